Context: an optimization exercise on an open-source flow, tuned for small area, a short achievable clock period and few clock cycles. The choices shown serve that exercise and are no tape-out recipe.
The RTL was checked by simulation tests, not by an equivalence proof against the original design.
Order is by start time. A run may have started before the one above it ended, and the first run may already hold edits.
Not every run is shown, and edits may drop behaviour that the tests do not exercise.
Power and IR drop assume default switching activity.

<file path="config.mk">
export PLATFORM = sky130hd
export DESIGN_NAME = mycpu_top
export DESIGN_NICKNAME = mycpu_top
export VERILOG_FILES = /design/flow/design.v
export SDC_FILE = /design/flow/constraint.sdc
export NUM_CORES = 8
export LEC_CHECK = 0
export CAP_MARGIN = 20
export CORE_MARGIN = 2
export CORE_UTILIZATION = 35
export SLEW_MARGIN = 20
</file>
<file path="constraint.sdc">
create_clock -name core_clock -period 25.0 [get_ports {clk}]
set_input_delay 5.0000 -clock core_clock [delete_from_list [all_inputs] [get_ports {clk}]]
set_output_delay 5.0000 -clock core_clock [all_outputs]
set_load 0.01 [all_outputs]
</file>
<file path="design.v">
module npc(
    input  [31:0]            pc,
    input  [31:0]          dest,
    input                   jmp,  
    input             int_flush,
    input  [31:0]        int_pc,
    input  [2:0]             op,
    output [31:0]           npc      
);
assign npc = int_flush ? int_pc : (jmp ? dest : (pc + 16'd4)) ;
endmodule
module pc(
    input                                  clk,
    input                                rst_n,
    input                         hazard_stall,
    input                            exe_stall,
    input                 ie_mfc0_hazard_stall,
    input                 im_mfc0_hazard_stall,
    input                          cond_branch,
    input  [31:0]                     saved_pc,
    input  [31:0]                          din,
    output [31:0]                           pc,
    output reg                  cond_exe_stall,
    output reg                  cond_cp0_stall
);
reg [31:0] pc_addr;
always @(posedge clk) begin
    if(~rst_n) begin
        pc_addr <= 32'hBFC00000;
        cond_exe_stall <= 1'b0;
        cond_cp0_stall <= 1'b0;
    end 
    else if(cond_branch && exe_stall) begin
        pc_addr <= saved_pc;
        cond_exe_stall <= 1'b1;
    end
    else if(cond_branch && im_mfc0_hazard_stall) begin
        pc_addr <= saved_pc;
        cond_cp0_stall <= 1'b1;
    end
    else begin
        pc_addr <= din;
        cond_exe_stall <= 1'b0;
        cond_cp0_stall <= 1'b0;
    end
end
assign pc = (hazard_stall | exe_stall | im_mfc0_hazard_stall | ie_mfc0_hazard_stall) ? saved_pc : pc_addr;
endmodule
module ifetch(
    input                                  clk,
    input                                rst_n,
    input                         hazard_stall,
    input                            exe_stall,
    input                          cond_branch,
    input                 ie_mfc0_hazard_stall,
    input                 im_mfc0_hazard_stall,
    input                            int_flush,
    input                            ifetch_ex,
    input  [31:0]                       int_pc,
    input  [31:0]                         dest,
    input                                  jmp,
    input  [2:0]                            op,
    output [31:0]                           pc,
    output [31:0]                          npc,
    output [31:0]               inst_sram_addr,
    output                      cond_exe_stall,
    output                      cond_cp0_stall,
    output                              cp0_ex,
    output [4:0]                    cp0_excode,
    output [31:0]                 cp0_badvaddr
);
reg [31:0]   saved_pc;
npc u_npc(
    .pc(pc),
    .dest(dest),
    .jmp(jmp),
    .int_flush(int_flush),
    .int_pc(int_pc),
    .op(op),
    .npc(npc)
);
pc u_pc(
    .clk(clk),
    .ie_mfc0_hazard_stall(ie_mfc0_hazard_stall),
    .im_mfc0_hazard_stall(im_mfc0_hazard_stall),
    .hazard_stall(hazard_stall),
    .cond_branch(cond_branch),
    .exe_stall(exe_stall),
    .saved_pc(saved_pc),
    .rst_n(rst_n),
    .din(npc),
    .pc(pc),
    .cond_exe_stall(cond_exe_stall),
    .cond_cp0_stall(cond_cp0_stall)
);
always @(posedge clk) begin
    if (rst_n == 1'b0) begin
        saved_pc <= 32'hBFC00000;
    end else begin
        saved_pc <= pc;
    end
end
assign cp0_ex = pc[1:0] != 2'b00;
assign cp0_excode = 5'h04;
assign cp0_badvaddr = cp0_ex ? pc : 32'h0;
assign inst_sram_addr = ((npc[1:0] != 2'b00 | ifetch_ex) & ~int_flush) ? 32'h0 : npc;
endmodule
module if_id(
        input                 clk,
        input                 resetn,
        input                 jmp,
        input                 exe_stall,
        input                 hazard_stall,
        input                 cond_exe_stall,
        input                 cond_cp0_stall,
        input                 int_div_stall,
        input                 ie_mfc0_hazard_stall,
        input                 im_mfc0_hazard_stall,
        input                 int_flush,
        input                 cp0_ex,   
        input    [4:0]        cp0_excode,   
        input    [31:0]       cp0_badvaddr,   
        input    [31:0]       pc,
        input    [31:0]       inst,
        output   [31:0]       if_pc,
        output   [31:0]       if_inst,
        output   reg          if_cp0_ex,
        output   reg [4:0]    if_cp0_excode, 
        output   reg [31:0]   if_cp0_badvaddr 
    );
reg [31:0] reg_if_pc;
reg [31:0] reg_if_inst;
always @(posedge clk) begin
    if (resetn == 1'b0 | cond_exe_stall | cond_cp0_stall | int_flush) begin  
        reg_if_pc <= 32'h0;
        reg_if_inst <= 32'h0;
        if_cp0_ex <= 1'b0;
        if_cp0_excode <= 5'h0;
        if_cp0_badvaddr <= 32'h0;
    end
    else if (hazard_stall | exe_stall | ie_mfc0_hazard_stall | im_mfc0_hazard_stall | int_div_stall) begin
        reg_if_pc <= reg_if_pc;
        reg_if_inst <= reg_if_inst;
        if_cp0_ex <= if_cp0_ex;
        if_cp0_excode <= if_cp0_excode;
        if_cp0_badvaddr <= if_cp0_badvaddr;
    end else
    begin
        reg_if_pc <= pc;
        reg_if_inst <= inst;
        if_cp0_ex <= cp0_ex;
        if_cp0_excode <= cp0_excode;
        if_cp0_badvaddr <= cp0_badvaddr;
    end
end
assign if_pc = reg_if_pc;
assign if_inst = reg_if_inst;
endmodule
module controller(
    input                    clk,
    input                 resetn,
    input [5:0]           opcode,
    input [5:0]             func,
    input [4:0]               rs,
    input [4:0]               rt,
    input [4:0]               rd,
    input [2:0]         cp0_wsel,
    output [1:0]          rs_sel,
    output [1:0]          rt_sel,
    output [4:0]          alu_op,
    output [2:0]          npc_op,
    output [3:0]         ram_wen,   
    output [1:0]        ram_sign,
    output                 rf_we,
    output [2:0]         rf_wsel,
    output [1:0]         hilo_we,
    output [2:0]         sext_op,
    output                ram_we,
    output                is_ram,
    output                 of_op,
    output reg            cp0_bd,    
    output                cp0_we,
    output [4:0]        cp0_addr,
    output [4:0]      cp0_excode,
    output                cp0_ex
);
always @(posedge clk) begin
    if (~resetn) begin
        cp0_bd <= 1'b0;
    end else begin
        cp0_bd <= npc_op == 3'b011 || npc_op == 3'b100 || npc_op == 3'b010;
    end
end
wire valid_inst;
assign npc_op = ({3{opcode == 6'b000000 && (func != 5'b001000 || func != 5'b001001) }} & 3'b000) |     
                ({3{opcode == 6'b000100}} & 3'b010) |
                ({3{opcode == 6'b000101}} & 3'b010) |
                ({3{opcode == 6'b000001}} & 3'b010) |
                ({3{opcode == 6'b000111}} & 3'b010) |
                ({3{opcode == 6'b000110}} & 3'b010) |
                ({3{opcode == 6'b000000 && func == 6'b001000}} & 3'b100) |                               
                ({3{opcode == 6'b000000 && func == 6'b001001}} & 3'b100) |                               
                ({3{opcode == 6'b000010}} & 3'b011) |                                                    
                ({3{opcode == 6'b000011}} & 3'b011) |                                                    
                ({3{opcode[5:3] == 3'b001}} & 3'b000) |                                                
                ({3{opcode[5:3] == 3'b100}} & 3'b000) |                                                
                ({3{opcode[5:3] == 3'b101}} & 3'b000);                                                
assign rf_we = ({opcode == 6'b000000 && func != 6'b001000 } & 1'b1)   |    
               ({opcode == 6'b000001 && rt == 5'b10001} & 1'b1)   |        
               ({opcode == 6'b000001 && rt == 5'b10000} & 1'b1)   |        
               ({opcode == 6'b000011} & 1'b1) |                            
               ({opcode[5:3] == 3'b001} & 1'b1) |                          
               ({opcode[5:3] == 3'b100} & 1'b1) |                          
               ({opcode == 6'b010000 && rs == 5'b00000});                  
assign rf_wsel = ({3{opcode == 6'b000000 && (func[5:2] != 4'b0100 && func != 6'b001001)}} & 3'b001) |   
                 ({3{opcode == 6'b000000 && func == 6'b010000}}  & 3'b100) |    
                 ({3{opcode == 6'b000000 && func == 6'b010010}}  & 3'b101) |    
                 ({3{opcode == 6'b000000 && func == 6'b001001}} & 3'b110) |    
                 ({3{opcode == 6'b000000 && (func == 6'b010011 || func == 6'b010001)}}  & 3'b010) |    
                 ({3{opcode == 6'b010000 && rs == 5'b00100}}  & 3'b010) |       
                 ({3{opcode == 6'b000001}} & 3'b110) |                         
                 ({3{opcode == 6'b000011}} & 3'b110) |                         
                 ({3{opcode[5:3] == 6'b001}} & 3'b001) |                       
                 ({3{opcode[5:3] == 6'b100}} & 3'b011) |                       
                 ({3{opcode == 6'b010000 && rs == 5'b00000}} & 3'b111);                
assign hilo_we = ({2{opcode == 6'b000000 && func == 6'b010001}}  & 2'b10) |    
                 ({2{opcode == 6'b000000 && func == 6'b010011}}  & 2'b01) |
                 ({2{alu_op == 5'b10010 || alu_op == 5'b10011 || alu_op == 5'b10100 || alu_op == 5'b10101}} & 2'b11 );
assign rs_sel = ({2{opcode == 6'b000000 && func == 6'b000000}} & 2'b11) | 
                ({2{opcode == 6'b000000 && func == 6'b000010}} & 2'b11) | 
                ({2{opcode == 6'b000000 && func == 6'b000011}} & 2'b11) | 
                ({2{opcode == 6'b000000 && (func != 6'b000000 && func != 6'b000010 && func != 6'b000011)}} & 2'b10);       
assign rt_sel = ({2{opcode == 6'b000000}} & 2'b01) |       
                ({2{opcode[5:3] == 3'b001}} & 2'b11) |    
                ({2{opcode[5:3] == 3'b100}} & 2'b11) |    
                ({2{opcode[5:3] == 3'b101}} & 2'b11) |    
                ({2{opcode == 6'b000100}} & 2'b01) |       
                ({2{opcode == 6'b000101}} & 2'b01) ;       
assign sext_op = ({3{opcode == 6'b001111}} & 3'b101) |
                 ({3{opcode[5:2] == 4'b0011 && opcode != 6'b001111}} & 3'b001) |
                 ({3{opcode == 6'b000001 || opcode[5:2] == 4'b0001}} & 3'b011) |
                 ({3{opcode == 6'b000010 || opcode == 6'b000011}} & 3'b100) |
                 ({3{opcode[5:2] == 4'b0010 || opcode[5:3] == 3'b100 || opcode[5:3] == 3'b101}} & 3'b010) |
                 ({3{opcode == 6'b000000 && (func == 6'b000000 || func == 6'b000011 || func == 6'b000010)}} & 3'b110);
assign ram_we = opcode[5:3] == 3'b101 ? 1'b1 : 1'b0;
assign is_ram = opcode[5:3] == 3'b100 || opcode[5:3] == 3'b101;
assign ram_wen = ({4{opcode == 6'b100011 || opcode == 6'b101011}} & 4'b1111) |
                 ({4{opcode == 6'b100000 || opcode == 6'b100100 || opcode == 6'b101000}} & 4'b0001) |
                 ({4{opcode == 6'b100001 || opcode == 6'b100101 || opcode == 6'b101001}} & 4'b0011);
assign ram_sign = ({2{opcode == 6'b100000 || opcode == 6'b100001 || opcode == 6'b101000 || opcode == 6'b101001}} & 2'b01) |
                  ({2{opcode == 6'b100100 || opcode == 6'b100101 }} & 2'b10);
assign alu_op = ({5{ opcode == 6'b000000 && func == 6'b100000 }} & 5'b00001) |
                ({5{ opcode == 6'b000000 && func == 6'b100001 }} & 5'b00010) |
                ({5{ opcode == 6'b000000 && func == 6'b010001 }} & 5'b00001) |
                ({5{ opcode == 6'b000000 && func == 6'b010011 }} & 5'b00001) |
                ({5{ opcode == 6'b001000 }} & 5'b00001) |
                ({5{ opcode == 6'b001001 }} & 5'b00010) |
                ({5{ opcode == 6'b000000 && func == 6'b100010 }} & 5'b00011) |
                ({5{ opcode == 6'b000000 && func == 6'b100011 }} & 5'b00100) |
                ({5{ opcode == 6'b000000 && func == 6'b101010 }} & 5'b01110) |
                ({5{ opcode == 6'b001010 }} & 5'b01110) |
                ({5{ opcode == 6'b000000 && func == 6'b101011 }} & 5'b11100) |
                ({5{ opcode == 6'b001011 }} & 5'b11100) |
                ({5{ opcode == 6'b000000 && func == 6'b011010 }} & 5'b10100) |
                ({5{ opcode == 6'b000000 && func == 6'b011011 }} & 5'b10101) |
                ({5{ opcode == 6'b000000 && func == 6'b011000 }} & 5'b10010) |
                ({5{ opcode == 6'b000000 && func == 6'b011001 }} & 5'b10011) |
                ({5{ opcode == 6'b000000 && func == 6'b100100 }} & 5'b01001) |
                ({5{ opcode == 6'b001100 }} & 5'b01001) |
                ({5{ opcode == 6'b001111 }} & 5'b10001) |
                ({5{ opcode == 6'b000000 && func == 6'b100111 }} & 5'b10000 ) |
                ({5{ opcode == 6'b000000 && func == 6'b100101 }} & 5'b01000 ) |
                ({5{ opcode == 6'b001101 }} & 5'b01000 ) |
                ({5{ opcode == 6'b000000 && func == 6'b100110 }} & 5'b01011) |
                ({5{ opcode == 6'b001110 }} & 5'b01011) |
                ({5{ opcode == 6'b000000 && (func == 6'b000100 || func == 6'b000000) }} & 5'b01111) |
                ({5{ opcode == 6'b000000 && (func == 6'b000111 || func == 6'b000011) }} & 5'b00110) |
                ({5{ opcode == 6'b000000 && (func == 6'b000110 || func == 6'b000010) }} & 5'b00111) |
                ({5{ opcode == 6'b000100 }} & 5'b10110) |
                ({5{ opcode == 6'b000101 }} & 5'b10111) |
                ({5{ opcode == 6'b000001 && rt == 5'b00001 }} & 5'b11000) |
                ({5{ opcode == 6'b000111 }} & 5'b11001) |
                ({5{ opcode == 6'b000110 }} & 5'b11010) |
                ({5{ opcode == 6'b000001 && rt == 5'b10001 }} & 5'b11000) |
                ({5{ opcode == 6'b000001 && rt == 5'b00000 }} & 5'b11011) |
                ({5{ opcode == 6'b000001 && rt == 5'b10000 }} & 5'b11011) |
                ({5{ opcode[5:3] == 3'b100 }} & 5'b00001) |
                ({5{ opcode[5:3] == 3'b101 }} & 5'b00001);
assign of_op =  ( opcode == 6'b000000 && func == 6'b100000 ) |
                ( opcode == 6'b001000 ) |
                ( opcode == 6'b000000 && func == 6'b100010 );
assign cp0_ex = (opcode == 6'b000000 && (func == 6'b001101 || func == 6'b001100)) | (~valid_inst);
assign cp0_we = (opcode == 6'b010000 && rs == 5'b00100);    
assign cp0_excode = ({5{opcode == 6'b000000 && func == 6'b001101}} & 5'h09) |
                    ({5{opcode == 6'b000000 && func == 6'b001100}} & 5'h08) |
                    ({5{~valid_inst}} & 5'h0a);
assign cp0_addr = ({5{rd == 5'd0 && cp0_wsel == 3'h0}} & 5'h01) |
                  ({5{rd == 5'd2 && cp0_wsel == 3'h0}} & 5'h02) |
                  ({5{rd == 5'd3 && cp0_wsel == 3'h0}} & 5'h03) |
                  ({5{rd == 5'd8 && cp0_wsel == 3'h0}} & 5'h04) |
                  ({5{rd == 5'd9 && cp0_wsel == 3'h0}} & 5'h05) |
                  ({5{rd == 5'd10 && cp0_wsel == 3'h0}} & 5'h06) |
                  ({5{rd == 5'd11 && cp0_wsel == 3'h0}} & 5'h07) |
                  ({5{rd == 5'd12 && cp0_wsel == 3'h0}} & 5'h08) |
                  ({5{rd == 5'd13 && cp0_wsel == 3'h0}} & 5'h09) |
                  ({5{rd == 5'd14 && cp0_wsel == 3'h0}} & 5'h0a) |
                  ({5{rd == 5'd16 && cp0_wsel == 3'h0}} & 5'h0b) |
                  ({5{rd == 5'd16 && cp0_wsel == 3'h1}} & 5'h0c) ;
assign valid_inst = (opcode == 6'b000000 && (func == 6'b100000 || func == 6'b100001 || func == 6'b100010 || func == 6'b100011 || func == 6'b101010 ||
                                             func == 6'b101011 || func == 6'b011010 || func == 6'b011011 || func == 6'b011000 || func == 6'b011001 ||
                                             func == 6'b100100 || func == 6'b100111 || func == 6'b100101 || func == 6'b100110 || func == 6'b000000 ||       
                                             func == 6'b000100 || func == 6'b000010 || func == 6'b000111 || func == 6'b000011 || func == 6'b000010 ||
                                             func == 6'b000110 || func == 6'b001000 || func == 6'b001001 || func == 6'b010000 || func == 6'b010010 ||
                                             func == 6'b010001 || func == 6'b010011 || func == 6'b001101 || func == 6'b001100)) |
                    (opcode == 6'b010000 && (rs == 5'b00000 || rs == 5'b00100)) |
                    (opcode == 6'b010000 && func == 6'b011000) |
                    (opcode == 6'b001000) |
                    (opcode == 6'b001001) |
                    (opcode == 6'b001010) |
                    (opcode == 6'b001011) |
                    (opcode == 6'b001100) |
                    (opcode == 6'b001111 && rs == 5'b00000) |
                    (opcode == 6'b001101) |
                    (opcode == 6'b001110) |
                    (opcode == 6'b000100) |
                    (opcode == 6'b000101) |
                    (opcode == 6'b000001 && (rt == 5'b00001 || rt == 5'b00000 || rt == 5'b10001 || rt == 5'b10000)) |
                    (opcode == 6'b000111 && (rt == 5'b00000)) |
                    (opcode == 6'b000110 && (rt == 5'b00000)) |
                    (opcode == 6'b000010) |
                    (opcode == 6'b000011) |
                    (opcode == 6'b100000) |
                    (opcode == 6'b100100) |
                    (opcode == 6'b100001) |
                    (opcode == 6'b100101) |
                    (opcode == 6'b100011) |
                    (opcode == 6'b101000) |
                    (opcode == 6'b101001) |
                    (opcode == 6'b101011);
endmodule
module rf_mux(
    input  [2:0]         rf_wsel,
    input             mem_rf_nwe,
    input             mem_cp0_ex,
    input              int_flush,
    input  [31:0]             pc,
    input  [31:0]         alu_in,
    input  [31:0]          rs_in,
    input  [31:0]         ram_in,
    input  [63:0]        hilo_in,
    input  [31:0]         cp0_in,
    output [31:0]       rf_wdata,
    output                rf_nwe
);
assign rf_wdata = ({32{rf_wsel == 3'b001}} & alu_in) |
                ({32{rf_wsel == 3'b010}} & rs_in) |
                ({32{rf_wsel == 3'b011}} & ram_in) |
                ({32{rf_wsel == 3'b100}} & hilo_in[63:32]) |
                ({32{rf_wsel == 3'b101}} & hilo_in[31:0]) |
                ({32{rf_wsel == 3'b110}} & (pc + 32'h8)) |
                ({32{rf_wsel == 3'b111}} & cp0_in);
assign rf_nwe = (mem_cp0_ex | int_flush) ? 1'b0 : mem_rf_nwe;
endmodule
module sext(
    input  [2:0]        op,
    input  [25:0]      din,
    output [31:0]      ext
);
assign ext = ( {32{op == 3'b101}} & {din[15:0], {16{1'b0}}} )|
             ( {32{op == 3'b010}} & {{16{din[15]}}, din[15:0]} ) |
             ( {32{op == 3'b001}} & {{16{1'b0}}, din[15:0]} ) |
             ( {32{op == 3'b110}} & {{27{1'b0}}, din[10:6]} ) |
             ( {32{op == 3'b011}} & {{14{din[15]}}, din[15:0], {2{1'b0}}} ) |
             ( {32{op == 3'b100}} & {{4{1'b0}}, din[25:0], {2{1'b0}}} );
endmodule
module regfile(
    input            clk,
    input  [4:0]  raddr1,
    output [31:0] rdata1,
    input  [4:0]  raddr2,
    output [31:0] rdata2,
    input             we,
    input  [4:0]   waddr,
    input  [31:0]  wdata
);
reg [31:0] regfile[31:0];
always @(posedge clk) begin
    if(we && waddr != 5'b00000) begin
        regfile[waddr] <= wdata;
    end
end
assign rdata1 = (raddr1 == 5'b00000) ? 32'h0 : ((we && waddr == raddr1) ? wdata : regfile[raddr1]);
assign rdata2 = (raddr2 == 5'b00000) ? 32'h0 : ((we && waddr == raddr2) ? wdata : regfile[raddr2]);
endmodule
module hilo(
    input               clk,
    input             rst_n,
    input  [1:0]         we,
    input  [63:0]   hilo_in,
    output [63:0]  hilo_out
);
reg [31:0]   HI_reg;
reg [31:0]   LO_reg;
 always @(posedge clk) begin
     if(~rst_n) begin
         HI_reg <= 32'h0;
         LO_reg <= 32'h0;
     end else begin
         if(we[1] == 1'b1) begin
            HI_reg  <= hilo_in[63:32];
         end
         if(we[0] == 1'b1) begin
             LO_reg <= hilo_in[31:0];
         end
     end
 end
assign hilo_out = {(~rst_n) ? 32'h0 : (we[1] ? hilo_in[63:32] : HI_reg),
                   (~rst_n) ? 32'h0 : (we[0] ? hilo_in[31:0]  : LO_reg)};
endmodule
module forward(
    input                          clk,
    input                       resetn,
    input  [31:0]                   pc, 
    input  [31:0]                ex_pc,
    input  [31:0]                  imm, 
    input  [4:0]                alu_op,
    input  [2:0]                npc_op,
    input  [31:0]               rdata1,
    input  [31:0]               rdata2,
    input  [31:0]            id_rdata1,
    input  [31:0]              alu_out,
    input  [31:0]              ram_out,
    input  [63:0]             hilo_out,
    input  [31:0]            ex_rdata1,
    input  [31:0]           ex_alu_out,
    input  [63:0]          ex_hilo_out,
    input  [31:0]              cp0_out,
    input  [2:0]            ex_rf_wsel,
    input  [2:0]            id_rf_wsel,
    input         id_wb_rs_hazard_mfc0,
    input         id_wb_rt_hazard_mfc0,
    input             id_ex_hazard_mem,
    input          id_ex_rs_hazard_reg,
    input         id_mem_rs_hazard_mem,
    input         id_mem_rs_hazard_reg,
    input          id_ex_rt_hazard_reg,
    input         id_mem_rt_hazard_mem,
    input         id_mem_rt_hazard_reg,
    output reg [31:0]       out_rdata1,
    output reg [31:0]       out_rdata2,
    output [31:0]                 dest,
    output                 cond_branch,
    output                         jmp  
);
wire [31:0]       pc4;
always @(*) begin
    if (resetn == 1'b0 || id_ex_hazard_mem) begin  
        out_rdata1 = 32'h0;
    end
    else if(id_ex_rs_hazard_reg) begin    
        if(id_rf_wsel == 3'b100) begin
            out_rdata1 = hilo_out[63:32];   
        end
        else if(id_rf_wsel == 3'b101) begin
            out_rdata1 = hilo_out[31:0];    
        end
        else begin
            out_rdata1 = alu_out;        
        end
    end
    else if(id_mem_rs_hazard_mem) begin  
        out_rdata1 = ram_out;             
    end
    else if(id_mem_rs_hazard_reg) begin   
        if (ex_rf_wsel == 3'b110) begin                          
            out_rdata1 = ex_pc + 32'h8;           
        end else if (ex_rf_wsel == 3'b100) begin
            out_rdata1 = ex_hilo_out[63:32];
        end else if (ex_rf_wsel == 3'b101) begin
            out_rdata1 = ex_hilo_out[31:0];
        end else begin
            out_rdata1 = ex_alu_out;        
        end
    end
    else if(id_wb_rs_hazard_mfc0) begin
        out_rdata1 = cp0_out;
    end
    else begin
        out_rdata1 = rdata1;             
    end
end
always @(*) begin
    if (resetn == 1'b0 || id_ex_hazard_mem) begin
        out_rdata2 = 32'h0;
    end
    else if(id_ex_rt_hazard_reg) begin
        if(id_rf_wsel == 3'b100) begin
            out_rdata2 = hilo_out[63:32];
        end
        else if(id_rf_wsel == 3'b101) begin
            out_rdata2 = hilo_out[31:0];
        end
        else begin
            out_rdata2 = alu_out;
        end
    end
    else if(id_mem_rt_hazard_mem) begin
        out_rdata2 = ram_out;
    end
    else if(id_mem_rt_hazard_reg) begin
        if (ex_rf_wsel == 3'b110) begin
            out_rdata2 = ex_pc + 32'h8;
        end else if (ex_rf_wsel == 3'b100) begin
            out_rdata2 = ex_hilo_out[63:32];
        end else if (ex_rf_wsel == 3'b101) begin
            out_rdata2 = ex_hilo_out[31:0];
        end else begin
            out_rdata2 = ex_alu_out;
        end
    end else if(id_wb_rt_hazard_mfc0) begin
        out_rdata2 = cp0_out;
    end
    else begin
        out_rdata2 = rdata2;
    end
end
assign pc4 = pc + 32'h4;
assign dest = ({32{alu_op == 5'b10110}} & (pc4 + imm)) |
             ({32{alu_op == 5'b10111}} &  (pc4 + imm)) |
             ({32{alu_op == 5'b11000}} & (pc4 + imm)) |
             ({32{alu_op == 5'b11001}} & (pc4 + imm)) |
             ({32{alu_op == 5'b11010}} & (pc4 + imm)) |
             ({32{alu_op == 5'b11011}} & (pc4 + imm)) |
             ({32{npc_op == 3'b011}} & ({pc4[31:28], imm[27:0]})) |
             ({32{npc_op == 3'b100}} & out_rdata1) ;                      
assign cond_branch = (alu_op == 5'b10110) | (alu_op == 5'b10111) | (alu_op == 5'b11000) | 
                     (alu_op == 5'b11001) | (alu_op == 5'b11010) | (alu_op == 5'b11011) ;
assign jmp = ({alu_op == 5'b10110} & out_rdata1 == out_rdata2) |
             ({alu_op == 5'b10111} & out_rdata1 != out_rdata2) |
             ({alu_op == 5'b11000} & $signed(out_rdata1) >= $signed(32'b0)) |
             ({alu_op == 5'b11001} & $signed(out_rdata1) > $signed(32'b0)) |
             ({alu_op == 5'b11010} & $signed(out_rdata1) <= $signed(32'b0)) |
             ({alu_op == 5'b11011} & $signed(out_rdata1) < $signed(32'b0)) |
             ({npc_op == 3'b011}) |
             ({npc_op == 3'b100}) ;
endmodule
module idecode(
    input                          clk,  
    input                       resetn,
    input  [31:0]                 inst,  
    input  [4:0]                 rf_rd,  
    input  [31:0]             rf_wdata,  
    input                        rf_we,  
    input                    if_cp0_ex,
    input [4:0]          if_cp0_excode, 
    input                   idecode_ex,   
    output [31:0]               rdata1,   
    output [31:0]               rdata2,   
    output [1:0]                rs_sel,   
    output [1:0]                rt_sel,   
    output [31:0]                  imm,  
    output [4:0]                alu_op,   
    output [2:0]                npc_op,   
    output                      ram_we,  
    output [2:0]               rf_wsel,  
    output                      rf_nwe,  
    output [4:0]                    rd,  
    output [5:0]                  func,  
    output [5:0]                opcode,  
    output                      is_ram,  
    output                       of_op,   
    output [1:0]               hilo_we,    
    output [3:0]               ram_wen,
    output [1:0]              ram_sign,
    output                   id_cp0_ex,
    output [4:0]         id_cp0_excode,
    output                   id_cp0_bd,
    output                   id_cp0_we,
    output [4:0]           id_cp0_addr,
    output           id_cp0_eret_flush
);
wire [4:0]                 rs;   
wire [4:0]                 rt;   
wire [2:0]            sext_op;  
wire                   rf_twe;  
wire                   cp0_ex;
wire [4:0]             cp0_excode;
assign id_cp0_eret_flush = inst == 32'h42000018;
wire soft_interrupt;
assign soft_interrupt = inst == 32'h1000ffff;
assign id_cp0_ex = cp0_ex | if_cp0_ex | id_cp0_eret_flush | soft_interrupt;
assign id_cp0_excode = if_cp0_ex ? if_cp0_excode : (id_cp0_eret_flush ? 5'h0d : (soft_interrupt ? 5'h00 :cp0_excode ));   
assign opcode = inst[31:26];
assign func = inst[5:0];
assign rs = ({5{opcode != 6'b000010 && opcode != 6'b000011}} & inst[25:21]);  
assign rt = ( {5{opcode != 6'b000001 && opcode != 6'b000010 && opcode != 6'b000011 &&  opcode[5:3] != 3'b100}} & inst[20:16] ); 
assign rd = ({5{opcode == 6'b000000}} & inst[15:11]) |                           
            ({5{opcode[5:3] == 3'b001}} & inst[20:16]) |                         
            ({5{opcode[5:3] == 3'b100}} & inst[20:16]) |                         
            ({5{opcode == 6'b010000 && inst[25:21] == 5'b00000}} & inst[20:16]) |   
            ({5{opcode == 6'b000001}} & 5'd31) |                                 
            ({5{opcode == 6'b000011}} & 5'd31);                                  
controller u_controller(
    .clk(clk),
    .resetn(resetn),
    .opcode(opcode),
    .func(func),
    .rs(inst[25:21]),
    .rt(inst[20:16]),   
    .rd(inst[15:11]),
    .cp0_wsel(inst[2:0]),
    .rs_sel(rs_sel),
    .rt_sel(rt_sel),
    .alu_op(alu_op),
    .npc_op(npc_op),
    .rf_we(rf_twe),
    .ram_wen(ram_wen),
    .ram_sign(ram_sign),
    .rf_wsel(rf_wsel),
    .sext_op(sext_op),
    .ram_we(ram_we),
    .is_ram(is_ram),
    .hilo_we(hilo_we),
    .of_op(of_op),
    .cp0_ex(cp0_ex),
    .cp0_excode(cp0_excode),
    .cp0_bd(id_cp0_bd),
    .cp0_we(id_cp0_we),
    .cp0_addr(id_cp0_addr)
);
sext u_ext(
    .op(sext_op),
    .din(inst[25:0]),
    .ext(imm)
);
regfile u_regfile(
    .clk(clk),
    .raddr1(rs),
    .rdata1(rdata1),
    .raddr2(rt),
    .rdata2(rdata2),
    .we(rf_we),
    .waddr(rf_rd),
    .wdata(rf_wdata)
);
assign rf_nwe = inst[31:0] == 32'b0 ? 1'b0 : rf_twe;
endmodule
module id_ex(
    input                                 clk,    
    input                              resetn,    
    input       [31:0]                  if_pc,    
    input       [31:0]                  rdata1,   
    input       [31:0]                  rdata2,   
    input       [1:0]                   rs_sel,   
    input       [1:0]                   rt_sel,   
    input       [31:0]                     imm,   
    input       [4:0]                   alu_op,   
    input                               ram_we,    
    input       [3:0]                  ram_wen,    
    input       [1:0]                 ram_sign,    
    input       [2:0]                  rf_wsel,    
    input       [4:0]                       rd,    
    input       [5:0]                     func,    
    input       [5:0]                   opcode,    
    input                               rf_nwe,    
    input                               is_ram,    
    input                         hazard_stall,    
    input                            exe_stall,    
    input                                of_op,
    input       [1:0]                  hilo_we,    
    input                            int_flush,
    input                               cp0_ex,   
    input       [4:0]               cp0_excode,   
    input       [31:0]         if_cp0_badvaddr,   
    input                               cp0_we,   
    input                               cp0_bd,   
    input       [4:0]                 cp0_addr,   
    input                       cp0_eret_flush,
    input                 ie_mfc0_hazard_stall,
    input                 im_mfc0_hazard_stall,
    input                        int_div_stall,
    output reg                        id_of_op,
    output reg  [31:0]                   id_pc,    
    output reg  [31:0]               id_rdata1,    
    output reg  [31:0]               id_rdata2,    
    output reg  [1:0]                id_rs_sel,    
    output reg  [1:0]                id_rt_sel,    
    output reg  [31:0]                  id_imm,   
    output reg  [4:0]                id_alu_op,   
    output reg                       id_ram_we,   
    output reg  [2:0]               id_rf_wsel,   
    output reg  [4:0]                    id_rd,   
    output reg  [5:0]                  id_func,   
    output reg  [5:0]                id_opcode,   
    output reg                       id_rf_nwe,   
    output reg                       id_is_ram,   
    output reg  [3:0]               id_ram_wen,
    output reg  [1:0]              id_ram_sign,
    output reg  [1:0]               id_hilo_we,   
    output reg  [4:0]            id_cp0_excode,    
    output reg                       id_cp0_ex,        
    output reg  [31:0]         id_cp0_badvaddr,   
    output reg                       id_cp0_we,         
    output reg                       id_cp0_bd,         
    output reg  [4:0]              id_cp0_addr,       
    output reg                id_cp0_eret_flush
);
always @(posedge clk) begin
    if (resetn == 1'b0 | hazard_stall | int_flush | ie_mfc0_hazard_stall | im_mfc0_hazard_stall) begin
        id_pc <= 32'h0;
        id_rt_sel <= 2'h0;
        id_rs_sel <= 2'h0;  
        id_imm <= 32'h0;    
        id_alu_op <= 5'h0;  
        id_ram_we <= 1'b0;  
        id_rf_wsel <= 3'h0; 
        id_rd <= 5'h0;
        id_func <= 6'h0;   
        id_opcode <= 6'h0; 
        id_rf_nwe <= 1'b0; 
        id_is_ram <= 1'b0; 
        id_rdata1 <= 32'h0;
        id_rdata2 <= 32'h0;
        id_hilo_we <= 2'h0;
        id_ram_wen <= 4'h0;
        id_ram_sign <= 2'h0;
        id_cp0_ex <= 1'b0;
        id_cp0_excode <= 5'h0;
        id_cp0_badvaddr <= 32'h0;
        id_cp0_we <= 1'b0;
        id_cp0_bd <= 1'b0;
        id_cp0_addr <= 5'h0;
        id_cp0_eret_flush <= 1'b0;
        id_of_op <= 1'h0;
    end
    else if(!exe_stall & !int_div_stall) begin
        id_pc <= if_pc;
        id_rt_sel <= rt_sel;
        id_rs_sel <= rs_sel;
        id_imm <= imm;
        id_alu_op <= alu_op;
        id_ram_we <= ram_we;
        id_rf_wsel <= rf_wsel;
        id_rd <= rd;
        id_func <= func;
        id_opcode <= opcode;
        id_rf_nwe <= rf_nwe;
        id_is_ram <= is_ram;
        id_rdata1 <= rdata1;
        id_rdata2 <= rdata2;
        id_hilo_we <= hilo_we;
        id_ram_wen <= ram_wen;
        id_ram_sign <= ram_sign;
        id_cp0_ex <= cp0_ex;
        id_cp0_excode <= cp0_excode;
        id_cp0_badvaddr <= if_cp0_badvaddr;
        id_cp0_we <= cp0_we;
        id_cp0_bd <= cp0_bd;
        id_cp0_addr <= cp0_addr;
        id_cp0_eret_flush <= cp0_eret_flush;
        id_of_op <= of_op;
    end
end
endmodule
module alu (
    input  [31:0]   A   ,
    input  [31:0]   B   ,
    input  [4 :0]   Card,
    input           of_op,
    output [31:0]   F   ,
    output [31:0]   AddF,   
    output          Cout,
    output          OF,
    output          Zero
);
    wire [31:0] add_result;
    wire [31:0] addu_result;
    wire [31:0] sub_result;
    wire [31:0] subu_result;
    wire [31:0] eq_b_result;
    wire [31:0] sra_result;
    wire [31:0] srl_result;
    wire [31:0] or_result;
    wire [31:0] and_result;
    wire [31:0] xnor_result;
    wire [31:0] xor_result;
    wire [31:0] nor_result;
    wire [31:0] nand_result;
    wire [31:0] zero_result;
    wire [31:0] slt_result;
    wire [31:0] sltu_result;
    wire [31:0] sll_result;
    wire [31:0] lui_result;
    wire [63:0] mult_result;
    wire [63:0] multu_result;
    wire        add_cout;
    wire        addu_cout;
    wire        sub_cout;
    wire        subu_cout;
    assign {add_cout, add_result}  = {A[31], A} + {B[31], B};
    assign {addu_cout, addu_result}  = A + B ;
    assign {sub_cout, sub_result}  = {A[31], A} - {B[31], B};
    assign {subu_cout, subu_result}  = A - B;
    assign eq_b_result = B;
    assign sra_result = $signed(B) >>> A[4:0];   
    assign srl_result = (B >> A[4:0]);
    assign or_result = A | B;
    assign and_result = A & B;
    assign xnor_result = ~(A ^ B);
    assign xor_result = A ^ B;
    assign nor_result = ~(A | B);
    assign nand_result = ~(A & B);
    assign zero_result = 32'b0;
    assign slt_result = ($signed(A) < $signed(B)) ? 32'b1 : 32'b0;
    assign sltu_result = ({1'b0, A} < {1'b0, B}) ? 32'b1 : 32'b0;
    assign sll_result = (B << A[4:0]);
    assign lui_result = B;
    assign mult_result = $signed(A) * $signed(B);
    assign multu_result = A * B;
    assign  OF  =   ({Card == 5'b00001} & add_cout != add_result[31]) |
                    ({Card == 5'b00011} & sub_cout != sub_result[31]);
    assign  F   =   ({32{Card == 5'b00001}}  & add_result)  |
                    ({32{Card == 5'b00010}} & addu_result) |
                    ({32{Card == 5'b00011}} & sub_result) |
                    ({32{Card == 5'b00100}} & subu_result) |
                    ({32{Card == 5'b10000}} & nor_result) |
                    ({32{Card == 5'b00101}} & eq_b_result) |
                    ({32{Card == 5'b00110}} & sra_result) |
                    ({32{Card == 5'b00111}} & srl_result) |
                    ({32{Card == 5'b01000}} & or_result) |
                    ({32{Card == 5'b01001}} & and_result) |
                    ({32{Card == 5'b01010}} & xnor_result) |
                    ({32{Card == 5'b01011}} & xor_result) |
                    ({32{Card == 5'b01100}} & nand_result) |
                    ({32{Card == 5'b01101}} & zero_result) |
                    ({32{Card == 5'b01110}} & slt_result) |
                    ({32{Card == 5'b11100}} & sltu_result) |
                    ({32{Card == 5'b01111}} & sll_result) |
                    ({32{Card == 5'b10001}} & lui_result) |
                    ({32{Card == 5'b10010}} & mult_result[31:0]) |
                    ({32{Card == 5'b10011}} & multu_result[31:0]);
    assign AddF =   ({32{Card == 5'b10010}}  & mult_result[63:32])  |
                    ({32{Card == 5'b10011}} & multu_result[63:32])  |
                    ({32{Card == 5'b00001}} & add_result);
    assign  Cout =  ({Card == 5'b00001} & add_cout) |
                    ({Card == 5'b00010} & addu_cout) |
                    ({Card == 5'b00011} & sub_cout) |
                    ({Card == 5'b00100} & subu_cout);
    assign  Zero =  (F == 32'b0) & (Cout == 1'b0);
endmodule
module div(
    input                 clk,
    input              resetn,
    input                sign,    
    input           int_flush,
    input [31:0]            A,
    input [31:0]            B,
    input          sourceData,
    output [63:0]           F,
    output  reg       hasData,
    output  reg        dataOK
);
reg                 state;
reg  [5:0]            cnt;
reg  [31:0]             q;
reg  [31:0]             r;
reg  [31:0]             d;
reg                  qneg;
reg                  rneg;
wire [32:0]  trial = {r, q[31]};
wire         fits  = trial >= {1'b0, d};
wire [32:0]  diff  = trial - {1'b0, d};
wire [31:0]  absA = (sign & A[31]) ? (~A + 32'h1) : A;
wire [31:0]  absB = (sign & B[31]) ? (~B + 32'h1) : B;
assign F = {qneg ? (~q + 32'h1) : q, rneg ? (~r + 32'h1) : r};
always @(posedge clk) begin
    if(~resetn | int_flush) begin
        state <= 1'b0;
        cnt <= 6'h0;
        q <= 32'h0;
        r <= 32'h0;
        d <= 32'h0;
        qneg <= 1'b0;
        rneg <= 1'b0;
        hasData <= 1'b0;
        dataOK <= 1'b0;
    end
    else if (state == 1'b0) begin
        dataOK <= 1'b0;
        if (sourceData) begin
            state <= 1'b1;
            hasData <= 1'b1;
            cnt <= 6'd32;
            q <= absA;
            r <= 32'h0;
            d <= absB;
            qneg <= sign & (A[31] ^ B[31]);
            rneg <= sign & A[31];
        end
        else begin
            hasData <= 1'b0;
        end
    end
    else begin
        q <= {q[30:0], fits};
        r <= fits ? diff[31:0] : trial[31:0];
        cnt <= cnt - 6'h1;
        if (cnt == 6'h1) begin
            state <= 1'b0;
            hasData <= 1'b0;
            dataOK <= 1'b1;
        end
    end
end
endmodule
module execute(
    input                       clk,
    input                     rst_n,
    input                  id_of_op,
    input                 int_flush,
    input [4:0]       id_cp0_excode,     
    input                 id_cp0_ex,  
    input                     ex_ex,
    input [2:0]             rf_wsel,
    input [1:0]             hilo_we,
    input [4:0]              alu_op,
    input [1:0]              rs_sel,
    input [1:0]              rt_sel,
    input [31:0]             rdata1,
    input [31:0]             rdata2,
    input [31:0]                imm,
    output[31:0]            alu_out,
    output[63:0]           hilo_out,
    output                     zero,
    output                    stall,
    output [4:0]     exe_cp0_excode,    
    output               exe_cp0_ex,
    output                  cp0_tag,
    output               div_finish
);
reg                div_tag;
wire                  Cout;
wire [31:0]          data1;
wire [31:0]          data2;
wire [31:0]           AddF;   
wire [31:0]       quotient;
wire [31:0]      remainder;  
wire            sourceData;  
wire               hasData;
wire                dataOK;
wire [63:0]        hilo_in;
wire                    OF;
wire [1:0]        hilo_nwe;
always @(posedge clk) begin
    if (!rst_n | int_flush) begin
        div_tag <= 1'b0;
    end  else if(alu_op == 5'b10100 | alu_op == 5'b10101) begin
        div_tag <= 1'b1;
    end else if (div_finish) begin
        div_tag <= 1'b0;
    end else begin
        div_tag <= div_tag;
    end
end
assign exe_cp0_ex = id_cp0_ex | (id_of_op & OF);
assign exe_cp0_excode = id_cp0_ex ? id_cp0_excode : 5'h0c;
assign hilo_nwe = ({2{~ex_ex}}) & ({2{dataOK}} | hilo_we);
assign data1 = (rs_sel == 2'b11) ? imm : rdata1;
assign data2 = (rt_sel == 2'b11) ? imm : rdata2;
assign sourceData = alu_op == 5'b10100 | alu_op == 5'b10101;
assign stall = int_flush ? 1'b0 : ((rf_wsel == 3'b100 | rf_wsel == 3'b101 | hilo_we != 2'b0) & ~div_finish) ;   
assign cp0_tag = div_tag;
assign div_finish = ~hasData | dataOK;
assign hilo_in[63:32] = ({32{hilo_we[1]}} & AddF) |
                        ({32{!hilo_we[1] & dataOK}} & remainder);   
assign hilo_in[31:0] = ({32{hilo_we[0]}} & alu_out) |
                       ({32{!hilo_we[0] & dataOK}} & quotient);
alu u_alu(
    .A(data1),
    .B(data2),
    .of_op(id_of_op),
    .Card(alu_op),
    .F(alu_out),
    .OF(OF),
    .AddF(AddF),
    .Cout(Cout),
    .Zero(zero)   
);
div u_div(
    .clk(clk),
    .resetn(rst_n),
    .sign(alu_op == 5'b10100),
    .int_flush(int_flush),
    .A(data1),
    .B(data2),
    .sourceData(sourceData),
    .F({quotient, remainder}),   
    .hasData(hasData),
    .dataOK(dataOK)
);
hilo u_hilo(
    .clk(clk),
    .rst_n(rst_n),
    .we(hilo_nwe),
    .hilo_in(hilo_in),
    .hilo_out(hilo_out)
);
endmodule
module ex_mem(
    input                                clk,   
    input                             resetn,   
    input       [31:0]                 id_pc,   
    input       [31:0]               alu_out,   
    input       [63:0]              hilo_out,   
    input                         div_finish, 
    input                          int_flush,
    input                      int_div_stall,
    input                            cp0_tag,
    input       [4:0]         exe_cp0_excode,   
    input                         exe_cp0_ex,   
    input       [4:0]      memory_cp0_excode,   
    input                      memory_cp0_ex,   
    input       [31:0]   memory_cp0_badvaddr,   
    input       [31:0]       id_cp0_badvaddr,   
    input                          id_cp0_we,   
    input                          id_cp0_bd,   
    input       [4:0]            id_cp0_addr,   
    input                  id_cp0_eret_flush,
    input       [2:0]             id_rf_wsel,   
    input       [4:0]                  id_rd,   
    input       [31:0]             id_rdata1,   
    input       [31:0]             id_rdata2,   
    input                          id_ram_we,   
    input                          id_rf_nwe,   
    input                          id_is_ram,   
    input      [3:0]              id_ram_wen,
    input      [1:0]             id_ram_sign,
    input      [5:0]               id_opcode,
    input      [5:0]                 id_func,
    input                          exe_stall,
    output reg [31:0]                  ex_pc,    
    output reg [31:0]             ex_alu_out,    
    output reg  [2:0]             ex_rf_wsel,    
    output reg  [4:0]                  ex_rd,    
    output reg [31:0]              ex_rdata1,   
    output reg [31:0]              ex_rdata2,   
    output reg [63:0]            ex_hilo_out,   
    output reg [5:0]               ex_opcode,
    output reg [5:0]                 ex_func,
    output reg                     ex_ram_we,   
    output reg                     ex_rf_nwe,   
    output reg                     ex_is_ram,   
    output reg [3:0]              ex_ram_wen,
    output reg [1:0]             ex_ram_sign,
    output reg                     ex_cp0_ex,  
    output reg [4:0]           ex_cp0_excode,  
    output reg [31:0]        ex_cp0_badvaddr,
    output reg                     ex_cp0_we,
    output reg                     ex_cp0_bd,
    output reg [4:0]             ex_cp0_addr,
    output reg             ex_cp0_eret_flush,
    output reg                    ex_cp0_tag
);
always @(posedge clk) begin
    if (resetn == 1'b0 | exe_stall | int_flush) begin
        ex_pc <= 32'h0;
        ex_alu_out <= 32'h0;
        ex_rf_wsel <= 3'h0;
        ex_rd <= 5'h0;  
        ex_rdata1 <= 32'h0;
        ex_rdata2 <= 32'h0;
        ex_ram_we <= 1'b0;
        ex_rf_nwe <= 1'b0;
        ex_is_ram <= 1'b0;
        ex_hilo_out <= 64'h0;
        ex_ram_wen <= 4'h0;
        ex_ram_sign <= 2'h0;
        ex_opcode <= 6'h0;
        ex_func <= 6'h0;
        ex_cp0_ex <= 1'b0;
        ex_cp0_excode <= 5'h0;
        ex_cp0_badvaddr <= 32'h0;
        ex_cp0_we <= 1'b0;
        ex_cp0_bd <= 1'b0;
        ex_cp0_addr <= 5'h0;
        ex_cp0_eret_flush <= 1'b0;
        ex_cp0_tag <= 1'b0;
    end
    else if(~int_div_stall) begin
        ex_pc <= id_pc;
        ex_alu_out <= alu_out;  
        ex_rf_wsel <= id_rf_wsel;
        ex_rd <= id_rd;          
        ex_rdata1 <= id_rdata1;  
        ex_rdata2 <= id_rdata2;  
        ex_ram_we <= id_ram_we;  
        ex_rf_nwe <= id_rf_nwe;    
        ex_is_ram <= id_is_ram;  
        ex_hilo_out <= hilo_out;
        ex_opcode <= id_opcode;
        ex_func <= id_func;
        ex_ram_wen <= id_ram_wen;
        ex_ram_sign <= id_ram_sign;
        ex_cp0_ex <= exe_cp0_ex | memory_cp0_ex;
        ex_cp0_excode <= exe_cp0_ex ? exe_cp0_excode : memory_cp0_excode;
        ex_cp0_badvaddr <= exe_cp0_ex ? id_cp0_badvaddr : memory_cp0_badvaddr;
        ex_cp0_we <= id_cp0_we;
        ex_cp0_bd <= id_cp0_bd;
        ex_cp0_addr <= id_cp0_addr;
        ex_cp0_eret_flush <= id_cp0_eret_flush;
        ex_cp0_tag <= div_finish ? 1'b0 : cp0_tag;
    end
end
endmodule
module memory(
    input  [1:0]            ex_ram_addr,
    input  [3:0]             ex_ram_wen,
    input  [1:0]            ex_ram_sign,
    input  [31:0]           id_ram_addr,
    input  [3:0]             id_ram_wen,
    input                     id_ram_we,
    input                     memory_ex,
    input                     id_cp0_ex,
    output [3:0]          data_sram_wen,
    output [31:0]        data_sram_addr,
    input  [31:0]                ram_in,
    output [31:0]               ram_out,
    input  [31:0]              s_ram_in,
    output [31:0]             s_ram_out,
    output [4:0]      memory_cp0_excode,    
    output                memory_cp0_ex,        
    output [31:0]   memory_cp0_badvaddr  
);
wire [31:0]  format_ram_in;
wire [5:0] ex_ram_addr_bias = ex_ram_addr << 3;
assign format_ram_in = ram_in >> ex_ram_addr_bias ;
assign ram_out = ({32{ex_ram_wen == 4'b1111}} & format_ram_in) |
                 ({32{ex_ram_wen == 4'b0001 & ex_ram_sign == 2'b01}} & {{24{format_ram_in[7]}},format_ram_in[7:0]}) |
                 ({32{ex_ram_wen == 4'b0001 & ex_ram_sign == 2'b10}} & {{24{1'b0}}, format_ram_in[7:0]}) |
                 ({32{ex_ram_wen == 4'b0011 & ex_ram_sign == 2'b01}} & {{16{format_ram_in[15]}}, format_ram_in[15:0]}) |
                 ({32{ex_ram_wen == 4'b0011 & ex_ram_sign == 2'b10}} & {{16{1'b0}}, format_ram_in[15:0]}) ;
assign data_sram_wen = ({4{!(memory_cp0_ex | memory_ex) && id_ram_we}}) & (id_ram_wen << id_ram_addr[1:0]);   
assign data_sram_addr  = memory_cp0_ex ? 32'h0 : ((id_ram_addr[31:28] >= 4'h8 && id_ram_addr[31:28] < 4'hC) ? {3'b0, id_ram_addr[28:0]}: id_ram_addr);
assign s_ram_out = ({32{id_ram_wen == 4'b1111}} & s_ram_in) |
                   ({32{id_ram_wen == 4'b0001}} & {4{s_ram_in[7:0]}}) |
                   ({32{id_ram_wen == 4'b0011}} & {2{s_ram_in[15:0]}}) ;
assign memory_cp0_ex = (id_ram_wen == 4'b0011 && id_ram_addr[0] != 1'b0) |
                       (id_ram_wen == 4'b1111 && id_ram_addr[1:0] != 2'b00) |
                       id_cp0_ex;
assign memory_cp0_excode = id_ram_we ? 5'h05 : 5'h04;
assign memory_cp0_badvaddr = (memory_cp0_ex | memory_ex) ? id_ram_addr : 32'h0;
endmodule
module mem_wb(
    input                            clk,   
    input                         resetn,   
    input                     div_finish,
    input                  int_div_stall,
    input       [5:0]          ex_opcode,
    input       [5:0]            ex_func,
    input       [31:0]             ex_pc,   
    input       [31:0]        ex_alu_out,   
    input       [31:0]           ram_out,   
    input       [31:0]         ex_rdata1,   
    input       [31:0]         ex_rdata2,   
    input       [2:0]         ex_rf_wsel,   
    input                      ex_rf_nwe,   
    input       [63:0]       ex_hilo_out,   
    input       [4:0]              ex_rd,   
    input                     ex_cp0_tag,
    input                      int_flush,
    input                      ex_cp0_ex,  
    input      [4:0]       ex_cp0_excode,  
    input      [31:0]    ex_cp0_badvaddr,
    input                      ex_cp0_we,
    input                      ex_cp0_bd,
    input      [4:0]         ex_cp0_addr,
    input              ex_cp0_eret_flush,
    output reg  [31:0]            mem_pc,   
    output reg  [31:0]       mem_alu_out,   
    output reg  [31:0]       mem_ram_out,   
    output reg  [31:0]        mem_rdata1,   
    output reg  [31:0]        mem_rdata2,   
    output reg  [2:0]        mem_rf_wsel,   
    output reg                mem_rf_nwe,   
    output reg  [4:0]             mem_rd,    
    output reg  [5:0]           mem_func,   
    output reg  [5:0]         mem_opcode,   
    output reg  [63:0]      mem_hilo_out,    
    output reg                mem_cp0_ex,  
    output reg [4:0]      mem_cp0_excode,  
    output reg [31:0]   mem_cp0_badvaddr,
    output reg                mem_cp0_we,
    output reg                mem_cp0_bd,
    output reg [4:0]        mem_cp0_addr,
    output reg        mem_cp0_eret_flush,
    output reg               mem_cp0_tag
);
always @(posedge clk) begin
    if (resetn == 1'b0 | int_flush) begin
        mem_pc <= 32'h0;
        mem_alu_out <= 32'h0;
        mem_ram_out <= 32'h0;
        mem_rdata1 <= 32'h0;
        mem_rdata2 <= 32'h0;
        mem_rf_wsel <= 3'h0;
        mem_rf_nwe <= 1'b0;
        mem_rd <= 5'h0;
        mem_hilo_out <= 64'h0;
        mem_opcode <= 6'h0;
        mem_func <= 6'h0;
        mem_cp0_ex <= 1'b0;
        mem_cp0_excode <= 5'h0;
        mem_cp0_badvaddr <= 32'h0;
        mem_cp0_we <= 1'b0;
        mem_cp0_bd <= 1'b0;
        mem_cp0_addr <= 5'h0;
        mem_cp0_eret_flush <= 1'b0;
        mem_cp0_tag <= 1'b0;
    end
    else if(~int_div_stall) begin
        mem_pc <= ex_pc;
        mem_alu_out <= ex_alu_out;  
        mem_ram_out <= ram_out;     
        mem_rdata1 <= ex_rdata1;
        mem_rdata2 <= ex_rdata2;    
        mem_rf_wsel <= ex_rf_wsel; 
        mem_rf_nwe <= ex_rf_nwe;     
        mem_rd <= ex_rd;    
        mem_hilo_out <= ex_hilo_out;
        mem_opcode <= ex_opcode;
        mem_func <= ex_func;    
        mem_cp0_ex <= ex_cp0_ex;
        mem_cp0_excode <= ex_cp0_excode;
        mem_cp0_badvaddr <= ex_cp0_badvaddr;
        mem_cp0_we <= ex_cp0_we;
        mem_cp0_bd <= ex_cp0_bd;
        mem_cp0_addr <= ex_cp0_addr;
        mem_cp0_eret_flush <= ex_cp0_eret_flush;
        mem_cp0_tag <=  div_finish ? 1'b0 : ex_cp0_tag;
    end
end
endmodule
module cp0_reg(
    input                         clk,
    input                      resetn,
    input                  eret_flush,
    input                     cp0_tag,
    input                  div_finish,
    input   [31:0]       cp0_badvaddr,   
    input   [31:0]             cp0_pc,   
    input   [4:0]        cp0_excode_t,   
    input                    cp0_ex_t,   
    input                      cp0_bd,   
    input                      cp0_we,
    input   [4:0]            cp0_addr,
    input   [31:0]          cp0_wdata,
    input   [5:0]             cp0_int,
    output  [31:0]          cp0_rdata,
    output  [31:0]             int_pc,
    output                  int_flush,
    output              int_div_stall
);
wire [31:0]  status_rdata;
wire [31:0]  cause_rdata;
wire [31:0]  epc_rdata;
wire [31:0]  badvaddr_rdata;
wire [31:0]  count_rdata;
wire [31:0]  compare_rdata;
wire         cp0_ex;
wire [4:0]   cp0_excode;
wire         mtc0_we;    
assign  cp0_ex = cp0_excode_t == 5'h0d ? 1'b0 : cp0_ex_t;   
assign  cp0_excode = cp0_excode_t == 5'h0d ? 5'h0 : cp0_excode_t;   
assign int_flush = (~cp0_tag | div_finish) & (eret_flush | cp0_ex);   
assign int_pc = ({32{eret_flush}} & epc_rdata) |
                ({32{cp0_ex}} & 32'hBFC00380);
assign mtc0_we = cp0_we && ~cp0_ex;
assign int_div_stall = (eret_flush | cp0_ex) & cp0_tag & ~div_finish;
assign cp0_rdata = ({32{cp0_addr == 5'h07}} & compare_rdata) |
                   ({32{cp0_addr == 5'h09}} & cause_rdata) |
                   ({32{cp0_addr == 5'h0a}} & epc_rdata) |
                   ({32{cp0_addr == 5'h04}} & badvaddr_rdata) |
                   ({32{cp0_addr == 5'h05}} & count_rdata) |
                   ({32{cp0_addr == 5'h08}} & status_rdata) ;
reg [31:0]  badvaddr;    
reg         tick;
reg [31:0]  count;       
reg [31:0]  compare;     
wire        status_bev;  
reg [7:0]   status_im;   
reg         status_exl;  
reg         status_ie;   
reg         cause_bd;    
reg         cause_ti;    
reg [7:0]   cause_ip;    
reg [4:0]   cause_excode;   
reg [31:0]  epc;         
assign status_rdata = {{9{1'b0}}, status_bev, {6{1'b0}}, status_im, {6{1'b0}}, status_exl, status_ie};
assign status_bev = 1'b1;
always @(posedge clk) begin
    if (~resetn) begin
        status_im <= 8'h0;
    end else if (mtc0_we && cp0_addr == 5'h08) begin
        status_im <= cp0_wdata[15:8];
    end
end
always @(posedge clk) begin
    if (~resetn) begin
        status_exl <= 1'b0;
    end
    else if (cp0_ex) begin
        status_exl <= 1'b1;
    end
    else if (eret_flush) begin
        status_exl <= 1'b0;
    end
    else if (mtc0_we && cp0_addr == 5'h08) begin
        status_exl <= cp0_wdata[1];
    end
end
always @(posedge clk) begin
    if(~resetn) begin
        status_ie <= 1'b0;
    end else if(mtc0_we && cp0_addr == 5'h08) begin
        status_ie <= cp0_wdata[0];
    end
end
assign cause_rdata = {cause_bd, cause_ti, {14{1'b0}}, cause_ip, 1'b0, cause_excode, {2{1'b0}}};
always @(posedge clk) begin
    if(~resetn) begin
        cause_bd <= 1'b0;
    end else if(~status_exl && cp0_ex) begin
        cause_bd <= cp0_bd;
    end 
end
always @(posedge clk) begin
    if(~resetn) begin
        cause_ti <= 1'b0;
    end else if(mtc0_we && cp0_addr == 5'h07) begin    
        cause_ti <= 1'b0;
    end else if(count == compare) begin
        cause_ti <= 1'b1;
    end
end
always @(posedge clk) begin
    if(~resetn) begin
        cause_ip[7:2] <= 6'b0;
    end else begin
        cause_ip[7] <= cp0_int[5] | cause_ti;
        cause_ip[6:2] <= cp0_int[4:0];
    end
end
always @(posedge clk) begin
    if(~resetn) begin
        cause_ip[1:0] <= 2'b0;
    end else if(mtc0_we && cp0_addr == 5'h09) begin
        cause_ip[1:0] <= cp0_wdata[9:8];
    end
end
always @(posedge clk) begin
    if(~resetn) begin
        cause_excode <= 5'b0;
    end else if(cp0_ex) begin
        cause_excode <= cp0_excode;
    end
end
assign epc_rdata = epc;
always @(posedge clk) begin
    if(~resetn) begin
        epc <= 32'h0;
    end else if(cp0_ex && ~status_exl) begin
        epc <= cp0_bd ? cp0_pc - 3'h4 : cp0_pc;
    end else if (mtc0_we && cp0_addr == 5'h0a) begin
        epc <= cp0_wdata;
    end
end
assign badvaddr_rdata = badvaddr;
always @(posedge clk) begin
    if (~resetn) begin
        badvaddr <= 32'h0;
    end else if(cp0_ex && (cp0_excode == 5'h04 || cp0_excode == 5'h05)) begin
        badvaddr <= cp0_badvaddr;
    end
end
assign count_rdata = count;
always @(posedge clk) begin
    if(~resetn) begin
        tick <= 1'b0;
    end else begin
        tick <= ~tick;
    end
    if(~resetn) begin
        count <= 32'h0;
    end else if (mtc0_we && cp0_addr == 5'h05) begin
        count <= cp0_wdata;
    end else if (tick) begin
        count <= count + 1'b1;
    end
end
assign compare_rdata = compare;
always @(posedge clk) begin
    if(~resetn) begin
        compare <= 32'h0;
    end else if (mtc0_we && cp0_addr == 5'h07) begin
        compare <= cp0_wdata;
    end
end
endmodule
module mycpu_top (
    input            clk             ,   
    input            resetn          ,   
    input  [5:0]     ext_int,
    output            inst_sram_en    ,
    output  [3:0]     inst_sram_wen   ,
    output  [31:0]    inst_sram_addr  ,
    output  [31:0]    inst_sram_wdata ,
    input   [31:0]    inst_sram_rdata ,  
    output            data_sram_en    ,
    output  [3:0]     data_sram_wen   ,
    output  [31:0]    data_sram_addr  ,
    output  [31:0]    data_sram_wdata ,
    input   [31:0]    data_sram_rdata , 
    output  [31:0]    debug_wb_pc     ,   
    output  [3:0]     debug_wb_rf_wen ,  
    output  [4 :0]    debug_wb_rf_wnum,  
    output  [31:0]    debug_wb_rf_wdata  
);
wire  [31:0]              pc;
wire                     jmp;   
wire                      br;   
wire  [2:0]           npc_op;   
wire  [2:0]          rf_wsel;   
wire  [31:0]    mux_rf_wdata;   
wire               mux_rf_we;
wire  [4:0]           alu_op;   
wire  [31:0]         alu_out;   
wire                  ram_we;   
wire  [31:0]         ram_out;   
wire  [31:0]          rdata1;   
wire  [31:0]          rdata2;   
wire  [1:0]           rs_sel;   
wire  [1:0]           rt_sel;   
wire  [31:0]             imm;   
wire  [31:0]            dest;   
wire  [31:0]            inst;   
wire                   of_op;
wire                   int_flush;
wire [31:0]               int_pc;
wire [31:0]            cp0_rdata;
wire                      cp0_ex;   
wire  [4:0]           cp0_excode;   
wire  [31:0]        cp0_badvaddr;   
wire                   if_cp0_ex; 
wire  [4:0]        if_cp0_excode; 
wire  [31:0]     if_cp0_badvaddr; 
wire                      cp0_we;   
wire                      cp0_bd;   
wire   [4:0]            cp0_addr;   
wire              cp0_eret_flush;
wire  [4:0]      ide_cp0_excode;     
wire             ide_cp0_ex;         
wire  [4:0]      id_cp0_excode;    
wire             id_cp0_ex;        
wire  [31:0]     id_cp0_badvaddr;   
wire             id_cp0_we;         
wire             id_cp0_bd;         
wire  [4:0]      id_cp0_addr;       
wire             id_cp0_eret_flush;
wire  [4:0]      exe_cp0_excode;     
wire             exe_cp0_ex;         
wire             cp0_tag;
wire             div_finish;
wire             cond_cp0_stall;
wire  [4:0]      ex_cp0_excode;     
wire             ex_cp0_ex;         
wire  [31:0]     ex_cp0_badvaddr;   
wire             ex_cp0_we;         
wire             ex_cp0_bd;         
wire  [4:0]      ex_cp0_addr;       
wire             ex_cp0_eret_flush;
wire             ex_cp0_tag;
wire  [4:0]      memory_cp0_excode;     
wire             memory_cp0_ex;         
wire  [31:0]     memory_cp0_badvaddr;   
wire  [4:0]      mem_cp0_excode;     
wire             mem_cp0_ex;         
wire  [31:0]     mem_cp0_badvaddr;   
wire             mem_cp0_we;         
wire             mem_cp0_bd;         
wire  [4:0]      mem_cp0_addr;       
wire             mem_cp0_eret_flush;
wire             mem_cp0_tag;
wire              ifetch_ex;
wire             idecode_ex;
wire                  ex_ex;
wire [4:0]              rd;   
wire [5:0]            func;  
wire [5:0]          opcode;  
wire                rf_nwe;  
wire                is_ram;
wire [1:0]         hilo_we;
wire  [63:0]      hilo_out;
wire           cond_branch;
wire        cond_exe_stall;
wire   [3:0]       ram_wen;
wire   [1:0]      ram_sign;
wire  [31:0]         if_pc;
wire  [31:0]           npc;
wire  [31:0]       if_inst;
wire              id_of_op;
wire  [31:0]         id_pc;
wire  [1:0]     id_hilo_we;
wire  [31:0]     id_rdata1;  
wire  [31:0]     id_rdata2;
wire  [1:0]      id_rs_sel;  
wire  [1:0]      id_rt_sel;
wire  [31:0]        id_imm;  
wire  [4:0]      id_alu_op;  
wire             id_ram_we;  
wire  [2:0]     id_rf_wsel; 
wire  [4:0]          id_rd;  
wire  [5:0]        id_func;  
wire  [5:0]      id_opcode;  
wire             id_rf_nwe;
wire             id_is_ram;
wire   [3:0]    id_ram_wen;
wire   [1:0]   id_ram_sign;
wire  [31:0]    out_rdata1;
wire  [31:0]    out_rdata2;
wire   [3:0]    ex_ram_wen;
wire   [1:0]   ex_ram_sign;
wire  [5:0]        ex_func;  
wire  [5:0]      ex_opcode;  
wire [31:0]          ex_pc;
wire [31:0]     ex_alu_out;
wire  [2:0]     ex_rf_wsel;   
wire  [4:0]          ex_rd;   
wire [31:0]      ex_rdata1;
wire [31:0]      ex_rdata2;
wire             ex_ram_we;   
wire             ex_rf_nwe;
wire             ex_is_ram;
wire [63:0]    ex_hilo_out;
wire  [5:0]        mem_func;  
wire  [5:0]      mem_opcode; 
wire [31:0]          mem_pc;
wire [31:0]     mem_alu_out;
wire [31:0]     mem_ram_out;
wire [31:0]      mem_rdata1;
wire [31:0]      mem_rdata2;
wire  [2:0]     mem_rf_wsel;
wire  [4:0]          mem_rd;   
wire [63:0]    mem_hilo_out;
wire             mem_rf_nwe;
reg            hazard_stall;
reg    ie_mfc0_hazard_stall;
reg    im_mfc0_hazard_stall;
wire              exe_stall;
wire          int_div_stall;
wire   id_ex_rs_hazard_reg =  !id_is_ram & id_rf_nwe & id_rd == if_inst[25:21] & if_inst[25:21] != 5'b00000;          
wire   id_ex_rt_hazard_reg =  !id_is_ram & id_rf_nwe & id_rd == if_inst[20:16] & if_inst[20:16] != 5'b00000;          
wire   id_ex_hazard_mem    =  (id_is_ram & id_rf_nwe & if_inst[25:21] != 5'b00000 & id_rd == if_inst[25:21]) || 
                              (id_is_ram & id_rf_nwe & if_inst[20:16] != 5'b00000 & id_rd == if_inst[20:16]);    
wire   id_ex_rs_hazard_mfc0 = id_rf_wsel == 3'b111 & id_rd == if_inst[25:21] & if_inst[25:21] != 5'b00000;   
wire   id_ex_rt_hazard_mfc0 = id_rf_wsel == 3'b111 & id_rd == if_inst[20:16] & if_inst[20:16] != 5'b00000;
wire   id_mem_rs_hazard_mem = ex_is_ram & ex_rf_nwe & ex_rd == if_inst[25:21] & if_inst[25:21] != 5'b00000;         
wire   id_mem_rt_hazard_mem = ex_is_ram & ex_rf_nwe & ex_rd == if_inst[20:16] & if_inst[20:16] != 5'b00000;   
wire   id_mem_rs_hazard_reg = !ex_is_ram & ex_rf_nwe & ex_rd == if_inst[25:21] & if_inst[25:21] != 5'b00000;       
wire   id_mem_rt_hazard_reg = !ex_is_ram & ex_rf_nwe & ex_rd == if_inst[20:16] & if_inst[20:16] != 5'b00000;     
wire   id_mem_rs_hazard_mfc0 = ex_rf_wsel == 3'b111 & ex_rd == if_inst[25:21] & if_inst[25:21] != 5'b00000;  
wire   id_mem_rt_hazard_mfc0 = ex_rf_wsel == 3'b111 & ex_rd == if_inst[20:16] & if_inst[20:16] != 5'b00000;
wire   id_wb_rs_hazard_mfc0 = mem_rf_wsel == 3'b111 & mem_rd == if_inst[25:21] & if_inst[25:21] != 5'b00000;  
wire   id_wb_rt_hazard_mfc0 = mem_rf_wsel == 3'b111 & mem_rd == if_inst[20:16] & if_inst[20:16] != 5'b00000;
always @(*) begin
    if(id_ex_hazard_mem) begin
        hazard_stall = 1'b1;
    end
    else begin
        hazard_stall = 1'b0;
    end
end
always @(*) begin
    if(id_ex_rs_hazard_mfc0 | id_ex_rt_hazard_mfc0) begin
        ie_mfc0_hazard_stall = 1'b1;
    end
    else begin
        ie_mfc0_hazard_stall = 1'b0;
    end
end
always @(*) begin
    if(id_mem_rs_hazard_mfc0 | id_mem_rt_hazard_mfc0) begin
        im_mfc0_hazard_stall = 1'b1;
    end
    else begin
        im_mfc0_hazard_stall = 1'b0;
    end
end
assign inst = inst_sram_rdata;
assign ifetch_ex = if_cp0_ex | id_cp0_ex | ex_cp0_ex | mem_cp0_ex;
assign idecode_ex = id_cp0_ex | ex_cp0_ex | mem_cp0_ex;
assign ex_ex = (ex_cp0_ex & ~ex_cp0_tag) | (mem_cp0_ex & ~mem_cp0_tag);    
if_id u_if_id(
    .clk(clk),
    .resetn(resetn),
    .hazard_stall(hazard_stall),
    .exe_stall(exe_stall),
    .cond_exe_stall(cond_exe_stall),
    .cond_cp0_stall(cond_cp0_stall),
    .int_div_stall(int_div_stall),
    .ie_mfc0_hazard_stall(ie_mfc0_hazard_stall),
    .im_mfc0_hazard_stall(im_mfc0_hazard_stall),
    .int_flush(int_flush),
    .cp0_ex(cp0_ex),
    .cp0_excode(cp0_excode),
    .cp0_badvaddr(cp0_badvaddr),
    .jmp(jmp),
    .pc(pc),
    .inst(inst),
    .if_pc(if_pc),
    .if_inst(if_inst),
    .if_cp0_ex(if_cp0_ex),
    .if_cp0_excode(if_cp0_excode),
    .if_cp0_badvaddr(if_cp0_badvaddr)
);
ifetch u_ifetch(
    .clk(clk),
    .ifetch_ex(ifetch_ex),
    .ie_mfc0_hazard_stall(ie_mfc0_hazard_stall),
    .im_mfc0_hazard_stall(im_mfc0_hazard_stall),
    .hazard_stall(hazard_stall),
    .exe_stall(exe_stall),
    .cond_branch(cond_branch),
    .int_flush(int_flush),
    .int_pc(int_pc),
    .rst_n(resetn),
    .dest(dest),
    .jmp(jmp),
    .op(npc_op),
    .pc(pc),
    .npc(npc),
    .inst_sram_addr(inst_sram_addr),
    .cond_exe_stall(cond_exe_stall),
    .cond_cp0_stall(cond_cp0_stall),
    .cp0_ex(cp0_ex),
    .cp0_excode(cp0_excode),
    .cp0_badvaddr(cp0_badvaddr)
);
idecode u_idecode(
    .clk(clk),
    .resetn(resetn),
    .inst(if_inst),
    .idecode_ex(idecode_ex),
    .if_cp0_ex(if_cp0_ex),
    .if_cp0_excode(if_cp0_excode),
    .rf_rd(mem_rd),
    .rf_wdata(mux_rf_wdata),
    .rf_we(mux_rf_we),
    .rdata1(rdata1),
    .rdata2(rdata2),
    .rs_sel(rs_sel),
    .rt_sel(rt_sel),
    .imm(imm),
    .alu_op(alu_op),
    .npc_op(npc_op),
    .ram_we(ram_we),
    .rf_wsel(rf_wsel), 
    .rf_nwe(rf_nwe),
    .rd(rd),  
    .func(func), 
    .opcode(opcode), 
    .is_ram(is_ram),
    .hilo_we(hilo_we),
    .ram_wen(ram_wen),
    .ram_sign(ram_sign),
    .id_cp0_ex(ide_cp0_ex),
    .id_cp0_excode(ide_cp0_excode),
    .id_cp0_bd(cp0_bd),
    .id_cp0_we(cp0_we),
    .id_cp0_addr(cp0_addr),
    .id_cp0_eret_flush(cp0_eret_flush),
    .of_op(of_op)
);
forward u_forward(
    .clk(clk),
    .resetn(resetn),
    .pc(if_pc),
    .ex_pc(ex_pc),
    .imm(imm),
    .alu_op(alu_op),
    .npc_op(npc_op),
    .rdata1(rdata1),
    .rdata2(rdata2),
    .hilo_out(hilo_out),
    .ex_hilo_out(ex_hilo_out),
    .id_rdata1(id_rdata1),
    .alu_out(alu_out),
    .ram_out(ram_out),
    .id_rf_wsel(id_rf_wsel),
    .ex_rf_wsel(ex_rf_wsel),
    .ex_rdata1(ex_rdata1),
    .ex_alu_out(ex_alu_out),
    .cp0_out(cp0_rdata),
    .id_ex_hazard_mem(id_ex_hazard_mem),
    .id_ex_rs_hazard_reg(id_ex_rs_hazard_reg),
    .id_mem_rs_hazard_mem(id_mem_rs_hazard_mem),
    .id_mem_rs_hazard_reg(id_mem_rs_hazard_reg),
    .id_ex_rt_hazard_reg(id_ex_rt_hazard_reg),
    .id_mem_rt_hazard_mem(id_mem_rt_hazard_mem),
    .id_mem_rt_hazard_reg(id_mem_rt_hazard_reg),
    .id_wb_rs_hazard_mfc0(id_wb_rs_hazard_mfc0),
    .id_wb_rt_hazard_mfc0(id_wb_rt_hazard_mfc0),
    .out_rdata1(out_rdata1),
    .out_rdata2(out_rdata2),
    .dest(dest),
    .cond_branch(cond_branch),
    .jmp(jmp)
);
id_ex u_id_ex(
    .clk(clk),
    .resetn(resetn),
    .if_pc(if_pc),
    .rdata1(out_rdata1),
    .rdata2(out_rdata2),
    .rs_sel(rs_sel),
    .rt_sel(rt_sel),
    .imm(imm),
    .alu_op(alu_op),
    .ram_we(ram_we),
    .ram_wen(ram_wen),
    .ram_sign(ram_sign),
    .rf_wsel(rf_wsel),
    .of_op(of_op),
    .rd(rd),
    .func(func),
    .opcode(opcode),
    .rf_nwe(rf_nwe),
    .is_ram(is_ram),
    .hilo_we(hilo_we),
    .exe_stall(exe_stall),
    .hazard_stall(hazard_stall),
    .ie_mfc0_hazard_stall(ie_mfc0_hazard_stall),
    .im_mfc0_hazard_stall(im_mfc0_hazard_stall),
    .int_div_stall(int_div_stall),
    .int_flush(int_flush),
    .cp0_ex(ide_cp0_ex),
    .cp0_excode(ide_cp0_excode),
    .if_cp0_badvaddr(if_cp0_badvaddr),
    .cp0_we(cp0_we),
    .cp0_bd(cp0_bd),
    .cp0_addr(cp0_addr),
    .cp0_eret_flush(cp0_eret_flush),
    .id_pc(id_pc),
    .id_rdata1(id_rdata1),
    .id_rdata2(id_rdata2),
    .id_rs_sel(id_rs_sel),
    .id_rt_sel(id_rt_sel),
    .id_imm(id_imm),
    .id_alu_op(id_alu_op),
    .id_ram_we(id_ram_we),
    .id_rf_wsel(id_rf_wsel),
    .id_rd(id_rd),
    .id_func(id_func),
    .id_opcode(id_opcode),
    .id_rf_nwe(id_rf_nwe),
    .id_is_ram(id_is_ram),
    .id_hilo_we(id_hilo_we),
    .id_ram_wen(id_ram_wen),
    .id_ram_sign(id_ram_sign),
    .id_cp0_ex(id_cp0_ex),
    .id_cp0_excode(id_cp0_excode),
    .id_cp0_badvaddr(id_cp0_badvaddr),
    .id_cp0_we(id_cp0_we),
    .id_cp0_bd(id_cp0_bd),
    .id_cp0_addr(id_cp0_addr),
    .id_cp0_eret_flush(id_cp0_eret_flush),
    .id_of_op(id_of_op)
);
execute u_execute(
    .clk(clk),
    .rst_n(resetn),
    .id_of_op(id_of_op),
    .id_cp0_ex(id_cp0_ex),
    .id_cp0_excode(id_cp0_excode),
    .ex_ex(ex_ex),
    .int_flush(int_flush),
    .rf_wsel(id_rf_wsel),
    .hilo_we(id_hilo_we),
    .alu_op(id_alu_op),
    .rs_sel(id_rs_sel),
    .rt_sel(id_rt_sel),
    .rdata1(id_rdata1),
    .rdata2(id_rdata2),
    .imm(id_imm),
    .alu_out(alu_out),
    .hilo_out(hilo_out),
    .zero(br),
    .stall(exe_stall),
    .exe_cp0_ex(exe_cp0_ex),
    .exe_cp0_excode(exe_cp0_excode),
    .cp0_tag(cp0_tag),
    .div_finish(div_finish)
);
ex_mem u_ex_mem(
    .clk(clk),
    .resetn(resetn),
    .id_pc(id_pc),
    .alu_out(alu_out),
    .hilo_out(hilo_out),
    .div_finish(div_finish),
    .int_flush(int_flush),
    .cp0_tag(cp0_tag),
    .exe_cp0_ex(exe_cp0_ex),
    .exe_cp0_excode(exe_cp0_excode),
    .int_div_stall(int_div_stall),
    .memory_cp0_ex(memory_cp0_ex),
    .memory_cp0_excode(memory_cp0_excode),
    .memory_cp0_badvaddr(memory_cp0_badvaddr),
    .id_cp0_badvaddr(id_cp0_badvaddr),
    .id_cp0_we(id_cp0_we),
    .id_cp0_bd(id_cp0_bd),
    .id_cp0_addr(id_cp0_addr),
    .id_cp0_eret_flush(id_cp0_eret_flush),
    .id_rf_wsel(id_rf_wsel),
    .id_rd(id_rd),
    .id_rdata1(id_rdata1),
    .id_rdata2(id_rdata2),
    .id_ram_we(id_ram_we),
    .id_rf_nwe(id_rf_nwe),
    .id_is_ram(id_is_ram),
    .id_ram_wen(id_ram_wen),
    .id_ram_sign(id_ram_sign),
    .id_opcode(id_opcode),
    .id_func(id_func),
    .exe_stall(exe_stall),
    .ex_pc(ex_pc),
    .ex_alu_out(ex_alu_out),
    .ex_rf_wsel(ex_rf_wsel),
    .ex_rd(ex_rd),
    .ex_rdata1(ex_rdata1),
    .ex_rdata2(ex_rdata2),
    .ex_ram_we(ex_ram_we),
    .ex_rf_nwe(ex_rf_nwe),
    .ex_is_ram(ex_is_ram),
    .ex_hilo_out(ex_hilo_out),
    .ex_opcode(ex_opcode),
    .ex_func(ex_func),
    .ex_ram_wen(ex_ram_wen),
    .ex_ram_sign(ex_ram_sign),
    .ex_cp0_ex(ex_cp0_ex),
    .ex_cp0_excode(ex_cp0_excode),
    .ex_cp0_badvaddr(ex_cp0_badvaddr),
    .ex_cp0_we(ex_cp0_we),
    .ex_cp0_bd(ex_cp0_bd),
    .ex_cp0_addr(ex_cp0_addr),
    .ex_cp0_eret_flush(ex_cp0_eret_flush),
    .ex_cp0_tag(ex_cp0_tag)
);
memory u_memory(
    .ex_ram_wen(ex_ram_wen),
    .ex_ram_sign(ex_ram_sign),
    .ex_ram_addr(ex_alu_out[1:0]),
    .id_ram_we(id_ram_we),
    .id_ram_wen(id_ram_wen),
    .id_ram_addr(alu_out),
    .id_cp0_ex(id_cp0_ex),
    .memory_ex(ex_ex),
    .data_sram_wen(data_sram_wen),
    .data_sram_addr(data_sram_addr),
    .ram_in(data_sram_rdata),
    .ram_out(ram_out),
    .s_ram_in(id_rdata2),
    .s_ram_out(data_sram_wdata),
    .memory_cp0_excode(memory_cp0_excode),    
    .memory_cp0_ex(memory_cp0_ex),
    .memory_cp0_badvaddr(memory_cp0_badvaddr)
);
mem_wb u_mem_wb(
    .clk(clk),
    .resetn(resetn),
    .ex_pc(ex_pc),
    .ex_alu_out(ex_alu_out),
    .div_finish(div_finish),
    .int_div_stall(int_div_stall),
    .ram_out(ram_out),
    .ex_rdata1(ex_rdata1),
    .ex_rdata2(ex_rdata2),
    .ex_rf_wsel(ex_rf_wsel),
    .ex_rf_nwe(ex_rf_nwe),
    .ex_hilo_out(ex_hilo_out),
    .ex_rd(ex_rd),
    .ex_opcode(ex_opcode),
    .ex_func(ex_func),
    .int_flush(int_flush),
    .ex_cp0_ex(ex_cp0_ex),
    .ex_cp0_excode(ex_cp0_excode),
    .ex_cp0_badvaddr(ex_cp0_badvaddr),
    .ex_cp0_we(ex_cp0_we),
    .ex_cp0_bd(ex_cp0_bd),
    .ex_cp0_addr(ex_cp0_addr),
    .ex_cp0_tag(ex_cp0_tag),
    .ex_cp0_eret_flush(ex_cp0_eret_flush),
    .mem_pc(mem_pc),
    .mem_alu_out(mem_alu_out),
    .mem_ram_out(mem_ram_out),
    .mem_rdata1(mem_rdata1),
    .mem_rdata2(mem_rdata2),
    .mem_rf_wsel(mem_rf_wsel),
    .mem_rf_nwe(mem_rf_nwe),
    .mem_rd(mem_rd),
    .mem_hilo_out(mem_hilo_out),
    .mem_opcode(mem_opcode),
    .mem_func(mem_func),
    .mem_cp0_ex(mem_cp0_ex),
    .mem_cp0_excode(mem_cp0_excode),
    .mem_cp0_badvaddr(mem_cp0_badvaddr),
    .mem_cp0_we(mem_cp0_we),
    .mem_cp0_bd(mem_cp0_bd),
    .mem_cp0_addr(mem_cp0_addr),
    .mem_cp0_tag(mem_cp0_tag),
    .mem_cp0_eret_flush(mem_cp0_eret_flush)
);
rf_mux u_rf_mux(
    .pc(mem_pc),
    .mem_rf_nwe(mem_rf_nwe),
    .mem_cp0_ex(mem_cp0_ex),
    .int_flush(int_flush),
    .rf_wsel(mem_rf_wsel),
    .alu_in(mem_alu_out),
    .rs_in(mem_rdata1),
    .ram_in(mem_ram_out),
    .hilo_in(mem_hilo_out),
    .cp0_in(cp0_rdata),
    .rf_wdata(mux_rf_wdata),
    .rf_nwe(mux_rf_we)
);
cp0_reg u_cp0_reg(
    .clk(clk),
    .resetn(resetn),
    .div_finish(div_finish),
    .eret_flush(mem_cp0_eret_flush),
    .cp0_tag(mem_cp0_tag),
    .cp0_badvaddr(mem_cp0_badvaddr),
    .cp0_excode_t(mem_cp0_excode),
    .cp0_pc(mem_pc),
    .cp0_ex_t(mem_cp0_ex),
    .cp0_bd(mem_cp0_bd),
    .cp0_we(mem_cp0_we),
    .cp0_addr(mem_cp0_addr),
    .cp0_wdata(mem_rdata2),
    .cp0_int(ext_int),
    .cp0_rdata(cp0_rdata),
    .int_pc(int_pc),
    .int_flush(int_flush),
    .int_div_stall(int_div_stall)
);
assign data_sram_en    = 1'b1;
assign inst_sram_en    = 1'b1;
assign inst_sram_wen   = {4{1'b0}};
assign inst_sram_wdata = 32'b0;
assign debug_wb_pc = mem_pc;
assign debug_wb_rf_wdata = mux_rf_wdata;
assign debug_wb_rf_wen = {4{mux_rf_we}};
assign debug_wb_rf_wnum = mem_rd;
endmodule
</file>
<file path="run.sh">
#!/bin/bash
# synth_recipe.tcl (not shown) runs the flow's synth.tcl, then flattens the netlist and writes it again
# the make line also repeats each setting of config.mk as NAME=value (left out here)
make -C /OpenROAD-flow-scripts/flow DESIGN_CONFIG=/design/flow/config.mk WORK_HOME=/design/flow/orfs CLKGATE_MAP_FILE= SYNTH_SCRIPT=/design/flow/synth_recipe.tcl finish
</file>
==> results of run 1 <==
metal layers:
layer | vias up | part of all wire, %
met3 | 4078 | 14
met4 | 70 | 11
met2 | 15180 | 40
li1 | 73410 | -
met5 | - | 0.046
met1 | 91870 | 36
kinds of logic (layout without fill, tap and decap cells):
kind of cell	count (synthesis)	in the layout	share of synthesized area, %
fa+ha+maj	2035	2035	19.67
simple gates	6898	6898	16.68
flops	2242	2242	29.72
mux	807	807	5.401
buf+inv	3432	3232	7.206
other cells	2	182	0.004049
compound gates	5190	5190	18.91
xor+xnor	508	508	2.399
power by group:
part	internal [mW]	leakage [nW]	switching, mW
Clock	2.16	3.96	1.65
Combinational	0.959	54.6	2.63
Sequential	3.88	19.7	0.136
Total	7.00	78.3	4.42
stage by stage:
stage,hold WS (ns),setup slack [ns]
final,0.4253,1.677
after global routing,0.4532,1.550
after CTS,0.4243,1.895
after detailed placement,0.4433,2.939
after global placement,0.4313,3.171
after floorplan,0.4174,7.408
area by class of cell:
cell class / instances / share of cell area [%]
multi-input combinational: 15510 / 57.65
clock inverter: 120 / 0.6823
antenna: 112 / 0.1357
timing repair buffer: 1020 / 4.115
sequential: 2242 / 26.72
tap: 6994 / 4.238
inverter: 1767 / 3.215
clock buffer: 325 / 3.246
synthesized netlist by cell type (all sizes together) (311+ instances only):
library cell	instances
fa	1468
inv	1742
clkbuf	1219
a21boi	366
o21ai	913
nand3	563
a211oi	378
nor3	426
dfxtp	1218
xnor2	311
buf	446
nor2	1646
nand2	2965
mux2i	517
a21oi	1269
edfxtp	1024
ha	567
worst max path at each step:
stage | from | to | slack [ns] | cells past startpoint
2_1_floorplan | u_id_ex.id_rs_sel[0]$_SDFFE_PP0P_ | inst_sram_addr[7] | 7.41 | 48
3_3_place_gp | u_id_ex.id_rs_sel[0]$_SDFFE_PP0P_ | inst_sram_addr[27] | 3.17 | 39
3_5_place_dp | u_id_ex.id_rs_sel[0]$_SDFFE_PP0P_ | inst_sram_addr[29] | 2.94 | 39
4_1_cts | u_id_ex.id_rs_sel[0]$_SDFFE_PP0P_ | inst_sram_addr[29] | 1.90 | 39
5_1_grt | u_id_ex.id_rs_sel[0]$_SDFFE_PP0P_ | inst_sram_addr[26] | 1.55 | 45
6_report | u_id_ex.id_rs_sel[0]$_SDFFE_PP0P_ | inst_sram_addr[29] | 1.68 | 44
worst register-to-register path, delay by kind of cell, from the launching register on:
kind / cells / cell delay (ns)
AND/OR/NAND/NOR: 12 / 5.51
adder cells (fa/ha/maj): 9 / 4.51
buffers and inverters: 11 / 2.84
AO/OA/AOI/OAI: 8 / 2.79
multiplexers: 1 / 0.42
flip-flops: 1 / 0.31
XOR/XNOR: 1 / 0.22
==> impl_metrics.csv, run 1 <==
group,metric,value,unit
status,status,"timing/DRC/antenna clean",
synthesis,ys_seq_area_share,29.72,%
cells_and_area,final_cell_mix,"2951 x nand2_1, 1710 x inv_1, 1595 x nor2_1, 1468 x fa_1, 1250 x a21oi_1",
floorplan,ios,283,
route,drc,0,
cells_and_area,seq_area,55170,um^2
global_route,grt_max_degree,165,
synthesis,ys_ff_latch,2242,
job,cap_viol_max_count,0,
sta,max_freq,42.88,MHz
route,via_count,184600,
cells_and_area,postLayoutCoreUtil,39.10,%
global_route,grt.busiest_layer,"met2",
cells_and_area,syn_to_final_growth,11.33,%
setup_path,r2r_end,"u_ifetch.u_pc.pc_addr[27]$_SDFF_PN1_",
global_route,grt_overflow,0,
cells_and_area,final_common_cell,"nand2_1",
sta,rsz0062_at_grt,"false",
setup_path,cpPeakStageDelay,0.82,ns
floorplan,dieArea,535800,um^2
cells_and_area,largest_register_ffs,1024,
cells_and_area,largestRegisters,"u_idecode.u_regfile.regfile x1024, u_ex_mem.ex_hilo_out x64, u_mem_wb.mem_hilo_out x64",
setup_path,crit_fanout,32,
clock_tree,clk_pin_slew,0.07,ns
cells_and_area,nets,22890,
cells_and_area,fin_cells,28090,
synthesis,synth_ff_type,"dfxtp_1",
cells_and_area,top_register,"u_idecode.u_regfile.regfile",
synthesis,synth_edf_count,1024,
placement,dp_hpwl,796000,um
sta,fin_skew,0.08869,ns
setup_path,worst_setup_path_start_kind,"flip-flop",
synthesis,syn_area_per_cell,8.785,um^2
power,vdd_ir_drop_max,0.06011,mV
clock_tree,h-tree-depth,4,
cells_and_area,multi_input_area,119000,um^2
setup_path,r2r-start,"u_id_ex.id_rs_sel[0]$_SDFFE_PP0P_",
clock_tree,cts_tree,"done",
synthesis,synth_cell_types,122,
global_route,antenna_found_initial,161,
synthesis,synthTopCellsByArea,"edfxtp_1 17%, fa_1 16%, dfxtp_1 13%",
clock_tree,worstSkewPairLatency,0.99,ns
route,routedWlPerCell,38.39,um
setup_path,cp_common_cell,"fa_1",
global_route,grt_first_pass_wirelength,1458000,um
placement,port_buffers,244,
hold_path,min_path_cells,2,
synthesis,syn_inst,21110,
cells_and_area,drive_gt1_share,9.127,%
placement,dp.cells,27510,
setup_path,ff2ff_path_depth,42,
setup_path,cpMaxStageDelayCell,"nor4b_1",
hold_path,min_path_type,"flip-flop to flip-flop",
global_route,use_met1,47.47,%
clock_tree,hold_buffers,0,
synthesis,synth_top_area_share,16.58,%
global_route,grt_pass1_vias,173400,
clock_tree,cts_resized,0,
route,detail-route-antenna-nets,0,
global_route,met3_usage,13.75,%
floorplan,initial_utilization,35.12,%
sta,tightest_slew,1.390,ns
clock_tree,cts-root-buf,"clkbuf_16",
synthesis,yosysWarnings,14,
route,drt_iter0_markers,31920,
clock_tree,cts_buffers,245,
power,power,11.42,mW
global_route,grt.met2_usage,53.64,%
sta,slew_viol_final,0,
power,power_density,55.30,nW/um^2
power,leakagePower,78.30,nW
clock_tree,clock-sinks,2242,
setup_path,cp.required,20.00,ns
setup_path,r2r_setup_slack,8.33,ns
synthesis,netlist.top_cell.by_area,"edfxtp_1",
floorplan,num_rows,267,
cells_and_area,fill_cells,53430,
sta,hold_viol,0,
route,wl,1078000,um
setup_path,path_class,"flip-flop to primary output",
setup_path,worst_setup_path_end_kind,"primary output",
sta,finalCriticalPeriod,23.32,ns
route,vias_per_cell,6.572,
synthesis,syn_area,185500,um^2
floorplan,die_width,732.0,um
synthesis,ys_async_sr_fraction,0,%
sta,final.setup.tns,0,ns
floorplan,die_h,732.0,um
floorplan,core,528200,um^2
clock_tree,post_cts_buffers,0,
setup_path,crit_buf_inv,13,
placement,gp_congestion,1.113,
cells_and_area,finalInstanceArea,206500,um^2
placement,post_dp_cell_area,197700,um^2
setup_path,cp_top_family,"simple AND/OR/NAND/NOR gates",
sta,post-route-period-util,93.29,%
sta,max_slew_margin,7.331,%
hold_path,hp-start,"u_ex_mem.ex_hilo_out[45]$_SDFFE_PP0N_",
clock_tree,cts_buffer_depth,4,
global_route,grt.total_usage,38.75,%
setup_path,worstPathArrival,18.32,ns
sta,finalSetupViolCount,0,
route,dr.pass1.iters,10,
hold_path,hold_end,"u_mem_wb.mem_hilo_out[45]$_SDFFE_PP0N_",
Testbench counts, summed over its fixed seeds: cycles 44,605.
==> inputs of run 2 (changes only) <==
==> design.v (replaced) <==
module mdu (
    input             clk,
    input             resetn,
    input             first_mul,   
    input             first_div,   
    input             start_mul,   
    input             start_div,
    input             sgn,
    input      [31:0] a,
    input      [31:0] b,
    input      [5:0]  la,          
    input      [5:0]  lb,          
    input             ld_mcand,    
    input      [32:0] mcand,
    input      [11:0] bd_in,       
    input             wr_hi,
    input             wr_lo,
    input      [31:0] wdata,
    output reg [31:0] hi,
    output reg [31:0] lo,
    output            busy,
    output            fin
);
localparam IDLE = 3'd0, MUL = 3'd1, DIV = 3'd3, FIX = 3'd4;
reg [2:0]  st;
reg [5:0]  cnt;
reg [32:0] dreg;    
reg        cin_d;   
reg        hx;      
reg        msgn;
reg        qneg;
reg        rneg;
wire        m_first = first_mul;
wire [32:0] m_a     = dreg;
wire [31:0] m_lsrc  = m_first ? b : lo;
wire [32:0] m_acc   = {hx, hi} & {33{~m_first}};
wire [34:0] m_a1    = {{2{m_a[32]}}, m_a};
wire [34:0] m_a2    = {m_a[32], m_a, 1'b0};
reg  [3:0]  bd_one, bd_two, bd_neg;
reg         bd_cor;    
function [11:0] bdec;    
    input [8:0] cb;
    integer k;
    reg [2:0] t;
    begin
        for (k = 0; k < 4; k = k + 1) begin
            t = cb[2*k +: 3];
            bdec[k]     = t[0] ^ t[1];
            bdec[4 + k] = (t == 3'b011) | (t == 3'b100);
            bdec[8 + k] = t[2] & ~(t[1] & t[0]);
        end
    end
endfunction
wire [11:0] bd_nx   = bdec({m_lsrc[15:8], m_lsrc[7]});
wire        cor_nx  = (st == MUL) && (cnt == 6'd2) && ~msgn && m_lsrc[15];
reg  [42:0] m_rows [0:3];
integer bk;
always @(*) begin
    for (bk = 0; bk < 4; bk = bk + 1) begin : booth
        reg [34:0] sel;
        sel = bd_one[bk] ? m_a1 : (bd_two[bk] ? m_a2 : 35'd0);
        sel = bd_neg[bk] ? ~sel : sel;
        m_rows[bk] = {{8{sel[34]}}, sel} << (2 * bk);
    end
end
wire [3:0]  m_neg   = bd_neg;
wire        m_cor   = bd_cor;
wire [42:0] m_x   = (m_cor ? {2'b00, m_a, 8'd0} : 43'd0) |
                    {35'd0, 1'b0, m_neg[3], 1'b0, m_neg[2], 1'b0, m_neg[1], 1'b0, m_neg[0]};
wire [42:0] m_ac  = {{10{m_acc[32]}}, m_acc};
function [85:0] csa;    
    input [42:0] x, y, z;
    begin
        csa[42:0]  = x ^ y ^ z;
        csa[85:43] = {(x[41:0] & y[41:0]) | (x[41:0] & z[41:0]) | (y[41:0] & z[41:0]), 1'b0};
    end
endfunction
wire [85:0] m_l1a = csa(m_rows[0], m_rows[1], m_rows[2]);
wire [85:0] m_l1b = csa(m_rows[3], m_ac, m_x);
wire [85:0] m_l2  = csa(m_l1a[42:0], m_l1a[85:43], m_l1b[42:0]);
wire [85:0] m_l3  = csa(m_l2[42:0], m_l2[85:43], m_l1b[85:43]);
wire [42:0] m_ps  = m_l3[42:0];
wire [42:0] m_pc  = m_l3[85:43];
wire [8:0]  m_s0  = {1'b0, m_ps[7:0]} + {1'b0, m_pc[7:0]};
wire [16:0] m_s1a = {1'b0, m_ps[23:8]} + {1'b0, m_pc[23:8]};
wire [16:0] m_s1b = {1'b0, m_ps[23:8]} + {1'b0, m_pc[23:8]} + 17'd1;
wire [16:0] m_s1  = m_s0[8] ? m_s1b : m_s1a;
wire [18:0] m_s2a = m_ps[42:24] + m_pc[42:24];
wire [18:0] m_s2b = m_ps[42:24] + m_pc[42:24] + 19'd1;
wire [42:0] m_sum = {m_s1[16] ? m_s2b : m_s2a, m_s1[15:0], m_s0[7:0]};
wire        sA   = sgn & a[31];
wire        sB   = sgn & b[31];
wire [31:0] a1   = a ^ {32{sA}};
wire [31:0] b1   = b ^ {32{sB}};
wire [31:0] absA = a1 + {31'd0, sA};
wire [7:0] n_raw = {2'b00, la} + {7'd0, sA} + 8'd1 - {2'b00, lb};
wire [5:0] n     = n_raw[7] ? 6'd0 : ((n_raw[6:0] > 7'd32) ? 6'd32 : n_raw[5:0]);
wire [4:0]  shn  = 5'd0 - n[4:0];               
wire [63:0] sh   = {32'd0, absA} << shn;
wire [32:0] trial = {hi, lo[31]};
wire [33:0] dsum  = {1'b0, trial} + {1'b0, dreg} + {33'd0, cin_d};
wire        fits  = dsum[33];
assign busy = (st != IDLE);
assign fin  = ((st == MUL) && (cnt == 6'd1)) ||
              ((st == DIV) && (cnt == 6'd1) && !(qneg | rneg)) ||
              (st == FIX);
wire [31:0] d_hi = fits ? dsum[31:0] : trial[31:0];
wire [31:0] d_lo = {lo[30:0], fits};
wire [31:0] hi_n = (first_mul | (st == MUL)) ? m_sum[39:8] :
                   first_div ? ((n != 6'd0) ? sh[63:32] : a) :
                   (st == DIV) ? d_hi :
                   (st == FIX) ? (~hi + 32'd1) : wdata;
wire [31:0] lo_n = (first_mul | (st == MUL)) ? {m_sum[7:0], m_lsrc[31:8]} :
                   first_div ? ((n != 6'd0) ? sh[31:0] : 32'd0) :
                   (st == DIV) ? d_lo :
                   (st == FIX) ? (~lo + 32'd1) : wdata;
wire        hi_en = start_mul | start_div | (st == MUL) | (st == DIV) | ((st == FIX) & rneg) | wr_hi;
wire        lo_en = start_mul | start_div | (st == MUL) | (st == DIV) | ((st == FIX) & qneg) | wr_lo;
always @(posedge clk) begin
    if (hi_en) hi <= hi_n;
    if (lo_en) lo <= lo_n;
    if (first_mul | (st == MUL))
        hx    <= m_sum[40];
    if (ld_mcand) begin
        {bd_neg, bd_two, bd_one} <= bd_in;
        bd_cor <= 1'b0;
    end else if (first_mul | (st == MUL)) begin
        {bd_neg, bd_two, bd_one} <= bd_nx;
        bd_cor <= cor_nx;
    end
    if (ld_mcand)
        dreg  <= mcand;
    else if (first_div)
        dreg  <= {1'b1, sB ? b : ~b};
    if (first_mul | first_div) begin
        msgn  <= sgn;
        cin_d <= ~sB;
        qneg  <= sA ^ sB;
        rneg  <= sA;
    end
    if (!resetn) begin
        st <= IDLE;
    end else if (start_mul) begin
        st  <= MUL;
        cnt <= 6'd3;
    end else if (start_div) begin
        st  <= (n != 6'd0) ? DIV : IDLE;
        cnt <= n;
    end else begin
        case (st)
            MUL: begin
                cnt <= cnt - 6'd1;
                if (cnt == 6'd1) st <= IDLE;
            end
            DIV: begin
                cnt <= cnt - 6'd1;
                if (cnt == 6'd1) st <= (qneg | rneg) ? FIX : IDLE;
            end
            FIX: st <= IDLE;
            default: ;
        endcase
    end
end
endmodule
module mycpu_top (
    input            clk,
    input            resetn,
    input  [5:0]     ext_int,
    output           inst_sram_en,
    output  [3:0]    inst_sram_wen,
    output  [31:0]   inst_sram_addr,
    output  [31:0]   inst_sram_wdata,
    input   [31:0]   inst_sram_rdata,
    output           data_sram_en,
    output  [3:0]    data_sram_wen,
    output  [31:0]   data_sram_addr,
    output  [31:0]   data_sram_wdata,
    input   [31:0]   data_sram_rdata,
    output  [31:0]   debug_wb_pc,
    output  [3:0]    debug_wb_rf_wen,
    output  [4:0]    debug_wb_rf_wnum,
    output  [31:0]   debug_wb_rf_wdata
);
localparam A_ADD = 4'd0, A_SUB = 4'd1, A_SLT = 4'd2, A_SLTU = 4'd3,
           A_AND = 4'd4, A_OR  = 4'd5, A_XOR = 4'd6, A_NOR  = 4'd7,
           A_SLL = 4'd8, A_SRL = 4'd9, A_SRA = 4'd10,
           A_HI  = 4'd11, A_LO = 4'd12, A_CP0 = 4'd13;
reg rstn;
always @(posedge clk) rstn <= resetn;
reg  [29:0] pc_f;        
reg  [29:0] pc_prev;     
reg         fv;          
reg         held;        
reg         acc_a;       
reg  [31:0] ib;
reg  [29:0] ib_pc;
reg         ib_v;
reg  [31:0] ir;
reg  [29:0] pc_d;
reg         d_v;
reg         e_v;
reg  [29:0] pc_e;
reg  [31:0] e_a, e_b;
reg         e_lateA, e_lateB;
reg  [3:0]  e_op;
reg         e_we;
reg  [4:0]  e_rd;
reg         e_ovf;
reg         e_exc;
reg  [4:0]  e_code;
reg         e_eret;
reg         e_load;
reg  [2:0]  e_lt;        
reg         e_mul, e_div, e_sgn;
reg  [5:0]  e_la, e_lb;    
reg         e_mthi, e_mtlo;
reg         e_mtc0;
reg  [1:0]  e_cp0r;      
reg         e_cp0z;      
reg  [31:0] dm_addr;
reg  [3:0]  dm_wen;
reg  [31:0] dm_wdata;
reg  [2:0]  dm_vtop;
reg         m_v;
reg  [29:0] pc_m;
reg  [31:0] m_res;
reg         m_we;
reg  [4:0]  m_rd;
reg         m_load;
reg  [2:0]  m_lt;
reg  [1:0]  m_off;
reg         m_exc;
reg         m_eret;
reg         w_we;
reg  [29:0] pc_w;
reg  [31:0] w_val;
reg  [4:0]  w_rd;
reg  [31:0] rf [1:31];
reg  [7:0]  c_im;
reg         c_exl, c_ie;
reg         c_ti;
reg  [5:0]  c_ip72;
reg  [1:0]  c_ip10;
reg  [4:0]  c_code;
reg  [31:0] c_epc;
reg  [31:0] c_bad;
wire [31:0] w_res  = w_val;
wire [15:0] m_half = m_off[1] ? data_sram_rdata[31:16] : data_sram_rdata[15:0];
wire [7:0]  m_byte = m_off[0] ? m_half[15:8] : m_half[7:0];
wire [31:0] m_ld   = m_lt[2] ? {{24{m_lt[0] & m_byte[7]}}, m_byte} :
                     m_lt[1] ? {{16{m_lt[0] & m_half[15]}}, m_half} : data_sram_rdata;
wire        m_flush = m_v & m_exc;
wire [29:0] m_tgt   = m_eret ? c_epc[31:2] : 30'h2FF000E0;    
wire [31:0] ea = e_lateA ? w_val : e_a;
wire [31:0] eb = e_lateB ? w_val : e_b;
wire        e_sub  = (e_op == A_SUB) | (e_op == A_SLT) | (e_op == A_SLTU);
wire [32:0] e_sum  = {1'b0, ea} + {1'b0, eb ^ {32{e_sub}}} + {32'd0, e_sub};
wire        e_lt_s = (ea[31] ^ eb[31]) ? ea[31] : e_sum[31];
wire        e_lt_u = ~e_sum[32];
wire        e_of   = (ea[31] == (eb[31] ^ e_sub)) & (e_sum[31] != ea[31]);
wire        e_sl   = (e_op == A_SLL);
wire [31:0] e_sin;
wire [31:0] e_sout;
genvar gi;
generate
    for (gi = 0; gi < 32; gi = gi + 1) begin : g_rev
        assign e_sin[gi]  = e_sl ? eb[31 - gi] : eb[gi];
    end
endgenerate
wire        e_fill = (e_op == A_SRA) & eb[31];
wire [63:0] e_sext = {{32{e_fill}}, e_sin} >> ea[4:0];
wire [31:0] e_sr   = e_sext[31:0];
generate
    for (gi = 0; gi < 32; gi = gi + 1) begin : g_rev2
        assign e_sout[gi] = e_sl ? e_sr[31 - gi] : e_sr[gi];
    end
endgenerate
wire [31:0] hi, lo;
wire [31:0] c_status = {9'd0, 1'b1, 6'd0, c_im, 6'd0, c_exl, c_ie};
wire [31:0] c_cause  = {1'b0, c_ti, 14'd0, c_ip72, c_ip10, 1'b0, c_code, 2'b00};
reg  [31:0] e_cp0v;
always @(*) begin
    case (e_cp0r)
        2'd0: e_cp0v = c_bad;
        2'd1: e_cp0v = c_status;
        2'd2: e_cp0v = c_cause;
        default: e_cp0v = c_epc;
    endcase
    if (e_cp0z) e_cp0v = 32'd0;
end
reg [31:0] e_res;
always @(*) begin
    case (e_op)
        A_ADD, A_SUB: e_res = e_sum[31:0];
        A_SLT:  e_res = {31'd0, e_lt_s};
        A_SLTU: e_res = {31'd0, e_lt_u};
        A_AND:  e_res = ea & eb;
        A_OR:   e_res = ea | eb;
        A_XOR:  e_res = ea ^ eb;
        A_NOR:  e_res = ~(ea | eb);
        A_SLL, A_SRL, A_SRA: e_res = e_sout;
        A_HI:   e_res = hi;
        A_LO:   e_res = lo;
        default: e_res = e_cp0v;
    endcase
end
wire        e_live   = e_v & ~m_flush;                  
wire        e_excnow = e_v & (e_exc | (e_ovf & e_of));  
wire [4:0]  e_excode = e_exc ? e_code : 5'h0c;
wire mdu_busy, mdu_fin;
mdu u_mdu (
    .clk(clk), .resetn(rstn),
    .first_mul(e_mul), .first_div(e_div),
    .start_mul(e_mul & ~m_flush), .start_div(e_div & ~m_flush), .sgn(e_sgn),
    .a(e_a), .b(e_b), .la(e_la), .lb(e_lb),
    .ld_mcand(d_go & (f_mult | f_multu) & d_valid), .mcand({f_mult & fw_s[31], fw_s}),
    .bd_in(bdec({fw_t[7:0], 1'b0})),
    .wr_hi(e_live & e_mthi), .wr_lo(e_live & e_mtlo), .wdata(e_sum[31:0]),
    .hi(hi), .lo(lo), .busy(mdu_busy), .fin(mdu_fin)
);
wire [5:0]  op = ir[31:26];
wire [4:0]  rs = ir[25:21];
wire [4:0]  rt = ir[20:16];
wire [4:0]  rdf = ir[15:11];
wire [5:0]  fn = ir[5:0];
wire [15:0] imm = ir[15:0];
wire o_r    = op == 6'h00;
wire o_rim  = op == 6'h01;
wire o_j    = op == 6'h02;
wire o_jal  = op == 6'h03;
wire o_beq  = op == 6'h04;
wire o_bne  = op == 6'h05;
wire o_blez = op == 6'h06;
wire o_bgtz = op == 6'h07;
wire o_addi = op == 6'h08;
wire o_addiu= op == 6'h09;
wire o_slti = op == 6'h0a;
wire o_sltiu= op == 6'h0b;
wire o_andi = op == 6'h0c;
wire o_ori  = op == 6'h0d;
wire o_xori = op == 6'h0e;
wire o_lui  = op == 6'h0f;
wire o_cop0 = op == 6'h10;
wire o_lb   = op == 6'h20;
wire o_lh   = op == 6'h21;
wire o_lw   = op == 6'h23;
wire o_lbu  = op == 6'h24;
wire o_lhu  = op == 6'h25;
wire o_sb   = op == 6'h28;
wire o_sh   = op == 6'h29;
wire o_sw   = op == 6'h2b;
wire f_sll  = o_r & (fn == 6'h00);
wire f_srl  = o_r & (fn == 6'h02);
wire f_sra  = o_r & (fn == 6'h03);
wire f_sllv = o_r & (fn == 6'h04);
wire f_srlv = o_r & (fn == 6'h06);
wire f_srav = o_r & (fn == 6'h07);
wire f_jr   = o_r & (fn == 6'h08);
wire f_jalr = o_r & (fn == 6'h09);
wire f_sys  = o_r & (fn == 6'h0c);
wire f_brk  = o_r & (fn == 6'h0d);
wire f_mfhi = o_r & (fn == 6'h10);
wire f_mthi = o_r & (fn == 6'h11);
wire f_mflo = o_r & (fn == 6'h12);
wire f_mtlo = o_r & (fn == 6'h13);
wire f_mult = o_r & (fn == 6'h18);
wire f_multu= o_r & (fn == 6'h19);
wire f_div  = o_r & (fn == 6'h1a);
wire f_divu = o_r & (fn == 6'h1b);
wire f_add  = o_r & (fn == 6'h20);
wire f_addu = o_r & (fn == 6'h21);
wire f_sub  = o_r & (fn == 6'h22);
wire f_subu = o_r & (fn == 6'h23);
wire f_and  = o_r & (fn == 6'h24);
wire f_or   = o_r & (fn == 6'h25);
wire f_xor  = o_r & (fn == 6'h26);
wire f_nor  = o_r & (fn == 6'h27);
wire f_slt  = o_r & (fn == 6'h2a);
wire f_sltu = o_r & (fn == 6'h2b);
wire c_mfc0 = o_cop0 & (rs == 5'd0);
wire c_mtc0 = o_cop0 & (rs == 5'd4);
wire d_eret = (ir == 32'h42000018);
wire d_sint = (ir == 32'h1000ffff);
wire r_alu   = f_add | f_addu | f_sub | f_subu | f_and | f_or | f_xor | f_nor | f_slt | f_sltu;
wire r_shi   = f_sll | f_srl | f_sra;
wire r_shv   = f_sllv | f_srlv | f_srav;
wire i_alu   = o_addi | o_addiu | o_slti | o_sltiu | o_andi | o_ori | o_xori;
wire d_ld    = o_lb | o_lh | o_lw | o_lbu | o_lhu;
wire d_st    = o_sb | o_sh | o_sw;
wire rim_ok  = o_rim & ((rt == 5'd0) | (rt == 5'd1) | (rt == 5'd16) | (rt == 5'd17));
wire d_muldiv= f_mult | f_multu | f_div | f_divu;
wire d_valid = r_alu | r_shi | r_shv | f_jr | f_jalr | f_sys | f_brk | f_mfhi | f_mthi |
               f_mflo | f_mtlo | d_muldiv |
               (o_cop0 & ((rs == 5'd0) | (rs == 5'd4) | (fn == 6'h18))) |
               i_alu | (o_lui & (rs == 5'd0)) | o_beq | o_bne | rim_ok |
               ((o_bgtz | o_blez) & (rt == 5'd0)) | o_j | o_jal | d_ld | d_st;
wire d_link  = o_jal | (o_rim & rt[4]) | f_jalr;
wire [4:0] d_dst = (o_r) ? rdf : (o_jal | o_rim) ? 5'd31 : rt;
wire d_wr    = (r_alu | r_shi | r_shv | f_jalr | f_mfhi | f_mflo | i_alu | o_lui | d_ld |
                c_mfc0 | o_jal | (rim_ok & rt[4])) & (d_dst != 5'd0);
wire use_rs_e = r_alu | r_shv | i_alu | d_muldiv | f_mthi | f_mtlo;   
wire use_rt_e = r_alu | r_shi | r_shv | d_muldiv | c_mtc0;              
wire use_rs_b = o_beq | o_bne | o_blez | o_bgtz | o_rim | f_jr | f_jalr;  
wire use_rt_b = o_beq | o_bne | d_st;                                  
wire use_rs_a = d_ld | d_st;                                           
wire e_hit_s = e_v & e_we & (e_rd == rs);
wire m_hit_s = m_v & m_we & (m_rd == rs);
wire w_hit_s = w_we & (w_rd == rs);
wire e_hit_t = e_v & e_we & (e_rd == rt);
wire m_hit_t = m_v & m_we & (m_rd == rt);
wire w_hit_t = w_we & (w_rd == rt);
wire [31:0] rf_s = (rs == 5'd0) ? 32'd0 : rf[rs];
wire [31:0] rf_t = (rt == 5'd0) ? 32'd0 : rf[rt];
reg  [1:0]  sh1_k, sh2_k;
reg  [4:0]  sh1_rd, sh2_rd;
reg         ds_pend;     
reg         def_v;       
reg  [29:0] def_tgt;
wire        m1s = (sh1_rd == rs) & (rs != 5'd0);
wire        m1t = (sh1_rd == rt) & (rt != 5'd0);
wire        m2s = (sh2_rd == rs) & (rs != 5'd0);
wire        m2t = (sh2_rd == rt) & (rt != 5'd0);
wire        oh   = (sh1_k == 2'd1) & (m1s | m1t);           
wire        oie  = (sh1_k == 2'd2) & (m1s | m1t);           
wire        oim  = (sh2_k == 2'd2) & (m2s | m2t);           
wire        ostall = oh | oie | oim;
wire        q_s = ~ostall & (sh1_k == 2'd3) & (sh1_rd == rs);
wire        q_t = ~ostall & (sh1_k == 2'd3) & (sh1_rd == rt);
wire [31:0] fw_s = q_s ? 32'd0 : e_hit_s ? e_res : m_hit_s ? m_res : w_hit_s ? w_res : rf_s;
wire [31:0] fw_t = q_t ? 32'd0 : e_hit_t ? e_res : m_hit_t ? m_res : w_hit_t ? w_res : rf_t;
wire late_s  = !q_s & !e_hit_s & m_hit_s & m_load;
wire late_t  = !q_t & !e_hit_t & m_hit_t & m_load;
wire hz_s = (use_rs_e | use_rs_b | use_rs_a) & e_hit_s & e_load |
            (use_rs_b | use_rs_a | d_muldiv) & late_s |
            use_rs_a & e_hit_s;
wire hz_t = (use_rt_e | use_rt_b) & e_hit_t & e_load |
            (use_rt_b | d_muldiv) & late_t;
wire d_hilo = f_mfhi | f_mflo | f_mthi | f_mtlo | d_muldiv;
wire hz_md  = d_hilo & (e_mul | e_div | (mdu_busy & ~mdu_fin));
wire stall_d = d_v & (hz_s | hz_t | hz_md);
wire d_go    = d_v & ~stall_d & ~m_flush;     
wire [29:0] pc_d1 = pc_d + 30'd1;
wire [29:0] pc_d2 = pc_d + 30'd2;
wire [29:0] br_tgt = pc_d1 + {{14{imm[15]}}, imm};
wire        eq    = (fw_s == fw_t);
wire        ltz   = fw_s[31];
wire        eqz   = (fw_s == 32'd0);
wire        taken = (o_beq & eq) | (o_bne & ~eq) | (o_blez & (ltz | eqz)) |
                    (o_bgtz & ~(ltz | eqz)) | (rim_ok & (ltz ^ rt[0])) |
                    o_j | o_jal | f_jr | f_jalr;
wire        d_ctl = (o_beq & ~d_sint) | o_bne | o_blez | o_bgtz | rim_ok | o_j | o_jal | f_jr | f_jalr;
wire [29:0] d_tgt = (o_j | o_jal) ? {pc_d1[29:26], ir[25:0]} :
                    (f_jr | f_jalr) ? fw_s[31:2] : br_tgt;
wire        ctl   = d_ctl & d_valid;
wire        cb     = o_beq | o_bne | o_blez | o_bgtz | rim_ok;      
wire        cbim   = cb & (oie | oim);        
wire        jz     = ~cb | o_beq | o_blez | (rim_ok & rt[0]);
wire        jr_z   = oh | ((sh1_k == 2'd2) & m1s) | ((sh2_k == 2'd2) & m2s);
wire [29:0] st_tgt = (f_jr | f_jalr) ? (jr_z ? 30'd0 : fw_s[31:2]) : d_tgt;
wire        imm0   = (imm == 16'd0);
wire        q_ctl  = ostall & ctl & ~cbim & jz & ~(cb & imm0);   
wire        q_cbim = ostall & cbim & ~imm0;               
wire        q_ds   = ostall & ~ctl & (ds_pend | def_v);   
wire        q_def  = ~ostall & def_v;
wire        fl     = d_go & (q_ctl | q_cbim | q_ds | q_def);
wire [29:0] fl_tgt = q_def ? def_tgt : q_ctl ? st_tgt : (q_cbim & taken) ? d_tgt : pc_d1;
wire        redir  = d_go & ctl & taken & ~fl & ~(ostall & cbim);
wire [31:0] fa_s  = q_s ? 32'd0 : m_hit_s ? m_res : w_hit_s ? w_val : rf_s;
wire [31:0] vaddr = fa_s + {{16{imm[15]}}, imm};
wire        ade   = ((o_lw | o_sw) & (vaddr[1:0] != 2'b00)) |
                    ((o_lh | o_lhu | o_sh) & vaddr[0]);
wire [31:0] paddr = (vaddr[31:30] == 2'b10) ? {3'b000, vaddr[28:0]} : vaddr;
wire [3:0]  st_wen = o_sw ? 4'hf :
                     o_sh ? (vaddr[1] ? 4'hc : 4'h3) :
                     (4'h1 << vaddr[1:0]);
wire [31:0] st_data = o_sw ? fw_t : o_sh ? {2{fw_t[15:0]}} : {4{fw_t[7:0]}};
wire        d_exc  = ~d_valid | f_sys | f_brk | d_sint | ((d_ld | d_st) & ade);
wire [4:0]  d_code = d_sint ? 5'h00 : f_sys ? 5'h08 : f_brk ? 5'h09 : ~d_valid ? 5'h0a :
                     d_st ? 5'h05 : 5'h04;
wire [3:0] d_op = (f_sub | f_subu) ? A_SUB :
                  (f_slt | o_slti) ? A_SLT :
                  (f_sltu | o_sltiu) ? A_SLTU :
                  (f_and | o_andi) ? A_AND :
                  (f_or | o_ori | o_lui | d_link) ? A_OR :
                  (f_xor | o_xori) ? A_XOR :
                  f_nor ? A_NOR :
                  (f_sll | f_sllv) ? A_SLL :
                  (f_srl | f_srlv) ? A_SRL :
                  (f_sra | f_srav) ? A_SRA :
                  f_mfhi ? A_HI :
                  f_mflo ? A_LO :
                  c_mfc0 ? A_CP0 : A_ADD;
wire [31:0] d_a = r_shi ? {27'd0, ir[10:6]} : (o_lui | d_link) ? 32'd0 : fw_s;
wire [31:0] d_b = d_link ? {pc_d2, 2'b00} :
                  o_lui ? {imm, 16'd0} :
                  (o_andi | o_ori | o_xori) ? {16'd0, imm} :
                  i_alu ? {{16{imm[15]}}, imm} : fw_t;
wire d_lateA = late_s & ~r_shi & ~o_lui & ~d_link;
wire d_lateB = late_t & ~d_link & ~o_lui & ~i_alu;
wire [1:0] d_cp0r = (rdf == 5'd8) ? 2'd0 : (rdf == 5'd12) ? 2'd1 : (rdf == 5'd13) ? 2'd2 : 2'd3;
wire       d_cp0z = ~(((rdf == 5'd8) | (rdf == 5'd12) | (rdf == 5'd13) | (rdf == 5'd14)) &
                      (ir[2:0] == 3'd0));
wire d_take   = ~d_v | ~stall_d;                  
wire arr_take = fv & (d_take | ~ib_v);            
wire acc_now  = acc_a | (held & arr_take);
wire ds_have  = ib_v | fv;                        
always @(posedge clk) begin
    if (!rstn) begin
        pc_f  <= 30'h2FF00000;                    
        fv    <= 1'b0;
        held  <= 1'b0;
        acc_a <= 1'b0;
        ib_v  <= 1'b0;
        d_v   <= 1'b0;
    end else if (m_flush | fl) begin
        pc_f  <= m_flush ? m_tgt : fl_tgt;
        fv    <= 1'b0;
        held  <= 1'b0;
        acc_a <= 1'b0;
        ib_v  <= 1'b0;
        d_v   <= 1'b0;
    end else begin
        if (d_take) begin
            if (ib_v) begin
                ir   <= ib;
                pc_d <= ib_pc;
                d_v  <= 1'b1;
                ib   <= inst_sram_rdata;
                ib_pc<= pc_prev;
                ib_v <= fv & ~redir;
            end else begin
                ir   <= inst_sram_rdata;
                pc_d <= pc_prev;
                d_v  <= fv;
            end
        end else if (!ib_v) begin
            ib    <= inst_sram_rdata;
            ib_pc <= pc_prev;
            ib_v  <= fv;
        end
        if (redir) begin
            pc_f  <= d_tgt;
            held  <= 1'b0;
            acc_a <= 1'b0;
            fv    <= ~ds_have;
        end else if (stall_d) begin
            held  <= 1'b1;
            acc_a <= acc_now;
            fv    <= ~acc_now;
        end else begin
            pc_f  <= pc_f + 30'd1;
            held  <= 1'b0;
            acc_a <= 1'b0;
            fv    <= ~acc_now;
        end
    end
    pc_prev <= pc_f;
end
wire [1:0] d_kind = (d_ld & (rt != 5'd0)) ? 2'd1 :
                    (c_mfc0 & (rt != 5'd0)) ? 2'd2 :
                    ((o_jal | (o_rim & rt[4] & rim_ok) | f_jalr) & (d_dst != 5'd0)) ? 2'd3 : 2'd0;
always @(posedge clk) begin
    if (!rstn | m_flush) begin
        sh1_k   <= 2'd0;
        sh2_k   <= 2'd0;
        ds_pend <= 1'b0;
        def_v   <= 1'b0;
    end else if (d_go) begin
        if (cbim) begin
            sh1_k  <= 2'd0;
            sh2_k  <= d_kind;
            sh2_rd <= d_dst;
        end else begin
            sh1_k  <= d_kind;
            sh1_rd <= d_dst;
            sh2_k  <= ostall ? 2'd0 : sh1_k;
            sh2_rd <= sh1_rd;
        end
        ds_pend <= redir;
        def_v   <= fl & ctl & ~cbim & taken;
        def_tgt <= d_tgt;
    end
end
function [11:0] bdec;
    input [8:0] cb;    
    integer k;
    reg [2:0] t;
    begin
        for (k = 0; k < 4; k = k + 1) begin
            t = cb[2*k +: 3];
            bdec[k]     = t[0] ^ t[1];
            bdec[4 + k] = (t == 3'b011) | (t == 3'b100);
            bdec[8 + k] = t[2] & ~(t[1] & t[0]);
        end
    end
endfunction
function [5:0] blen;
    input [31:0] x;
    integer i;
    begin
        blen = 6'd0;
        for (i = 0; i < 32; i = i + 1)
            if (x[i]) blen = i[5:0] + 6'd1;
    end
endfunction
always @(posedge clk) begin
    if (!rstn) begin
        e_v    <= 1'b0;
        dm_wen <= 4'd0;
    end else begin
        e_v    <= d_go;
        dm_wen <= (d_go & d_st & ~ade & ~e_excnow & ~e_eret) ? st_wen : 4'd0;
    end
    pc_e    <= pc_d;
    e_a     <= d_a;
    e_b     <= d_b;
    e_lateA <= d_lateA;
    e_lateB <= d_lateB;
    e_op    <= d_op;
    e_we    <= d_wr & ~d_exc & ~d_eret;
    e_rd    <= d_dst;
    e_ovf   <= f_add | f_sub | o_addi;
    e_exc   <= d_exc;
    e_code  <= d_code;
    e_eret  <= d_eret;
    e_load  <= d_ld;
    e_lt    <= {o_lb | o_lbu, o_lh | o_lhu, o_lb | o_lh};
    e_mul   <= d_go & (f_mult | f_multu) & d_valid;
    e_div   <= d_go & (f_div | f_divu) & d_valid;
    e_sgn   <= f_mult | f_div;
    e_la    <= blen(fw_s ^ {32{f_div & fw_s[31]}});
    e_lb    <= blen(fw_t ^ {32{f_div & fw_t[31]}});
    e_mthi  <= f_mthi;
    e_mtlo  <= f_mtlo;
    e_mtc0  <= c_mtc0;
    e_cp0r  <= d_cp0r;
    e_cp0z  <= d_cp0z;
    dm_addr <= paddr;
    dm_wdata<= st_data;
    dm_vtop <= vaddr[31:29];
end
always @(posedge clk) begin
    if (!rstn) begin
        m_v <= 1'b0;
    end else begin
        m_v <= e_live;
    end
    pc_m   <= pc_e;
    m_res  <= e_res;
    m_we   <= e_we & ~e_excnow;
    m_rd   <= e_rd;
    m_load <= e_load;
    m_lt   <= e_lt;
    m_off  <= dm_addr[1:0];
    m_exc  <= e_excnow | e_eret;
    m_eret <= e_eret;
end
always @(posedge clk) begin
    if (!rstn) begin
        c_im   <= 8'd0;
        c_exl  <= 1'b0;
        c_ie   <= 1'b0;
        c_ti   <= 1'b0;
        c_ip72 <= 6'd0;
        c_ip10 <= 2'd0;
        c_code <= 5'd0;
        c_epc  <= 32'd0;
        c_bad  <= 32'd0;
    end else begin
        c_ti   <= 1'b1;
        c_ip72 <= {ext_int[5] | c_ti, ext_int[4:0]};
        if (e_live & e_excnow) begin
            c_exl  <= 1'b1;
            c_code <= e_excode;
            if (!c_exl) c_epc <= {pc_e, 2'b00};
            if (e_exc & ((e_code == 5'h04) | (e_code == 5'h05)))
                c_bad <= {dm_vtop, dm_addr[28:0]};
        end else if (e_live & e_eret) begin
            c_exl <= 1'b0;
        end else if (e_live & e_mtc0) begin
            if (e_cp0r == 2'd1 && !e_cp0z) begin
                c_im  <= eb[15:8];
                c_exl <= eb[1];
                c_ie  <= eb[0];
            end
            if (e_cp0r == 2'd2 && !e_cp0z) c_ip10 <= eb[9:8];
            if (e_cp0r == 2'd3 && !e_cp0z) c_epc  <= eb;
        end
    end
end
always @(posedge clk) begin
    if (!rstn) begin
        w_we <= 1'b0;
    end else begin
        w_we <= m_v & m_we;
    end
    pc_w   <= pc_m;
    w_val  <= m_load ? m_ld : m_res;
    w_rd   <= m_rd;
    if (w_we) rf[w_rd] <= w_res;
end
assign inst_sram_en    = 1'b1;
assign inst_sram_wen   = 4'h0;
assign inst_sram_addr  = {pc_f, 2'b00};
assign inst_sram_wdata = 32'd0;
assign data_sram_en    = 1'b1;
assign data_sram_wen   = dm_wen;
assign data_sram_addr  = dm_addr;
assign data_sram_wdata = dm_wdata;
assign debug_wb_pc       = {pc_w, 2'b00};
assign debug_wb_rf_wen   = {4{w_we}};
assign debug_wb_rf_wnum  = w_rd;
assign debug_wb_rf_wdata = w_val;
endmodule
==> flow/run.sh (new file) <==
#!/bin/bash
# Own layout flow: the standard ORFS flow (standard.sh, unchanged scripts,
# standard synthesis), with the timing repair steps asked to keep every path
# 19 ns inside the 25 ns clock so that they shorten the critical paths.
# The clock, the SDC and the I/O constraints are the standard flow's, unchanged.
# make's full output goes to orfs_flow.log; ORFS keeps each step's log under
# orfs/logs/.
set -uo pipefail
bash standard.sh SETUP_SLACK_MARGIN=19 TNS_END_PERCENT=100 finish > orfs_flow.log 2>&1
status=$?
exit $status
==> standard.sh (new file) <==
#!/bin/bash
# synth_recipe.tcl (not shown) runs the flow's synth.tcl, then flattens the netlist and writes it again
# the make line also repeats each setting of config.mk as NAME=value (left out here)
make -C /OpenROAD-flow-scripts/flow DESIGN_CONFIG=/design/flow/config.mk WORK_HOME=/design/flow/orfs CLKGATE_MAP_FILE= SYNTH_SCRIPT=/design/flow/synth_recipe.tcl "${@:-finish}"
--- a/config.mk
+++ b/config.mk
@@ -9,3 +9,3 @@
 export CORE_MARGIN = 2
-export CORE_UTILIZATION = 35
+export CORE_UTILIZATION = 45
 export SLEW_MARGIN = 20
removed: run.sh
==> run 2 against run 1 <==
Die area fell by 52%; clock skew increased by 0.012 ns; sequential power is 3% lower; register-to-register slack better by 9.6 ns; critical endpoint is now u_mdu.hi[29]$_DFFE_PN_.
==> impl_metrics.csv, run 2 <==
group,metric,value,unit
synthesis,synth_edf_count,1276,
synthesis,ys_async_sr_fraction,0,%
placement,dp_hpwl,396800,um
setup_path,crit_fanout,11,
floorplan,core,248900,um^2
setup_path,cpPeakStageDelay,0.56,ns
synthesis,ys_seq_area_share,43.32,%
sta,finalSetupViolCount,0,
setup_path,r2r_setup_slack,17.90,ns
synthesis,syn_area,112800,um^2
cells_and_area,final_common_cell,"edfxtp_1",
clock_tree,cts-root-buf,"clkbuf_16",
setup_path,crit_path_start,"u_mdu.bd_one[3]$_DFFE_PP_",
synthesis,ys_ff_latch,1804,
hold_path,hp-start,"e_lt[1]$_DFF_P_",
synthesis,synth_top_cells_by_count,"1276 x edfxtp_1, 804 x nor2_1, 789 x nand2_1",
placement,port_buffers,240,
clock_tree,cts_buffers,198,
power,vdd_ir_drop_max,0.06930,mV
synthesis,synth_top_area_share,33.96,%
sta,post-route-period-util,28.40,%
setup_path,cpMaxStageDelayCell,"fa_2",
setup_path,worst_setup_path_end_kind,"flip-flop",
route,routedWlPerCell,41.89,um
route,via_count,102000,
placement,post_dp_cell_area,119900,um^2
route,drt_iter0_markers,16770,
cells_and_area,drive_gt1_share,29.25,%
cells_and_area,fill_cells,20910,
cells_and_area,nets,11440,
route,wl,606800,um
cells_and_area,final_cell_mix,"1276 x edfxtp_1, 761 x nand2_1, 729 x nor2_1, 697 x buf_4, 589 x a21oi_1",
synthesis,yosysWarnings,3,
setup_path,cp-endpoint,"u_mdu.hi[29]$_DFFE_PN_",
synthesis,synth_most_common_cell,"edfxtp_1",
cells_and_area,largest_register_ffs,992,
sta,slew_viol_final,0,
setup_path,ff2ff_path_depth,28,
global_route,grt_max_degree,76,
cells_and_area,syn_to_final_growth,24.63,%
floorplan,num_rows,183,
sta,max_slew_margin,14.70,%
synthesis,synth_cell_types,117,
placement,post-place-ws,14.80,ns
synthesis,netlist.top_cell.by_area,"edfxtp_1",
cells_and_area,largestRegisters,"rf x992, u_mdu.dreg x33",
sta,final.setup.tns,0,ns
global_route,grt_overflow,0,
floorplan,initial_utilization,45.34,%
power,leakagePower,51.39,nW
synthesis,syn_area_per_cell,11.02,um^2
clock_tree,cts_tree,"done",
setup_path,worst_setup_path_start_kind,"flip-flop",
route,drc,0,
placement,gp_congestion,1.079,
sta,max_freq,140.9,MHz
cells_and_area,finalInstanceArea,140600,um^2
sta,whs,0.2873,ns
synthesis,synthTopCellsByArea,"edfxtp_1 34%, mux4_2 11%, dfxtp_1 9.4%",
global_route,antenna_found_initial,80,
clock_tree,h-tree-depth,4,
power,power_density,87.42,nW/um^2
sta,hold_viol,0,
synthesis,syn_inst,10240,
sta,setup_slack,17.90,ns
floorplan,dieArea,254800,um^2
global_route,grt_first_pass_wirelength,810800,um
job,cap_viol_max_count,0,
cells_and_area,top_register,"rf",
sta,finalCriticalPeriod,7.099,ns
synthesis,synth_ff_type,"edfxtp_1",
sta,rsz0062_at_grt,"true",
clock_tree,cts_buffer_depth,3,
route,detail-route-antenna-nets,0,
floorplan,die_h,504.8,um
setup_path,cp.required,25.60,ns
cells_and_area,multi_input_area,63950,um^2
setup_path,worstPathArrival,7.70,ns
sta,fin_skew,0.1012,ns
global_route,grt.total_usage,46.11,%
global_route,grt_pass1_vias,95190,
floorplan,ios,283,
cells_and_area,seq_area,49330,um^2
clock_tree,clk_pin_slew,0.07,ns
status,status,"timing/DRC/antenna clean",
sta,tightest_slew,1.270,ns
setup_path,r2r_end,"u_mdu.hi[29]$_DFFE_PN_",
route,vias_per_cell,7.040,
clock_tree,worstSkewPairLatency,0.95,ns
setup_path,path_class,"flip-flop to flip-flop",
setup_path,r2r-start,"u_mdu.bd_one[3]$_DFFE_PP_",
floorplan,die_width,504.8,um
clock_tree,clock-sinks,1804,
route,dr.pass1.iters,9,
hold_path,min_path_type,"flip-flop to flip-flop",
-- run 2: cell count changes after synthesis, sizes merged, moves of 421 or more --
cell    delta
nand2   -2176
fa      -1320
inv     -1311
nor2     -842
dfxtp    -690
clkbuf   -678
a21oi    -582
o21ai    -446
mux4     +434
nand3    -421
-- run 2: how the worst min path moves through the flow --
stage / to / slack, ns / cells past startpoint
finish: m_lt[1]$_DFF_P_ / 0.29 / 0
global route: m_lt[1]$_DFF_P_ / 0.28 / 0
CTS: m_lt[1]$_DFF_P_ / 0.28 / 0
detailed placement: pc_w[13]$_DFF_P_ / 0.31 / 0
global placement: pc_w[3]$_DFF_P_ / 0.31 / 0
floorplan: m_lt[0]$_DFF_P_ / 0.31 / 0
-- run 2: worst max-delay path: cells and delay by family (launching register included) --
| family | cells | cell delay (ns) |
|---|---|---|
| compound gates | 12 | 1.97 |
| fa+ha+maj | 4 | 1.88 |
| simple gates | 7 | 1.75 |
| flops | 1 | 0.43 |
| buf+inv | 3 | 0.40 |
| xor+xnor | 2 | 0.35 |
-- run 2: through the flow --
stage                     cells  power [mW]  utilization [%]
after floorplan           10280       5.792                -
after global placement    13400       7.601            48.15
after detailed placement  13400       7.612            48.19
after CTS                 14320       11.78            55.42
after global routing      14460       12.42            56.47
final                     14490       12.29            56.50
-- run 2: what timing repair did --
action,in CTS,in global routing
hold buffers,0,0
gates cloned,96,4
hold endpoints to repair,0,0
pin swaps,180,159
gates resized for setup,1926,315
setup endpoints to repair,629,371
buffers inserted,442,124
-- run 2: per-layer routing --
layer / part of all wire (%) / vias to the layer above / GRT usage, %
met1: 37 / 51440 / 60.41
li1: - / 40040 / -
met5: 0.11 / - / 0
met4: 8.3 / 68 / 29.96
met2: 41 / 8432 / 64.20
met3: 14 / 2006 / 16.45
-- run 2: where the power goes --
group / switching (mW) / internal, mW
sequential: 0.264 / 3.62
clock: 1.40 / 1.76
combinational: 3.30 / 1.95
-- run 2: cells by family after synthesis --
group           count (synthesis)  share of synthesized area, %
xor+xnor                      635                         4.929
other cells                     2                      0.006656
buf+inv                      1234                         4.481
simple gates                 2503                         10.19
compound gates               2504                         14.73
mux                          1126                         16.61
flops                        1804                         43.32
fa+ha+maj                     428                         5.731
-- run 2: final cells by class --
cell class	count	area share, %
antenna	40	0.07117
clock buffer	243	3.804
clock inverter	134	1.165
inverter	438	1.231
multi-input combinational	7247	45.47
sequential	1804	35.07
tap	3330	2.963
timing repair buffer	1250	10.21
timing repair inverter	1	0.006228
Testbench counts for the RTL of run 2, summed over its fixed seeds: cycles 32,638.
==> inputs of run 3 (changes only) <==
==> flow/run.sh (replaced) <==
#!/bin/bash
# Own layout flow: the standard ORFS flow (standard.sh, unchanged scripts,
# standard synthesis), with the timing repair steps asked to keep every path
# 18.5 ns inside the 25 ns clock so that they shorten the critical paths.
# The clock, the SDC and the I/O constraints are the standard flow's, unchanged.
# make's full output goes to orfs_flow.log; ORFS keeps each step's log under
# orfs/logs/.
set -uo pipefail
bash standard.sh SETUP_SLACK_MARGIN=18.5 TNS_END_PERCENT=100 finish > orfs_flow.log 2>&1
status=$?
exit $status
--- a/config.mk
+++ b/config.mk
@@ -10,2 +10,4 @@
 export CORE_UTILIZATION = 45
+export CTS_CLUSTER_DIAMETER = 70
+export CTS_CLUSTER_SIZE = 25
 export SLEW_MARGIN = 20
==> run 3 against run 2 <==
Critical endpoint is now u_mdu.hi[19]$_DFFE_PN_; largest power group unchanged; sequential cell count stayed put; worst hold slack improved by 0.034 ns; clock skew fell by 0.012 ns; worst setup slack worse by 0.26 ns; final area down 3.4%; routed wire length increased by 1.8%; area after synthesis unchanged; sequential power about the same.
==> impl_metrics.csv, run 3 <==
group,metric,value,unit
cells_and_area,largest_register_ffs,992,
global_route,grt_first_pass_wirelength,819100,um
synthesis,ys_async_sr_fraction,0,%
setup_path,cpMaxStageDelayCell,"edfxtp_1",
setup_path,worstPathArrival,7.95,ns
cells_and_area,final_common_cell,"edfxtp_1",
synthesis,syn_area_per_cell,11.02,um^2
global_route,grt_overflow,0,
global_route,grt.total_usage,46.81,%
synthesis,yosys.area_share.simple,10.19,%
floorplan,core,248900,um^2
sta,tightest_slew,1.366,ns
sta,rsz0062_at_grt,"true",
synthesis,synth_most_common_cell,"edfxtp_1",
synthesis,syn_area,112800,um^2
power,power,11.37,mW
global_route,grt.busiest_layer,"met2",
cells_and_area,fin_cells,14260,
floorplan,die_width,504.8,um
synthesis,synthMuxAreaShare,16.61,%
sta,hold_viol,0,
setup_path,worst_setup_path_start_kind,"flip-flop",
synthesis,yosysWarnings,3,
status,status,"timing/DRC/antenna clean",
sta,fin_skew,0.08930,ns
cells_and_area,top_register,"rf",
clock_tree,cts-root-buf,"clkbuf_16",
synthesis,syn_inst,10240,
setup_path,cp_common_cell,"fa_1",
route,via_count,101200,
sta,finalCriticalPeriod,7.357,ns
synthesis,synth_edf_count,1276,
placement,port_buffers,240,
global_route,grt_max_degree,129,
clock_tree,worstSkewPairLatency,0.89,ns
placement,dp_hpwl,420300,um
route,drc,0,
placement,gp_congestion,1.061,
setup_path,cp_top_family,"compound AO/OA/AOI/OAI gates",
synthesis,synth_top_family_by_area,"multiplexers",
setup_path,worst_setup_path_end_kind,"flip-flop",
sta,post-route-period-util,29.43,%
synthesis,ys_ff_latch,1804,
global_route,grt_pass1_vias,94190,
cells_and_area,final_cell_mix,"1276 x edfxtp_1, 770 x nand2_1, 738 x nor2_1, 657 x buf_4, 618 x a21oi_1",
route,wl,617600,um
cells_and_area,largestRegisters,"rf x992, u_mdu.dreg x33",
synthesis,synth_top_area_share,33.96,%
clock_tree,h-tree-depth,4,
synthesis,synth_cell_types,117,
synthesis,synth_ff_type,"edfxtp_1",
setup_path,path_class,"flip-flop to flip-flop",
synthesis,synth_compound_area_share,14.73,%
clock_tree,cts_buffers,135,
cells_and_area,fill_cells,20990,
sta,max_freq,135.9,MHz
sta,final.setup.tns,0,ns
placement,dp.cells,13420,
floorplan,dieArea,254800,um^2
setup_path,crit_buf_inv,6,
floorplan,ios,283,
synthesis,synthTopCellsByArea,"edfxtp_1 34%, mux4_2 11%, dfxtp_1 9.4%",
power,leakagePower,49.24,nW
clock_tree,clk_pin_slew,0.09,ns
clock_tree,cts_buffer_depth,3,
global_route,met3_usage,15.73,%
sta,finalSetupViolCount,0,
cells_and_area,nets,11290,
cells_and_area,drive_gt1_share,25.69,%
sta,slew_viol_final,0,
power,power_density,83.75,nW/um^2
clock_tree,hold_buffers,0,
route,routedWlPerCell,43.32,um
clock_tree,cts_tree,"done",
floorplan,num_rows,183,
floorplan,die_h,504.8,um
route,vias_per_cell,7.096,
synthesis,synth_fa_ha_area_share,5.731,%
sta,max_slew_margin,8.250,%
synthesis,synth_xor_xnor_area_share,4.929,%
global_route,use_met1,60.96,%
floorplan,initial_utilization,45.34,%
synthesis,ys_seq_area_share,43.32,%
global_route,grt.met2_usage,66.63,%
route,drt_iter0_markers,17860,
global_route,antenna_found_initial,102,
route,detail-route-antenna-nets,0,
setup_path,cp.required,25.59,ns
route,dr.pass1.iters,10,
synthesis,netlist.top_cell.by_area,"edfxtp_1",
setup_path,cpPeakStageDelay,0.77,ns
setup_path,crit_fanout,10,
synthesis,synth_top_cells_by_count,"1276 x edfxtp_1, 804 x nor2_1, 789 x nand2_1",
cells_and_area,syn_to_final_growth,20.35,%
hold_path,min_path_type,"flip-flop to flip-flop",
clock_tree,clock-sinks,1804,
power,vdd_ir_drop_max,0.09989,mV
job,cap_viol_max_count,0,
[run 3: cell counts after synthesis]
Identical to the previous run, type by type.
[run 3: worst paths after layout]
path                             to  cells past startpoint  slack (ns)                     from
min reg2reg        pc_w[23]$_DFF_P_                      0        0.32         pc_m[23]$_DFF_P_
max reg2reg  u_mdu.hi[19]$_DFFE_PN_                     29       17.64  u_mdu.dreg[6]$_DFFE_PP_
min                pc_w[23]$_DFF_P_                      0        0.32         pc_m[23]$_DFF_P_
max          u_mdu.hi[19]$_DFFE_PN_                     29       17.64  u_mdu.dreg[6]$_DFFE_PP_
[run 3: cell families (layout without fill, tap and decap cells)]
kind of cell / Yosys count / in the layout
muxes: 1126 / 1126
xor gates and xnor gates: 635 / 635
buffers and inverters: 1234 / 1852
other: 2 / 73
and+or+nand+nor: 2503 / 2505
DFF: 1804 / 1804
adders and majority gates: 428 / 428
AOI/OAI and AO/OA: 2504 / 2506
[run 3: per-stage QoR]
| stage | area, um^2 | setup slack [ns] | utilization [%] | hold WS [ns] |
|---|---|---|---|---|
| floorplan | 113300 | 18.45 | - | 0.3096 |
| global placement | 119700 | 14.62 | 48.09 | 0.3128 |
| detailed placement | 119700 | 14.67 | 48.11 | 0.3132 |
| CTS | 132800 | 17.74 | 53.36 | 0.3277 |
| global route | 135700 | 17.52 | 54.54 | 0.3285 |
| finish | 135800 | 17.64 | 54.56 | 0.3211 |
[run 3: where the power goes]
part	internal, mW	switching (mW)	total [mW]
clock network	1.17	1.36	2.53
registers	3.61	0.267	3.88
logic	1.82	3.14	4.96
[run 3: area by class of cell]
cell class	count	area [um^2]	area share, %
inverter	438	1694	1.248
clock buffer	147	3476	2.560
clock inverter	98	1533	1.129
timing repair buffer	1168	12830	9.451
tap	3330	4167	3.068
timing repair inverter	1	5.005	0.003685
antenna	31	77.57	0.05712
multi-input combinational	7242	62730	46.19
sequential	1804	49290	36.30
[run 3: what timing repair did]
item	4_1_cts	5_1_grt
pin swaps	103	163
setup endpoints to repair	576	155
setup buffers	351	133
hold endpoints to repair	0	0
gates cloned	64	10
resized for setup	1340	341
[run 3: layer usage]
metal | routed length, um | vias up
met3 | 83120 | 1976
met5 | 446 | -
li1 | - | 39690
met1 | 228600 | 51040
met2 | 254400 | 8418
met4 | 51090 | 60
[run 3: worst reg2reg max path, delay by kind of cell, from the launching register on]
kind                     cells  cell delay [ns]
AND/OR/NAND/NOR              4             0.83
AO/OA/AOI/OAI               11             2.07
buffers and inverters        6             0.63
adder cells (fa/ha/maj)      5             2.03
XOR/XNOR                     3             0.71
flip-flops                   1             0.77
==> inputs of run 4 (changes only) <==
--- a/design.v
+++ b/design.v
@@ -81,11 +81,19 @@
 wire [85:0] m_l3  = csa(m_l2[42:0], m_l2[85:43], m_l1b[85:43]);
-wire [42:0] m_ps  = m_l3[42:0];
-wire [42:0] m_pc  = m_l3[85:43];
-wire [8:0]  m_s0  = {1'b0, m_ps[7:0]} + {1'b0, m_pc[7:0]};
-wire [16:0] m_s1a = {1'b0, m_ps[23:8]} + {1'b0, m_pc[23:8]};
-wire [16:0] m_s1b = {1'b0, m_ps[23:8]} + {1'b0, m_pc[23:8]} + 17'd1;
-wire [16:0] m_s1  = m_s0[8] ? m_s1b : m_s1a;
-wire [18:0] m_s2a = m_ps[42:24] + m_pc[42:24];
-wire [18:0] m_s2b = m_ps[42:24] + m_pc[42:24] + 19'd1;
-wire [42:0] m_sum = {m_s1[16] ? m_s2b : m_s2a, m_s1[15:0], m_s0[7:0]};
+function [42:0] ks43;
+    input [42:0] x, y;
+    reg   [42:0] g, p;
+    integer i, d;
+    begin
+        g = x & y;
+        p = x ^ y;
+        for (d = 1; d < 43; d = d * 2)
+            for (i = 42; i >= 1; i = i - 1)
+                if (i >= d) begin
+                    g[i] = g[i] | (p[i] & g[i-d]);
+                    p[i] = p[i] & p[i-d];
+                end
+        ks43 = (x ^ y) ^ {g[41:0], 1'b0};
+    end
+endfunction
+wire [42:0] m_sum = ks43(m_l3[42:0], m_l3[85:43]);
 wire        sA   = sgn & a[31];
@@ -108,10 +116,11 @@
 wire [31:0] d_lo = {lo[30:0], fits};
-wire [31:0] hi_n = (first_mul | (st == MUL)) ? m_sum[39:8] :
-                   first_div ? ((n != 6'd0) ? sh[63:32] : a) :
-                   (st == DIV) ? d_hi :
-                   (st == FIX) ? (~hi + 32'd1) : wdata;
-wire [31:0] lo_n = (first_mul | (st == MUL)) ? {m_sum[7:0], m_lsrc[31:8]} :
-                   first_div ? ((n != 6'd0) ? sh[31:0] : 32'd0) :
-                   (st == DIV) ? d_lo :
-                   (st == FIX) ? (~lo + 32'd1) : wdata;
+wire        m_sel = first_mul | (st == MUL);
+wire [31:0] hi_o  = first_div ? ((n != 6'd0) ? sh[63:32] : a) :
+                    (st == DIV) ? d_hi :
+                    (st == FIX) ? (~hi + 32'd1) : wdata;
+wire [31:0] lo_o  = first_div ? ((n != 6'd0) ? sh[31:0] : 32'd0) :
+                    (st == DIV) ? d_lo :
+                    (st == FIX) ? (~lo + 32'd1) : wdata;
+wire [31:0] hi_n  = m_sel ? m_sum[39:8] : hi_o;
+wire [31:0] lo_n  = m_sel ? {m_sum[7:0], m_lsrc[31:8]} : lo_o;
 wire        hi_en = start_mul | start_div | (st == MUL) | (st == DIV) | ((st == FIX) & rneg) | wr_hi;
==> flow/run.sh (replaced) <==
#!/bin/bash
# Own layout flow: the standard ORFS flow (standard.sh, unchanged scripts,
# standard synthesis), with the timing repair steps asked to keep every path
# 19 ns inside the 25 ns clock so that they shorten the critical paths.
# The clock, the SDC and the I/O constraints are the standard flow's, unchanged.
# make's full output goes to orfs_flow.log; ORFS keeps each step's log under
# orfs/logs/.
set -uo pipefail
bash standard.sh SETUP_SLACK_MARGIN=19 TNS_END_PERCENT=100 finish > orfs_flow.log 2>&1
status=$?
exit $status
--- a/config.mk
+++ b/config.mk
@@ -7,2 +7,3 @@
 export LEC_CHECK = 0
+export ABC_AREA = 1
 export CAP_MARGIN = 20
==> run 4 against run 3 <==
Still clean on timing, DRC and antenna; via count increased by 17%; die area increased by 0.67%; cell count increased by 27%; global-route usage decreased by 1.5 points; power decreased by 0.79%; final area increased by 1.2%; worst setup slack improved by 0.83 ns; sequential share of layout area decreased by 0.37 points; routed wire length about the same; register-to-register slack improved by 0.96 ns; clock skew decreased by 0.0072 ns; critical endpoint is now debug_wb_rf_wdata[1].
==> impl_metrics.csv, run 4 <==
group,metric,value,unit
synthesis,synth_most_common_cell,"o21ai_0",
global_route,grt_overflow,0,
clock_tree,cts-root-buf,"clkbuf_16",
global_route,grt_max_degree,157,
cells_and_area,seq_area,49360,um^2
setup_path,cp.required,20.00,ns
global_route,grt_pass1_vias,106200,
route,via_count,118700,
clock_tree,clk_pin_slew,0.10,ns
synthesis,synthTopCellsByArea,"edfxtp_1 34%, o21ai_0 11%, dfxtp_1 9.3%",
route,detail-route-antenna-nets,0,
clock_tree,h-tree-depth,4,
floorplan,initial_utilization,45.23,%
route,drt_iter0_markers,21180,
sta,max_slew_margin,10.50,%
placement,gp_congestion,1.081,
cells_and_area,syn_to_final_growth,20.94,%
global_route,antenna_found_initial,77,
route,drc,0,
cells_and_area,multi_input_area,59060,um^2
clock_tree,cts_tree,"done",
status,status,"timing/DRC/antenna clean",
power,vdd_ir_drop_max,0.1057,mV
power,pwr-share-comb,44.0,%
sta,finalSetupViolCount,0,
job,cap_viol_max_count,0,
cells_and_area,top_register,"rf",
floorplan,die_h,506.4,um
sta,rsz0062_at_grt,"true",
cells_and_area,fill_cells,22910,
synthesis,synth_cell_types,85,
floorplan,core,251200,um^2
synthesis,ys_seq_area_share,43.03,%
power,internal-power,6.392,mW
route,wl,618000,um
setup_path,path_class,"flip-flop to primary output",
power,leakagePower,54.61,nW
hold_path,min_path_type,"flip-flop to flip-flop",
power,switching_share,43.34,%
route,dr.pass1.iters,12,
cells_and_area,nets,15080,
floorplan,dieArea,256500,um^2
clock_tree,cts_buffers,136,
sta,fin_skew,0.08211,ns
synthesis,ys_async_sr_fraction,0,%
sta,tightest_slew,1.328,ns
synthesis,syn_inst,14150,
sta,post-route-period-util,26.13,%
setup_path,worst_setup_path_start_kind,"flip-flop",
route,routedWlPerCell,34.19,um
global_route,grt.total_usage,45.28,%
synthesis,yosysWarnings,3,
synthesis,synth_ff_type,"edfxtp_1",
cells_and_area,drive_gt1_share,16.17,%
power,seqPwrFrac,34.1,%
placement,port_buffers,240,
synthesis,synth_top_cells_by_count,"2385 x o21ai_0, 2150 x nand2_1, 1496 x inv_1",
floorplan,die_width,506.4,um
power,power.share.clock,21.8,%
setup_path,crit_fanout,3,
sta,finalCriticalPeriod,6.532,ns
clock_tree,clock-sinks,1804,
route,vias_per_cell,6.566,
cells_and_area,final_cell_mix,"2222 x o21ai_0, 2003 x nand2_1, 1436 x inv_1, 1276 x edfxtp_1, 1011 x nor2_1",
cells_and_area,largestRegisters,"rf x992, u_mdu.dreg x33",
power,power_density,82.12,nW/um^2
sta,max_freq,153.1,MHz
sta,hold_viol,0,
synthesis,syn_area,113600,um^2
cells_and_area,final_common_cell,"o21ai_0",
clock_tree,cts_buffer_depth,3,
power,switchingPower,4.890,mW
setup_path,worst_setup_path_end_kind,"primary output",
floorplan,num_rows,184,
synthesis,synth_edf_count,1276,
cells_and_area,largest_register_ffs,992,
clock_tree,hold_buffers,0,
synthesis,netlist.top_cell.by_area,"edfxtp_1",
synthesis,synth_top_area_share,33.73,%
global_route,grt_first_pass_wirelength,825300,um
clock_tree,worstSkewPairLatency,0.89,ns
synthesis,ys_ff_latch,1804,
placement,dp_hpwl,403100,um
sta,slew_viol_final,0,
setup_path,worstPathArrival,1.53,ns
power,power,11.28,mW
floorplan,ios,283,
synthesis,syn_area_per_cell,8.031,um^2
sta,final.setup.tns,0,ns
run 4: layer usage:
layer  part of all wire [%]  wire, um  global-route usage [%]  up-vias
li1                       -         -                       -    49800
met1                     36    223800                   58.44    56710
met2                     41    255200                   65.42     9871
met3                     14     86200                   13.66     2278
met4                    8.5     52420                   30.06       50
met5                  0.072       446                       0        -
run 4: logic make-up after synthesis:
group / count (synthesis) / synth area share (%)
adders and majority gates: 424 / 5.635
other: 2 / 0.006611
DFF: 1804 / 43.03
muxes: 15 / 0.1322
xor gates and xnor gates: 557 / 4.301
buffers and inverters: 2495 / 8.705
AOI/OAI and AO/OA: 4489 / 22.21
and+or+nand+nor: 4359 / 15.98
run 4: worst paths after layout:
kind,start,endpoint,slack [ns],depth (start not counted)
worst max-delay path,w_val[1]$_DFF_P_,debug_wb_rf_wdata[1],18.47,2
worst min-delay path,pc_m[20]$_DFF_P_,pc_w[20]$_DFF_P_,0.32,0
worst max register to register,u_mdu.bd_two[1]$_DFFE_PP_,u_mdu.hi[30]$_DFFE_PP_,18.60,44
worst min register to register,pc_m[20]$_DFF_P_,pc_w[20]$_DFF_P_,0.32,0
run 4: power by group through the flow:
stage               clock (mW)  combinational (mW)  sequential (mW)
finish                    2.46                4.97             3.85
global route              2.56                5.04             3.85
CTS                       2.45                4.37             3.83
detailed placement           0                3.60             3.89
global placement             0                3.60             3.89
floorplan                    0                1.74             3.89
run 4: layout make-up:
class	count	area share, %
Multi-Input combinational cell	9898	42.99
Clock buffer	149	2.565
Inverter	1561	4.534
Timing Repair inverter	15	0.1065
Clock inverter	97	0.9407
Timing Repair Buffer	1169	9.827
Antenna cell	37	0.06739
Sequential cell	1804	35.92
Tap cell	3348	3.049
run 4: stage by stage:
stage	setup WS, ns	instances	util [%]	hold WS [ns]	area (um^2)
3_5_place_dp	16.49	17120	47.38	0.3121	119000
2_1_floorplan	19.01	14190	-	0.3096	113800
5_1_grt	18.31	18050	54.67	0.3229	137300
3_3_place_gp	16.42	17110	47.36	0.3112	119000
6_report	18.47	18080	54.70	0.3197	137400
4_1_cts	18.47	17740	52.26	0.3230	131300
run 4: what timing repair did:
action	in CTS	in global routing
endpoints found under the setup margin	530	488
gates resized for setup	1723	790
cloned	73	40
setup buffers	306	259
pin swaps	115	297
run 4: worst max-delay path, stage by stage (launching register included):
cell and delay (ns):
dfxtp_4 0.45, buf_12 0.13, buf_6 0.09
Testbench counts for the RTL of run 4, summed over its fixed seeds: cycles 32,638.
==> inputs of run 5 (changes only) <==
--- a/config.mk
+++ b/config.mk
@@ -10,3 +10,3 @@
 export CORE_MARGIN = 2
-export CORE_UTILIZATION = 45
+export CORE_UTILIZATION = 40
 export CTS_CLUSTER_DIAMETER = 70
==> run 5 against run 4 <==
Via count decreased by 3.9%; power decreased by 3.4%; critical path depth unchanged; final area decreased by 1.9%; routed wire length decreased by 8.2%.
==> impl_metrics.csv, run 5 <==
group,metric,value,unit
hold_path,min_path_type,"flip-flop to flip-flop",
sta,finalSetupViolCount,0,
route,routedWlPerCell,30.99,um
power,power.share.clock,22.2,%
synthesis,synth_xor_xnor_area_share,4.301,%
global_route,antenna_found_initial,60,
synthesis,syn_area_per_cell,8.031,um^2
synthesis,ys_seq_area_share,43.03,%
synthesis,ys_ff_latch,1804,
hold_path,hp-start,"pc_m[24]$_DFF_P_",
cells_and_area,top_register,"rf",
cells_and_area,fill_cells,27210,
placement,dp_hpwl,362800,um
clock_tree,hold_buffers,0,
synthesis,ys_async_sr_fraction,0,%
setup_path,ff2ff_path_depth,42,
synthesis,synth_fa_ha_area_share,5.635,%
global_route,grt_overflow,0,
job,cap_viol_max_count,0,
sta,max_freq,153.0,MHz
clock_tree,cts_buffer_depth,4,
sta,post-route-period-util,26.15,%
synthesis,synth_cell_types,85,
synthesis,synth_top_area_share,33.73,%
synthesis,syn_area,113600,um^2
sta,finalCriticalPeriod,6.537,ns
sta,tightest_slew,1.307,ns
power,vdd_ir_drop_max,0.06252,mV
power,seqPwrFrac,35.4,%
global_route,grt_first_pass_wirelength,770400,um
synthesis,synthTopCellsByArea,"edfxtp_1 34%, o21ai_0 11%, dfxtp_1 9.3%",
route,drc,0,
power,pwr-share-comb,42.4,%
setup_path,cpPeakStageDelay,0.40,ns
floorplan,die_width,536.9,um
route,dr.pass1.iters,7,
clock_tree,worstSkewPairLatency,0.90,ns
setup_path,cp.required,20.00,ns
placement,post_dp_cell_area,119300,um^2
global_route,grt_pass1_vias,101700,
setup_path,worst_setup_path_start_kind,"flip-flop",
synthesis,yosysWarnings,3,
route,detail-route-antenna-nets,0,
setup_path,r2r_setup_slack,18.67,ns
power,switchingPower,4.652,mW
cells_and_area,final_cell_mix,"2250 x o21ai_0, 2050 x nand2_1, 1452 x inv_1, 1276 x edfxtp_1, 1030 x nor2_1",
cells_and_area,syn_to_final_growth,18.60,%
setup_path,worstPathArrival,1.54,ns
clock_tree,cts_buffers,141,
power,switching_share,42.66,%
floorplan,core,282300,um^2
floorplan,ios,283,
placement,gp_congestion,1.091,
synthesis,synth_top_family_by_area,"compound AO/OA/AOI/OAI gates",
clock_tree,cts_tree,"done",
power,internal-power,6.252,mW
setup_path,worst_setup_path_end_kind,"primary output",
sta,max_slew_margin,11.91,%
cells_and_area,drive_gt1_share,13.81,%
sta,fin_skew,0.1114,ns
synthesis,yosys.area_share.simple,15.98,%
synthesis,synth_ff_type,"edfxtp_1",
power,power_density,80.93,nW/um^2
hold_path,min_path_cells,0,
placement,port_buffers,240,
cells_and_area,seq_area,49360,um^2
sta,rsz0062_at_grt,"true",
power,leakagePower,53.29,nW
floorplan,num_rows,195,
synthesis,synth_edf_count,1276,
cells_and_area,postLayoutCoreUtil,47.73,%
synthesis,synthMuxAreaShare,0.1322,%
route,wl,567500,um
sta,setup_slack,18.46,ns
hold_path,hold_end,"pc_w[24]$_DFF_P_",
route,vias_per_cell,6.230,
status,status,"timing/DRC/antenna clean",
global_route,grt_max_degree,107,
setup_path,r2r_end,"u_mdu.hi[26]$_DFFE_PP_",
cells_and_area,largest_register_ffs,992,
sta,hold_viol,0,
clock_tree,h-tree-depth,4,
placement,post-place-ws,16.69,ns
route,drt_iter0_markers,18820,
cells_and_area,fin_cells,18310,
clock_tree,clock-sinks,1804,
synthesis,synth_compound_area_share,22.21,%
floorplan,initial_utilization,40.24,%
power,power,10.90,mW
setup_path,crit_fanout,2,
floorplan,dieArea,288300,um^2
global_route,grt.total_usage,37.27,%
placement,dp.cells,17490,
setup_path,cpMaxStageDelayCell,"dfxtp_4",
setup_path,r2r-start,"u_mdu.bd_two[2]$_DFFE_PP_",
cells_and_area,final_common_cell,"o21ai_0",
sta,slew_viol_final,0,
floorplan,die_h,536.9,um
synthesis,synth_top_cells_by_count,"2385 x o21ai_0, 2150 x nand2_1, 1496 x inv_1",
synthesis,synth_most_common_cell,"o21ai_0",
clock_tree,cts-root-buf,"clkbuf_16",
synthesis,netlist.top_cell.by_area,"edfxtp_1",
cells_and_area,finalInstanceArea,134700,um^2
route,via_count,114100,
sta,whs,0.3298,ns
cells_and_area,nets,14930,
synthesis,syn_inst,14150,
sta,final.setup.tns,0,ns
setup_path,path_class,"flip-flop to primary output",
setup_path,crit_chain,"buf_12, buf_6",
cells_and_area,multi_input_area,57860,um^2
cells_and_area,largestRegisters,"rf x992, u_mdu.dreg x33",
clock_tree,clk_pin_slew,0.09,ns
[run 5: layout make-up]
cell class	instances	share of cell area, %
flip-flops and latches	1804	36.64
diodes	38	0.07057
repair inverters	14	0.09007
clock buffers	150	2.660
inverters	1561	4.601
repair buffers	1014	8.724
clock inverters	89	0.7967
well taps	3743	3.476
multi-input cells	9899	42.94
[run 5: worst max-delay path by stage]
stage                                   start                      to  slack, ns
global route        u_mdu.bd_two[0]$_DFFE_PP_      u_mdu.hx$_DFFE_PN_      18.39
CTS                         w_val[12]$_DFF_P_   debug_wb_rf_wdata[12]      18.45
detailed placement                  flip-flop  dm_addr[31]$_SDFF_PN0_      16.69
global placement                    flip-flop  dm_addr[29]$_SDFF_PN0_      16.82
floorplan           u_mdu.bd_two[1]$_DFFE_PP_      u_mdu.hx$_DFFE_PN_      19.01
finish                      w_val[12]$_DFF_P_   debug_wb_rf_wdata[12]      18.46
[run 5: kinds of logic after synthesis]
family	after synthesis
AO/OA/AOI/OAI	4489
AND/OR/NAND/NOR	4359
buffers and inverters	2495
flip-flops	1804
XOR/XNOR	557
adder cells (fa/ha/maj)	424
multiplexers	15
other	2
[run 5: routing by layer]
layer	share of wire, %	vias to the layer above	GRT usage, %
met5	0.063	-	0.1645
met4	8.5	40	25.73
met3	13	1845	10.12
met2	40	8452	52.92
met1	38	54270	49.09
li1	-	49470	-
[run 5: timing repair]
action                     in CTS  in global routing
buffers inserted              265                175
resized for setup            1586                574
setup endpoints to repair     571                492
pin swaps                      67                182
cloned                         67                 38
[run 5: power groups by stage]
stage          Combinational (mW)  Sequential (mW)  Clock (mW)
2_1_floorplan                1.74             3.89           0
3_3_place_gp                 3.43             3.91           0
3_5_place_dp                 3.43             3.90           0
4_1_cts                      4.10             3.84        2.43
5_1_grt                      4.71             3.85        2.53
6_report                     4.62             3.86        2.43
[run 5: critical path, delay by kind of cell, from the launching register on]
kind	cells	cell delay, ns
buffers and inverters	2	0.26
DFF	1	0.40
==> inputs of run 6 (changes only) <==
--- a/config.mk
+++ b/config.mk
@@ -10,3 +10,3 @@
 export CORE_MARGIN = 2
-export CORE_UTILIZATION = 40
+export CORE_UTILIZATION = 35
 export CTS_CLUSTER_DIAMETER = 70
==> run 6 against run 5 <==
First-iteration DRC count up 5.3%; die area up 14%; via count up 1.9%.
==> impl_metrics.csv, run 6 <==
group,metric,value,unit
setup_path,cpPeakStageDelay,0.36,ns
placement,port_buffers,240,
clock_tree,clock-sinks,1804,
floorplan,ios,283,
clock_tree,cts-root-buf,"clkbuf_16",
floorplan,die_width,573.7,um
power,leakagePower,54.19,nW
hold_path,hold_end,"pc_w[18]$_DFF_P_",
power,power.share.clock,22.8,%
sta,max_slew_margin,4.120,%
clock_tree,clk_pin_slew,0.09,ns
cells_and_area,largest_register_ffs,992,
setup_path,r2r_setup_slack,18.69,ns
global_route,grt_pass1_vias,103400,
power,power,11.35,mW
power,vdd_ir_drop_max,0.05433,mV
floorplan,initial_utilization,35.12,%
global_route,grt_first_pass_wirelength,815300,um
clock_tree,cts_buffer_depth,4,
setup_path,worst_setup_path_start_kind,"flip-flop",
global_route,antenna_found_initial,77,
route,dr.pass1.iters,7,
clock_tree,worstSkewPairLatency,0.93,ns
sta,max_freq,152.7,MHz
setup_path,crit_cells,2,
sta,final.setup.tns,0,ns
synthesis,syn_area_per_cell,8.031,um^2
synthesis,netlist.top_cell.by_area,"edfxtp_1",
floorplan,num_rows,209,
global_route,grt_overflow,0,
floorplan,die_h,573.7,um
synthesis,ys_seq_area_share,43.03,%
synthesis,synth_ff_type,"edfxtp_1",
job,cap_viol_max_count,0,
cells_and_area,seq_area,49350,um^2
sta,hold_viol,0,
power,pwr-share-comb,42.9,%
route,detail-route-antenna-nets,0,
cells_and_area,drive_gt1_share,15.19,%
route,drc,0,
setup_path,ff2ff_path_depth,42,
setup_path,crit_buf_inv,2,
synthesis,synth_edf_count,1276,
setup_path,worstPathArrival,1.55,ns
global_route,grt.total_usage,34.67,%
setup_path,cpMaxStageDelayCell,"dfxtp_4",
setup_path,cp_top_family,"flip-flops",
synthesis,synth_most_common_cell,"o21ai_0",
sta,fin_skew,0.08110,ns
setup_path,crit_fanout,2,
clock_tree,h-tree-depth,4,
synthesis,syn_area,113600,um^2
cells_and_area,nets,15020,
sta,slew_viol_final,0,
power,power_density,82.46,nW/um^2
route,via_count,116300,
synthesis,synth_top_cells_by_count,"2385 x o21ai_0, 2150 x nand2_1, 1496 x inv_1",
synthesis,synthTopCellsByArea,"edfxtp_1 34%, o21ai_0 11%, dfxtp_1 9.3%",
setup_path,crit_chain,"buf_12, buf_6",
route,routedWlPerCell,31.83,um
cells_and_area,syn_to_final_growth,21.13,%
hold_path,hp-start,"pc_m[18]$_DFF_P_",
route,wl,605700,um
floorplan,core,323500,um^2
synthesis,synth_top_area_share,33.73,%
synthesis,synth_cell_types,85,
synthesis,yosysWarnings,3,
sta,rsz0062_at_grt,"true",
cells_and_area,final_common_cell,"o21ai_0",
synthesis,syn_inst,14150,
hold_path,min_path_type,"flip-flop to flip-flop",
synthesis,ys_async_sr_fraction,0,%
global_route,grt_max_degree,223,
power,seqPwrFrac,34.2,%
setup_path,path_class,"flip-flop to primary output",
placement,gp_congestion,1.095,
placement,post_dp_cell_area,120100,um^2
setup_path,worst_setup_path_end_kind,"primary output",
cells_and_area,top_register,"rf",
power,switching_share,43.03,%
sta,finalSetupViolCount,0,
cells_and_area,multi_input_area,58460,um^2
sta,tightest_slew,1.423,ns
clock_tree,cts_buffers,144,
cells_and_area,finalInstanceArea,137600,um^2
cells_and_area,largestRegisters,"rf x992, u_mdu.dreg x33",
sta,whs,0.3108,ns
cells_and_area,final_cell_mix,"2255 x o21ai_0, 2028 x nand2_1, 1441 x inv_1, 1276 x edfxtp_1, 1018 x nor2_1",
placement,dp_hpwl,387100,um
power,switchingPower,4.883,mW
floorplan,dieArea,329200,um^2
cells_and_area,fin_cells,19030,
setup_path,r2r-start,"u_mdu.dreg[4]$_DFFE_PP_",
cells_and_area,fill_cells,32200,
clock_tree,cts_tree,"done",
power,internal-power,6.464,mW
route,drt_iter0_markers,19810,
placement,dp.cells,18070,
route,vias_per_cell,6.110,
sta,post-route-period-util,26.19,%
setup_path,cp.required,20.00,ns
status,status,"timing/DRC/antenna clean",
hold_path,min_path_cells,0,
setup_path,r2r_end,"u_mdu.hx$_DFFE_PN_",
sta,finalCriticalPeriod,6.547,ns
synthesis,ys_ff_latch,1804,
run 6: power groups by stage:
| stage | combinational, mW | clock, mW | sequential [mW] |
|---|---|---|---|
| 6_report | 4.87 | 2.59 | 3.89 |
| 5_1_grt | 4.95 | 2.70 | 3.87 |
| 4_1_cts | 4.31 | 2.60 | 3.86 |
| 3_5_place_dp | 3.50 | 0 | 3.93 |
| 3_3_place_gp | 3.52 | 0 | 3.93 |
| 2_1_floorplan | 1.74 | 0 | 3.89 |
run 6: cell type report:
class	count	area share [%]
diodes	72	0.1309
clock buffers	160	2.808
clock inverters	96	0.8893
inverters	1561	4.589
multi-input cells	9897	42.49
flip-flops and latches	1804	35.87
well taps	4325	3.933
repair buffers	1095	9.164
repair inverters	17	0.1355
run 6: timing repair:
item	in CTS	in global routing
setup buffers	294	225
hold endpoints to repair	0	0
pin swaps	75	262
cloned	75	31
hold buffers	0	0
endpoints found under the setup margin	572	546
gates resized for setup	1687	621
run 6: layer usage:
metal  track usage, %  up-vias  wire length, um
met2            49.64     8835           247400
met3            9.060     2040            76220
met1            44.57    55620           225900
met5                0        -              162
li1                 -    49740                -
met4            26.35       24            55920
run 6: worst max-delay path by stage:
stage / start / endpoint
floorplan: u_mdu.bd_two[1]$_DFFE_PP_ / u_mdu.hx$_DFFE_PN_
global placement: e_sgn$_DFF_P_ / u_mdu.hi[1]$_DFFE_PP_
detailed placement: e_sgn$_DFF_P_ / u_mdu.hi[1]$_DFFE_PP_
CTS: w_val[27]$_DFF_P_ / debug_wb_rf_wdata[27]
global route: u_mdu.bd_two[0]$_DFFE_PP_ / u_mdu.hi[31]$_DFFE_PP_
finish: w_val[27]$_DFF_P_ / debug_wb_rf_wdata[27]
run 6: kinds of logic after synthesis:
logic type | after synthesis | synth area share, %
AO/OA/AOI/OAI | 4489 | 22.21
XOR/XNOR | 557 | 4.301
adder cells (fa/ha/maj) | 424 | 5.635
buffers and inverters | 2495 | 8.705
flip-flops | 1804 | 43.03
multiplexers | 15 | 0.1322
other | 2 | 0.006611
AND/OR/NAND/NOR | 4359 | 15.98
run 6: per-stage QoR:
| step | worst slack [ns] | utilization, % |
|---|---|---|
| CTS | 18.42 | 40.95 |
| global route | 18.36 | 42.51 |
| detailed placement | 16.24 | 37.13 |
| global placement | 16.26 | 37.13 |
| floorplan | 19.01 | - |
| finish | 18.45 | 42.54 |
run 6: worst register-to-register path, delay by kind of cell, from the launching register on:
family                   cells  cell delay [ns]
AND/OR/NAND/NOR             22             1.95
XOR/XNOR                     2             0.23
buffers and inverters        4             0.37
flip-flops                   1             0.45
AO/OA/AOI/OAI               10             1.22
adder cells (fa/ha/maj)      4             1.83
==> inputs of run 7 (changes only) <==
--- a/config.mk
+++ b/config.mk
@@ -10,5 +10,6 @@
 export CORE_MARGIN = 2
-export CORE_UTILIZATION = 35
+export CORE_UTILIZATION = 40
 export CTS_CLUSTER_DIAMETER = 70
 export CTS_CLUSTER_SIZE = 25
+export PLACE_DENSITY = 0.5
 export SLEW_MARGIN = 20
==> run 7 against run 6 <==
Largest cell class unchanged; power hardly changed; critical path type unchanged; worst hold slack improved by 0.0029 ns; area after synthesis is the same; non-clock buffer count increased by 70; worst setup slack worse by 0.064 ns; die area decreased by 12%.
==> impl_metrics.csv, run 7 <==
group,metric,value,unit
route,vias_per_cell,6.247,
synthesis,ys_seq_area_share,43.03,%
synthesis,netlist.top_cell.by_area,"edfxtp_1",
route,routedWlPerCell,32.88,um
route,drc,0,
synthesis,synth_most_common_cell,"o21ai_0",
synthesis,syn_area_per_cell,8.031,um^2
cells_and_area,postLayoutCoreUtil,48.75,%
setup_path,crit_cells,2,
placement,port_buffers,240,
setup_path,worstPathArrival,1.61,ns
global_route,grt_first_pass_wirelength,817700,um
sta,hold_viol,0,
global_route,antenna_found_initial,70,
clock_tree,cts_buffer_depth,4,
cells_and_area,syn_to_final_growth,21.14,%
synthesis,synth_ff_type,"edfxtp_1",
floorplan,initial_utilization,40.24,%
global_route,grt_max_degree,152,
setup_path,crit_buf_inv,2,
sta,max_freq,151.3,MHz
synthesis,ys_ff_latch,1804,
clock_tree,cts_tree,"done",
cells_and_area,finalInstanceArea,137600,um^2
floorplan,num_rows,195,
setup_path,worst_setup_path_start_kind,"flip-flop",
clock_tree,h-tree-depth,4,
synthesis,synth_edf_count,1276,
setup_path,path_class,"flip-flop to primary output",
global_route,grt_overflow,0,
setup_path,crit_fanout,3,
setup_path,crit_chain,"buf_12, buf_6",
placement,post_dp_cell_area,119400,um^2
sta,finalSetupViolCount,0,
setup_path,cp_top_family,"flip-flops",
synthesis,ys_async_sr_fraction,0,%
cells_and_area,drive_gt1_share,15.80,%
global_route,grt_pass1_vias,104600,
power,vdd_ir_drop_max,0.06806,mV
placement,gp_congestion,1.035,
cells_and_area,largestRegisters,"rf x992, u_mdu.dreg x33",
sta,final.setup.tns,0,ns
floorplan,die_width,536.9,um
route,wl,607700,um
hold_path,min_path_cells,0,
clock_tree,clk_pin_slew,0.10,ns
synthesis,syn_area,113600,um^2
sta,setup_slack,18.39,ns
route,via_count,115400,
placement,dp_hpwl,396800,um
sta,tightest_slew,1.298,ns
power,power,11.34,mW
sta,max_slew_margin,12.85,%
floorplan,die_h,536.9,um
route,drt_iter0_markers,18000,
floorplan,dieArea,288300,um^2
job,cap_viol_max_count,0,
synthesis,syn_inst,14150,
clock_tree,clock-sinks,1804,
setup_path,cpPeakStageDelay,0.45,ns
cells_and_area,top_register,"rf",
sta,fin_skew,0.1064,ns
cells_and_area,nets,15090,
floorplan,ios,283,
cells_and_area,final_cell_mix,"2235 x o21ai_0, 2003 x nand2_1, 1431 x inv_1, 1276 x edfxtp_1, 1028 x nor2_1",
synthesis,synth_cell_types,85,
setup_path,ff2ff_path_depth,38,
floorplan,core,282300,um^2
placement,post-place-ws,16.40,ns
setup_path,cp.required,20.00,ns
power,leakagePower,54.65,nW
power,power_density,82.40,nW/um^2
hold_path,min_path_type,"flip-flop to flip-flop",
synthesis,synth_top_cells_by_count,"2385 x o21ai_0, 2150 x nand2_1, 1496 x inv_1",
clock_tree,cts_buffers,148,
sta,finalCriticalPeriod,6.611,ns
status,status,"timing/DRC/antenna clean",
route,detail-route-antenna-nets,0,
cells_and_area,final_common_cell,"o21ai_0",
sta,rsz0062_at_grt,"true",
cells_and_area,largest_register_ffs,992,
global_route,grt.total_usage,40.02,%
setup_path,cpMaxStageDelayCell,"dfxtp_4",
synthesis,synthTopCellsByArea,"edfxtp_1 34%, o21ai_0 11%, dfxtp_1 9.3%",
sta,slew_viol_final,0,
sta,post-route-period-util,26.45,%
setup_path,worst_setup_path_end_kind,"primary output",
clock_tree,cts-root-buf,"clkbuf_16",
synthesis,yosysWarnings,3,
synthesis,synth_top_area_share,33.73,%
route,dr.pass1.iters,7,
clock_tree,worstSkewPairLatency,0.91,ns
==> run 7: path summary, 6_finish.rpt <==
check	to	slack, ns	start
worst min register to register	pc_w[29]$_DFF_P_	0.31	pc_m[29]$_DFF_P_
worst max-delay path	debug_wb_rf_wdata[11]	18.39	w_val[11]$_DFF_P_
worst max register to register	u_mdu.hi[31]$_DFFE_PP_	18.67	u_mdu.bd_two[0]$_DFFE_PP_
worst min-delay path	pc_w[29]$_DFF_P_	0.31	pc_m[29]$_DFF_P_
==> run 7: logic make-up after synthesis <==
logic type / synth area share, %
AO/OA/AOI/OAI: 22.21
XOR/XNOR: 4.301
adder cells (fa/ha/maj): 5.635
buffers and inverters: 8.705
flip-flops: 43.03
multiplexers: 0.1322
other: 0.006611
AND/OR/NAND/NOR: 15.98
==> run 7: cell type report <==
class                      instances  area [um^2]
timing repair inverter            12        122.6
antenna                           29        72.57
timing repair buffer            1165        13500
clock buffer                     160         3822
inverter                        1561         6248
sequential                      1804        49350
tap                             3743         4683
fill                           27210       144700
multi-input combinational       9899        58550
clock inverter                   106         1267
==> run 7: power by group <==
group | switching [mW] | internal [mW]
logic | 3.27 | 1.63
clock network | 1.33 | 1.26
registers | 0.234 | 3.63
==> run 7: through the flow <==
stage	hold WS (ns)	instances
6_report	0.3136	18480
2_1_floorplan	0.3096	14190
4_1_cts	0.3178	18170
5_1_grt	0.3313	18450
3_3_place_gp	0.3144	17490
3_5_place_dp	0.3132	17500
==> run 7: what timing repair did <==
item                       4_1_cts  5_1_grt
gates resized for setup       1672      716
setup endpoints to repair      574      487
pin swaps                       86      216
cloned                          80       32
buffers inserted               329      243
hold buffers                     0        0
==> run 7: routing by layer <==
metal	global-route usage (%)	part of all wire, %	up-vias
met5	0	0.054	-
met4	23.08	6.8	48
met3	9.322	12	1594
met2	58.88	42	7878
met1	53.71	40	56110
li1	-	-	49810
==> inputs of run 8 (changes only) <==
--- a/design.v
+++ b/design.v
@@ -217,2 +217,4 @@
 reg         e_ovf;
+reg         e_ost;      
+reg         e_mf0;      
 reg         e_exc;
@@ -241,2 +243,3 @@
 reg         m_exc;
+reg         m_exx;      
 reg         m_eret;
@@ -260,3 +263,3 @@
                      m_lt[1] ? {{16{m_lt[0] & m_half[15]}}, m_half} : data_sram_rdata;
-wire        m_flush = m_v & m_exc;
+wire        m_flush = m_v & m_exc;                
 wire [29:0] m_tgt   = m_eret ? c_epc[31:2] : 30'h2FF000E0;    
@@ -329,2 +332,4 @@
 );
+reg  [1:0]  wst;       
+wire        wact   = (wst != 2'd0);
 wire [5:0]  op = ir[31:26];
@@ -449,3 +454,3 @@
 wire stall_d = d_v & (hz_s | hz_t | hz_md);
-wire d_go    = d_v & ~stall_d & ~m_flush;     
+wire d_go    = d_v & ~stall_d & ~m_flush & ~wact;     
 wire [29:0] pc_d1 = pc_d + 30'd1;
@@ -511,3 +516,19 @@
                       (ir[2:0] == 3'd0));
-wire d_take   = ~d_v | ~stall_d;                  
+wire        w_cons = wact & d_v;
+wire        w_i1ok = c_mfc0 & (rt != 5'd0) & ~ostall;
+wire        w_hit  = ((wst == 2'd3) & cb & oim) | ((wst == 2'd2) & cb & ostall);
+wire        w_fire = w_cons & (((wst == 2'd1) & ~w_i1ok) | ((wst == 2'd2) & ostall) | (wst == 2'd3));
+wire        e_i1ok = e_mf0 & ~e_ost;
+wire        w_enter = m_flush & m_exx & ~(e_v & ~e_i1ok);
+wire        fe_go  = (m_flush & ~w_enter) | w_fire;    
+wire [29:0] fe_tgt = ~w_fire ? m_tgt : w_hit ? pc_d1 : 30'h2FF000E0;
+always @(posedge clk) begin
+    if (!rstn | fe_go)
+        wst <= 2'd0;
+    else if (w_enter)
+        wst <= (e_v & e_i1ok) ? 2'd2 : 2'd1;
+    else if (w_cons)
+        wst <= wst + 2'd1;
+end
+wire d_take   = ~d_v | d_go | w_cons;             
 wire arr_take = fv & (d_take | ~ib_v);            
@@ -523,4 +544,4 @@
         d_v   <= 1'b0;
-    end else if (m_flush | fl) begin
-        pc_f  <= m_flush ? m_tgt : fl_tgt;
+    end else if (fe_go | fl) begin
+        pc_f  <= fe_go ? fe_tgt : fl_tgt;
         fv    <= 1'b0;
@@ -554,3 +575,3 @@
             fv    <= ~ds_have;
-        end else if (stall_d) begin
+        end else if (d_v & ~d_take) begin
             held  <= 1'b1;
@@ -571,3 +592,3 @@
 always @(posedge clk) begin
-    if (!rstn | m_flush) begin
+    if (!rstn | fe_go) begin
         sh1_k   <= 2'd0;
@@ -576,3 +597,3 @@
         def_v   <= 1'b0;
-    end else if (d_go) begin
+    end else if (d_go | w_cons) begin
         if (cbim) begin
@@ -631,2 +652,4 @@
     e_ovf   <= f_add | f_sub | o_addi;
+    e_ost   <= ostall;
+    e_mf0   <= c_mfc0 & (rt != 5'd0);
     e_exc   <= d_exc;
@@ -664,2 +687,3 @@
     m_exc  <= e_excnow | e_eret;
+    m_exx  <= e_excnow & (~e_exc | (e_code == 5'h04) | (e_code == 5'h05));
     m_eret <= e_eret;
--- a/config.mk
+++ b/config.mk
@@ -13,3 +13,2 @@
 export CTS_CLUSTER_SIZE = 25
-export PLACE_DENSITY = 0.5
 export SLEW_MARGIN = 20
==> run 8 against run 7 <==
Routed wire length down 4.3%; register-to-register slack worse by 0.05 ns; sequential power up 5.2%; still clean; die area up 1.0%; clock power down 3%; area after synthesis up 1.0%; critical endpoint is now data_sram_addr[2]; sequential cell count up 5; non-clock buffer count down 8; utilization down 0.86 points; critical path type unchanged; count of clock-buffer cells in the layout down 5.
==> impl_metrics.csv, run 8 <==
group,metric,value,unit
status,status,"timing/DRC/antenna clean",
power,vdd_ir_drop_max,0.1011,mV
cells_and_area,fin_cells,18590,
setup_path,cpPeakStageDelay,0.49,ns
power,power_density,106.1,nW/um^2
global_route,grt_max_degree,214,
sta,fin_skew,0.1358,ns
synthesis,synth_most_common_cell,"o21ai_0",
setup_path,r2r-start,"ir[25]$_DFFE_PP_",
placement,port_buffers,240,
route,drt_iter0_markers,18540,
synthesis,synth_top_area_share,33.39,%
synthesis,synth_top_cells_by_count,"2380 x o21ai_0, 2164 x nand2_1, 1521 x inv_1",
route,via_count,116000,
placement,gp_congestion,1.094,
power,pwr-share-comb,54.7,%
floorplan,core,285200,um^2
hold_path,min_path_type,"flip-flop to flip-flop",
sta,rsz0062_at_grt,"true",
placement,dp_hpwl,380500,um
setup_path,crit_chain,"buf_6",
global_route,grt.total_usage,37.96,%
power,internal-power,7.558,mW
clock_tree,clk_pin_slew,0.09,ns
route,wl,581500,um
sta,max_freq,152.8,MHz
power,power.share.clock,17.2,%
sta,post-route-period-util,26.18,%
setup_path,worst_setup_path_start_kind,"flip-flop",
setup_path,crit_fanout,4,
cells_and_area,final_cell_mix,"2276 x o21ai_0, 2081 x nand2_1, 1452 x inv_1, 1276 x edfxtp_1, 1041 x nor2_1",
synthesis,synth_ff_type,"edfxtp_1",
cells_and_area,final_common_cell,"o21ai_0",
setup_path,cpMaxStageDelayCell,"dfxtp_4",
global_route,grt_first_pass_wirelength,793900,um
cells_and_area,syn_to_final_growth,19.02,%
route,detail-route-antenna-nets,0,
floorplan,dieArea,291200,um^2
synthesis,yosysWarnings,3,
clock_tree,cts_tree,"done",
hold_path,min_path_cells,0,
clock_tree,cts_buffer_depth,4,
floorplan,initial_utilization,40.24,%
synthesis,ys_async_sr_fraction,0,%
sta,finalSetupViolCount,0,
cells_and_area,fill_cells,27580,
cells_and_area,largest_register_ffs,992,
setup_path,ff2ff_path_depth,43,
clock_tree,cts_buffers,142,
global_route,antenna_found_initial,42,
hold_path,hold_end,"pc_w[19]$_DFF_P_",
setup_path,r2r_end,"dm_addr[31]$_SDFF_PN0_",
route,dr.pass1.iters,6,
placement,dp.cells,17630,
synthesis,synth_edf_count,1276,
global_route,grt_overflow,0,
clock_tree,h-tree-depth,4,
power,seqPwrFrac,28.1,%
cells_and_area,top_register,"rf",
sta,finalCriticalPeriod,6.546,ns
cells_and_area,nets,15200,
synthesis,ys_seq_area_share,42.69,%
sta,max_slew_margin,6.514,%
sta,tightest_slew,1.397,ns
route,vias_per_cell,6.238,
sta,slew_viol_final,0,
synthesis,syn_area_per_cell,8.035,um^2
global_route,grt_pass1_vias,103900,
setup_path,cp_top_family,"flip-flops",
setup_path,worstPathArrival,1.55,ns
route,routedWlPerCell,31.28,um
sta,hold_viol,0,
clock_tree,cts-root-buf,"clkbuf_16",
job,cap_viol_max_count,0,
synthesis,synthTopCellsByArea,"edfxtp_1 33%, o21ai_0 10%, dfxtp_1 9.3%",
setup_path,crit_buf_inv,1,
setup_path,r2r_setup_slack,18.62,ns
setup_path,worst_setup_path_end_kind,"primary output",
synthesis,syn_inst,14280,
synthesis,synth_cell_types,90,
floorplan,ios,283,
setup_path,path_class,"flip-flop to primary output",
cells_and_area,drive_gt1_share,15.05,%
synthesis,ys_ff_latch,1809,
cells_and_area,largestRegisters,"rf x992, u_mdu.dreg x33",
synthesis,syn_area,114800,um^2
power,switchingPower,6.931,mW
hold_path,hp-start,"pc_m[19]$_DFF_P_",
setup_path,cp.required,20.00,ns
setup_path,crit_cells,1,
clock_tree,clock-sinks,1809,
clock_tree,worstSkewPairLatency,0.91,ns
route,drc,0,
floorplan,die_h,539.6,um
floorplan,num_rows,196,
power,leakagePower,54.30,nW
sta,final.setup.tns,0,ns
synthesis,netlist.top_cell.by_area,"edfxtp_1",
floorplan,die_width,539.6,um
power,switching_share,47.84,%
-- run 8: stage by stage --
stage	instance area (um^2)	power, mW	util [%]	setup slack (ns)	hold WS [ns]
finish	136600	14.49	47.89	18.45	0.3253
global route	136500	14.80	47.87	18.32	0.3368
CTS	132300	13.53	46.38	18.44	0.3267
global placement	120200	10.07	42.14	16.47	0.3107
detailed placement	120200	10.04	42.15	16.60	0.3138
floorplan	115000	7.292	-	19.00	0.3096
-- run 8: cell families after synthesis --
family	synth area share (%)
AO/OA/AOI/OAI	22.22
buffers and inverters	8.885
adder cells (fa/ha/maj)	5.621
XOR/XNOR	4.236
flip-flops	42.69
other	0.006544
AND/OR/NAND/NOR	16.24
multiplexers	0.1047
-- run 8: how the worst max path moves through the flow --
stage                                    from  slack [ns]                      to
floorplan           u_mdu.bd_one[2]$_DFFE_PP_       19.00      u_mdu.hx$_DFFE_PN_
global placement             ir[25]$_DFFE_PP_       16.47  dm_addr[29]$_SDFF_PN0_
detailed placement           ir[23]$_DFFE_PP_       16.60  dm_addr[29]$_SDFF_PN0_
CTS                         w_val[15]$_DFF_P_       18.44   debug_wb_rf_wdata[15]
global route        u_mdu.bd_two[1]$_DFFE_PP_       18.32  u_mdu.hi[30]$_DFFE_PP_
finish                     dm_addr[2]$_DFF_P_       18.45       data_sram_addr[2]
-- run 8: layer usage --
metal	track usage, %	vias up	wire length, um	part of all wire, %
li1	-	50150	-	-
met1	50.16	55590	220800	38
met2	54.55	8452	237800	41
met3	8.552	1765	71680	12
met4	27.19	18	51110	8.8
met5	0	-	124	0.021
-- run 8: cell type report --
cell class / instances / area [um^2] / area share [%]
clock buffers: 155 / 3709 / 2.715
flip-flops and latches: 1809 / 49450 / 36.21
repair inverters: 9 / 68.82 / 0.05038
well taps: 3762 / 4707 / 3.446
diodes: 33 / 82.58 / 0.06046
multi-input cells: 9987 / 58730 / 43.00
inverters: 1590 / 6324 / 4.630
clock inverters: 90 / 1100 / 0.8052
repair buffers: 1157 / 12410 / 9.085
-- run 8: power groups by stage --
stage | Sequential, mW | Clock (mW) | Combinational, mW
after floorplan | 4.04 | 0 | 3.26
after global placement | 4.10 | 0 | 5.97
after detailed placement | 4.09 | 0 | 5.94
after CTS | 4.03 | 2.51 | 6.99
after global routing | 4.06 | 2.60 | 8.14
final | 4.06 | 2.49 | 7.93
-- run 8: what timing repair did --
action                     in CTS  in global routing
setup endpoints to repair     529                484
pin swaps                      76                163
buffers inserted              411                196
hold buffers                    0                  0
gates cloned                   59                 18
resized for setup            1586                571
Testbench counts for the RTL of run 8, summed over its fixed seeds: cycles 32,638.

-- afterwards: timing with drivers on the ports --
The results above use ideal ports. As a check the final layouts listed here were re-extracted and re-timed, cells and wires unchanged.
Step 1 assumes that a clkbuf_16 drives the clock port and a buf_2 every other input.
Step 2 times the ports against the registers' clock, not the clock port: input delays grow and output delays shrink by t, the midpoint of the rising clock arrivals with the driver on.
a / b / c = ideal ports / drivers / drivers and shift; a / b = the first two.
run	t (ns)	setup WS [ns]	worst setup path after step 2	worst slew at a driven data input, ns
run 1	1.053	1.677 / 1.568 / 2.621	register to output	0.09
run 2	1.022	17.901 / 17.901 / 17.901	register to register	0.13
run 3	0.958	17.643 / 17.643 / 17.630	input to register	0.13
run 4	0.948	18.468 / 18.364 / 18.121	input to register	0.07
run 5	0.951	18.464 / 18.358 / 18.139	input to register	0.04
run 6	0.999	18.453 / 18.344 / 18.024	input to register	0.05
run 7	0.970	18.389 / 18.279 / 18.115	input to register	0.06
run 8	0.942	18.454 / 18.353 / 18.127	input to register	0.04
After both steps setup and hold are still met in every run listed. For run 6, which loses most, drivers alone change the setup slack by -0.109 ns; drivers and shift together by -0.429 ns.
